What follows belongs to an exercise in optimizing a design on an open flow for small area; a production flow would make more cautious choices.
Where RTL was checked, it was by simulation tests only, not by an equivalence proof against the original.
Runs are listed by start time; runs that overlapped did not see each other's results, and the first one shown may already differ from the original design.
Not every run is shown, and edits may drop behaviour that the tests do not exercise.
For runs 2 to 9, only the layout was checked, not whether the RTL still works.
In runs 14 to 16 the design's own scripts or RTL, not TritonCTS, make the clock network.
No driver is modelled on the clock port, so clock power and skew are understated where the tree is cut down; a real chip needs a root buffer or a tree.

File: flow/constraint.sdc
create_clock -name core_clock -period 20.0 [get_ports {clk_50M}]
set_input_delay 4.0000 -clock core_clock [delete_from_list [all_inputs] [get_ports {clk_50M}]]
set_output_delay 4.0000 -clock core_clock [all_outputs]
set_load 0.01 [all_outputs]
File: flow/design.v
`timescale 1ns/10ps
module lab4(clk_50M,reset_n,write,write_control,write_address,write_data,write_complete,i2c_sda_o,i2c_sda_oe,i2c_scl);
	input clk_50M,reset_n,write;
	input [7:0]write_control;
	input [7:0] write_data;
	input [15:0] write_address;
	output reg write_complete;
	output reg i2c_scl;
	output i2c_sda_o;
	output i2c_sda_oe;
	reg i2c_sda;
	reg i2c_sda_en;
	reg write_d1;
	reg write_d2;
	reg scl_d1;
	reg scl_d2;
	reg start;
	reg OE;
	wire write_neg;
	wire write_pos;
	assign write_neg= ~write_d1 & write_d2;
	assign write_pos= write_d1 & ~write_d2;
	reg [6:0] count_scl;
	reg init;
	reg [20:0] count_100us;
	reg [20:0] count_50us;
	assign i2c_sda_o = i2c_sda;
	assign i2c_sda_oe = i2c_sda_en;
always @ (posedge clk_50M or negedge reset_n)
begin
	if(!reset_n)
	begin
		write_complete<=1'b1;
		i2c_scl<=1'b1;
		i2c_sda<=1'b1;
		i2c_sda_en<=1'b1;
		write_d1<= 1'b0;
		write_d2<= 1'b0;
		start<=1'b0;
		count_scl<=7'd0;
		count_100us<=20'd0;
		count_50us<=20'd0;
		init<=1'b0;
	end
	else begin
		write_d1<= write;
		write_d2<= write_d1;
		if(write_pos==1 && write_complete==1'b1)
		begin
			begin i2c_sda<=1'b0; i2c_sda_en<=1'b1; end
			start<=1'b1;
			write_complete<=1'b0;
		end
		if(start==1)
		begin
			begin i2c_sda<=1'b0; i2c_sda_en<=1'b1; end
			init<=1'b1;    
			start<=1'b0;
		end
		if(init==1 && count_scl<7'd75)    
		begin
			if(count_100us<20'd5000)
			begin
				count_100us<=count_100us+1'd1;
			end
			else if(count_100us>=20'd5000)
			begin
				count_100us<=20'd0;
				count_scl<=count_scl+1'd1;
			end
		end
		else if(init==1 && count_scl>=7'd75)
		begin
			init<=1'b0;
			count_scl<=7'd0;
		end
		case(count_scl)
		7'd1: begin  i2c_scl<=1'b0; if(count_50us<2500)begin    count_50us<=count_50us+1'd1; end  else if(count_50us>=2500)begin i2c_sda<=write_control[7]; i2c_sda_en<=1'b1; end  end
		7'd2: begin  i2c_scl<=1'b1; count_50us<=20'd0; begin i2c_sda<=write_control[7]; i2c_sda_en<=1'b1; end  end
		7'd3: begin  i2c_scl<=1'b0; if(count_50us<2500)begin    count_50us<=count_50us+1'd1; end  else if(count_50us>=2500)begin i2c_sda<=write_control[6]; i2c_sda_en<=1'b1; end  end
		7'd4: begin  i2c_scl<=1'b1;count_50us<=20'd0; begin i2c_sda<=write_control[6]; i2c_sda_en<=1'b1; end  end
		7'd5: begin  i2c_scl<=1'b0; if(count_50us<2500)begin    count_50us<=count_50us+1'd1; end  else if(count_50us>=2500)begin i2c_sda<=write_control[5]; i2c_sda_en<=1'b1; end  end
		7'd6: begin  i2c_scl<=1'b1;count_50us<=20'd0; begin i2c_sda<=write_control[5]; i2c_sda_en<=1'b1; end  end
		7'd7: begin  i2c_scl<=1'b0; if(count_50us<2500)begin    count_50us<=count_50us+1'd1; end  else if(count_50us>=2500)begin i2c_sda<=write_control[4]; i2c_sda_en<=1'b1; end  end
		7'd8: begin  i2c_scl<=1'b1;count_50us<=20'd0; begin i2c_sda<=write_control[4]; i2c_sda_en<=1'b1; end  end
		7'd9: begin  i2c_scl<=1'b0; if(count_50us<2500)begin    count_50us<=count_50us+1'd1; end  else if(count_50us>=2500)begin i2c_sda<=write_control[3]; i2c_sda_en<=1'b1; end  end
		7'd10: begin  i2c_scl<=1'b1;count_50us<=20'd0; begin i2c_sda<=write_control[3]; i2c_sda_en<=1'b1; end  end
		7'd11: begin  i2c_scl<=1'b0;if(count_50us<2500)begin    count_50us<=count_50us+1'd1; end  else if(count_50us>=2500) begin i2c_sda<=write_control[2]; i2c_sda_en<=1'b1; end  end
		7'd12: begin  i2c_scl<=1'b1;count_50us<=20'd0; begin i2c_sda<=write_control[2]; i2c_sda_en<=1'b1; end  end
		7'd13: begin  i2c_scl<=1'b0;if(count_50us<2500)begin    count_50us<=count_50us+1'd1; end  else if(count_50us>=2500) begin i2c_sda<=write_control[1]; i2c_sda_en<=1'b1; end  end
		7'd14: begin  i2c_scl<=1'b1;count_50us<=20'd0; begin i2c_sda<=write_control[1]; i2c_sda_en<=1'b1; end  end
		7'd15: begin  i2c_scl<=1'b0; if(count_50us<2500)begin    count_50us<=count_50us+1'd1; end  else if(count_50us>=2500)begin i2c_sda<=write_control[0]; i2c_sda_en<=1'b1; end  end
		7'd16: begin  i2c_scl<=1'b1;count_50us<=20'd0; begin i2c_sda<=write_control[0]; i2c_sda_en<=1'b1; end  end
		7'd17: begin  i2c_scl<=1'b0;if(count_50us<2500)begin    count_50us<=count_50us+1'd1; end  else if(count_50us>=2500) i2c_sda_en<=1'b0;  end
		7'd18: begin  i2c_scl<=1'b1;count_50us<=20'd0; i2c_sda_en<=1'b0;  end
 		7'd19: begin  i2c_scl<=1'b0;if(count_50us<2500)begin    count_50us<=count_50us+1'd1; end  else if(count_50us>=2500) begin i2c_sda<=1'b0; i2c_sda_en<=1'b1; end  end
		7'd20: begin  i2c_scl<=1'b1; count_50us<=20'd0;begin i2c_sda<=1'b0; i2c_sda_en<=1'b1; end  end
		7'd21: begin  i2c_scl<=1'b0; if(count_50us<2500)begin    count_50us<=count_50us+1'd1; end  else if(count_50us>=2500)begin i2c_sda<=write_address[14]; i2c_sda_en<=1'b1; end  end
		7'd22: begin  i2c_scl<=1'b1; count_50us<=20'd0;begin i2c_sda<=write_address[14]; i2c_sda_en<=1'b1; end  end
		7'd23: begin  i2c_scl<=1'b0; if(count_50us<2500)begin    count_50us<=count_50us+1'd1; end  else if(count_50us>=2500)begin i2c_sda<=write_address[13]; i2c_sda_en<=1'b1; end  end
		7'd24: begin  i2c_scl<=1'b1; count_50us<=20'd0;begin i2c_sda<=write_address[13]; i2c_sda_en<=1'b1; end  end
		7'd25: begin  i2c_scl<=1'b0; if(count_50us<2500)begin    count_50us<=count_50us+1'd1; end  else if(count_50us>=2500)begin i2c_sda<=write_address[12]; i2c_sda_en<=1'b1; end  end
		7'd26: begin  i2c_scl<=1'b1;count_50us<=20'd0; begin i2c_sda<=write_address[12]; i2c_sda_en<=1'b1; end  end
		7'd27: begin  i2c_scl<=1'b0; if(count_50us<2500)begin    count_50us<=count_50us+1'd1; end  else if(count_50us>=2500)begin i2c_sda<=write_address[11]; i2c_sda_en<=1'b1; end  end
		7'd28: begin  i2c_scl<=1'b1; count_50us<=20'd0;begin i2c_sda<=write_address[11]; i2c_sda_en<=1'b1; end  end
		7'd29: begin  i2c_scl<=1'b0; if(count_50us<2500)begin    count_50us<=count_50us+1'd1; end  else if(count_50us>=2500)begin i2c_sda<=write_address[10]; i2c_sda_en<=1'b1; end  end
		7'd30: begin  i2c_scl<=1'b1;count_50us<=20'd0; begin i2c_sda<=write_address[10]; i2c_sda_en<=1'b1; end  end
		7'd31: begin  i2c_scl<=1'b0;if(count_50us<2500)begin    count_50us<=count_50us+1'd1; end  else if(count_50us>=2500) begin i2c_sda<=write_address[9]; i2c_sda_en<=1'b1; end  end
		7'd32: begin  i2c_scl<=1'b1;count_50us<=20'd0; begin i2c_sda<=write_address[9]; i2c_sda_en<=1'b1; end  end
		7'd33: begin  i2c_scl<=1'b0; if(count_50us<2500)begin    count_50us<=count_50us+1'd1; end  else if(count_50us>=2500)begin i2c_sda<=write_address[8]; i2c_sda_en<=1'b1; end  end
		7'd34: begin  i2c_scl<=1'b1; count_50us<=20'd0; begin i2c_sda<=write_address[8]; i2c_sda_en<=1'b1; end  end
		7'd35: begin  i2c_scl<=1'b0;if(count_50us<2500)begin    count_50us<=count_50us+1'd1; end  else if(count_50us>=2500) i2c_sda_en<=1'b0;  end
		7'd36: begin  i2c_scl<=1'b1;count_50us<=20'd0; i2c_sda_en<=1'b0;  end
		7'd37: begin  i2c_scl<=1'b0;if(count_50us<2500)begin    count_50us<=count_50us+1'd1; end  else if(count_50us>=2500) begin i2c_sda<=write_address[7]; i2c_sda_en<=1'b1; end  end
		7'd38: begin  i2c_scl<=1'b1;count_50us<=20'd0; begin i2c_sda<=write_address[7]; i2c_sda_en<=1'b1; end  end
		7'd39: begin  i2c_scl<=1'b0;if(count_50us<2500)begin    count_50us<=count_50us+1'd1; end  else if(count_50us>=2500) begin i2c_sda<=write_address[6]; i2c_sda_en<=1'b1; end  end
		7'd40: begin  i2c_scl<=1'b1;count_50us<=20'd0; begin i2c_sda<=write_address[6]; i2c_sda_en<=1'b1; end  end
		7'd41: begin  i2c_scl<=1'b0;if(count_50us<2500)begin    count_50us<=count_50us+1'd1; end  else if(count_50us>=2500) begin i2c_sda<=write_address[5]; i2c_sda_en<=1'b1; end  end
		7'd42: begin  i2c_scl<=1'b1;count_50us<=20'd0; begin i2c_sda<=write_address[5]; i2c_sda_en<=1'b1; end  end
		7'd43: begin  i2c_scl<=1'b0;if(count_50us<2500)begin    count_50us<=count_50us+1'd1; end  else if(count_50us>=2500) begin i2c_sda<=write_address[4]; i2c_sda_en<=1'b1; end  end
		7'd44: begin  i2c_scl<=1'b1;count_50us<=20'd0; begin i2c_sda<=write_address[4]; i2c_sda_en<=1'b1; end  end
		7'd45: begin  i2c_scl<=1'b0;if(count_50us<2500)begin    count_50us<=count_50us+1'd1; end  else if(count_50us>=2500) begin i2c_sda<=write_address[3]; i2c_sda_en<=1'b1; end  end
		7'd46: begin  i2c_scl<=1'b1;count_50us<=20'd0; begin i2c_sda<=write_address[3]; i2c_sda_en<=1'b1; end  end
		7'd47: begin  i2c_scl<=1'b0; if(count_50us<2500)begin    count_50us<=count_50us+1'd1; end  else if(count_50us>=2500)begin i2c_sda<=write_address[2]; i2c_sda_en<=1'b1; end  end
		7'd48: begin  i2c_scl<=1'b1;count_50us<=20'd0; begin i2c_sda<=write_address[2]; i2c_sda_en<=1'b1; end  end
		7'd49: begin  i2c_scl<=1'b0;if(count_50us<2500)begin    count_50us<=count_50us+1'd1; end  else if(count_50us>=2500) begin i2c_sda<=write_address[1]; i2c_sda_en<=1'b1; end  end
		7'd50: begin  i2c_scl<=1'b1;count_50us<=20'd0; begin i2c_sda<=write_address[1]; i2c_sda_en<=1'b1; end  end
		7'd51: begin  i2c_scl<=1'b0;if(count_50us<2500)begin    count_50us<=count_50us+1'd1; end  else if(count_50us>=2500) begin i2c_sda<=write_address[0]; i2c_sda_en<=1'b1; end  end
		7'd52: begin  i2c_scl<=1'b1;count_50us<=20'd0; begin i2c_sda<=write_address[0]; i2c_sda_en<=1'b1; end  end
		7'd53: begin  i2c_scl<=1'b0;if(count_50us<2500)begin    count_50us<=count_50us+1'd1; end  else if(count_50us>=2500) i2c_sda_en<=1'b0;  end
		7'd54: begin  i2c_scl<=1'b1;count_50us<=20'd0; i2c_sda_en<=1'b0;  end
		7'd55: begin  i2c_scl<=1'b0; if(count_50us<2500)begin    count_50us<=count_50us+1'd1; end  else if(count_50us>=2500)begin i2c_sda<=write_data[7]; i2c_sda_en<=1'b1; end  end
		7'd56: begin  i2c_scl<=1'b1;count_50us<=20'd0; begin i2c_sda<=write_data[7]; i2c_sda_en<=1'b1; end  end
		7'd57: begin  i2c_scl<=1'b0; if(count_50us<2500)begin    count_50us<=count_50us+1'd1; end  else if(count_50us>=2500)begin i2c_sda<=write_data[6]; i2c_sda_en<=1'b1; end  end
		7'd58: begin  i2c_scl<=1'b1;count_50us<=20'd0; begin i2c_sda<=write_data[6]; i2c_sda_en<=1'b1; end  end
		7'd59: begin  i2c_scl<=1'b0; if(count_50us<2500)begin    count_50us<=count_50us+1'd1; end  else if(count_50us>=2500)begin i2c_sda<=write_data[5]; i2c_sda_en<=1'b1; end  end
		7'd60: begin  i2c_scl<=1'b1;count_50us<=20'd0; begin i2c_sda<=write_data[5]; i2c_sda_en<=1'b1; end  end
		7'd61: begin  i2c_scl<=1'b0; if(count_50us<2500)begin    count_50us<=count_50us+1'd1; end  else if(count_50us>=2500)begin i2c_sda<=write_data[4]; i2c_sda_en<=1'b1; end  end
		7'd62: begin  i2c_scl<=1'b1;count_50us<=20'd0; begin i2c_sda<=write_data[4]; i2c_sda_en<=1'b1; end  end
		7'd63: begin  i2c_scl<=1'b0; if(count_50us<2500)begin    count_50us<=count_50us+1'd1; end  else if(count_50us>=2500)begin i2c_sda<=write_data[3]; i2c_sda_en<=1'b1; end  end
		7'd64: begin  i2c_scl<=1'b1;count_50us<=20'd0; begin i2c_sda<=write_data[3]; i2c_sda_en<=1'b1; end  end
		7'd65: begin  i2c_scl<=1'b0; if(count_50us<2500)begin    count_50us<=count_50us+1'd1; end  else if(count_50us>=2500)begin i2c_sda<=write_data[2]; i2c_sda_en<=1'b1; end  end
		7'd66: begin  i2c_scl<=1'b1;count_50us<=20'd0; begin i2c_sda<=write_data[2]; i2c_sda_en<=1'b1; end  end
		7'd67: begin  i2c_scl<=1'b0; if(count_50us<2500)begin    count_50us<=count_50us+1'd1; end  else if(count_50us>=2500)begin i2c_sda<=write_data[1]; i2c_sda_en<=1'b1; end  end
		7'd68: begin  i2c_scl<=1'b1;count_50us<=20'd0; begin i2c_sda<=write_data[1]; i2c_sda_en<=1'b1; end  end
		7'd69: begin  i2c_scl<=1'b0; if(count_50us<2500)begin    count_50us<=count_50us+1'd1; end  else if(count_50us>=2500)begin i2c_sda<=write_data[0]; i2c_sda_en<=1'b1; end  end
		7'd70: begin  i2c_scl<=1'b1;count_50us<=20'd0; begin i2c_sda<=write_data[0]; i2c_sda_en<=1'b1; end  end
		7'd71: begin  i2c_scl<=1'b0; if(count_50us<2500)begin    count_50us<=count_50us+1'd1; end  else if(count_50us>=2500)  i2c_sda_en<=1'b0;  end
		7'd72: begin  i2c_scl<=1'b1;count_50us<=20'd0; i2c_sda_en<=1'b0;  end
		7'd73:begin  i2c_scl<=1'b0; begin i2c_sda<=1'b0; i2c_sda_en<=1'b1; end end
		7'd74:begin  i2c_scl<=1'b1; begin i2c_sda<=1'b0; i2c_sda_en<=1'b1; end end
		7'd75:begin  i2c_scl<=1'b1; begin i2c_sda<=1'b1; i2c_sda_en<=1'b1; end  write_complete<=1'b1; end
		endcase
	end
end
endmodule
File: flow/run.sh
#!/bin/bash
# synth_recipe.tcl (not shown) runs the flow's synth.tcl, then flattens the netlist and writes it again
# the make line also repeats each setting of config.mk as NAME=value (left out here)
make -C /OpenROAD-flow-scripts/flow DESIGN_CONFIG=/design/flow/config.mk WORK_HOME=/design/flow/orfs CLKGATE_MAP_FILE= SYNTH_SCRIPT=/design/flow/synth_recipe.tcl finish
File: flow/config.mk
export PLATFORM = sky130hd
export DESIGN_NAME = lab4
export DESIGN_NICKNAME = lab4
export VERILOG_FILES = /design/flow/design.v
export SDC_FILE = /design/flow/constraint.sdc
export NUM_CORES = 4
export LEC_CHECK = 0
export CAP_MARGIN = 20
export CORE_MARGIN = 2
export CORE_UTILIZATION = 40
export PLACE_DENSITY = 0.6
export SLEW_MARGIN = 20
==> qor.csv, run 1 <==
stage,metric,value,unit
clock_tree,"Clk pin slew, worst setup/hold paths",70,ps
setup_path,R2R cell count,9,
sta,Least-Margin Pin Slew,902.5,ps
yosys,synth unique cells,86,
sta,Final setup viols,0,
setup_path,WP data required,20270,ps
global_route,grt ovf,0,
yosys,"top cells by count, synth","dfrtp_1, o21ai_0, nand2_1",
clock_tree,H-Tree Level Count,3,
hold_path,hold depth,0,
placed_design,DP HPWL,7857,um
drt,DRC viols,0,
clock_tree,Num CTS Buffers,9,
yosys,Post-Syn Area per Cell,8.729,sq um
setup_path,"reg-to-reg slack, setup",16470,ps
drt,uppermost layer routed,met4,
yosys,post-synthesis cell area,4443,sq um
cells_and_area,# diodes,0,
yosys,sequential-to-total area share from yosys stat,32.22,%
sta,Clock Skew,11.27,ps
clock_tree,PostCTS Resize Cnt,0,
sta,Final Hold Viols,0,
setup_path,CP Capture Type,flop,
placed_design,gpl congestion,0.8708,
yosys,number of synthesized flops with an enable pin,0,
outcome,status,finished clean,
yosys,synth top area cells,"dfrtp_1, o21ai_0, buf_6",
clock_tree,TritonCTS clock tree,done,
sta,Period minus WS final,5941,ps
floorplanning,Die Span Y,109.4,um
yosys,"Top FF cell, synth",dfrtp_1,
yosys,post-synth net total,551,
floorplanning,row count,38,
setup_path,worst path arrival time,6210,ps
yosys,"flops & latches, synth",57,
sta,RSZ-0062 raised after global routing,false,
setup_path,largest fanout on the critical path,2,
drt,Detailed Route Iter0 Violations,376,
global_route,largest net degree at the start of global routing,58,
clock_tree,clock buffer depth,2,
clock_tree,Post-CTS Setup Inserts,0,
setup_path,worst setup path start,write_address[10],
yosys,Yosys top cell by area,dfrtp_1,
drt,drt pass-1 iters,5,
run,Max-Cap Viols,0,
cells_and_area,Nets,568,
sta,Final TNS setup,0,ps
floorplanning,Die Wd,109.4,um
yosys,cell with the most instances after synthesis,dfrtp_1,
floorplanning,core box area,10840,sq um
global_route,overall routing resource usage,20.35,%
global_route,first-pass GRT wire length,19220,um
drt,Routed WL,11680,um
cells_and_area,share of layout cells above drive strength 1,9.228,%
yosys,YS warnings,1,
global_route,number of global-route vias before repair,3828,
sta,fmax,168.3,MHz
placed_design,PortBufs,37,
floorplanning,I/O pin cnt,39,
floorplanning,initial core utilization,40.99,%
clock_tree,clock latency (worst-skew pair),340,ps
yosys,top cell type's share of synthesized area,29.85,%
yosys,Synth Instances,509,
drt,routed length on met1,5412,um
clock_tree,clk root buf,clkbuf_8,
sta,Final Max Tran Viols,0,
drt,met3 WL post-DR,646,um
drt,wire per inst,17.40,um
hold_path,Worst Hold Class,flop to flop,
clock_tree,cts hold-fix bufs,0,
cells_and_area,area delta synth->final,11.41,%
drt,drt via density,6.060,
global_route,antenna violations before repair,0,
drt,Via Count,4066,
clock_tree,clock sink count,57,
drt,post-route ant nets,0,
setup_path,RR Endpoint,count_50us[14],
drt,met2 routed wirelength,5526,um
sta,fin crit share,29.71,%
setup_path,Worst R2R Start,count_scl[1],
sta,relative slew slack,39.70,%
floorplanning,die area,11970,sq um
yosys,Async SR Flop Fraction,100.0,%
setup_path,critical path class,input port to flop,
setup_path,startpoint types,input port,
setup_path,worst setup path end,i2c_sda,
[worst max-delay path, cell delays in order]
cell and delay, ps:
clkdlybuf4s50_1 410, mux2_1 290, a22oi_1 140, nor2b_1 100, o41ai_4 380, nand2_1 80
or4_1 500, o32a_1 310
[area by class of cell]
type                    instances  area (sq um)
clock buffers                  13         148.9
clock inverters                 3         40.04
fillers                      1096          5891
inverters                      11         41.29
multi-input cells             403          2695
flip-flops and latches         57          1431
well taps                     140         175.2
repair buffers                 44         417.9
[layout by cell type (no fill, tap or decap), drive strengths merged, types with 10 or more instances in the layout]
cell | synthesis | layout
dfrtp | 53 | 53
o21ai | 50 | 50
clkdlybuf4s50 | 0 | 36
nand2 | 34 | 34
nor2 | 30 | 30
a21oi | 20 | 20
nand3 | 18 | 18
and2 | 18 | 18
and3 | 14 | 14
nor2b | 13 | 13
clkbuf | 12 | 13
nand4 | 12 | 12
inv | 11 | 11
nor3 | 11 | 11
nand2b | 11 | 11
mux2i | 10 | 10
[registers in the layout (all words and copies together), names as in the netlist]
signal	flops
count_scl	7
write_d2	1
i2c_scl	1
count_100us	21
init	1
count_50us	21
i2c_sda_en	1
write_d1	1
i2c_sda	1
start	1
write_complete	1
[metal layers]
metal  vias up  GRT usage (%)
li1       1955              -
met1      1987          27.62
met2       118          32.72
met3         6          4.268
met4         0          5.877
met5         -              0
[through the flow]
stage	setup WS, ps	std cells	hold slack [ps]	utilization, %	area, sq um
2_1_floorplan	14240	509	373.9	-	4443
3_3_place_gp	13710	655	413.2	43.84	4752
3_5_place_dp	13730	655	419.4	43.84	4752
4_1_cts	14090	671	434.5	45.58	4941
5_1_grt	13980	671	446.4	45.66	4950
6_report	14060	671	428.8	45.66	4950
[cell families (layout without fill, tap and decap cells)]
family                     after synthesis  after routing  synth area share [%]
and+or+nand+nor                        227            227                 30.81
DFF                                     57             57                 32.22
adders and majority gates                7              7                 1.971
muxes                                   15             15                 3.689
buffers and inverters                   49             71                 7.322
xor gates and xnor gates                 3              3                0.5915
AOI/OAI and AO/OA                      151            151                 23.40
[worst min path at each step]
stage,slack [ps],startpoint,to
2_1_floorplan,370,write_d1,write_d2
3_3_place_gp,410,write_d1,write_d2
3_5_place_dp,420,write_d1,write_d2
4_1_cts,430,write_d1,write_d2
5_1_grt,450,write_d1,write_d2
6_report,430,write_d1,write_d2
Power of run 1 is not shown: the default activity estimate is doubtful for this run.
==> run 2: changes to the inputs <==
==> flow/design.v (replaced) <==
`timescale 1ns/10ps
module lab4(clk_50M,reset_n,write,write_control,write_address,write_data,write_complete,i2c_sda_o,i2c_sda_oe,i2c_scl);
	input clk_50M,reset_n,write;
	input [7:0] write_control;
	input [7:0] write_data;
	input [15:0] write_address;
	output write_complete;
	output i2c_scl;
	output i2c_sda_o;
	output i2c_sda_oe;
	reg write_d1;
	reg write_d2;
	reg busy;
	reg [11:0] c;
	reg [1:0] g;
	reg [3:0] j;
	reg [1:0] q;
	wire start = write_d1 & ~write_d2 & ~busy;
	wire tc = c[11] & ~c[10] & c[8] & c[7] & c[6] & c[2];
	wire pre = (j == 4'd15);
	wire post = (j == 4'd9);
	wire ack = (j == 4'd8);
	wire last = ack & (g == 2'd3);
	wire done = post & (q == 2'd2) & tc;
	always @(posedge clk_50M or negedge reset_n)
		if (!reset_n) begin
			write_d1 <= 1'b0;
			write_d2 <= 1'b0;
			busy <= 1'b0;
		end else begin
			write_d1 <= write;
			write_d2 <= write_d1;
			if (start)
				busy <= 1'b1;
			else if (done)
				busy <= 1'b0;
		end
	always @(posedge clk_50M)
		if (!busy) begin
			c <= 12'hfff;
			g <= 2'd0;
			j <= 4'd15;
			q <= 2'd1;
		end else if (tc) begin
			c <= {11'd0, ~q[0]};
			q <= q + 1'b1;
			if (q == 2'd3) begin
				if (ack && !last) begin
					j <= 4'd0;
					g <= g + 1'b1;
				end else
					j <= j + 1'b1;
			end
		end else
			c <= c + 1'b1;
	reg bit_v;
	always @(*)
		case ({g, j[2:0]})
			5'd0: bit_v = write_control[7];
			5'd1: bit_v = write_control[6];
			5'd2: bit_v = write_control[5];
			5'd3: bit_v = write_control[4];
			5'd4: bit_v = write_control[3];
			5'd5: bit_v = write_control[2];
			5'd6: bit_v = write_control[1];
			5'd7: bit_v = write_control[0];
			5'd8: bit_v = 1'b0;
			5'd9: bit_v = write_address[14];
			5'd10: bit_v = write_address[13];
			5'd11: bit_v = write_address[12];
			5'd12: bit_v = write_address[11];
			5'd13: bit_v = write_address[10];
			5'd14: bit_v = write_address[9];
			5'd15: bit_v = write_address[8];
			5'd16: bit_v = write_address[7];
			5'd17: bit_v = write_address[6];
			5'd18: bit_v = write_address[5];
			5'd19: bit_v = write_address[4];
			5'd20: bit_v = write_address[3];
			5'd21: bit_v = write_address[2];
			5'd22: bit_v = write_address[1];
			5'd23: bit_v = write_address[0];
			5'd24: bit_v = write_data[7];
			5'd25: bit_v = write_data[6];
			5'd26: bit_v = write_data[5];
			5'd27: bit_v = write_data[4];
			5'd28: bit_v = write_data[3];
			5'd29: bit_v = write_data[2];
			5'd30: bit_v = write_data[1];
			default: bit_v = write_data[0];
		endcase
	wire stop_low = post | (last & (q == 2'd3));
	assign write_complete = ~busy;
	assign i2c_scl = ~busy | (q[1] ^ q[0]);
	assign i2c_sda_o = ~busy | (~pre & ~stop_low & bit_v);
	assign i2c_sda_oe = ~busy | pre | stop_low | ~ack;
endmodule
==> run 2 against run 1 <==
Against the previous run: still clean on timing, DRC and antenna; utilization is 7.4 points higher; clock skew is 8.1 ps lower; synthesized cell count shrank 65%; sequential share of layout area decreased by 4.8 points; die area decreased by 63%; sequential cell count fell by 34; register-to-register slack improved by 1800 ps; clock-buffer cell count is 9 lower; non-clock buffer count is 6 lower; critical path type is now input port to primary output.
==> qor.csv, run 2 <==
stage,metric,value,unit,change
outcome,status,finished clean,,
cells_and_area,"most common cell after layout, fill and taps aside",clkdlybuf4s50_1,,
drt,Detailed Route Iter0 Violations,87,,-77%
yosys,Yosys top cell by area,dfxtp_1,,
yosys,"flops & latches, synth",23,,-60%
setup_path,Top delay family on crit path,buffers and inverters,,
yosys,"Top FF cell, synth",dfxtp_1,,
setup_path,"reg-to-reg slack, setup",18220,ps,+1750 ps
drt,drt via density,5.343,,-12%
sta,Period minus WS final,10170,ps,+4227 ps
sta,RSZ-0062 raised after global routing,false,,
setup_path,critical path class,input port to primary output,,
clock_tree,"Clk pin slew, worst setup/hold paths",70,ps,about the same
floorplanning,row count,22,,-42%
sta,Clock Skew,3.124,ps,-8.145 ps
global_route,number of global-route vias before repair,1312,,-66%
floorplanning,core box area,3716,sq um,-66%
sta,Least-Margin Pin Slew,874.8,ps,-27.73 ps
floorplanning,I/O pin cnt,39,,unchanged
cells_and_area,Nets,250,,-56%
yosys,Synth Instances,178,,-65%
setup_path,R2R cell count,5,,-4
setup_path,worst setup path end,i2c_sda_o,,
global_route,largest net degree at the start of global routing,26,,-55%
sta,fmax,98.35,MHz,-42%
setup_path,Bufs and invs on worst path,2,,+1
cells_and_area,Biggest register,c,,
clock_tree,PostCTS Resize Cnt,0,,unchanged
clock_tree,cts hold-fix bufs,0,,unchanged
clock_tree,clk root buf,clkbuf_8,,
sta,Final Hold Viols,0,,unchanged
yosys,"top cells by count, synth","dfxtp_1, nand3_1, nand2_1, o21ai_0, xor2_1",,
hold_path,Worst Hold Class,flop to flop,,
cells_and_area,"commonest cells after routing, fill and taps aside","clkdlybuf4s50_1, dfxtp_1, nand3_1, nand2_1, o21ai_0",,
drt,DRC viols,0,,unchanged
sta,relative slew slack,41.60,%,+1.9 points
drt,uppermost layer routed,met4,,
drt,post-route ant nets,0,,unchanged
yosys,Post-Syn Area per Cell,8.765,sq um,+0.42%
floorplanning,Die Span Y,66.46,um,-39%
clock_tree,Post-CTS Setup Inserts,0,,unchanged
clock_tree,H-Tree Level Count,1,,-2
setup_path,CP Capture Type,primary output,,
setup_path,largest fanout on the critical path,1,,-1
drt,met2 routed wirelength,1574,um,-72%
sta,Final TNS setup,0,ps,unchanged
yosys,top cell type's share of synthesized area,25.66,%,-4.2 points
yosys,cell with the most instances after synthesis,dfxtp_1,,
setup_path,Crit path top cell by count,clkdlybuf4s50_1,,
yosys,post-synth net total,221,,-60%
sta,Final setup viols,0,,unchanged
sta,fin crit share,50.84,%,+21 points
cells_and_area,area delta synth->final,26.38,%,
drt,wire per inst,13.56,um,-22%
drt,Routed WL,3443,um,-71%
placed_design,gpl congestion,0.8025,,-7.8%
setup_path,startpoint types,input port,,
drt,drt pass-1 iters,4,,-1
cells_and_area,share of layout cells above drive strength 1,5.825,%,-3.4 points
clock_tree,Num CTS Buffers,3,,-6
cells_and_area,# diodes,0,,unchanged
yosys,sequential-to-total area share from yosys stat,30.47,%,-1.7 points
yosys,synth top area cells,"dfxtp_1, ha_1, xor2_1",,
placed_design,PortBufs,37,,unchanged
floorplanning,initial core utilization,41.99,%,+1.0 points
global_route,antenna violations before repair,0,,unchanged
setup_path,RR Endpoint,g[1],,
setup_path,worst setup path start,write_address[0],,
setup_path,worst path cell trace,clkdlybuf4s50_1 -> a222oi_1 -> nor3_1 -> or4_4 -> nor4b_2 -> o21ai_1 -> clkdlybuf4s50_1,,
setup_path,WP data required,16000,ps,-4270 ps
run,Max-Cap Viols,0,,unchanged
floorplanning,die area,4416,sq um,-63%
clock_tree,clock latency (worst-skew pair),250,ps,-90 ps
setup_path,critical path's slowest cell,or4_4,,
sta,Final Max Tran Viols,0,,unchanged
setup_path,WP depth,7,,-1
global_route,grt ovf,0,,unchanged
cells_and_area,Largest regs,"c x12, j x4",,
cells_and_area,number of flip-flops under the largest register name,12,,
drt,Via Count,1357,,-67%
yosys,number of synthesized flops with an enable pin,0,,unchanged
setup_path,Slowest Stage Delay on Critical Path,530,ps,+30 ps
yosys,YS warnings,1,,unchanged
drt,routed length on met1,1731,um,-68%
global_route,first-pass GRT wire length,5844,um,-70%
yosys,post-synthesis cell area,1560,sq um,-65%
setup_path,worst path arrival time,6170,ps,-40 ps
yosys,synth unique cells,49,,-43%
clock_tree,TritonCTS clock tree,done,,
clock_tree,clock sink count,23,,-60%
clock_tree,clock buffer depth,2,,unchanged
drt,met3 WL post-DR,123,um,-81%
placed_design,DP HPWL,2505,um,-68%
global_route,overall routing resource usage,16.86,%,-3.5 points
yosys,Async SR Flop Fraction,13.04,%,-87 points
setup_path,Worst R2R Start,g[1],,
floorplanning,Die Wd,66.46,um,-39%
run 2: cell count changes in the layout (fill, tap and decap cells not counted), moves of 9 or more:
cell,delta
o21ai_0,-37
and2_1,-18
nand2_1,-22
dfrtp_1,-50
xor2_1,+11
nor2b_1,-10
nor2_1,-24
a21oi_1,-18
dfxtp_1,+20
or3_1,-9
and3_1,-11
run 2: cell type report:
cell class,instances,area (sq um)
clock buffers,4,45.04
fillers,368,1744
inverters,8,30.03
multi-input cells,133,983.4
flip-flops and latches,23,475.5
well taps,48,60.06
repair buffers,38,377.9
run 2: worst min path at each step:
stage | from | endpoint | slack (ps) | depth (start not counted)
after floorplan | write_d1 | write_d2 | 350 | 0
after global placement | write_d1 | write_d2 | 360 | 0
after detailed placement | write_d1 | write_d2 | 380 | 0
after CTS | write_d1 | write_d2 | 390 | 0
after global routing | write_d1 | write_d2 | 410 | 0
final | write_d1 | write_d2 | 390 | 0
run 2: logic make-up (layout without fill, tap and decap cells):
logic type | Yosys count | in the layout | synth area share, %
AOI/OAI and AO/OA | 41 | 41 | 19.09
xor gates and xnor gates | 15 | 15 | 8.420
adders and majority gates | 8 | 8 | 6.416
buffers and inverters | 22 | 50 | 6.816
DFF | 23 | 23 | 30.47
muxes | 7 | 7 | 5.453
and+or+nand+nor | 62 | 62 | 23.34
run 2: routing by layer:
metal	GRT usage [%]	vias to the layer above
li1	-	712
met2	28.25	21
met5	0	-
met3	3.716	2
met1	22.70	622
met4	2.296	0
run 2: metrics by stage:
stage                     instances  worst slack (ps)  utilization (%)  instance area (sq um)  hold slack, ps
after floorplan                 178             10780                -                   1560           354.5
after global placement          250              9840            51.85                   1927           362.1
after detailed placement        250              9822            51.85                   1927           375.8
after CTS                       254              9808            53.06                   1972           392.0
after global routing            254              9761            53.06                   1972           412.1
final                           254              9832            53.06                   1972           385.7
Power of run 2 is not shown: the default activity estimate is doubtful for this run.
==> run 3: changes to the inputs <==
==> flow/design.v (replaced) <==
`timescale 1ns/10ps
module lab4(clk_50M,reset_n,write,write_control,write_address,write_data,write_complete,i2c_sda_o,i2c_sda_oe,i2c_scl);
	input clk_50M,reset_n,write;
	input [7:0] write_control;
	input [7:0] write_data;
	input [15:0] write_address;
	output write_complete;
	output i2c_scl;
	output i2c_sda_o;
	output i2c_sda_oe;
	reg write_d1;
	reg write_d2;
	reg idle;
	reg [11:0] c;
	reg [1:0] q;
	reg [3:0] j;
	reg [1:0] g;
	wire busy = ~idle;
	wire tc = ~c[11] & c[10] & ~c[9] & ~c[8] & c[7] & c[5] & c[4] & c[2] & ~c[1] & ~c[0];
	wire adv = tc & q[1] & ~q[0];
	wire g3 = g[1] & g[0];
	wire tostop = j[3] & ~j[0] & g3;
	wire done = j[3] & j[0] & ~g[1] & ~g[0] & q[1] & q[0] & tc;
	always @(posedge clk_50M or negedge reset_n)
		if (!reset_n) begin
			write_d1 <= 1'b0;
			write_d2 <= 1'b0;
			idle <= 1'b1;
		end else begin
			write_d1 <= write;
			write_d2 <= write_d1;
			idle <= idle ? ~(write_d1 & ~write_d2) : done;
		end
	always @(posedge clk_50M) begin
		c[11:10] <= idle ? 2'b11 : tc ? 2'b00 : c[10:9];
		c[9:1] <= (idle | tc) ? 9'd0 : c[8:0];
		c[0] <= busy & (tc ? q[0] : ~(c[11] ^ c[0]));
		if (idle)
			q <= 2'b01;
		else if (tc)
			q <= {q[0], ~q[1]};
		if (idle) begin
			j <= 4'b1111;
			g <= 2'b11;
		end else if (adv) begin
			if (j[3])
				j <= {4{tostop}};
			else
				j <= j + 1'b1;
			if (j[3])
				g <= g + 1'b1;
		end
	end
	wire [31:0] dv = {write_data[0], write_data[1], write_data[2], write_data[3],
		write_data[4], write_data[5], write_data[6], write_data[7],
		write_address[0], write_address[1], write_address[2], write_address[3],
		write_address[4], write_address[5], write_address[6], write_address[7],
		write_address[8], write_address[9], write_address[10], write_address[11],
		write_address[12], write_address[13], write_address[14], j[3],
		write_control[0], write_control[1], write_control[2], write_control[3],
		write_control[4], write_control[5], write_control[6], write_control[7]};
	wire [7:0] m1;
	wire [1:0] m2;
	genvar k;
	generate for (k = 0; k < 8; k = k + 1) begin : l1
		lab4_mux4 u (.s(j[1:0]), .d(dv[4*k+3:4*k]), .y(m1[k]));
	end endgenerate
	lab4_mux4 u20 (.s({g[0], j[2]}), .d(m1[3:0]), .y(m2[0]));
	lab4_mux4 u21 (.s({g[0], j[2]}), .d(m1[7:4]), .y(m2[1]));
	wire bit_v = g[1] ? m2[1] : m2[0];
	assign write_complete = idle;
	assign i2c_scl = idle | q[0];
	assign i2c_sda_o = idle | (~j[3] & bit_v);
	assign i2c_sda_oe = idle | ~j[3] | j[0] | (g3 & q[1] & ~q[0]);
endmodule
module lab4_mux4(s, d, y);
	input [1:0] s;
	input [3:0] d;
	output y;
	assign y = d[s];
endmodule
==> flow/flow/run.sh (new file) <==
#!/bin/bash
# Standard ORFS layout, with two changes:
#  - synthesis maps logic with an area-oriented ABC script (flow/abc_area.script)
#    in place of ORFS's abc_speed.script;
#  - port buffers are sky130_fd_sc_hd__buf_1.
set -euo pipefail
D=$(pwd)
mkdir -p "$D/scripts"
for f in "$FLOW_HOME"/scripts/*; do ln -sf "$f" "$D/scripts/"; done
rm -f "$D/scripts/abc_speed.script"
cp "$D/flow/abc_area.script" "$D/scripts/abc_speed.script"
export SCRIPTS_DIR="$D/scripts"
export BUFFER_PORTS_ARGS="-buffer_cell sky130_fd_sc_hd__buf_1"
bash standard.sh finish > "$D/standard.log" 2>&1
==> flow/flow/abc_area.script (new file) <==
&get -n
&st
&dch
&nf -R 1000 -p
&put
==> flow/standard.sh (new file) <==
#!/bin/bash
# synth_recipe.tcl (not shown) runs the flow's synth.tcl, then flattens the netlist and writes it again
# the make line also repeats each setting of config.mk as NAME=value (left out here)
make -C /OpenROAD-flow-scripts/flow DESIGN_CONFIG=/design/flow/config.mk WORK_HOME=/design/flow/orfs CLKGATE_MAP_FILE= SYNTH_SCRIPT=/design/flow/synth_recipe.tcl "${@:-finish}"
--- a/flow/config.mk
+++ b/flow/config.mk
@@ -10,3 +10,5 @@
 export CORE_UTILIZATION = 40
 export PLACE_DENSITY = 0.6
 export SLEW_MARGIN = 20
+export SYNTH_HIERARCHICAL = 1
+export SYNTH_MINIMUM_KEEP_SIZE = 0
removed: flow/run.sh
==> run 3 against run 2 <==
Against the previous run: still clean on timing, DRC and antenna; sequential cell count is the same; design area shrank 34%; synthesized cell count shrank 48%; setup slack gained 810 ps; critical path depth shrank 1; via count shrank 37%; non-clock buffer count is the same; die area shrank 28%; final cell count shrank 35%; maximum frequency grew 8.6%; largest cell class unchanged.
==> qor.csv, run 3 <==
stage,metric,value,unit,change
yosys,top cell type's share of synthesized area,36.61,%,+11 points
drt,DRC viols,0,,unchanged
yosys,Post-Syn Area per Cell,11.89,sq um,+36%
placed_design,gpl congestion,0.7333,,-8.6%
sta,RSZ-0062 raised after global routing,false,,
yosys,Synth Instances,92,,-48%
setup_path,Slowest Stage Delay on Critical Path,470,ps,-60 ps
floorplanning,Die Wd,56.29,um,-15%
clock_tree,PostCTS Resize Cnt,0,,unchanged
cells_and_area,Largest regs,"c x12, j x4",,
drt,post-route ant nets,0,,unchanged
drt,Detailed Route Iter0 Violations,15,,-83%
drt,Via Count,859,,-37%
floorplanning,die area,3168,sq um,-28%
yosys,Async SR Flop Fraction,13.04,%,unchanged
sta,fin crit share,46.80,%,-4.0 points
yosys,Yosys top cell by area,dfxtp_1,,
yosys,"top cells by count, synth","dfxtp_1, mux4_2, nand2b_1",,
sta,Final Hold Viols,0,,unchanged
cells_and_area,Biggest register,c,,
clock_tree,TritonCTS clock tree,done,,
floorplanning,row count,18,,-18%
setup_path,CP Capture Type,primary output,,
global_route,number of global-route vias before repair,827,,-37%
outcome,status,finished clean,,
placed_design,pre-CTS WS,10630,ps,+808.5 ps
clock_tree,Post-CTS Setup Inserts,0,,unchanged
yosys,cell with the most instances after synthesis,dfxtp_1,,
setup_path,R2R cell count,7,,+2
run,Max-Cap Viols,0,,unchanged
clock_tree,H-Tree Level Count,1,,unchanged
cells_and_area,Nets,172,,-31%
clock_tree,clock latency (worst-skew pair),300,ps,+50 ps
cells_and_area,"commonest cells after routing, fill and taps aside","buf_1, dfxtp_1, mux4_2, nand2b_1",,
clock_tree,clock buffer depth,2,,unchanged
yosys,synth top area cells,"dfxtp_1, mux4_2, mux2i_1",,
cells_and_area,"most common cell after layout, fill and taps aside",buf_1,,
global_route,antenna violations before repair,0,,unchanged
sta,Period minus WS final,9361,ps,-807.4 ps
setup_path,startpoint types,input port,,
yosys,"flops & latches, synth",23,,unchanged
yosys,post-synth net total,129,,-42%
yosys,post-synthesis cell area,1094,sq um,-30%
clock_tree,clk root buf,clkbuf_4,,
floorplanning,Die Span Y,56.29,um,-15%
sta,Final setup viols,0,,unchanged
hold_path,Worst Hold Class,flop to flop,,
clock_tree,clock sink count,23,,unchanged
global_route,grt ovf,0,,unchanged
placed_design,DP HPWL,1546,um,-38%
sta,relative slew slack,53.76,%,+12 points
setup_path,WP data required,16000,ps,about the same
clock_tree,Num CTS Buffers,3,,unchanged
global_route,first-pass GRT wire length,3525,um,-40%
cells_and_area,number of flip-flops under the largest register name,12,,unchanged
placed_design,PortBufs,37,,unchanged
placed_design,Area after DPL,1277,sq um,-34%
drt,drt via density,5.238,,-2.0%
cells_and_area,Final Cell Area,1305,sq um,-34%
yosys,"Top FF cell, synth",dfxtp_1,,
clock_tree,cts hold-fix bufs,0,,unchanged
sta,Least-Margin Pin Slew,692.6,ps,-182.2 ps
sta,Final TNS setup,0,ps,unchanged
sta,Final Max Tran Viols,0,,unchanged
sta,fmax,106.8,MHz,+8.6%
yosys,number of synthesized flops with an enable pin,0,,unchanged
floorplanning,core box area,2545,sq um,-32%
cells_and_area,area delta synth->final,19.34,%,
clock_tree,"Clk pin slew, worst setup/hold paths",120,ps,+50 ps
yosys,sequential-to-total area share from yosys stat,43.59,%,+13 points
setup_path,critical path's slowest cell,mux4_2,,
global_route,largest net degree at the start of global routing,22,,-15%
sta,Clock Skew,2.151,ps,-0.9723 ps
drt,Routed WL,1970,um,-43%
hold_path,hold depth,0,,unchanged
drt,drt pass-1 iters,4,,unchanged
setup_path,critical path class,input port to primary output,,
setup_path,largest fanout on the critical path,1,,unchanged
yosys,YS warnings,7,,+6
cells_and_area,Layout Utilization,51.28,%,-1.8 points
global_route,overall routing resource usage,13.61,%,-3.2 points
setup_path,worst path arrival time,5360,ps,-810 ps
floorplanning,initial core utilization,42.97,%,+0.98 points
yosys,synth unique cells,27,,-45%
sta,Final WS setup,10640,ps,+807.4 ps
setup_path,worst path cell trace,buf_1 -> mux4_2 -> mux4_2 -> mux2i_1 -> o21bai_1 -> buf_1,,
drt,wire per inst,12.01,um,-11%
floorplanning,I/O pin cnt,39,,unchanged
cells_and_area,share of layout cells above drive strength 1,11.94,%,+6.1 points
cells_and_area,# diodes,0,,unchanged
[run 3: cells by family after synthesis]
logic type	share of synthesized area (%)
adders and majority gates	2.288
DFF	43.59
AOI/OAI and AO/OA	6.178
buffers and inverters	1.030
xor gates and xnor gates	2.403
muxes	26.09
and+or+nand+nor	18.42
[run 3: through the flow]
stage / instances / hold WS [ps]
after floorplan: 92 / 360.9
after global placement: 160 / 372.0
after detailed placement: 160 / 377.7
after CTS: 164 / 416.7
after global routing: 164 / 427.9
final: 164 / 411.6
[run 3: layer usage]
metal,GRT usage (%),share of wire [%],vias to the layer above
li1,-,-,429
met1,18.22,48,403
met2,22.69,47,25
met3,1.382,3.8,2
met4,5.102,1.4,0
met5,0,0,-
[run 3: final timing paths]
check,start,end,slack (ps)
max in group asynchronous,reset_n,idle,16300
setup reg to reg,c[8],j[0],18130
min in group asynchronous,reset_n,write_d2,3470
hold reg to reg,write_d1,write_d2,410
setup / recovery,write_data[0],i2c_sda_o,10640
hold / removal,write_d1,write_d2,410
[run 3: layout make-up]
type | count | area, sq um
well taps | 30 | 37.54
multi-input cells | 66 | 605.6
clock inverters | 1 | 5.005
repair buffers | 38 | 146.4
fillers | 252 | 1240
clock buffers | 3 | 22.52
flip-flops and latches | 23 | 476.7
inverters | 3 | 11.26
[run 3: per-module statistics from Yosys, one instance, submodules excluded]
| module | times used | flops+latches | cell area, sq um |
|---|---|---|---|
| lab4_mux4 | 10 | 0 | 22.52 |
| lab4 | 1 | 23 | 868.3 |
[run 3: worst max-delay path, delay by kind of cell]
kind / cells / cell delay (ps)
buffers and inverters: 2 / 220
AO/OA/AOI/OAI: 1 / 80
multiplexers: 3 / 1070
Power of run 3 is not shown: the default activity estimate is doubtful for this run.
==> run 4: changes to the inputs <==
--- a/flow/design.v
+++ b/flow/design.v
@@ -11,14 +11,15 @@
 	reg write_d1;
 	reg write_d2;
 	reg idle;
-	reg [11:0] c;
+	reg [11:0] cs;
 	reg [1:0] q;
 	reg [3:0] j;
 	reg [1:0] g;
 	wire busy = ~idle;
-	wire tc = ~c[11] & c[10] & ~c[9] & ~c[8] & c[7] & c[5] & c[4] & c[2] & ~c[1] & ~c[0];
+	wire tc = cs[11] & cs[10] & cs[9] & ~cs[8] & ~cs[7] & ~cs[5] & cs[4] & cs[2] & cs[1] & ~cs[0];
+	wire load = idle | tc;
 	wire adv = tc & q[1] & ~q[0];
-	wire g3 = g[1] & g[0];
+	wire g3 = g[1] & ~g[0];
 	wire tostop = j[3] & ~j[0] & g3;
 	wire done = j[3] & j[0] & ~g[1] & ~g[0] & q[1] & q[0] & tc;
 	always @(posedge clk_50M or negedge reset_n)
@@ -32,29 +33,39 @@
 			idle <= idle ? ~(write_d1 & ~write_d2) : done;
 		end
 	always @(posedge clk_50M) begin
-		c[11:10] <= idle ? 2'b11 : tc ? 2'b00 : c[10:9];
-		c[9:1] <= (idle | tc) ? 9'd0 : c[8:0];
-		c[0] <= busy & (tc ? q[0] : ~(c[11] ^ c[0]));
+		cs[11] <= ~(idle | (~tc & cs[10]));
+		cs[10] <= ~(busy & (tc | cs[9]));
+		cs[9] <= ~(~load & cs[8]);
+		cs[8] <= ~(load | cs[7]);
+		cs[7] <= ~(~load & cs[6]);
+		cs[6] <= ~(load | cs[5]);
+		cs[5] <= ~(~load & cs[4]);
+		cs[4] <= ~(load | cs[3]);
+		cs[3] <= ~(~load & cs[2]);
+		cs[2] <= ~(load | cs[1]);
+		cs[1] <= ~(~load & cs[0]);
+		cs[0] <= busy & (tc ? q[0] : cs[11] ^ cs[0]);
 		if (idle)
 			q <= 2'b01;
 		else if (tc)
 			q <= {q[0], ~q[1]};
 		if (idle) begin
 			j <= 4'b1111;
-			g <= 2'b11;
+			g <= 2'b10;
 		end else if (adv) begin
+			j[0] <= ~j[0] & (~j[3] | g3);
+			j[1] <= (j[1] ^ j[0]) | tostop;
+			j[2] <= (j[2] ^ (j[1] & j[0])) | tostop;
+			j[3] <= (~j[3] & j[2] & j[1] & j[0]) | tostop;
 			if (j[3])
-				j <= {4{tostop}};
-			else
-				j <= j + 1'b1;
-			if (j[3])
-				g <= g + 1'b1;
+				g <= {g[0], ~g[1]};
 		end
 	end
-	wire [31:0] dv = {write_data[0], write_data[1], write_data[2], write_data[3],
-		write_data[4], write_data[5], write_data[6], write_data[7],
+	wire [31:0] dv = {
 		write_address[0], write_address[1], write_address[2], write_address[3],
 		write_address[4], write_address[5], write_address[6], write_address[7],
+		write_data[0], write_data[1], write_data[2], write_data[3],
+		write_data[4], write_data[5], write_data[6], write_data[7],
 		write_address[8], write_address[9], write_address[10], write_address[11],
 		write_address[12], write_address[13], write_address[14], j[3],
 		write_control[0], write_control[1], write_control[2], write_control[3],
==> run 4 against run 3 <==
Against the previous run: still clean; worst hold slack got worse by 27 ps; global-route usage increased by 1.8 points; area after synthesis decreased by 2.5%.
==> qor.csv, run 4 <==
stage,metric,value,unit,change
sta,Final setup viols,0,,unchanged
yosys,number of synthesized flops with an enable pin,0,,unchanged
placed_design,pre-CTS WS,10630,ps,-2.000 ps
drt,Via Count,869,,+1.2%
yosys,Yosys top cell by area,dfxtp_1,,
sta,Final WS setup,10630,ps,-11.20 ps
yosys,Post-Syn Area per Cell,10.88,sq um,-8.5%
drt,Detailed Route Iter0 Violations,17,,+2
cells_and_area,"most common cell after layout, fill and taps aside",buf_1,,
yosys,synth top area cells,"dfxtp_1, mux4_2, nand2_1",,
global_route,first-pass GRT wire length,3829,um,+8.6%
sta,Final TNS setup,0,ps,unchanged
sta,Final Hold Viols,0,,unchanged
setup_path,worst path arrival time,5370,ps,about the same
drt,wire per inst,12.72,um,+5.9%
placed_design,gpl congestion,0.7120,,-2.9%
yosys,"Top FF cell, synth",dfxtp_1,,
clock_tree,Num CTS Buffers,3,,unchanged
global_route,overall routing resource usage,15.38,%,+1.8 points
yosys,Synth Area in Simple Gates,21.83,%,+3.4 points
yosys,"top cells by count, synth","dfxtp_1, nand2_1, mux4_2",,
sta,fin crit share,46.86,%,+0.056 points
drt,DRC viols,0,,unchanged
yosys,Adder-Cell Fraction of Synth Area,1.174,%,-1.1 points
sta,relative slew slack,54.63,%,+0.87 points
clock_tree,"Clk pin slew, worst setup/hold paths",110,ps,about the same
yosys,largest family of logic cells by synthesized area,multiplexers,,
clock_tree,clk root buf,clkbuf_4,,
clock_tree,H-Tree Level Count,1,,unchanged
global_route,grt ovf,0,,unchanged
drt,post-route ant nets,0,,unchanged
cells_and_area,fin cells,169,,+3.0%
clock_tree,clock latency (worst-skew pair),310,ps,about the same
cells_and_area,Nets,176,,+2.3%
sta,Final Max Tran Viols,0,,unchanged
cells_and_area,"commonest cells after routing, fill and taps aside","buf_1, dfxtp_1, nand2_1, mux4_2, nor2_1",,
setup_path,WP data required,16000,ps,about the same
placed_design,PortBufs,37,,unchanged
yosys,cell with the most instances after synthesis,dfxtp_1,,
floorplanning,I/O pin cnt,39,,unchanged
clock_tree,cts hold-fix bufs,0,,unchanged
global_route,number of global-route vias before repair,892,,+7.9%
yosys,compound-cell area share of the yosys netlist,6.925,%,+0.75 points
placed_design,Area after DPL,1242,sq um,-2.7%
yosys,"flops & latches, synth",23,,unchanged
clock_tree,Post-CTS Setup Inserts,0,,unchanged
floorplanning,core box area,2500,sq um,-1.8%
floorplanning,Die Span Y,55.63,um,-1.2%
placed_design,DP HPWL,1630,um,+5.4%
yosys,post-synthesis mux area share,23.00,%,-3.1 points
cells_and_area,Largest regs,"cs x12, j x4",,
drt,drt via density,5.142,,-1.8%
yosys,post-synth net total,134,,+3.9%
yosys,post-synthesis cell area,1066,sq um,-2.5%
drt,Routed WL,2150,um,+9.1%
sta,Least-Margin Pin Slew,679.0,ps,-13.56 ps
floorplanning,die area,3094,sq um,-2.3%
cells_and_area,# diodes,0,,unchanged
hold_path,Worst Hold Class,flop to flop,,
floorplanning,initial core utilization,42.64,%,-0.33 points
cells_and_area,Final Cell Area,1269,sq um,-2.8%
sta,Period minus WS final,9372,ps,+11.20 ps
yosys,sequential-to-total area share from yosys stat,44.72,%,+1.1 points
yosys,top cell type's share of synthesized area,37.56,%,+0.95 points
yosys,YS warnings,7,,unchanged
drt,drt pass-1 iters,4,,unchanged
cells_and_area,share of layout cells above drive strength 1,10.07,%,-1.9 points
setup_path,critical path class,input port to primary output,,
yosys,Async SR Flop Fraction,13.04,%,unchanged
cells_and_area,number of flip-flops under the largest register name,12,,unchanged
global_route,largest net degree at the start of global routing,21,,-4.5%
clock_tree,PostCTS Resize Cnt,0,,unchanged
clock_tree,clock sink count,23,,unchanged
placed_design,Post-Place Cells,165,,+3.1%
sta,RSZ-0062 raised after global routing,false,,
cells_and_area,Biggest register,cs,,
setup_path,startpoint types,input port,,
setup_path,largest fanout on the critical path,1,,unchanged
outcome,status,finished clean,,
floorplanning,row count,18,,unchanged
cells_and_area,area delta synth->final,19.01,%,
setup_path,"reg-to-reg slack, setup",17760,ps,-370 ps
floorplanning,Die Wd,55.63,um,-1.2%
setup_path,CP Capture Type,primary output,,
run,Max-Cap Viols,0,,unchanged
global_route,antenna violations before repair,0,,unchanged
clock_tree,clock buffer depth,2,,unchanged
clock_tree,TritonCTS clock tree,done,,
yosys,Synth Area in XOR/XNOR,1.643,%,-0.76 points
yosys,synth unique cells,27,,unchanged
sta,Clock Skew,5.417,ps,+3.266 ps
yosys,Synth Instances,98,,+6.5%
sta,fmax,106.7,MHz,-0.12%
## run 4: metal layers
| layer | vias to the layer above | routed length (um) | global-route usage, % |
|---|---|---|---|
| met4 | 0 | 0 | 3.136 |
| li1 | 441 | - | - |
| met2 | 16 | 1054 | 26.19 |
| met5 | - | 0 | 0 |
| met1 | 412 | 1015 | 19.29 |
| met3 | 0 | 80 | 4.651 |
## run 4: final cells by class
class	count	area, sq um
clock buffers	4	26.28
fillers	237	1231
inverters	2	7.507
multi-input cells	73	581.8
flip-flops and latches	23	476.7
well taps	30	37.54
repair buffers	37	138.9
## run 4: worst max-delay path, stage by stage
cell      delay (ps)
buf_1             80
mux4_2           440
mux4_2           490
mux2i_1          140
o21bai_1          80
buf_1            140
## run 4: per-module statistics from Yosys (local to each module, per instance)
module     cells inside  area, sq um
lab4_mux4             1        22.52
lab4                 88        840.8
## run 4: final timing paths
| check | cells past startpoint | end | start |
|---|---|---|---|
| min in group asynchronous | 1 | write_d2 | reset_n |
| max in group asynchronous | 1 | idle | reset_n |
| worst min-delay path | 1 | cs[7] | cs[6] |
| worst max register to register | 7 | g[0] | cs[11] |
| worst min register to register | 1 | cs[7] | cs[6] |
| worst max-delay path | 6 | i2c_sda_o | write_address[3] |
## run 4: metrics by stage
step	hold slack (ps)	utilization [%]
6_report	384.8	50.75
5_1_grt	404.8	50.75
4_1_cts	387.9	50.75
3_5_place_dp	361.4	49.70
3_3_place_gp	345.8	49.70
2_1_floorplan	343.4	-
## run 4: kinds of logic after synthesis
kind of cell	after synthesis
AOI/OAI and AO/OA	12
xor gates and xnor gates	2
adders and majority gates	1
buffers and inverters	2
DFF	23
muxes	12
and+or+nand+nor	46
Power of run 4 is not shown: the default activity estimate is doubtful for this run.
==> run 5: changes to the inputs <==
--- a/flow/config.mk
+++ b/flow/config.mk
@@ -7,8 +7,11 @@
 export LEC_CHECK = 0
 export CAP_MARGIN = 20
 export CORE_MARGIN = 2
-export CORE_UTILIZATION = 40
-export PLACE_DENSITY = 0.6
+export CORE_UTILIZATION = 70
+export CTS_BUF_LIST = sky130_fd_sc_hd__clkbuf_8
+export CTS_CLUSTER_DIAMETER = 200
+export CTS_CLUSTER_SIZE = 30
+export PLACE_DENSITY = 0.85
 export SLEW_MARGIN = 20
 export SYNTH_HIERARCHICAL = 1
 export SYNTH_MINIMUM_KEEP_SIZE = 0
==> run 5 against run 4 <==
Against the previous run: critical endpoint unchanged; highest routed layer is now met4; worst hold slack lost 5.5 ps; die area shrank 40%; utilization grew 36 points; critical path depth is the same; clock-buffer cell count shrank 1.
==> qor.csv, run 5 <==
stage,metric,value,unit,change
yosys,"Top FF cell, synth",dfxtp_1,,
setup_path,worst path arrival time,5420,ps,+50 ps
cells_and_area,Nets,176,,unchanged
clock_tree,"Clk pin slew, worst setup/hold paths",80,ps,-30 ps
global_route,antenna violations before repair,0,,unchanged
yosys,Post-Syn Area per Cell,10.88,sq um,unchanged
sta,Final setup viols,0,,unchanged
setup_path,WP data required,16000,ps,about the same
cells_and_area,Fillers,79,,-67%
drt,Via Count,902,,+3.8%
setup_path,CP Capture Type,primary output,,
sta,Final Max Tran Viols,0,,unchanged
drt,post-route ant nets,0,,unchanged
yosys,Async SR Flop Fraction,13.04,%,unchanged
clock_tree,Post-CTS Setup Inserts,0,,unchanged
sta,Final TNS setup,0,ps,unchanged
sta,Period minus WS final,9417,ps,+44.90 ps
global_route,largest net degree at the start of global routing,21,,unchanged
run,Max-Cap Viols,0,,unchanged
clock_tree,PostCTS Resize Cnt,0,,unchanged
cells_and_area,number of flip-flops under the largest register name,12,,unchanged
floorplanning,I/O pin cnt,39,,unchanged
cells_and_area,"most common cell after layout, fill and taps aside",buf_1,,
setup_path,Slowest Stage Delay on Critical Path,480,ps,about the same
clock_tree,Num CTS Buffers,3,,unchanged
yosys,Yosys top cell by area,dfxtp_1,,
setup_path,R2R cell count,7,,unchanged
yosys,post-synth net total,134,,unchanged
placed_design,gpl congestion,0.7796,,+9.5%
sta,RSZ-0062 raised after global routing,false,,
clock_tree,cts hold-fix bufs,0,,unchanged
drt,wire per inst,15.75,um,+24%
outcome,status,finished clean,,
setup_path,critical path's slowest cell,mux4_2,,
clock_tree,H-Tree Level Count,1,,unchanged
yosys,number of synthesized flops with an enable pin,0,,unchanged
yosys,top cell type's share of synthesized area,37.56,%,unchanged
yosys,cell with the most instances after synthesis,dfxtp_1,,
setup_path,worst path cell trace,buf_1 -> mux4_2 -> mux4_2 -> mux2i_1 -> o21bai_1 -> buf_1,,
setup_path,startpoint types,input port,,
yosys,YS warnings,7,,unchanged
cells_and_area,"commonest cells after routing, fill and taps aside","buf_1, dfxtp_1, nand2_1, mux4_2, nor2_1",,
drt,drt pass-1 iters,4,,unchanged
sta,Final Hold Viols,0,,unchanged
floorplanning,die area,1851,sq um,-40%
yosys,Synth Instances,98,,unchanged
yosys,synth top area cells,"dfxtp_1, mux4_2, nand2_1",,
hold_path,Worst Hold Class,flop to flop,,
cells_and_area,share of layout cells above drive strength 1,10.79,%,+0.72 points
yosys,sequential-to-total area share from yosys stat,44.72,%,unchanged
sta,fmax,106.2,MHz,-0.48%
global_route,overall routing resource usage,28.29,%,+13 points
global_route,number of global-route vias before repair,869,,-2.6%
yosys,synth unique cells,27,,unchanged
clock_tree,clock buffer depth,2,,unchanged
drt,Routed WL,2441,um,+14%
hold_path,hold depth,1,,unchanged
cells_and_area,area delta synth->final,19.25,%,
floorplanning,Die Span Y,43.03,um,-23%
sta,Clock Skew,5.294,ps,-0.1231 ps
floorplanning,initial core utilization,72.45,%,+30 points
clock_tree,clock latency (worst-skew pair),260,ps,-50 ps
drt,DRC viols,0,,unchanged
clock_tree,clk root buf,clkbuf_8,,
clock_tree,clock sink count,23,,unchanged
floorplanning,Die Wd,43.03,um,-23%
sta,fin crit share,47.08,%,+0.22 points
floorplanning,core box area,1471,sq um,-41%
cells_and_area,# diodes,0,,unchanged
placed_design,DP HPWL,1834,um,+12%
clock_tree,TritonCTS clock tree,done,,
placed_design,PortBufs,37,,unchanged
yosys,"flops & latches, synth",23,,unchanged
setup_path,largest fanout on the critical path,1,,unchanged
global_route,grt ovf,0,,unchanged
sta,Least-Margin Pin Slew,674.7,ps,-4.361 ps
yosys,"top cells by count, synth","dfxtp_1, nand2_1, mux4_2",,
sta,relative slew slack,54.96,%,+0.33 points
yosys,post-synthesis cell area,1066,sq um,unchanged
cells_and_area,Largest regs,"cs x12, j x4",,
cells_and_area,Biggest register,cs,,
global_route,first-pass GRT wire length,3795,um,-0.89%
setup_path,critical path class,input port to primary output,,
drt,Detailed Route Iter0 Violations,14,,-3
floorplanning,row count,14,,-4
drt,drt via density,5.819,,+13%
## run 5: cell counts after synthesis
Identical to the previous run, type by type.
## run 5: critical path: cells and delay by family
kind	cells	cell delay, ps
mux	3	1090
compound gates	1	90
buf+inv	2	230
## run 5: cells by family (layout without fill, tap and decap cells)
| logic type | after synthesis | after routing | share of synthesized area, % |
|---|---|---|---|
| xor gates and xnor gates | 2 | 2 | 1.643 |
| buffers and inverters | 2 | 43 | 0.7045 |
| adders and majority gates | 1 | 1 | 1.174 |
| muxes | 12 | 12 | 23.01 |
| and+or+nand+nor | 46 | 46 | 21.83 |
| AOI/OAI and AO/OA | 12 | 12 | 6.925 |
| DFF | 23 | 23 | 44.72 |
## run 5: cell type report
cell class / count / area (sq um) / share of cell area [%]
flip-flops and latches: 23 / 476.7 / 37.50
clock buffers: 3 / 41.29 / 3.248
inverters: 2 / 7.507 / 0.5906
multi-input cells: 73 / 581.8 / 45.77
repair buffers: 37 / 138.9 / 10.93
clock inverters: 1 / 5.005 / 0.3937
well taps: 16 / 20.02 / 1.575
## run 5: final timing paths
| path | start | to | slack (ps) |
|---|---|---|---|
| setup / recovery | write_control[4] | i2c_sda_o | 10580 |
| hold / removal | cs[6] | cs[7] | 380 |
| setup reg to reg | cs[11] | g[0] | 17710 |
| hold reg to reg | cs[6] | cs[7] | 380 |
| max in group asynchronous | reset_n | idle | 16230 |
| min in group asynchronous | reset_n | write_d2 | 3540 |
## run 5: modules after synthesis (local to each module, per instance)
module | cell area [sq um] | flops+latches | copies in the design | cells inside
lab4_mux4 | 22.52 | 0 | 10 | 1
lab4 | 840.8 | 23 | 1 | 88
## run 5: metal layers
metal	global-route usage (%)	wire (um)
met4	7.273	6
met1	36.86	1014
met2	47.58	1279
met3	6.809	139
met5	0	0
## run 5: metrics by stage
step	utilization [%]	area [sq um]	worst slack (ps)	hold slack, ps	cells
after floorplan	-	1066	10870	343.4	98
after global placement	83.25	1225	10630	345.8	151
after detailed placement	83.25	1225	10570	367.2	151
after CTS	86.39	1271	10580	384.4	155
after global routing	86.39	1271	10520	392.8	155
final	86.39	1271	10580	379.3	155
Power of run 5 is not shown: the default activity estimate is doubtful for this run.
==> run 6: changes to the inputs <==
--- a/flow/config.mk
+++ b/flow/config.mk
@@ -8,9 +8,6 @@
 export CAP_MARGIN = 20
 export CORE_MARGIN = 2
 export CORE_UTILIZATION = 70
-export CTS_BUF_LIST = sky130_fd_sc_hd__clkbuf_8
-export CTS_CLUSTER_DIAMETER = 200
-export CTS_CLUSTER_SIZE = 30
 export PLACE_DENSITY = 0.85
 export SLEW_MARGIN = 20
 export SYNTH_HIERARCHICAL = 1
==> run 6 against run 5 <==
Against the previous run: clock-buffer cell count unchanged; first-iteration DRC count increased by 79%; clock skew is 2.4 ps lower; maximum frequency hardly changed; register-to-register slack better by 30 ps; critical path depth unchanged; synthesized cell count did not move; utilization fell by 1.3 points; die area did not move; design area down 1.5%; critical endpoint unchanged; largest cell class unchanged; highest routed layer unchanged.
==> qor.csv, run 6 <==
stage,metric,value,unit,change
outcome,status,finished clean,,
global_route,largest net degree at the start of global routing,21,,unchanged
clock_tree,clock latency (worst-skew pair),300,ps,+40 ps
yosys,"top cells by count, synth","dfxtp_1, nand2_1, mux4_2",,
yosys,"flops & latches, synth",23,,unchanged
floorplanning,die area,1851,sq um,unchanged
clock_tree,clock sink count,23,,unchanged
setup_path,critical path class,input port to primary output,,
clock_tree,cts hold-fix bufs,0,,unchanged
clock_tree,clk root buf,clkbuf_4,,
yosys,synth unique cells,27,,unchanged
cells_and_area,"commonest cells after routing, fill and taps aside","buf_1, dfxtp_1, nand2_1, mux4_2, nor2_1",,
cells_and_area,area delta synth->final,17.49,%,
clock_tree,H-Tree Level Count,1,,unchanged
drt,Routed WL,2355,um,-3.5%
yosys,synth top area cells,"dfxtp_1, mux4_2, nand2_1",,
clock_tree,PostCTS Resize Cnt,0,,unchanged
setup_path,critical path's slowest cell,mux4_2,,
sta,Final Max Tran Viols,0,,unchanged
setup_path,Slowest Stage Delay on Critical Path,480,ps,about the same
drt,Detailed Route Iter0 Violations,25,,+11
drt,wire per inst,15.19,um,-3.5%
sta,Least-Margin Pin Slew,665.8,ps,-8.859 ps
clock_tree,"Clk pin slew, worst setup/hold paths",120,ps,+40 ps
yosys,YS warnings,7,,unchanged
sta,RSZ-0062 raised after global routing,false,,
drt,DRC viols,0,,unchanged
global_route,number of global-route vias before repair,846,,-2.6%
yosys,Post-Syn Area per Cell,10.88,sq um,unchanged
floorplanning,row count,14,,unchanged
cells_and_area,area of the multi-input gates,581.8,sq um,unchanged
yosys,sequential-to-total area share from yosys stat,44.72,%,unchanged
sta,Clock Skew,2.896,ps,-2.398 ps
sta,fin crit share,47.08,%,about the same
cells_and_area,sequential cell area,476.7,sq um,unchanged
sta,relative slew slack,55.55,%,+0.59 points
global_route,grt ovf,0,,unchanged
clock_tree,Num CTS Buffers,3,,unchanged
clock_tree,TritonCTS clock tree,done,,
drt,drt via density,5.910,,+1.6%
setup_path,WP data required,16000,ps,about the same
yosys,Synth Instances,98,,unchanged
setup_path,worst path cell trace,buf_1 -> mux4_2 -> mux4_2 -> mux2i_1 -> o21bai_1 -> buf_1,,
floorplanning,initial core utilization,72.45,%,unchanged
cells_and_area,Biggest register,cs,,
yosys,top cell type's share of synthesized area,37.56,%,unchanged
placed_design,gpl congestion,0.7796,,unchanged
setup_path,worst path arrival time,5420,ps,about the same
sta,Final Hold Viols,0,,unchanged
yosys,number of synthesized flops with an enable pin,0,,unchanged
floorplanning,I/O pin cnt,39,,unchanged
global_route,overall routing resource usage,27.48,%,-0.81 points
global_route,first-pass GRT wire length,3712,um,-2.2%
cells_and_area,Largest regs,"cs x12, j x4",,
cells_and_area,number of flip-flops under the largest register name,12,,unchanged
sta,fmax,106.2,MHz,about the same
setup_path,Bufs and invs on worst path,2,,unchanged
global_route,antenna violations before repair,0,,unchanged
run,Max-Cap Viols,0,,unchanged
setup_path,CP Capture Type,primary output,,
drt,post-route ant nets,0,,unchanged
cells_and_area,Fillers,83,,+5.1%
sta,Period minus WS final,9416,ps,-0.3000 ps
floorplanning,Die Wd,43.03,um,unchanged
sta,Final TNS setup,0,ps,unchanged
yosys,post-synthesis cell area,1066,sq um,unchanged
clock_tree,clock buffer depth,2,,unchanged
setup_path,largest fanout on the critical path,1,,unchanged
yosys,"Top FF cell, synth",dfxtp_1,,
yosys,Async SR Flop Fraction,13.04,%,unchanged
yosys,post-synth net total,134,,unchanged
yosys,Yosys top cell by area,dfxtp_1,,
clock_tree,Post-CTS Setup Inserts,0,,unchanged
cells_and_area,share of layout cells above drive strength 1,10.79,%,unchanged
setup_path,startpoint types,input port,,
setup_path,Top delay family on crit path,multiplexers,,
cells_and_area,# diodes,0,,unchanged
drt,Via Count,916,,+1.6%
floorplanning,Die Span Y,43.03,um,unchanged
placed_design,PortBufs,37,,unchanged
cells_and_area,"most common cell after layout, fill and taps aside",buf_1,,
sta,Final setup viols,0,,unchanged
drt,drt pass-1 iters,4,,unchanged
cells_and_area,Nets,176,,unchanged
hold_path,Worst Hold Class,flop to flop,,
floorplanning,core box area,1471,sq um,unchanged
yosys,cell with the most instances after synthesis,dfxtp_1,,
placed_design,DP HPWL,1834,um,unchanged
[run 6: cell counts after synthesis]
No cell type changed its count.
[run 6: Yosys stat by module, one instance, submodules excluded]
module / cells / times used / area, sq um
lab4: 88 / 1 / 840.8
lab4_mux4: 1 / 10 / 22.52
[run 6: cell families after synthesis]
logic type / share of synthesized area, %
fa+ha+maj: 1.174
simple gates: 21.83
flops: 44.72
compound gates: 6.925
buf+inv: 0.7045
mux: 23.01
xor+xnor: 1.643
[run 6: layer usage]
layer	global-route usage (%)	share of wire [%]	vias to the layer above
li1	-	-	443
met1	35.71	41	426
met2	46.67	51	41
met3	5.532	6.7	6
met4	7.879	1.1	0
met5	0	0	-
[run 6: final cells by class]
class / instances / area share [%]
Tap cell: 16 / 1.598
Sequential cell: 23 / 38.06
Timing Repair Buffer: 37 / 11.09
Clock inverter: 1 / 0.3996
Multi-Input combinational cell: 73 / 46.45
Clock buffer: 3 / 1.798
Inverter: 2 / 0.5994
[run 6: worst paths after layout]
kind	slack [ps]	depth (start not counted)	to	from
setup / recovery	10580	6	i2c_sda_o	write_control[4]
hold reg to reg	390	0	write_d2	write_d1
hold / removal	390	0	write_d2	write_d1
setup reg to reg	17740	8	g[0]	cs[11]
max in group asynchronous	16280	1	idle	reset_n
min in group asynchronous	3480	1	write_d1	reset_n
[run 6: per-stage QoR]
stage | hold slack [ps] | instances | worst slack (ps) | area [sq um] | util (%)
after floorplan | 343.4 | 98 | 10870 | 1066 | -
after global placement | 345.8 | 151 | 10630 | 1225 | 83.25
after global routing | 410.9 | 155 | 10520 | 1252 | 85.12
after CTS | 394.5 | 155 | 10580 | 1252 | 85.12
final | 392.9 | 155 | 10580 | 1252 | 85.12
after detailed placement | 367.2 | 151 | 10570 | 1225 | 83.25
Power of run 6 is not shown: the default activity estimate is doubtful for this run.
==> run 7: changes to the inputs <==
--- a/flow/flow/run.sh
+++ b/flow/flow/run.sh
@@ -11,4 +11,5 @@
 cp "$D/flow/abc_area.script" "$D/scripts/abc_speed.script"
 export SCRIPTS_DIR="$D/scripts"
 export BUFFER_PORTS_ARGS="-buffer_cell sky130_fd_sc_hd__buf_1"
+export CTS_ARGS="-sink_clustering_enable -sink_clustering_size 40 -sink_clustering_max_diameter 500 -buf_list sky130_fd_sc_hd__clkbuf_8 -root_buf sky130_fd_sc_hd__clkbuf_8 -dont_use_dummy_load -repair_clock_nets"
 bash standard.sh finish > "$D/standard.log" 2>&1
==> run 7 against run 6 <==
Against the previous run: still clean on timing, DRC and antenna; utilization up 0.94 points; global-route usage grew 1.4 points; area after synthesis is the same; largest cell class unchanged.
==> qor.csv, run 7 <==
stage,metric,value,unit,change
outcome,status,finished clean,,
yosys,number of synthesized flops with an enable pin,0,,unchanged
hold_path,Worst Hold Class,flop to flop,,
clock_tree,PostCTS Resize Cnt,0,,unchanged
yosys,YS warnings,7,,unchanged
hold_path,hold path start,write_d1,,
floorplanning,die area,1851,sq um,unchanged
placed_design,PortBufs,37,,unchanged
floorplanning,I/O pin cnt,39,,unchanged
placed_design,gpl congestion,0.7796,,unchanged
yosys,"flops & latches, synth",23,,unchanged
yosys,synth top area cells,"dfxtp_1, mux4_2, nand2_1",,
clock_tree,cts hold-fix bufs,0,,unchanged
sta,fin crit share,47.08,%,about the same
clock_tree,clock latency (worst-skew pair),260,ps,-40 ps
sta,Clock Skew,5.501,ps,+2.605 ps
clock_tree,"Clk pin slew, worst setup/hold paths",80,ps,-40 ps
run,Max-Cap Viols,0,,unchanged
cells_and_area,Layout Utilization,86.05,%,+0.94 points
yosys,top cell type's share of synthesized area,37.56,%,unchanged
drt,wire per inst,15.97,um,+5.1%
yosys,"Top FF cell, synth",dfxtp_1,,
cells_and_area,Fillers,79,,-4.8%
cells_and_area,sequential cell area,476.7,sq um,unchanged
floorplanning,initial core utilization,72.45,%,unchanged
clock_tree,Num CTS Buffers,3,,unchanged
setup_path,worst setup path start,write_control[4],,
drt,drt pass-1 iters,4,,unchanged
setup_path,WP data required,16000,ps,about the same
setup_path,worst path arrival time,5420,ps,about the same
sta,fmax,106.2,MHz,about the same
sta,Final Max Tran Viols,0,,unchanged
sta,Period minus WS final,9415,ps,-1.000 ps
yosys,Yosys top cell by area,dfxtp_1,,
yosys,post-synth net total,134,,unchanged
setup_path,critical path class,input port to primary output,,
floorplanning,Die Span Y,43.03,um,unchanged
cells_and_area,"most common cell after layout, fill and taps aside",buf_1,,
cells_and_area,# diodes,0,,unchanged
sta,relative slew slack,55.00,%,-0.55 points
clock_tree,TritonCTS clock tree,done,,
yosys,Post-Syn Area per Cell,10.88,sq um,unchanged
global_route,antenna violations before repair,0,,unchanged
floorplanning,core box area,1471,sq um,unchanged
sta,RSZ-0062 raised after global routing,false,,
drt,Via Count,902,,-1.5%
drt,post-route ant nets,0,,unchanged
yosys,"top cells by count, synth","dfxtp_1, nand2_1, mux4_2",,
floorplanning,Die Wd,43.03,um,unchanged
clock_tree,H-Tree Level Count,1,,unchanged
placed_design,DP HPWL,1834,um,unchanged
clock_tree,clock buffer depth,2,,unchanged
clock_tree,Post-CTS Setup Inserts,0,,unchanged
yosys,cell with the most instances after synthesis,dfxtp_1,,
cells_and_area,area delta synth->final,18.78,%,
sta,Final Hold Viols,0,,unchanged
yosys,post-synthesis cell area,1066,sq um,unchanged
cells_and_area,"commonest cells after routing, fill and taps aside","buf_1, dfxtp_1, nand2_1, mux4_2, nor2_1",,
clock_tree,clk root buf,clkbuf_8,,
cells_and_area,area of the multi-input gates,581.8,sq um,unchanged
yosys,sequential-to-total area share from yosys stat,44.72,%,unchanged
setup_path,largest fanout on the critical path,1,,unchanged
cells_and_area,Largest regs,"cs x12, j x4",,
global_route,number of global-route vias before repair,872,,+3.1%
setup_path,Worst R2R Start,cs[11],,
drt,DRC viols,0,,unchanged
sta,Least-Margin Pin Slew,674.0,ps,+8.216 ps
floorplanning,row count,14,,unchanged
global_route,largest net degree at the start of global routing,21,,unchanged
cells_and_area,share of layout cells above drive strength 1,10.14,%,-0.65 points
yosys,synth unique cells,27,,unchanged
drt,Detailed Route Iter0 Violations,23,,-8.0%
setup_path,startpoint types,input port,,
cells_and_area,number of flip-flops under the largest register name,12,,unchanged
yosys,Async SR Flop Fraction,13.04,%,unchanged
setup_path,CP Capture Type,primary output,,
sta,Final setup viols,0,,unchanged
sta,Final TNS setup,0,ps,unchanged
drt,drt via density,5.857,,-0.89%
clock_tree,clock sink count,23,,unchanged
cells_and_area,Nets,176,,unchanged
global_route,first-pass GRT wire length,3836,um,+3.3%
yosys,Synth Instances,98,,unchanged
global_route,overall routing resource usage,28.92,%,+1.4 points
global_route,grt ovf,0,,unchanged
cells_and_area,Biggest register,cs,,
drt,Routed WL,2460,um,+4.5%
-- run 7: changes by cell type in the layout (fill, tap and decap cells not counted) --
cell | before | now
clkbuf_8 | 0 | 3
clkbuf_4 | 3 | 0
clkinv_2 | 1 | 0
-- run 7: cell type report --
type	count	share of cell area [%]
Multi-Input combinational cell	73	45.95
Clock buffer	3	3.261
Tap cell	16	1.581
Inverter	2	0.5929
Timing Repair Buffer	37	10.97
Sequential cell	23	37.65
-- run 7: final timing paths --
check	end	slack (ps)	cells past startpoint
worst max-delay path	i2c_sda_o	10580	6
worst min-delay path	write_d2	380	0
worst max register to register	g[0]	17710	7
worst min register to register	write_d2	380	0
max in group asynchronous	idle	16230	1
min in group asynchronous	write_d2	3540	1
-- run 7: per-stage QoR --
stage               worst slack [ps]  instance area, sq um  hold slack, ps  std cells
floorplan                      10870                  1066           343.4         98
global placement               10630                  1225           345.8        151
detailed placement             10570                  1225           367.2        151
CTS                            10580                  1266           384.4        154
global route                   10520                  1266           402.0        154
finish                         10580                  1266           384.4        154
-- run 7: cells by family (layout without fill, tap and decap cells) --
| logic type | after synthesis | in the layout | share of synthesized area [%] |
|---|---|---|---|
| AND/OR/NAND/NOR | 46 | 46 | 21.83 |
| XOR/XNOR | 2 | 2 | 1.643 |
| adder cells (fa/ha/maj) | 1 | 1 | 1.174 |
| buffers and inverters | 2 | 42 | 0.7045 |
| multiplexers | 12 | 12 | 23.01 |
| flip-flops | 23 | 23 | 44.72 |
| AO/OA/AOI/OAI | 12 | 12 | 6.925 |
-- run 7: metal layers --
layer / vias to the layer above / wire length [um] / track usage (%)
met2: 33 / 1301 / 49.09
met1: 428 / 1027 / 36.57
met5: - / 0 / 0
met3: 0 / 131 / 8.085
li1: 441 / - / -
met4: 0 / 0 / 7.273
-- run 7: critical path, stage by stage --
cell and delay, ps:
buf_1 90, mux4_2 480, mux4_2 470, mux2i_1 140
o21bai_1 90, buf_1 140
-- run 7: Yosys stat by module, one instance, submodules excluded --
module,copies in the design,area [sq um]
lab4_mux4,10,22.52
lab4,1,840.8
Power of run 7 is not shown: the default activity estimate is doubtful for this run.
==> run 8: changes to the inputs <==
--- a/flow/flow/run.sh
+++ b/flow/flow/run.sh
@@ -11,5 +11,5 @@
 cp "$D/flow/abc_area.script" "$D/scripts/abc_speed.script"
 export SCRIPTS_DIR="$D/scripts"
 export BUFFER_PORTS_ARGS="-buffer_cell sky130_fd_sc_hd__buf_1"
-export CTS_ARGS="-sink_clustering_enable -sink_clustering_size 40 -sink_clustering_max_diameter 500 -buf_list sky130_fd_sc_hd__clkbuf_8 -root_buf sky130_fd_sc_hd__clkbuf_8 -dont_use_dummy_load -repair_clock_nets"
+export CTS_ARGS="-buf_list sky130_fd_sc_hd__clkbuf_8 -root_buf sky130_fd_sc_hd__clkbuf_8 -dont_use_dummy_load -repair_clock_nets"
 bash standard.sh finish > "$D/standard.log" 2>&1
==> run 8 against run 7 <==
Against the previous run: design area unchanged; register-to-register slack about the same; routed wire length unchanged; maximum frequency unchanged; utilization unchanged; synthesized cell count unchanged; setup slack unchanged; critical path depth unchanged.
==> qor.csv, run 8 <==
stage,metric,value,unit,change
outcome,status,finished clean,,
yosys,"top cells by count, synth","dfxtp_1, nand2_1, mux4_2",,
yosys,YS warnings,7,,unchanged
clock_tree,"Clk pin slew, worst setup/hold paths",80,ps,about the same
setup_path,largest fanout on the critical path,1,,unchanged
cells_and_area,area delta synth->final,18.78,%,unchanged
global_route,grt ovf,0,,unchanged
cells_and_area,"most common cell after layout, fill and taps aside",buf_1,,
yosys,Async SR Flop Fraction,13.04,%,unchanged
global_route,overall routing resource usage,28.92,%,unchanged
cells_and_area,"commonest cells after routing, fill and taps aside","buf_1, dfxtp_1, nand2_1, mux4_2, nor2_1",,
floorplanning,I/O pin cnt,39,,unchanged
sta,Least-Margin Pin Slew,674.0,ps,unchanged
yosys,"flops & latches, synth",23,,unchanged
floorplanning,core box area,1471,sq um,unchanged
run,Max-Cap Viols,0,,unchanged
yosys,Post-Syn Area per Cell,10.88,sq um,unchanged
drt,Routed WL,2460,um,unchanged
setup_path,Worst R2R Start,cs[11],,
floorplanning,die area,1851,sq um,unchanged
hold_path,Worst Hold Class,flop to flop,,
yosys,Yosys top cell by area,dfxtp_1,,
clock_tree,clk root buf,clkbuf_8,,
drt,Detailed Route Iter0 Violations,23,,unchanged
floorplanning,Die Wd,43.03,um,unchanged
drt,drt via density,5.857,,unchanged
global_route,first-pass GRT wire length,3836,um,unchanged
clock_tree,clock sink count,23,,unchanged
yosys,post-synth net total,134,,unchanged
drt,post-route ant nets,0,,unchanged
setup_path,worst path arrival time,5420,ps,about the same
sta,Clock Skew,5.501,ps,unchanged
setup_path,R2R cell count,7,,unchanged
clock_tree,Num CTS Buffers,3,,unchanged
clock_tree,Post-CTS Setup Inserts,0,,unchanged
global_route,antenna violations before repair,0,,unchanged
cells_and_area,number of flip-flops under the largest register name,12,,unchanged
clock_tree,clock latency (worst-skew pair),260,ps,about the same
setup_path,RR Endpoint,g[0],,
floorplanning,initial core utilization,72.45,%,unchanged
yosys,post-synthesis cell area,1066,sq um,unchanged
yosys,sequential-to-total area share from yosys stat,44.72,%,unchanged
sta,Final setup viols,0,,unchanged
yosys,number of synthesized flops with an enable pin,0,,unchanged
sta,fin crit share,47.08,%,unchanged
clock_tree,PostCTS Resize Cnt,0,,unchanged
setup_path,WP data required,16000,ps,about the same
sta,Final TNS setup,0,ps,unchanged
yosys,synth top area cells,"dfxtp_1, mux4_2, nand2_1",,
setup_path,"reg-to-reg slack, setup",17710,ps,about the same
cells_and_area,# diodes,0,,unchanged
setup_path,CP Capture Type,primary output,,
cells_and_area,Biggest register,cs,,
drt,DRC viols,0,,unchanged
yosys,Synth Instances,98,,unchanged
global_route,largest net degree at the start of global routing,21,,unchanged
clock_tree,H-Tree Level Count,1,,unchanged
setup_path,worst setup path start,write_control[4],,
yosys,cell with the most instances after synthesis,dfxtp_1,,
cells_and_area,share of layout cells above drive strength 1,10.14,%,unchanged
drt,drt pass-1 iters,4,,unchanged
cells_and_area,Largest regs,"cs x12, j x4",,
cells_and_area,Nets,176,,unchanged
setup_path,critical path class,input port to primary output,,
sta,Period minus WS final,9415,ps,unchanged
sta,Final Max Tran Viols,0,,unchanged
sta,fmax,106.2,MHz,unchanged
clock_tree,cts hold-fix bufs,0,,unchanged
floorplanning,Die Span Y,43.03,um,unchanged
clock_tree,TritonCTS clock tree,done,,
yosys,top cell type's share of synthesized area,37.56,%,unchanged
cells_and_area,Fillers,79,,unchanged
clock_tree,clock buffer depth,2,,unchanged
setup_path,worst setup path end,i2c_sda_o,,
drt,Via Count,902,,unchanged
hold_path,hold depth,0,,unchanged
placed_design,gpl congestion,0.7796,,unchanged
placed_design,DP HPWL,1834,um,unchanged
yosys,"Top FF cell, synth",dfxtp_1,,
floorplanning,row count,14,,unchanged
sta,RSZ-0062 raised after global routing,false,,
drt,wire per inst,15.97,um,unchanged
sta,Final Hold Viols,0,,unchanged
setup_path,startpoint types,input port,,
yosys,synth unique cells,27,,unchanged
sta,relative slew slack,55.00,%,unchanged
global_route,number of global-route vias before repair,872,,unchanged
placed_design,PortBufs,37,,unchanged
-- run 8: kinds of logic (layout without fill, tap and decap cells) --
kind of cell / after synthesis / in the layout / share of synthesized area [%]
AO/OA/AOI/OAI: 12 / 12 / 6.925
XOR/XNOR: 2 / 2 / 1.643
adder cells (fa/ha/maj): 1 / 1 / 1.174
buffers and inverters: 2 / 42 / 0.7045
flip-flops: 23 / 23 / 44.72
multiplexers: 12 / 12 / 23.01
AND/OR/NAND/NOR: 46 / 46 / 21.83
-- run 8: per-module statistics from Yosys, one instance, submodules excluded --
module / cell area (sq um) / flip-flops and latches / cells inside / times used
lab4: 840.8 / 23 / 88 / 1
lab4_mux4: 22.52 / 0 / 1 / 10
-- run 8: cell type report --
| class | instances | area, sq um | area share (%) |
|---|---|---|---|
| clock buffer | 3 | 41.29 | 3.261 |
| inverter | 2 | 7.507 | 0.5929 |
| multi-input combinational | 73 | 581.8 | 45.95 |
| sequential | 23 | 476.7 | 37.65 |
| tap | 16 | 20.02 | 1.581 |
| timing repair buffer | 37 | 138.9 | 10.97 |
-- run 8: metrics by stage --
stage                     std cells  area, sq um  setup slack (ps)  util, %  hold slack (ps)
final                           154         1266             10580    86.05            384.4
after global routing            154         1266             10520    86.05            402.0
after CTS                       154         1266             10580    86.05            384.4
after detailed placement        151         1225             10570    83.25            367.2
after global placement          151         1225             10630    83.25            345.8
after floorplan                  98         1066             10870        -            343.4
-- run 8: how the worst min path moves through the flow --
| stage | to | from |
|---|---|---|
| 6_report | write_d2 | write_d1 |
| 4_1_cts | write_d2 | write_d1 |
| 2_1_floorplan | cs[7] | cs[6] |
| 3_3_place_gp | cs[7] | cs[6] |
| 5_1_grt | cs[7] | cs[6] |
| 3_5_place_dp | write_d2 | write_d1 |
-- run 8: critical path, cell delays in order --
cell,delay [ps]
buf_1,90
mux4_2,480
mux4_2,470
mux2i_1,140
o21bai_1,90
buf_1,140
-- run 8: per-layer routing --
metal | GRT usage, % | vias to the layer above | part of all wire, %
met4 | 7.273 | 0 | 0
li1 | - | 441 | -
met5 | 0 | - | 0
met2 | 49.09 | 33 | 53
met3 | 8.085 | 0 | 5.3
met1 | 36.57 | 428 | 42
Power of run 8 is not shown: the default activity estimate is doubtful for this run.
==> run 9: changes to the inputs <==
--- a/flow/flow/run.sh
+++ b/flow/flow/run.sh
@@ -11,5 +11,5 @@
 cp "$D/flow/abc_area.script" "$D/scripts/abc_speed.script"
 export SCRIPTS_DIR="$D/scripts"
 export BUFFER_PORTS_ARGS="-buffer_cell sky130_fd_sc_hd__buf_1"
-export CTS_ARGS="-buf_list sky130_fd_sc_hd__clkbuf_8 -root_buf sky130_fd_sc_hd__clkbuf_8 -dont_use_dummy_load -repair_clock_nets"
+export CTS_ARGS="-buf_list sky130_fd_sc_hd__clkbuf_4 sky130_fd_sc_hd__clkbuf_8 -root_buf sky130_fd_sc_hd__clkbuf_2 -dont_use_dummy_load -repair_clock_nets"
 bash standard.sh finish > "$D/standard.log" 2>&1
==> run 9 against run 8 <==
Against the previous run: the run now fails in clock tree synthesis (4_1_cts); area after synthesis stayed put; synthesized cell count is the same.
==> qor.csv, run 9 <==
stage,metric,value,unit,change
yosys,Yosys top cell by area,dfxtp_1,,
floorplanning,initial core utilization,72.45,%,unchanged
placed_design,PortBufs,37,,unchanged
placed_design,pre-CTS WS,10570,ps,unchanged
yosys,"Top FF cell, synth",dfxtp_1,,
yosys,Async SR Flop Fraction,13.04,%,unchanged
placed_design,DP HPWL,1834,um,unchanged
floorplanning,I/O pin cnt,39,,unchanged
outcome,Exit stage,clock tree synthesis (4_1_cts),,
yosys,post-synthesis cell area,1066,sq um,unchanged
yosys,cell with the most instances after synthesis,dfxtp_1,,
yosys,number of synthesized flops with an enable pin,0,,unchanged
floorplanning,Die Span Y,43.03,um,unchanged
yosys,Synth Instances,98,,unchanged
yosys,"top cells by count, synth","dfxtp_1, nand2_1, mux4_2",,
outcome,Error,[ERROR STA-0564] clock_tree_synthesis positional arguments not supported.,,
placed_design,gpl congestion,0.7796,,unchanged
yosys,"flops & latches, synth",23,,unchanged
yosys,post-synth net total,134,,unchanged
yosys,synth top area cells,"dfxtp_1, mux4_2, nand2_1",,
yosys,top cell type's share of synthesized area,37.56,%,unchanged
yosys,Post-Syn Area per Cell,10.88,sq um,unchanged
floorplanning,row count,14,,unchanged
yosys,synth unique cells,27,,unchanged
yosys,YS warnings,7,,unchanged
outcome,status,aborted with a tool error,,
yosys,sequential-to-total area share from yosys stat,44.72,%,unchanged
floorplanning,Die Wd,43.03,um,unchanged
run 9: through the flow:
| stage | instance area, sq um | instances | hold WS, ps | utilization, % |
|---|---|---|---|---|
| after floorplan | 1066 | 98 | 343.4 | - |
| after global placement | 1225 | 151 | 345.8 | 83.25 |
| after detailed placement | 1225 | 151 | 367.2 | 83.25 |
run 9: worst max-delay path by stage:
stage                endpoint  depth (start not counted)  slack, ps
detailed placement  i2c_sda_o                          6      10570
floorplan           i2c_sda_o                          4      10870
global placement    i2c_sda_o                          6      10630
run 9: kinds of logic after synthesis:
kind of cell / Yosys count / share of synthesized area [%]
mux: 12 / 23.01
xor+xnor: 2 / 1.643
simple gates: 46 / 21.83
buf+inv: 2 / 0.7045
fa+ha+maj: 1 / 1.174
compound gates: 12 / 6.925
flops: 23 / 44.72
run 9: Yosys stat by module (local to each module, per instance):
module,copies in the design,flops+latches
lab4_mux4,10,0
lab4,1,23
==> run 10: changes to the inputs <==
--- a/flow/design.v
+++ b/flow/design.v
@@ -25,13 +25,13 @@
 	always @(posedge clk_50M or negedge reset_n)
 		if (!reset_n) begin
 			write_d1 <= 1'b0;
-			write_d2 <= 1'b0;
 			idle <= 1'b1;
 		end else begin
 			write_d1 <= write;
-			write_d2 <= write_d1;
 			idle <= idle ? ~(write_d1 & ~write_d2) : done;
 		end
+	always @(posedge clk_50M)
+		write_d2 <= write_d1;
 	always @(posedge clk_50M) begin
 		cs[11] <= ~(idle | (~tc & cs[10]));
 		cs[10] <= ~(busy & (tc | cs[9]));
==> flow/flow/run.sh (replaced) <==
#!/bin/bash
# Standard ORFS layout (standard.sh), with these changes:
#  - synthesis maps logic with an area-oriented ABC script (flow/abc_area.script)
#    in place of ORFS's abc_speed.script;
#  - port buffers are sky130_fd_sc_hd__buf_1;
#  - CTS adds no dummy load cells.
set -euo pipefail
D=$(pwd)
mkdir -p "$D/scripts"
for f in "$FLOW_HOME"/scripts/*; do ln -sf "$f" "$D/scripts/"; done
rm -f "$D/scripts/abc_speed.script"
cp "$D/flow/abc_area.script" "$D/scripts/abc_speed.script"
export SCRIPTS_DIR="$D/scripts"
export BUFFER_PORTS_ARGS="-buffer_cell sky130_fd_sc_hd__buf_1"
export CTS_ARGS="-sink_clustering_enable -repair_clock_nets -dont_use_dummy_load"
bash standard.sh finish > "$D/standard.log" 2>&1
==> flow/flow/abc_area.script (replaced) <==
&get -n
&st
&dc2
&dch -f
&nf -R 1000 -p -C 32 -F 8 -A 8
&put
==> run 10 against run 9 <==
Against the previous run: now clean on timing, DRC and antenna; synthesized cell count decreased by 7.1%; area after synthesis down 5.3%.
==> qor.csv, run 10 <==
stage,metric,value,unit,change
yosys,Post-Syn Area per Cell,11.10,sq um,+2.0%
cells_and_area,area of the multi-input gates,526.8,sq um,
setup_path,critical path's slowest cell,mux4_2,,
yosys,Synth Instances,91,,-7.1%
sta,RSZ-0062 raised after global routing,false,,
yosys,post-synth net total,127,,-5.2%
clock_tree,cts hold-fix bufs,0,,
yosys,synth unique cells,25,,-7.4%
sta,Clock Skew,8.502,ps,
clock_tree,TritonCTS clock tree,done,,
yosys,sequential-to-total area share from yosys stat,46.72,%,+2.0 points
floorplanning,core box area,1318,sq um,
setup_path,Top delay family on crit path,multiplexers,,
clock_tree,clock latency (worst-skew pair),300,ps,
run,Max-Cap Viols,0,,
sta,relative slew slack,58.07,%,
cells_and_area,# diodes,0,,
yosys,"Top FF cell, synth",dfxtp_1,,
sta,Final Max Tran Viols,0,,
drt,drt pass-1 iters,4,,
cells_and_area,area delta synth->final,17.84,%,
sta,fin crit share,47.02,%,
floorplanning,Die Span Y,41.98,um,-2.4%
setup_path,largest fanout on the critical path,1,,
cells_and_area,Fillers,61,,
global_route,grt ovf,0,,
global_route,antenna violations before repair,0,,
yosys,synth top area cells,"dfxtp_1, mux4_2, o21ai_0",,
clock_tree,clock buffer depth,2,,
outcome,status,finished clean,,
drt,Via Count,922,,
floorplanning,Die Wd,41.98,um,-2.4%
placed_design,gpl congestion,0.7615,,-2.3%
sta,Final TNS setup,0,ps,
cells_and_area,share of layout cells above drive strength 1,10.69,%,
placed_design,DP HPWL,1840,um,+0.33%
cells_and_area,sequential cell area,471.7,sq um,
placed_design,PortBufs,37,,unchanged
clock_tree,clock sink count,23,,
setup_path,worst path arrival time,5400,ps,
floorplanning,row count,13,,-1
sta,Final setup viols,0,,
setup_path,Slowest Stage Delay on Critical Path,490,ps,
placed_design,Area after DPL,1167,sq um,-4.7%
yosys,"flops & latches, synth",23,,unchanged
yosys,top cell type's share of synthesized area,41.64,%,+4.1 points
yosys,Yosys top cell by area,dfxtp_1,,
sta,Least-Margin Pin Slew,628.2,ps,
cells_and_area,"commonest cells after routing, fill and taps aside","buf_1, dfxtp_1, nand2_1, mux4_2, o21ai_0",,
global_route,number of global-route vias before repair,922,,
floorplanning,initial core utilization,76.64,%,+4.2 points
cells_and_area,number of flip-flops under the largest register name,12,,
global_route,largest net degree at the start of global routing,17,,
yosys,cell with the most instances after synthesis,dfxtp_1,,
yosys,"top cells by count, synth","dfxtp_1, nand2_1, mux4_2",,
cells_and_area,Nets,169,,
yosys,number of synthesized flops with an enable pin,0,,unchanged
yosys,Async SR Flop Fraction,8.696,%,-4.3 points
hold_path,Worst Hold Class,flop to flop,,
setup_path,Bufs and invs on worst path,2,,
cells_and_area,"most common cell after layout, fill and taps aside",buf_1,,
drt,Routed WL,2395,um,
drt,post-route ant nets,0,,
setup_path,critical path class,input port to primary output,,
drt,DRC viols,0,,
clock_tree,"Clk pin slew, worst setup/hold paths",110,ps,
sta,fmax,106.3,MHz,
drt,Detailed Route Iter0 Violations,19,,
sta,Final Hold Viols,0,,
cells_and_area,Biggest register,cs,,
cells_and_area,Largest regs,"cs x12, j x4",,
floorplanning,I/O pin cnt,39,,unchanged
global_route,first-pass GRT wire length,4098,um,
floorplanning,die area,1762,sq um,
global_route,overall routing resource usage,31.94,%,
clock_tree,PostCTS Resize Cnt,0,,
setup_path,WP data required,16000,ps,
setup_path,startpoint types,input port,,
clock_tree,H-Tree Level Count,1,,
setup_path,CP Capture Type,primary output,,
clock_tree,Post-CTS Setup Inserts,0,,
drt,drt via density,6.315,,
sta,Period minus WS final,9404,ps,
yosys,YS warnings,7,,unchanged
setup_path,worst path cell trace,buf_1 -> mux4_2 -> mux4_2 -> mux2i_1 -> o21bai_1 -> buf_1,,
yosys,post-synthesis cell area,1010,sq um,-5.3%
clock_tree,Num CTS Buffers,3,,
drt,wire per inst,16.40,um,
clock_tree,clk root buf,clkbuf_4,,
cells_and_area,Final Cell Area,1190,sq um,
## run 10: modules after synthesis, one instance, submodules excluded
module	cells inside	area, sq um	copies in the design
lab4_mux4	1	22.52	10
lab4	81	784.5	1
## run 10: per-layer routing
metal  GRT usage [%]  vias up  wire length (um)
met3           11.64       10               168
met1           38.48      439               929
met2           49.69       50              1200
met5               0        -                 0
li1                -      423                 -
met4           17.42        0                97
## run 10: layout make-up
| class | count | share of cell area (%) |
|---|---|---|
| multi-input cells | 65 | 44.27 |
| clock buffers | 3 | 1.893 |
| inverters | 3 | 0.9464 |
| repair buffers | 37 | 11.67 |
| well taps | 15 | 1.577 |
| flip-flops and latches | 23 | 39.64 |
## run 10: path summary, 6_finish.rpt
check,start,to,slack (ps),cells after the start
worst max register to register,cs[11],g[0],17910,7
worst max-delay path,write_data[4],i2c_sda_o,10600,6
worst min register to register,cs[6],cs[7],380,1
min in group asynchronous,reset_n,write_d1,3460,1
worst min-delay path,cs[6],cs[7],380,1
max in group asynchronous,reset_n,idle,16330,1
## run 10: per-stage QoR
step                setup WS (ps)  utilization [%]  cells  hold WS (ps)
global route                10490            90.31    146         399.2
detailed placement          10620            88.60    143         355.3
floorplan                   10870                -     91         343.4
finish                      10600            90.31    146         380.7
global placement            10670            88.60    143         345.3
CTS                         10620            90.31    146         382.1
## run 10: logic make-up (layout without fill, tap and decap cells)
| kind of cell | after synthesis | after routing | synth area share [%] |
|---|---|---|---|
| flip-flops | 23 | 23 | 46.72 |
| AO/OA/AOI/OAI | 19 | 19 | 10.91 |
| AND/OR/NAND/NOR | 32 | 32 | 14.87 |
| XOR/XNOR | 1 | 1 | 0.8676 |
| multiplexers | 12 | 12 | 24.29 |
| buffers and inverters | 3 | 43 | 1.115 |
| adder cells (fa/ha/maj) | 1 | 1 | 1.239 |
Power of run 10 is not shown: the default activity estimate is doubtful for this run.
==> run 11: changes to the inputs <==
--- a/flow/config.mk
+++ b/flow/config.mk
@@ -6,9 +6,9 @@
 export NUM_CORES = 4
 export LEC_CHECK = 0
 export CAP_MARGIN = 20
-export CORE_MARGIN = 2
-export CORE_UTILIZATION = 70
-export PLACE_DENSITY = 0.85
+export CORE_AREA = 2 2 68 68
+export DIE_AREA = 0 0 70 70
+export PLACE_DENSITY = 0.9
 export SLEW_MARGIN = 20
 export SYNTH_HIERARCHICAL = 1
 export SYNTH_MINIMUM_KEEP_SIZE = 0
==> run 11 against run 10 <==
Against the previous run: design area is 5.5% higher; maximum frequency increased by 0.57%; critical path depth unchanged; die area rose to 2.8 times the previous value; final cell count rose by 25%.
==> qor.csv, run 11 <==
stage,metric,value,unit,change
floorplanning,Die Wd,70,um,+67%
sta,RSZ-0062 raised after global routing,false,,
floorplanning,core box area,4264,sq um,+220%
setup_path,critical path's slowest cell,mux4_2,,
floorplanning,Die Span Y,70,um,+67%
run,Max-Cap Viols,0,,unchanged
setup_path,"reg-to-reg slack, setup",18180,ps,+270 ps
cells_and_area,# diodes,0,,unchanged
clock_tree,"Clk pin slew, worst setup/hold paths",70,ps,-40 ps
setup_path,worst path arrival time,5350,ps,-50 ps
yosys,Synth Instances,91,,unchanged
setup_path,Top delay family on crit path,multiplexers,,
setup_path,Worst R2R Start,cs[11],,
cells_and_area,"most common cell after layout, fill and taps aside",buf_1,,
sta,Final Max Tran Viols,0,,unchanged
setup_path,CP Capture Type,primary output,,
drt,Detailed Route Iter0 Violations,7,,-12
yosys,sequential-to-total area share from yosys stat,46.72,%,unchanged
sta,Least-Margin Pin Slew,627.3,ps,-0.8950 ps
setup_path,R2R cell count,7,,unchanged
sta,Period minus WS final,9351,ps,-53.70 ps
global_route,overall routing resource usage,9.570,%,-22 points
yosys,post-synth net total,127,,unchanged
cells_and_area,share of layout cells above drive strength 1,10.69,%,unchanged
floorplanning,initial core utilization,23.68,%,-53 points
global_route,largest net degree at the start of global routing,17,,unchanged
sta,Final setup viols,0,,unchanged
drt,drt via density,4.694,,-26%
yosys,cell with the most instances after synthesis,dfxtp_1,,
clock_tree,clock sink count,23,,unchanged
global_route,grt ovf,0,,unchanged
cells_and_area,Final Cell Area,1255,sq um,+5.5%
clock_tree,clock latency (worst-skew pair),260,ps,-40 ps
drt,Routed WL,2148,um,-10%
drt,Via Count,859,,-6.8%
setup_path,worst setup path start,write_address[7],,
setup_path,Bufs and invs on worst path,2,,unchanged
yosys,Yosys top cell by area,dfxtp_1,,
cells_and_area,area delta synth->final,24.29,%,
clock_tree,H-Tree Level Count,1,,unchanged
placed_design,DP HPWL,1730,um,-6.0%
floorplanning,I/O pin cnt,39,,unchanged
clock_tree,Post-CTS Setup Inserts,0,,unchanged
setup_path,largest fanout on the critical path,1,,unchanged
placed_design,Post-Place Cells,180,,+26%
clock_tree,cts hold-fix bufs,0,,unchanged
clock_tree,TritonCTS clock tree,done,,
sta,Final WS setup,10650,ps,+53.70 ps
setup_path,RR Endpoint,g[0],,
setup_path,worst path cell trace,buf_1 -> mux4_2 -> mux4_2 -> mux2i_1 -> o21bai_1 -> buf_1,,
drt,DRC viols,0,,unchanged
hold_path,hold path start,write_d1,,
setup_path,Slowest Stage Delay on Critical Path,460,ps,-30 ps
hold_path,hold depth,0,,-1
floorplanning,die area,4900,sq um,+180%
yosys,post-synthesis cell area,1010,sq um,unchanged
cells_and_area,Nets,169,,unchanged
placed_design,PortBufs,37,,unchanged
sta,Clock Skew,5.889,ps,-2.613 ps
outcome,status,finished clean,,
yosys,"Top FF cell, synth",dfxtp_1,,
sta,Final TNS setup,0,ps,unchanged
clock_tree,PostCTS Resize Cnt,0,,unchanged
setup_path,startpoint types,input port,,
cells_and_area,fin cells,183,,+25%
sta,Final Hold Viols,0,,unchanged
yosys,synth unique cells,25,,unchanged
hold_path,Worst Hold Class,flop to flop,,
placed_design,Area after DPL,1214,sq um,+4.0%
placed_design,pre-CTS WS,10650,ps,+26.70 ps
yosys,Post-Syn Area per Cell,11.10,sq um,unchanged
yosys,"flops & latches, synth",23,,unchanged
drt,post-route ant nets,0,,unchanged
hold_path,worst hold endpoint,write_d2,,
clock_tree,clock buffer depth,2,,unchanged
setup_path,critical path class,input port to primary output,,
cells_and_area,"commonest cells after routing, fill and taps aside","buf_1, dfxtp_1, nand2_1, mux4_2, o21ai_0",,
yosys,synth top area cells,"dfxtp_1, mux4_2, o21ai_0",,
global_route,first-pass GRT wire length,3836,um,-6.4%
cells_and_area,Biggest register,cs,,
global_route,number of global-route vias before repair,884,,-4.1%
cells_and_area,number of flip-flops under the largest register name,12,,unchanged
yosys,number of synthesized flops with an enable pin,0,,unchanged
yosys,top cell type's share of synthesized area,41.64,%,unchanged
yosys,YS warnings,7,,unchanged
global_route,antenna violations before repair,0,,unchanged
sta,fin crit share,46.75,%,-0.27 points
placed_design,gpl congestion,0.7156,,-6.0%
sta,fmax,106.9,MHz,+0.57%
setup_path,WP data required,16000,ps,about the same
yosys,Async SR Flop Fraction,8.696,%,unchanged
clock_tree,Num CTS Buffers,3,,unchanged
yosys,"top cells by count, synth","dfxtp_1, nand2_1, mux4_2",,
drt,drt pass-1 iters,4,,unchanged
floorplanning,row count,24,,+11
clock_tree,clk root buf,clkbuf_8,,
cells_and_area,Largest regs,"cs x12, j x4",,
cells_and_area,Fillers,450,,+640%
drt,wire per inst,11.74,um,-28%
sta,relative slew slack,58.13,%,+0.060 points
[run 11: cell counts after synthesis]
Identical to the previous run, type by type.
[run 11: worst max path at each step]
stage	slack, ps	to	depth (start not counted)
after floorplan	10870	i2c_sda_o	4
after global placement	10660	i2c_sda_o	6
after detailed placement	10650	i2c_sda_o	6
after CTS	10640	i2c_sda_o	6
after global routing	10590	i2c_sda_o	6
final	10650	i2c_sda_o	6
[run 11: through the flow]
stage | hold slack [ps] | util [%]
global route | 388.5 | 29.43
detailed placement | 358.0 | 28.46
CTS | 368.0 | 29.43
finish | 368.3 | 29.43
global placement | 345.8 | 28.46
floorplan | 343.4 | -
[run 11: cell type report]
cell class                 count  area [sq um]  share of cell area (%)
multi-input combinational     65         526.8                   41.97
sequential                    23         471.7                   37.59
timing repair buffer          37         138.9                   11.07
tap                           52         65.06                   5.184
clock buffer                   3         41.29                   3.290
inverter                       3         11.26                  0.8973
[run 11: Yosys stat by module (local to each module, per instance)]
module / area, sq um / cells inside
lab4_mux4: 22.52 / 1
lab4: 784.5 / 81
[run 11: layer usage]
layer / share of wire (%) / track usage (%) / vias to the layer above
met4: 4.1 / 6.624 / 0
met1: 41 / 10.76 / 409
met5: 0 / 0 / -
met3: 2.7 / 1.587 / 9
li1: - / - / 416
met2: 52 / 16.40 / 25
[run 11: kinds of logic after synthesis]
logic type                 after synthesis  synth area share (%)
AOI/OAI and AO/OA                       19                 10.91
muxes                                   12                 24.29
adders and majority gates                1                 1.239
buffers and inverters                    3                 1.115
xor gates and xnor gates                 1                0.8676
DFF                                     23                 46.72
and+or+nand+nor                         32                 14.87
Power of run 11 is not shown: the default activity estimate is doubtful for this run.
==> run 12: changes to the inputs <==
--- a/flow/flow/run.sh
+++ b/flow/flow/run.sh
@@ -12,5 +12,5 @@
 cp "$D/flow/abc_area.script" "$D/scripts/abc_speed.script"
 export SCRIPTS_DIR="$D/scripts"
 export BUFFER_PORTS_ARGS="-buffer_cell sky130_fd_sc_hd__buf_1"
-export CTS_ARGS="-sink_clustering_enable -repair_clock_nets -dont_use_dummy_load"
+export CTS_ARGS="-sink_clustering_enable -repair_clock_nets -dont_use_dummy_load -buf_list sky130_fd_sc_hd__clkbuf_4"
 bash standard.sh finish > "$D/standard.log" 2>&1
==> run 12 against run 11 <==
Against the previous run: first-iteration DRC count grew to 3.0 times the previous value; highest routed layer unchanged; still clean on timing, DRC and antenna; critical endpoint unchanged; setup slack got worse by 9.9 ps; worst hold slack improved by 5.4 ps; maximum frequency decreased by 0.11%.
==> qor.csv, run 12 <==
stage,metric,value,unit,change
cells_and_area,Largest regs,"cs x12, j x4",,
placed_design,gpl congestion,0.7156,,unchanged
cells_and_area,"most common cell after layout, fill and taps aside",buf_1,,
placed_design,pre-CTS WS,10650,ps,unchanged
global_route,antenna violations before repair,0,,unchanged
floorplanning,core box area,4264,sq um,unchanged
sta,Clock Skew,9.333,ps,+3.444 ps
yosys,sequential-to-total area share from yosys stat,46.72,%,unchanged
yosys,synth top area cells,"dfxtp_1, mux4_2, o21ai_0",,
yosys,Async SR Flop Fraction,8.696,%,unchanged
cells_and_area,Final Cell Area,1236,sq um,-1.5%
drt,Detailed Route Iter0 Violations,21,,+14
cells_and_area,# diodes,0,,unchanged
drt,Via Count,851,,-0.93%
placed_design,Area after DPL,1214,sq um,unchanged
clock_tree,clock sink count,23,,unchanged
floorplanning,row count,24,,unchanged
global_route,number of global-route vias before repair,866,,-2.0%
clock_tree,"Clk pin slew, worst setup/hold paths",120,ps,+50 ps
hold_path,hold path start,write_d1,,
global_route,grt ovf,0,,unchanged
yosys,"Top FF cell, synth",dfxtp_1,,
hold_path,worst hold endpoint,write_d2,,
setup_path,worst path arrival time,5360,ps,about the same
yosys,cell with the most instances after synthesis,dfxtp_1,,
setup_path,CP Capture Type,primary output,,
cells_and_area,Nets,169,,unchanged
sta,Final Hold Viols,0,,unchanged
floorplanning,Die Wd,70,um,unchanged
drt,wire per inst,11.78,um,+0.37%
clock_tree,PostCTS Resize Cnt,0,,unchanged
clock_tree,TritonCTS clock tree,done,,
cells_and_area,Layout Utilization,28.99,%,-0.44 points
drt,DRC viols,0,,unchanged
yosys,Synth Instances,91,,unchanged
sta,Period minus WS final,9361,ps,+9.900 ps
sta,RSZ-0062 raised after global routing,false,,
drt,post-route ant nets,0,,unchanged
yosys,synth unique cells,25,,unchanged
hold_path,Worst Hold Class,flop to flop,,
sta,Final setup viols,0,,unchanged
yosys,top cell type's share of synthesized area,41.64,%,unchanged
yosys,"flops & latches, synth",23,,unchanged
cells_and_area,Fillers,450,,unchanged
cells_and_area,area delta synth->final,22.43,%,
clock_tree,Post-CTS Setup Inserts,0,,unchanged
cells_and_area,"commonest cells after routing, fill and taps aside","buf_1, dfxtp_1, nand2_1, mux4_2, o21ai_0",,
placed_design,DP HPWL,1730,um,unchanged
setup_path,"reg-to-reg slack, setup",18160,ps,-20 ps
drt,Routed WL,2156,um,+0.37%
global_route,overall routing resource usage,9.328,%,-0.24 points
floorplanning,Die Span Y,70,um,unchanged
setup_path,WP data required,16000,ps,about the same
drt,drt via density,4.650,,-0.93%
cells_and_area,Biggest register,cs,,
sta,fmax,106.8,MHz,-0.11%
yosys,Yosys top cell by area,dfxtp_1,,
sta,relative slew slack,57.93,%,-0.20 points
sta,fin crit share,46.80,%,+0.050 points
hold_path,hold depth,0,,unchanged
yosys,post-synth net total,127,,unchanged
run,Max-Cap Viols,0,,unchanged
sta,Final Max Tran Viols,0,,unchanged
clock_tree,clock buffer depth,2,,unchanged
setup_path,R2R cell count,7,,unchanged
global_route,largest net degree at the start of global routing,17,,unchanged
placed_design,PortBufs,37,,unchanged
clock_tree,H-Tree Level Count,1,,unchanged
setup_path,critical path class,input port to primary output,,
setup_path,Worst R2R Start,cs[11],,
yosys,post-synthesis cell area,1010,sq um,unchanged
yosys,Post-Syn Area per Cell,11.10,sq um,unchanged
sta,Final TNS setup,0,ps,unchanged
clock_tree,Num CTS Buffers,3,,unchanged
clock_tree,clk root buf,clkbuf_4,,
sta,Least-Margin Pin Slew,630.2,ps,+2.942 ps
drt,drt pass-1 iters,4,,unchanged
floorplanning,die area,4900,sq um,unchanged
floorplanning,initial core utilization,23.68,%,unchanged
setup_path,largest fanout on the critical path,1,,unchanged
sta,Final WS setup,10640,ps,-9.900 ps
yosys,number of synthesized flops with an enable pin,0,,unchanged
clock_tree,cts hold-fix bufs,0,,unchanged
cells_and_area,number of flip-flops under the largest register name,12,,unchanged
global_route,first-pass GRT wire length,3739,um,-2.5%
floorplanning,I/O pin cnt,39,,unchanged
clock_tree,clock latency (worst-skew pair),300,ps,+40 ps
cells_and_area,share of layout cells above drive strength 1,10.69,%,unchanged
setup_path,startpoint types,input port,,
outcome,status,finished clean,,
yosys,"top cells by count, synth","dfxtp_1, nand2_1, mux4_2",,
setup_path,RR Endpoint,g[0],,
yosys,YS warnings,7,,unchanged
## run 12: cell counts after synthesis
Identical to the previous run, type by type.
## run 12: routing by layer
| layer | track usage, % | part of all wire [%] | vias up | wire, um |
|---|---|---|---|---|
| met5 | 0 | 0 | - | 0 |
| met3 | 1.443 | 2.6 | 8 | 55 |
| li1 | - | - | 419 | - |
| met1 | 10.67 | 42 | 399 | 906 |
| met2 | 16.19 | 52 | 25 | 1112 |
| met4 | 5.769 | 3.8 | 0 | 82 |
## run 12: kinds of logic after synthesis
| group | after synthesis | synth area share [%] |
|---|---|---|
| AO/OA/AOI/OAI | 19 | 10.91 |
| XOR/XNOR | 1 | 0.8676 |
| adder cells (fa/ha/maj) | 1 | 1.239 |
| buffers and inverters | 3 | 1.115 |
| flip-flops | 23 | 46.72 |
| multiplexers | 12 | 24.29 |
| AND/OR/NAND/NOR | 32 | 14.87 |
## run 12: worst max-delay path by stage
| stage | startpoint | end | slack [ps] | cells after the start |
|---|---|---|---|---|
| 6_report | write_address[7] | i2c_sda_o | 10640 | 6 |
| 3_3_place_gp | write_address[0] | i2c_sda_o | 10660 | 6 |
| 2_1_floorplan | write_address[0] | i2c_sda_o | 10870 | 4 |
| 3_5_place_dp | write_address[4] | i2c_sda_o | 10650 | 6 |
| 5_1_grt | write_address[4] | i2c_sda_o | 10590 | 6 |
| 4_1_cts | write_address[4] | i2c_sda_o | 10640 | 6 |
## run 12: per-module statistics from Yosys, one instance, submodules excluded
module     area (sq um)  flops+latches  copies in the design
lab4              784.5             23                     1
lab4_mux4         22.52              0                    10
## run 12: layout make-up
cell class / count / area [sq um] / share of cell area [%]
repair buffers: 37 / 138.9 / 11.23
clock buffers: 3 / 22.52 / 1.822
multi-input cells: 65 / 526.8 / 42.61
flip-flops and latches: 23 / 471.7 / 38.16
well taps: 52 / 65.06 / 5.263
inverters: 3 / 11.26 / 0.9109
## run 12: metrics by stage
stage / hold WS [ps] / cells
floorplan: 343.4 / 91
CTS: 370.2 / 183
global route: 393.3 / 183
detailed placement: 358.0 / 180
global placement: 345.8 / 180
finish: 373.7 / 183
## run 12: critical path, stage by stage
cell,delay (ps)
buf_1,90
mux4_2,460
mux4_2,460
mux2i_1,140
o21bai_1,70
buf_1,130
Power of run 12 is not shown: the default activity estimate is doubtful for this run.
==> run 13: changes to the inputs <==
==> flow/flow/run.sh (replaced) <==
#!/bin/bash
# Standard ORFS layout (standard.sh), with these changes:
#  - synthesis maps logic with an area-oriented ABC script (flow/abc_area.script)
#    in place of ORFS's abc_speed.script;
#  - port buffers are sky130_fd_sc_hd__buf_1;
#  - the clock tree is a single clkbuf_8 at the centre of the registers
#    (flow/cts.tcl in place of ORFS's cts.tcl; everything else in it unchanged).
set -euo pipefail
D=$(pwd)
mkdir -p "$D/scripts"
for f in "$FLOW_HOME"/scripts/*; do ln -sf "$f" "$D/scripts/"; done
rm -f "$D/scripts/abc_speed.script" "$D/scripts/cts.tcl"
cp "$D/flow/abc_area.script" "$D/scripts/abc_speed.script"
cp "$D/flow/cts.tcl" "$D/scripts/cts.tcl"
export SCRIPTS_DIR="$D/scripts"
export BUFFER_PORTS_ARGS="-buffer_cell sky130_fd_sc_hd__buf_1"
export CLOCK_PORT_NAME=clk_50M
export CLOCK_BUFFER_CELL=sky130_fd_sc_hd__clkbuf_8
bash standard.sh finish > "$D/standard.log" 2>&1
==> flow/flow/cts.tcl (new file) <==
utl::set_metrics_stage "cts__{}"
source $::env(SCRIPTS_DIR)/load.tcl
source $::env(SCRIPTS_DIR)/lec_check.tcl
erase_non_stage_variables cts
load_design 3_place.odb 3_place.sdc
source_step_tcl PRE CTS

# Clone clock tree inverters next to register loads
# so cts does not try to buffer the inverted clocks.
repair_clock_inverters

proc save_progress { stage } {
  puts "Run 'make gui_$stage.odb' to load progress snapshot"
  orfs_write_db $::env(RESULTS_DIR)/$stage.odb
  orfs_write_sdc $::env(RESULTS_DIR)/$stage.sdc
}

# Clock tree: one clock buffer, placed at the centre of the registers, drives
# every register clock pin.
set_dont_use $::env(DONT_USE_CELLS)
set sx 0
set sy 0
set n 0
foreach inst [[ord::get_db_block] getInsts] {
  if { [[$inst getMaster] isSequential] } {
    set box [$inst getBBox]
    set sx [expr { $sx + ([$box xMin] + [$box xMax]) / 2.0 }]
    set sy [expr { $sy + ([$box yMin] + [$box yMax]) / 2.0 }]
    incr n
  }
}
set dbu [[ord::get_db_tech] getDbUnitsPerMicron]
set cx [expr { $sx / $n / $dbu }]
set cy [expr { $sy / $n / $dbu }]
set clk_port [lindex [get_ports $::env(CLOCK_PORT_NAME)] 0]
set clk_net [get_nets -of_objects $clk_port]
log_cmd insert_buffer -buffer_cell $::env(CLOCK_BUFFER_CELL) -net $clk_net \
  -location [list $cx $cy] -buffer_name clkbuf_0_clk -net_name clknet_0_clk
global_connect
set_propagated_clock [all_clocks]

utl::push_metrics_stage "cts__{}__pre_repair_timing"
log_cmd estimate_parasitics -placement
if { $::env(DETAILED_METRICS) } {
  report_metrics 4 "cts pre-repair-timing"
}
utl::pop_metrics_stage

set_placement_padding -global \
  -left $::env(CELL_PAD_IN_SITES_DETAIL_PLACEMENT) \
  -right $::env(CELL_PAD_IN_SITES_DETAIL_PLACEMENT)

set result [catch { detailed_placement } msg]
if { $result != 0 } {
  save_progress 4_1_error
  error "Detailed placement failed in CTS: $msg"
}

log_cmd estimate_parasitics -placement

if { $::env(CTS_SNAPSHOTS) } {
  save_progress 4_1_pre_repair_hold_setup
}

if { !$::env(SKIP_CTS_REPAIR_TIMING) } {
  if { $::env(EQUIVALENCE_CHECK) } {
    write_eqy_verilog 4_before_rsz.v
  }
  if { $::env(LEC_CHECK) } {
    write_lec_verilog 4_before_rsz_lec.v
  }

  repair_timing_helper

  if { $::env(EQUIVALENCE_CHECK) } {
    run_equivalence_test
  }
  if { $::env(LEC_CHECK) } {
    write_lec_verilog 4_after_rsz_lec.v
    run_lec_test 4_rsz 4_before_rsz_lec.v 4_after_rsz_lec.v
  }

  set result [catch { detailed_placement } msg]
  if { $result != 0 } {
    save_progress 4_1_error
    error "Detailed placement failed in CTS: $msg"
  }

  check_placement -verbose
}

report_metrics 4 "cts final"

source_step_tcl POST CTS

orfs_write_db $::env(RESULTS_DIR)/4_1_cts.odb
orfs_write_sdc $::env(RESULTS_DIR)/4_cts.sdc
==> run 13 against run 12 <==
Against the previous run: the flow now stops in clock tree synthesis (4_1_cts); area after synthesis unchanged; synthesized cell count unchanged.
==> qor.csv, run 13 <==
stage,metric,value,unit,change
outcome,status,aborted with a tool error,,
outcome,Exit stage,clock tree synthesis (4_1_cts),,
outcome,Error,[ERROR STA-0100] unsupported object type Port.,,
yosys,YS warnings,7,,unchanged
floorplanning,row count,24,,unchanged
floorplanning,I/O pin cnt,39,,unchanged
yosys,Synth Instances,91,,unchanged
placed_design,gpl congestion,0.7156,,unchanged
placed_design,DP HPWL,1730,um,unchanged
yosys,post-synth net total,127,,unchanged
placed_design,PortBufs,37,,unchanged
yosys,"flops & latches, synth",23,,unchanged
yosys,top cell type's share of synthesized area,41.64,%,unchanged
yosys,post-synthesis cell area,1010,sq um,unchanged
yosys,sequential-to-total area share from yosys stat,46.72,%,unchanged
floorplanning,Die Wd,70,um,unchanged
yosys,cell with the most instances after synthesis,dfxtp_1,,
yosys,"Top FF cell, synth",dfxtp_1,,
yosys,number of synthesized flops with an enable pin,0,,unchanged
yosys,synth unique cells,25,,unchanged
yosys,Post-Syn Area per Cell,11.10,sq um,unchanged
yosys,Yosys top cell by area,dfxtp_1,,
yosys,"top cells by count, synth","dfxtp_1, nand2_1, mux4_2",,
floorplanning,Die Span Y,70,um,unchanged
yosys,Async SR Flop Fraction,8.696,%,unchanged
yosys,synth top area cells,"dfxtp_1, mux4_2, o21ai_0",,
floorplanning,initial core utilization,23.68,%,unchanged
[run 13: cell counts after synthesis]
Identical to the previous run, type by type.
[run 13: worst max path at each step]
stage                startpoint        end  slack, ps  cells past startpoint
3_5_place_dp   write_address[4]  i2c_sda_o      10650                      6
3_3_place_gp   write_address[0]  i2c_sda_o      10660                      6
2_1_floorplan  write_address[0]  i2c_sda_o      10870                      4
[run 13: per-stage QoR]
step,hold slack (ps),instance area (sq um),std cells,setup WS (ps),utilization [%]
after global placement,345.8,1214,180,10660,28.46
after floorplan,343.4,1010,91,10870,-
after detailed placement,358.0,1214,180,10650,28.46
[run 13: cells by family after synthesis]
logic type	count (synthesis)	share of synthesized area, %
AO/OA/AOI/OAI	19	10.91
adder cells (fa/ha/maj)	1	1.239
flip-flops	23	46.72
buffers and inverters	3	1.115
XOR/XNOR	1	0.8676
multiplexers	12	24.29
AND/OR/NAND/NOR	32	14.87
[run 13: modules after synthesis (local to each module, per instance)]
module / times used / cells inside
lab4: 1 / 81
lab4_mux4: 10 / 1
==> run 14: changes to the inputs <==
--- a/flow/flow/run.sh
+++ b/flow/flow/run.sh
@@ -3,7 +3,7 @@
 #  - synthesis maps logic with an area-oriented ABC script (flow/abc_area.script)
 #    in place of ORFS's abc_speed.script;
 #  - port buffers are sky130_fd_sc_hd__buf_1;
-#  - the clock tree is a single clkbuf_8 at the centre of the registers
+#  - the clock tree is two clkbuf_4, each driving half of the registers
 #    (flow/cts.tcl in place of ORFS's cts.tcl; everything else in it unchanged).
 set -euo pipefail
 D=$(pwd)
@@ -15,5 +15,5 @@
 export SCRIPTS_DIR="$D/scripts"
 export BUFFER_PORTS_ARGS="-buffer_cell sky130_fd_sc_hd__buf_1"
 export CLOCK_PORT_NAME=clk_50M
-export CLOCK_BUFFER_CELL=sky130_fd_sc_hd__clkbuf_8
+export CLOCK_BUFFER_CELL=sky130_fd_sc_hd__clkbuf_4
 bash standard.sh finish > "$D/standard.log" 2>&1
--- a/flow/flow/cts.tcl
+++ b/flow/flow/cts.tcl
@@ -15,27 +15,45 @@
   orfs_write_sdc $::env(RESULTS_DIR)/$stage.sdc
 }
 
-# Clock tree: one clock buffer, placed at the centre of the registers, drives
-# every register clock pin.
+# Clock tree: the registers are split into two halves by position, and each
+# half is driven by its own clock buffer, placed at the centre of its registers.
+# The clock port drives only these buffers.
 set_dont_use $::env(DONT_USE_CELLS)
-set sx 0
-set sy 0
-set n 0
-foreach inst [[ord::get_db_block] getInsts] {
+set block [ord::get_db_block]
+set clk_net [$block findNet $::env(CLOCK_PORT_NAME)]
+set regs {}
+foreach inst [$block getInsts] {
   if { [[$inst getMaster] isSequential] } {
     set box [$inst getBBox]
-    set sx [expr { $sx + ([$box xMin] + [$box xMax]) / 2.0 }]
-    set sy [expr { $sy + ([$box yMin] + [$box yMax]) / 2.0 }]
-    incr n
+    lappend regs [list [expr { ([$box xMin] + [$box xMax]) / 2 }] \
+      [expr { ([$box yMin] + [$box yMax]) / 2 }] $inst]
   }
 }
-set dbu [[ord::get_db_tech] getDbUnitsPerMicron]
-set cx [expr { $sx / $n / $dbu }]
-set cy [expr { $sy / $n / $dbu }]
-set clk_port [lindex [get_ports $::env(CLOCK_PORT_NAME)] 0]
-set clk_net [get_nets -of_objects $clk_port]
-log_cmd insert_buffer -buffer_cell $::env(CLOCK_BUFFER_CELL) -net $clk_net \
-  -location [list $cx $cy] -buffer_name clkbuf_0_clk -net_name clknet_0_clk
+set regs [lsort -integer -index 0 $regs]
+set half [expr { [llength $regs] / 2 }]
+set groups [list [lrange $regs 0 [expr { $half - 1 }]] [lrange $regs $half end]]
+set master [[ord::get_db] findMaster $::env(CLOCK_BUFFER_CELL)]
+set k 0
+foreach group $groups {
+  set buf [odb::dbInst_create $block $master clkbuf_$k]
+  set net [odb::dbNet_create $block clknet_$k]
+  $net setSigType CLOCK
+  [$buf findITerm A] connect $clk_net
+  [$buf findITerm X] connect $net
+  set sx 0
+  set sy 0
+  foreach r $group {
+    set sx [expr { $sx + [lindex $r 0] }]
+    set sy [expr { $sy + [lindex $r 1] }]
+    set iterm [[lindex $r 2] findITerm CLK]
+    $iterm disconnect
+    $iterm connect $net
+  }
+  set n [llength $group]
+  $buf setLocation [expr { $sx / $n }] [expr { $sy / $n }]
+  $buf setPlacementStatus PLACED
+  incr k
+}
 global_connect
 set_propagated_clock [all_clocks]
 
==> run 14 against run 13 <==
Against the previous run: the run now finishes clean; synthesized cell count stayed put; area after synthesis stayed put.
==> qor.csv, run 14 <==
stage,metric,value,unit,change
outcome,status,finished clean,,
clock_tree,Post-CTS Setup Inserts,0,,
setup_path,startpoint types,input port,,
sta,Final Max Tran Viols,0,,
yosys,"flops & latches, synth",23,,unchanged
sta,Final setup viols,0,,
cells_and_area,"most common cell after layout, fill and taps aside",buf_1,,
clock_tree,"Clk pin slew, worst setup/hold paths",120,ps,
sta,fmax,107.0,MHz,
placed_design,gpl congestion,0.7156,,unchanged
cells_and_area,number of flip-flops under the largest register name,12,,
sta,RSZ-0062 raised after global routing,false,,
cells_and_area,Fillers,450,,
sta,Period minus WS final,9349,ps,
sta,relative slew slack,57.93,%,
run,Max-Cap Viols,0,,
global_route,number of global-route vias before repair,871,,
yosys,YS warnings,7,,unchanged
cells_and_area,area of the multi-input gates,526.8,sq um,
cells_and_area,Layout Utilization,28.81,%,
floorplanning,die area,4900,sq um,
cells_and_area,"commonest cells after routing, fill and taps aside","buf_1, dfxtp_1, nand2_1, mux4_2, o21ai_0",,
yosys,top cell type's share of synthesized area,41.64,%,unchanged
clock_tree,clock latency (worst-skew pair),170,ps,
global_route,grt ovf,0,,
sta,Final TNS setup,0,ps,
drt,Via Count,851,,
cells_and_area,share of layout cells above drive strength 1,10.00,%,
yosys,synth top area cells,"dfxtp_1, mux4_2, o21ai_0",,
drt,post-route ant nets,0,,
global_route,overall routing resource usage,8.752,%,
global_route,antenna violations before repair,0,,
setup_path,critical path class,input port to primary output,,
cells_and_area,# diodes,0,,
yosys,sequential-to-total area share from yosys stat,46.72,%,unchanged
yosys,post-synth net total,127,,unchanged
drt,Detailed Route Iter0 Violations,15,,
yosys,number of synthesized flops with an enable pin,0,,unchanged
setup_path,Slowest Stage Delay on Critical Path,460,ps,
floorplanning,Die Span Y,70,um,unchanged
drt,wire per inst,11.73,um,
clock_tree,PostCTS Resize Cnt,0,,
setup_path,CP Capture Type,primary output,,
sta,Final Hold Viols,0,,
yosys,"top cells by count, synth","dfxtp_1, nand2_1, mux4_2",,
sta,Least-Margin Pin Slew,630.2,ps,
floorplanning,row count,24,,unchanged
yosys,Yosys top cell by area,dfxtp_1,,
drt,DRC viols,0,,
hold_path,Worst Hold Class,flop to flop,,
sta,Hold WS,372.0,ps,
yosys,post-synthesis cell area,1010,sq um,unchanged
cells_and_area,area delta synth->final,21.69,%,
yosys,Synth Instances,91,,unchanged
setup_path,Bufs and invs on worst path,2,,
clock_tree,cts hold-fix bufs,0,,
setup_path,WP data required,16000,ps,
yosys,cell with the most instances after synthesis,dfxtp_1,,
floorplanning,core box area,4264,sq um,
placed_design,PortBufs,37,,unchanged
setup_path,critical path's slowest cell,mux4_2,,
drt,Routed WL,2135,um,
yosys,"Top FF cell, synth",dfxtp_1,,
setup_path,worst path arrival time,5350,ps,
yosys,Post-Syn Area per Cell,11.10,sq um,unchanged
sta,Clock Skew,12.57,ps,
floorplanning,initial core utilization,23.68,%,unchanged
yosys,Async SR Flop Fraction,8.696,%,unchanged
placed_design,DP HPWL,1730,um,unchanged
cells_and_area,Largest regs,"cs x12, j x4",,
setup_path,Top delay family on crit path,multiplexers,,
floorplanning,I/O pin cnt,39,,unchanged
setup_path,worst path cell trace,buf_1 -> mux4_2 -> mux4_2 -> mux2i_1 -> o21bai_1 -> buf_1,,
cells_and_area,sequential cell area,471.7,sq um,
floorplanning,Die Wd,70,um,unchanged
sta,fin crit share,46.75,%,
cells_and_area,Biggest register,cs,,
cells_and_area,Nets,168,,
yosys,synth unique cells,25,,unchanged
drt,drt via density,4.676,,
global_route,first-pass GRT wire length,3746,um,
drt,drt pass-1 iters,4,,
global_route,largest net degree at the start of global routing,17,,
setup_path,largest fanout on the critical path,1,,
-- run 14: metrics by stage --
step	cell area, sq um	instances	worst slack (ps)
after floorplan	1010	91	10870
after detailed placement	1214	180	10650
after CTS	1229	182	10640
after global placement	1214	180	10660
final	1229	182	10650
after global routing	1229	182	10590
-- run 14: worst paths after layout --
path,startpoint,end,slack (ps),cells past startpoint
worst max-delay path,write_address[7],i2c_sda_o,10650,6
worst min-delay path,cs[3],cs[4],370,1
worst max register to register,cs[11],g[0],18180,7
worst min register to register,cs[3],cs[4],370,1
max in group asynchronous,reset_n,idle,16200,1
min in group asynchronous,reset_n,write_d1,3590,1
-- run 14: worst register-to-register path: stages (launching register included) --
cell	delay, ps
dfxtp_1	370
nand2_1	60
nor3_1	130
nand4_1	250
nor2_1	390
and2_0	290
nor2_1	60
a211oi_1	190
-- run 14: per-module statistics from Yosys (local to each module, per instance) --
| module | copies in the design | cells |
|---|---|---|
| lab4 | 1 | 81 |
| lab4_mux4 | 10 | 1 |
-- run 14: per-layer routing --
layer / vias to the layer above / track usage (%) / routed length, um
met2: 22 / 16.61 / 1154
met4: 0 / 2.778 / 62
li1: 418 / - / -
met5: - / 0 / 0
met1: 404 / 10.40 / 862
met3: 7 / 0.5772 / 56
-- run 14: cell type report --
| cell class | instances | area share (%) |
|---|---|---|
| plain buffers | 2 | 1.222 |
| inverters | 3 | 0.9165 |
| multi-input cells | 65 | 42.87 |
| flip-flops and latches | 23 | 38.39 |
| well taps | 52 | 5.295 |
| repair buffers | 37 | 11.30 |
-- run 14: logic make-up after synthesis --
| kind of cell | count (synthesis) | share of synthesized area (%) |
|---|---|---|
| simple gates | 32 | 14.87 |
| flops | 23 | 46.72 |
| compound gates | 19 | 10.91 |
| mux | 12 | 24.29 |
| buf+inv | 3 | 1.115 |
| xor+xnor | 1 | 0.8676 |
| fa+ha+maj | 1 | 1.239 |
Power of run 14 is not shown: the default activity estimate is doubtful for this run.
==> run 15: changes to the inputs <==
--- a/flow/design.v
+++ b/flow/design.v
@@ -10,12 +10,12 @@
 	output i2c_sda_oe;
 	reg write_d1;
 	reg write_d2;
-	reg idle;
+	reg busy;
 	reg [11:0] cs;
 	reg [1:0] q;
 	reg [3:0] j;
 	reg [1:0] g;
-	wire busy = ~idle;
+	wire idle = ~busy;
 	wire tc = cs[11] & cs[10] & cs[9] & ~cs[8] & ~cs[7] & ~cs[5] & cs[4] & cs[2] & cs[1] & ~cs[0];
 	wire load = idle | tc;
 	wire adv = tc & q[1] & ~q[0];
@@ -25,10 +25,10 @@
 	always @(posedge clk_50M or negedge reset_n)
 		if (!reset_n) begin
 			write_d1 <= 1'b0;
-			idle <= 1'b1;
+			busy <= 1'b0;
 		end else begin
 			write_d1 <= write;
-			idle <= idle ? ~(write_d1 & ~write_d2) : done;
+			busy <= busy ? ~done : (write_d1 & ~write_d2);
 		end
 	always @(posedge clk_50M)
 		write_d2 <= write_d1;
==> run 15 against run 14 <==
Against the previous run: worst hold slack improved by 21 ps; sequential cell count unchanged; critical path depth stayed put; clock skew fell by 6.8 ps; sequential share of layout area decreased by 0.14 points; final cell count rose by 1.1%; die area did not move; global-route usage fell by 0.37 points.
==> qor.csv, run 15 <==
stage,metric,value,unit,change
global_route,met3 GRT Util,1.443,%,+0.87 points
outcome,status,finished clean,,
cells_and_area,number of flip-flops under the largest register name,12,,unchanged
cells_and_area,area delta synth->final,21.96,%,
sta,RSZ-0062 raised after global routing,false,,
cells_and_area,share of layout cells above drive strength 1,9.160,%,-0.84 points
drt,Detailed Route Iter0 Violations,22,,+7
cells_and_area,Biggest register,cs,,
hold_path,hold depth,1,,unchanged
yosys,"Top FF cell, synth",dfxtp_1,,
sta,Clock Skew,5.793,ps,-6.775 ps
yosys,number of synthesized flops with an enable pin,0,,unchanged
global_route,antenna violations before repair,1,,+1
cells_and_area,Largest regs,"cs x12, j x4",,
floorplanning,I/O pin cnt,39,,unchanged
sta,Final Max Tran Viols,0,,unchanged
clock_tree,PostCTS Resize Cnt,0,,unchanged
setup_path,worst path cell trace,buf_1 -> mux4_2 -> mux4_2 -> mux2i_1 -> o21ai_0 -> buf_1,,
global_route,GRT met1 Usage,11.37,%,+0.97 points
yosys,sequential-to-total area share from yosys stat,46.65,%,-0.066 points
placed_design,gpl congestion,0.7486,,+4.6%
yosys,Synth Instances,92,,+1.1%
global_route,largest net degree at the start of global routing,16,,-1
setup_path,critical path's slowest cell,mux4_2,,
cells_and_area,Fillers,471,,+4.7%
setup_path,Slowest Stage Delay on Critical Path,480,ps,+20 ps
yosys,post-synth net total,128,,+0.79%
placed_design,DP HPWL,1649,um,-4.7%
setup_path,R2R cell count,6,,-1
sta,Final Hold Viols,0,,unchanged
yosys,Post-Syn Area per Cell,10.96,sq um,-1.2%
floorplanning,core box area,4264,sq um,unchanged
setup_path,CP Capture Type,primary output,,
yosys,cell with the most instances after synthesis,dfxtp_1,,
setup_path,WP data required,16000,ps,about the same
drt,Via Count,848,,-0.35%
cells_and_area,"commonest cells after routing, fill and taps aside","buf_1, dfxtp_1, nand2_1, mux4_2, nor2_1",,
sta,Final TNS setup,0,ps,unchanged
cells_and_area,area of the multi-input gates,523.0,sq um,-0.71%
setup_path,worst path arrival time,5370,ps,+20 ps
yosys,Yosys top cell by area,dfxtp_1,,
drt,Routed WL,1963,um,-8.1%
sta,Final setup viols,0,,unchanged
cells_and_area,"most common cell after layout, fill and taps aside",buf_1,,
setup_path,startpoint types,input port,,
drt,post-route ant nets,0,,unchanged
setup_path,largest fanout on the critical path,1,,unchanged
global_route,overall routing resource usage,8.384,%,-0.37 points
drt,drt via density,4.609,,-1.4%
yosys,"flops & latches, synth",23,,unchanged
setup_path,critical path class,input port to primary output,,
clock_tree,cts hold-fix bufs,0,,unchanged
clock_tree,Post-CTS Setup Inserts,0,,unchanged
global_route,number of global-route vias before repair,810,,-7.0%
yosys,"top cells by count, synth","dfxtp_1, nand2_1, mux4_2",,
sta,Period minus WS final,9374,ps,+25.30 ps
yosys,Async SR Flop Fraction,8.696,%,unchanged
floorplanning,Die Wd,70,um,unchanged
global_route,first-pass GRT wire length,3553,um,-5.2%
yosys,post-synthesis cell area,1008,sq um,-0.12%
global_route,"Most Used Layer, Global Route",met2,,
floorplanning,row count,24,,unchanged
cells_and_area,Nets,169,,+0.60%
drt,drt pass-1 iters,4,,unchanged
placed_design,PortBufs,37,,unchanged
sta,Least-Margin Pin Slew,695.9,ps,+65.78 ps
placed_design,Area after DPL,1212,sq um,-0.10%
floorplanning,initial core utilization,23.65,%,-0.029 points
cells_and_area,Final Cell Area,1230,sq um,+0.10%
sta,relative slew slack,53.54,%,-4.4 points
yosys,YS warnings,7,,unchanged
run,Max-Cap Viols,0,,unchanged
global_route,grt ovf,0,,unchanged
floorplanning,die area,4900,sq um,unchanged
yosys,synth top area cells,"dfxtp_1, mux4_2, nand2_1",,
yosys,synth unique cells,22,,-12%
global_route,M2 GR Usage,14.81,%,-1.8 points
sta,fin crit share,46.87,%,+0.13 points
floorplanning,Die Span Y,70,um,unchanged
cells_and_area,sequential cell area,470.5,sq um,-0.27%
clock_tree,clock latency (worst-skew pair),170,ps,about the same
hold_path,Worst Hold Class,flop to flop,,
clock_tree,"Clk pin slew, worst setup/hold paths",110,ps,about the same
drt,wire per inst,10.67,um,-9.1%
yosys,top cell type's share of synthesized area,41.69,%,+0.052 points
drt,DRC viols,0,,unchanged
sta,fmax,106.7,MHz,-0.27%
## run 15: kinds of logic (layout without fill, tap and decap cells)
| family | Yosys count | after routing | synth area share [%] |
|---|---|---|---|
| AO/OA/AOI/OAI | 14 | 14 | 8.314 |
| XOR/XNOR | 1 | 1 | 0.8686 |
| adder cells (fa/ha/maj) | 1 | 1 | 1.240 |
| buffers and inverters | 4 | 43 | 1.488 |
| flip-flops | 23 | 23 | 46.65 |
| multiplexers | 14 | 14 | 26.30 |
| other | 0 | 1 | 0 |
| AND/OR/NAND/NOR | 35 | 35 | 15.14 |
## run 15: critical path: cells and delay by family
family                 cells  cell delay (ps)
AOI/OAI and AO/OA          1               90
buffers and inverters      2              230
muxes                      3             1050
## run 15: final cells by class
class / count / share of cell area, %
multi-input cells: 65 / 42.52
flip-flops and latches: 23 / 38.25
repair buffers: 37 / 11.29
well taps: 52 / 5.290
plain buffers: 2 / 1.221
inverters: 4 / 1.221
diodes: 1 / 0.2035
## run 15: path summary, 6_finish.rpt
check	startpoint	end	slack (ps)
setup / recovery	write_address[8]	i2c_sda_o	10630
hold / removal	cs[2]	cs[3]	390
setup reg to reg	cs[11]	g[1]	18280
hold reg to reg	cs[2]	cs[3]	390
max in group asynchronous	reset_n	busy	16290
min in group asynchronous	reset_n	write_d1	3590
## run 15: per-layer routing
layer | wire, um | part of all wire, % | up-vias
met1 | 924 | 47 | 394
li1 | - | - | 423
met4 | 0 | 0 | 0
met2 | 887 | 45 | 31
met3 | 152 | 7.7 | 0
met5 | 0 | 0 | -
## run 15: per-module statistics from Yosys (local to each module, per instance)
| module | copies in the design | flops+latches | cells inside |
|---|---|---|---|
| lab4 | 1 | 23 | 82 |
| lab4_mux4 | 10 | 0 | 1 |
## run 15: through the flow
stage	worst slack [ps]	std cells	utilization, %	hold slack (ps)
global placement	10640	181	28.43	358.7
floorplan	10840	92	-	343.4
finish	10630	184	28.84	393.2
CTS	10620	183	28.79	400.2
global route	10570	184	28.84	416.8
detailed placement	10620	181	28.43	361.3
Power of run 15 is not shown: the default activity estimate is doubtful for this run.
==> run 16: changes to the inputs <==
--- a/flow/design.v
+++ b/flow/design.v
@@ -9,7 +9,6 @@
 	output i2c_sda_o;
 	output i2c_sda_oe;
 	reg write_d1;
-	reg write_d2;
 	reg busy;
 	reg [11:0] cs;
 	reg [1:0] q;
@@ -18,10 +17,11 @@
 	wire idle = ~busy;
 	wire tc = cs[11] & cs[10] & cs[9] & ~cs[8] & ~cs[7] & ~cs[5] & cs[4] & cs[2] & cs[1] & ~cs[0];
 	wire load = idle | tc;
-	wire adv = tc & q[1] & ~q[0];
+	wire adv = tc & ~q[1] & q[0];
 	wire g3 = g[1] & ~g[0];
 	wire tostop = j[3] & ~j[0] & g3;
 	wire done = j[3] & j[0] & ~g[1] & ~g[0] & q[1] & q[0] & tc;
+	wire write_d2 = q[1];
 	always @(posedge clk_50M or negedge reset_n)
 		if (!reset_n) begin
 			write_d1 <= 1'b0;
@@ -30,8 +30,6 @@
 			write_d1 <= write;
 			busy <= busy ? ~done : (write_d1 & ~write_d2);
 		end
-	always @(posedge clk_50M)
-		write_d2 <= write_d1;
 	always @(posedge clk_50M) begin
 		cs[11] <= ~(idle | (~tc & cs[10]));
 		cs[10] <= ~(busy & (tc | cs[9]));
@@ -44,11 +42,11 @@
 		cs[3] <= ~(~load & cs[2]);
 		cs[2] <= ~(load | cs[1]);
 		cs[1] <= ~(~load & cs[0]);
-		cs[0] <= busy & (tc ? q[0] : cs[11] ^ cs[0]);
+		cs[0] <= busy & (tc ? q[1] : cs[11] ^ cs[0]);
 		if (idle)
-			q <= 2'b01;
+			q <= {write_d1, 1'b0};
 		else if (tc)
-			q <= {q[0], ~q[1]};
+			q <= {done ? write_d1 : ~q[0], q[1]};
 		if (idle) begin
 			j <= 4'b1111;
 			g <= 2'b10;
@@ -80,9 +78,9 @@
 	lab4_mux4 u21 (.s({g[0], j[2]}), .d(m1[7:4]), .y(m2[1]));
 	wire bit_v = g[1] ? m2[1] : m2[0];
 	assign write_complete = idle;
-	assign i2c_scl = idle | q[0];
+	assign i2c_scl = idle | q[1];
 	assign i2c_sda_o = idle | (~j[3] & bit_v);
-	assign i2c_sda_oe = idle | ~j[3] | j[0] | (g3 & q[1] & ~q[0]);
+	assign i2c_sda_oe = idle | ~j[3] | j[0] | (g3 & ~q[1] & q[0]);
 endmodule
 module lab4_mux4(s, d, y);
 	input [1:0] s;
==> run 16 against run 15 <==
Against the previous run: first-iteration DRC count is 77% higher; area after synthesis is 0.37% lower; via count is 1.7% lower; highest routed layer is now met4; largest cell class unchanged; clock skew is 1.6 ps higher; setup slack stayed put; worst hold slack worse by 21 ps; design area is 0.51% lower.
==> qor.csv, run 16 <==
stage,metric,value,unit,change
outcome,status,finished clean,,
floorplanning,initial core utilization,23.56,%,-0.088 points
clock_tree,clock latency (worst-skew pair),170,ps,about the same
cells_and_area,number of flip-flops under the largest register name,12,,unchanged
global_route,antenna violations before repair,0,,-1
setup_path,WP data required,16000,ps,about the same
placed_design,gpl congestion,0.7248,,-3.2%
setup_path,worst path cell trace,buf_1 -> mux4_2 -> mux4_2 -> mux2i_1 -> o21ai_0 -> buf_1,,
yosys,sequential-to-total area share from yosys stat,45.83,%,-0.82 points
yosys,post-synthesis cell area,1005,sq um,-0.37%
yosys,"Top FF cell, synth",dfxtp_1,,
cells_and_area,"most common cell after layout, fill and taps aside",buf_1,,
floorplanning,Die Span Y,70,um,unchanged
yosys,post-synth net total,122,,-4.7%
cells_and_area,share of layout cells above drive strength 1,9.600,%,+0.44 points
placed_design,Area after DPL,1209,sq um,-0.31%
yosys,synth top area cells,"dfxtp_1, mux4_2, dfrtp_1",,
sta,Final Hold Viols,0,,unchanged
drt,drt pass-1 iters,4,,unchanged
sta,Final Max Tran Viols,0,,unchanged
clock_tree,cts hold-fix bufs,0,,unchanged
run,Max-Cap Viols,0,,unchanged
placed_design,DP HPWL,1698,um,+3.0%
floorplanning,core box area,4264,sq um,unchanged
floorplanning,I/O pin cnt,39,,unchanged
yosys,top cell type's share of synthesized area,37.86,%,-3.8 points
global_route,grt ovf,0,,unchanged
setup_path,critical path class,input port to primary output,,
placed_design,PortBufs,37,,unchanged
sta,Period minus WS final,9374,ps,unchanged
yosys,cell with the most instances after synthesis,dfxtp_1,,
placed_design,pre-CTS WS,10610,ps,-13.00 ps
setup_path,startpoint types,input port,,
yosys,"flops & latches, synth",22,,-4.3%
yosys,Synth Instances,86,,-6.5%
setup_path,"reg-to-reg slack, setup",18070,ps,-210 ps
yosys,number of synthesized flops with an enable pin,1,,+1
drt,Routed WL,2087,um,+6.3%
cells_and_area,Biggest register,cs,,
clock_tree,PostCTS Resize Cnt,0,,unchanged
cells_and_area,Nets,163,,-3.6%
setup_path,largest fanout on the critical path,1,,unchanged
floorplanning,Die Wd,70,um,unchanged
sta,Final WS setup,10630,ps,unchanged
hold_path,Worst Hold Class,flop to flop,,
sta,Final setup viols,0,,unchanged
drt,wire per inst,11.79,um,+11%
yosys,Post-Syn Area per Cell,11.68,sq um,+6.6%
clock_tree,"Clk pin slew, worst setup/hold paths",110,ps,about the same
drt,post-route ant nets,0,,unchanged
setup_path,worst path arrival time,5370,ps,about the same
sta,RSZ-0062 raised after global routing,false,,
hold_path,worst hold endpoint,cs[7],,
drt,DRC viols,0,,unchanged
global_route,largest net degree at the start of global routing,16,,unchanged
yosys,Yosys top cell by area,dfxtp_1,,
cells_and_area,Fillers,447,,-5.1%
sta,fin crit share,46.87,%,unchanged
global_route,number of global-route vias before repair,855,,+5.6%
setup_path,RR Endpoint,g[0],,
global_route,overall routing resource usage,8.490,%,+0.11 points
hold_path,hold path start,cs[6],,
cells_and_area,Largest regs,"cs x12, j x4",,
cells_and_area,area delta synth->final,21.79,%,
global_route,first-pass GRT wire length,3650,um,+2.7%
setup_path,Worst R2R Start,cs[7],,
hold_path,hold depth,1,,unchanged
yosys,YS warnings,7,,unchanged
yosys,Async SR Flop Fraction,9.091,%,+0.40 points
sta,Final TNS setup,0,ps,unchanged
setup_path,CP Capture Type,primary output,,
cells_and_area,# diodes,0,,-1
floorplanning,die area,4900,sq um,unchanged
yosys,"top cells by count, synth","dfxtp_1, mux4_2, nand2_1",,
cells_and_area,Final Cell Area,1224,sq um,-0.51%
sta,Clock Skew,7.418,ps,+1.625 ps
setup_path,Slowest Stage Delay on Critical Path,480,ps,about the same
sta,relative slew slack,53.13,%,-0.41 points
setup_path,critical path's slowest cell,mux4_2,,
yosys,synth unique cells,29,,+32%
clock_tree,Post-CTS Setup Inserts,0,,unchanged
sta,Least-Margin Pin Slew,702.1,ps,+6.203 ps
drt,Detailed Route Iter0 Violations,39,,+77%
drt,Via Count,834,,-1.7%
cells_and_area,"commonest cells after routing, fill and taps aside","buf_1, dfxtp_1, nand2_1, mux4_2",,
floorplanning,row count,24,,unchanged
drt,drt via density,4.712,,+2.2%
sta,fmax,106.7,MHz,about the same
setup_path,R2R cell count,6,,unchanged
==> run 16: how the worst max path moves through the flow <==
stage,from,endpoint,slack (ps),cells past startpoint
floorplan,write_address[0],i2c_sda_o,10840,4
global placement,write_address[0],i2c_sda_o,10640,6
detailed placement,write_address[3],i2c_sda_o,10610,6
CTS,write_address[3],i2c_sda_o,10610,6
global route,write_address[3],i2c_sda_o,10570,6
finish,write_address[3],i2c_sda_o,10630,6
==> run 16: routing by layer <==
| layer | GRT usage (%) | up-vias | share of wire (%) |
|---|---|---|---|
| met5 | 0 | - | 0 |
| met4 | 1.923 | 0 | 1.2 |
| met1 | 9.891 | 397 | 41 |
| met2 | 16.08 | 23 | 53 |
| met3 | 1.443 | 2 | 3.9 |
| li1 | - | 412 | - |
==> run 16: per-module statistics from Yosys, one instance, submodules excluded <==
| module | copies in the design | area (sq um) | flip-flops and latches |
|---|---|---|---|
| lab4 | 1 | 779.5 | 22 |
| lab4_mux4 | 10 | 22.52 | 0 |
==> run 16: final cells by class <==
cell class / count / area [sq um] / area share, %
multi-input cells: 59 / 525.5 / 42.94
repair buffers: 37 / 138.9 / 11.35
inverters: 5 / 18.77 / 1.534
flip-flops and latches: 22 / 460.4 / 37.63
plain buffers: 2 / 15.01 / 1.227
well taps: 52 / 65.06 / 5.317
==> run 16: worst max-delay path, delay by kind of cell <==
kind                   cells  cell delay [ps]
AOI/OAI and AO/OA          1               80
buffers and inverters      2              230
muxes                      3             1060
==> run 16: cell families (layout without fill, tap and decap cells) <==
kind of cell | Yosys count | after routing | synth area share (%)
muxes | 12 | 12 | 24.41
AOI/OAI and AO/OA | 16 | 16 | 10.71
and+or+nand+nor | 29 | 29 | 15.07
xor gates and xnor gates | 1 | 1 | 0.8719
adders and majority gates | 1 | 1 | 1.245
buffers and inverters | 5 | 44 | 1.868
DFF | 22 | 22 | 45.83
==> run 16: stage by stage <==
step	cells	utilization [%]	hold WS, ps
floorplan	86	-	343.4
global placement	175	28.35	344.3
detailed placement	175	28.35	352.1
CTS	177	28.70	384.5
global route	177	28.70	402.6
finish	177	28.70	372.5
Power of run 16 is not shown: the default activity estimate is doubtful for this run.

static timing again, ports no longer ideal:
The flow's constraints put no driver on any port. The routed layouts listed below were extracted and timed again, unchanged, in two steps. Step 1 (the two cells are an assumption about what drives the block):
set clk [get_ports {clk_50M}]
set_driving_cell -lib_cell sky130_fd_sc_hd__clkbuf_16 $clk
set_driving_cell -lib_cell sky130_fd_sc_hd__buf_2 [delete_from_list [all_inputs] $clk]
Step 2 moves the port delays by t, midway between the first and last clock arrival at a register: inputs arrive t later, outputs are due t later. That takes back most of the time a late clock gives input paths. Three values: ideal ports, drivers, drivers and shift; two values: the first two.
| run | shift t [ns] | setup WS [ns] | worst data-port slew with drivers (ns) |
|---|---|---|---|
| run 1 | 0.361 | 14.059 / 14.065 / 13.704 | 0.04 |
| run 2 | 0.278 | 9.832 / 9.810 / 9.810 | 0.04 |
| run 3 | 0.321 | 10.639 / 10.610 / 10.610 | 0.04 |
| run 4 | 0.323 | 10.628 / 10.606 / 10.606 | 0.03 |
| run 5 | 0.281 | 10.583 / 10.560 / 10.560 | 0.05 |
| run 6 | 0.321 | 10.584 / 10.560 / 10.560 | 0.05 |
| run 7 | 0.277 | 10.585 / 10.562 / 10.562 | 0.05 |
| run 8 | 0.277 | 10.585 / 10.562 / 10.562 | 0.05 |
| run 10 | 0.318 | 10.596 / 10.574 / 10.574 | 0.04 |
| run 11 | 0.281 | 10.649 / 10.629 / 10.629 | 0.04 |
| run 12 | 0.320 | 10.640 / 10.619 / 10.619 | 0.04 |
| run 14 | 0.194 | 10.651 / 10.627 / 10.627 | 0.04 |
| run 15 | 0.193 | 10.626 / 10.605 / 10.605 | 0.04 |
| run 16 | 0.188 | 10.626 / 10.591 / 10.591 | 0.04 |
After both steps setup and hold are still met in every run listed. For run 1, which loses most, drivers alone change the setup slack by +0.006 ns; drivers and shift together by -0.355 ns.
